Source: an optimization exercise on an open RTL-to-GDS flow (aim: small area). Production flows keep margins and buffers that such runs may drop. Where RTL was checked, it was by simulation tests only, not by an equivalence proof against the original. Runs are listed by start time; runs that overlapped did not see each other's results, and the first one shown may already differ from the original design. The series may have gaps, and a smaller design here may also do less where the tests do not look. For run 2, only the layout was checked, not whether the RTL still works. Power figures rest on the tool's default switching activity, not on a simulated workload.

### design/flow/constraint.sdc
create_clock -name core_clock -period 10.0 [get_ports {clk}]
set_input_delay 2.0000 -clock core_clock [delete_from_list [all_inputs] [get_ports {clk}]]
set_output_delay 2.0000 -clock core_clock [all_outputs]
set_load 0.01 [all_outputs]
### design/flow/design.v
module processor(clk, rst_n, load, dload, laddr, insload, loadreg, reg_addr, reg_load,
                 pc_out, rf_we, rf_waddr, rf_wdata, dm_we, dm_addr, dm_wdata);
	input clk;
	input rst_n;
	input load,dload;
	input [15:0]laddr;
	input [15:0]insload;
	input loadreg;
	input [3:0]reg_addr;
	input [15:0]reg_load;
	output [15:0]pc_out;
	output rf_we;
	output [3:0]rf_waddr;
	output [15:0]rf_wdata;
	output dm_we;
	output [15:0]dm_addr;
	output [15:0]dm_wdata;
	wire [16:1]insout;
	wire [15:0]pcaddr;
	wire c_load;
	wire [15:0] w_write;
	wire [15:0] A,B;
	wire [15:0]m0_out;
	wire [15:0]i2,i3;
	wire c_m0,c_m1,cout,lt,eq,gt,overf;
	wire cout1,lt1,eq1,gt1,overf1;
	wire cout2,lt2,eq2,gt2,overf2;
	wire [15:0]w_extend,reginput;
	wire [15:0]alu0_out;
	wire [2:0] c_alu0;
	wire [15:0]mem_out;
	wire memread,memwrite,c_and,c_m2,c_m3,cload;
	wire [15:0]m2_out;
	wire [15:0] alu1_out,alu2_out,m3_out,jump_out;
	wire [3:0]regload,iMe1,iMe2;
	assign i2 = 16'd0;
	assign i3 = 16'd0;
	assign iMe1 = 4'd0;
	assign iMe2 = 4'd0;
	MUX4bit Me0(regload,insout[4:1],reg_addr,iMe1, iMe2, 1'b0,loadreg);
	MUX Me(w_write,reginput,reg_load, i2, i3, 1'b0,loadreg);
	assign c_load = loadreg | (cload & rst_n);
	pc progcounter(pcaddr,m2_out,rst_n,clk);
	insmemory insfetch(insout,insload,laddr,pcaddr,load,rst_n,clk);
	registerfile reg_file(A,B,insout[12:9],insout[8:5],regload,w_write,c_load,rst_n,clk);
	MUX M0(m0_out, B,w_extend, i2, i3, 1'b0, c_m0);
	signextender wordextend(w_extend,insout[4:1]);
	alu alu0(alu0_out,cout,lt,eq,gt,overf,A,m0_out,1'b0,c_alu0);
	memory datamem(mem_out,alu0_out,B,memread & rst_n,memwrite & rst_n,insload,laddr,dload,rst_n,clk);
	MUX M1(reginput,mem_out,alu0_out, i2, i3, 1'b0, c_m1);
	alu alu1(alu1_out,cout1,lt1,eq1,gt1,overf1,pcaddr,16'd2,1'b0,3'b010);
	alu alu2(alu2_out,cout2,lt2,eq2,gt2,overf2,alu1_out,w_extend,1'b0,3'b010);
	MUX M3(m3_out,alu1_out,alu2_out, i2, i3, 1'b0, c_and);
	and (c_and ,~eq ,c_m3);
	MUX M2(m2_out,m3_out,jump_out, i2, i3, 1'b0, c_m2);
	jump jumpins(jump_out,insout[12:1],pcaddr[15:13]);
	controller maincontroller({c_m2,c_m1,c_m0},c_m3,c_alu0,memread,memwrite,cload,insout[16:13],rst_n,clk);
	assign pc_out = pcaddr;
	assign rf_we = c_load;
	assign rf_waddr = regload;
	assign rf_wdata = w_write;
	assign dm_we = memwrite & rst_n;
	assign dm_addr = alu0_out;
	assign dm_wdata = B;
endmodule
module insmemory(ins_out,ins_load,l_addr,pc_addr,load,rst_n,clock);
input  clock,load,rst_n;
input  [15:0]ins_load;   
input  [15:0]l_addr;      
input  [15:0]pc_addr;     
output reg[15:0]ins_out;    
reg [7:0]mem_file[63:0];    
wire [5:0] l0 = l_addr[5:0];
wire [5:0] l1 = l_addr[5:0] + 6'd1;
wire [5:0] p0 = pc_addr[5:0];
wire [5:0] p1 = pc_addr[5:0] + 6'd1;
always @(posedge clock)
begin
    if (load)
    begin
        mem_file[l0] <= ins_load[15:8];
        mem_file[l1] <= ins_load[7:0];
    end
end
always @(posedge clock)
begin
     if (!rst_n)
         ins_out <= 16'd0;
     else
         ins_out[15:0] <= {mem_file[p0],mem_file[p1]};
end
endmodule
module registerfile(A,B,Aaddr,Baddr,Caddr,C,load,rst_n,clock);
input [3:0] Aaddr,Baddr,Caddr;
input [15:0]C;
input load,rst_n,clock;
output reg [15:0] A,B;
reg [15:0]reg_file[15:0];
always @(posedge clock)
begin
	if(load)
		begin
		reg_file[Caddr]	<= C;
		end
end
always @(posedge clock)
begin
	if (!rst_n)
	begin
		A <= 16'd0;
		B <= 16'd0;
	end
	else
	begin
		A <= reg_file[Aaddr];
		B <= reg_file[Baddr];
	end
end
endmodule
module MUX(out, i0, i1, i2, i3, s1, s0);
	output [15:0]out;
	input [15:0]i0, i1, i2, i3;
	input s1, s0;
	reg [15:0]tempout;
	always @(*)
	begin	
		case ({s1,s0})
			2'd0 : tempout = i0;
			2'd1 : tempout = i1;
			2'd2 : tempout = i2;
			default : tempout = i3;
		endcase
	end	
	assign out=tempout;
endmodule
module MUX4bit(out, i0, i1, i2, i3, s1, s0);
	output [3:0]out;
	input [3:0]i0, i1, i2, i3;
	input s1, s0;
	reg [3:0]tempout;
	always @(*)
	begin	
		case ({s1,s0})
			2'd0 : tempout = i0;
			2'd1 : tempout = i1;
			2'd2 : tempout = i2;
			default : tempout = i3;
		endcase
	end	
	assign out=tempout;
endmodule
module signextender(out,in);
input [3:0]in;
output reg [15:0] out;
always @(*)
begin
	case(in[3])
		1'd0 : 	out = {12'b0,in};
		default :	out = {12'b1,in};
	endcase	
end
endmodule
module alu(z,c_out,lt,eq,gt,overflow,x,y,c_in,c);
input c_in;
input [2:0] c;
input [15:0]x,y;
output reg [15:0] z;
output reg c_out,lt,eq,gt,overflow;
always @(*)
begin
	c_out = 1'b0;
	case(c)
		3'd0:	z = x & y;
		3'd1:	z = x | y;
		3'd2:	{c_out,z} = x + y + c_in ; 	
		3'd3:	z = x - y;
		3'd7:	z = (x < y) ? 16'd1 : 16'd0;
		default : z = 16'd0;
	endcase
	overflow = c_out;
end
always @(*)
begin
	lt = (x < y);
	gt = (x > y);
	eq = (x == y);
end
endmodule 
module memory(read,addr,write,memread,memwrite,ld_data,ld_addr,ld,rst_n,clock);
input [15:0] addr,write;
input memread,memwrite,clock;
input [15:0] ld_data,ld_addr;
input ld,rst_n;
output reg [15:0] read;
reg [15:0]reg_file[31:0];
always @(posedge clock)
begin
	if(ld == 1)
		begin
		reg_file[ld_addr[4:0]] <= ld_data;
		end
	else if(memwrite == 1)
		begin
		reg_file[addr[4:0]] <= write;
		end
end
always @(posedge clock)
begin
	if(!rst_n)
		read <= 16'd0;
	else if(memwrite == 0 && memread == 1)
		read <= reg_file[addr[4:0]];
end
endmodule
module pc(pc_old,pc_new,rst_n,clock);
input clock,rst_n;
input [15:0]pc_new;
output reg[15:0]pc_old;
always@(posedge clock)
begin
   if (!rst_n)
      pc_old <= 16'd0;
   else
      pc_old <= pc_new; 
end
endmodule
module jump(out,offset,pc);
input [11:0] offset;
input [2:0] pc;
output reg [15:0] out;
always @(*)
begin
	out = {pc,offset,1'b0};
end
endmodule
module controller(muxinput,inputofand,aluinput,memread,memwrite,regload,opcode,rst_n,clock);
input [3:0] opcode;
input clock,rst_n;
output reg [2:0] muxinput;	 
output reg inputofand,memread,memwrite,regload;	 
output reg [2:0] aluinput;	 
always @(posedge clock)
begin
	if (!rst_n)
	begin
		regload <= 0;
		memread <= 0;
		memwrite <= 0;
		inputofand <= 0;
		aluinput <= 3'd0;
		muxinput <= 3'd0;
	end
	else
	case(opcode)
	4'd0:	begin
				regload <= 1;
				memread <= 0;
				memwrite <= 0;
				inputofand <= 0;
				aluinput <= 3'd0;
				muxinput[0] <= 0;
				muxinput[1] <= 1;
				muxinput[2] <= 0;
			end
	4'd1:	begin
				regload <= 1;
				memread <= 0;
				memwrite <= 0;
				inputofand <= 0;
				aluinput <= 3'd1;
				muxinput[0] <= 0;
				muxinput[1] <= 1;
				muxinput[2] <= 0;
			end
	4'd2:	begin
				regload <= 1;
				memread <= 0;
				memwrite <= 0;
				inputofand <= 0;
				aluinput <= 3'd2;
				muxinput[0] <= 0;
				muxinput[1] <= 1;
				muxinput[2] <= 0;
			end
	4'd6:	begin
				regload <= 1;
				memread <= 0;
				memwrite <= 0;
				inputofand <= 0;
				aluinput <= 3'd3;
				muxinput[0] <= 0;
				muxinput[1] <= 1;
				muxinput[2] <= 0;
			end
	4'd7:	begin
				regload <= 1;
				memread <= 0;
				memwrite <= 0;
				inputofand <= 0;
				aluinput <= 3'd7;
				muxinput[0] <= 0;
				muxinput[1] <= 1;
				muxinput[2] <= 0;
			end
	4'd8:	begin
				regload <= 1;
				inputofand <= 0;
				aluinput <= 3'd2;
				memread <= 1;
				memwrite <= 0;
				muxinput[0] <= 1;
				muxinput[1] <= 0;
				muxinput[2] <= 0;
			end
	4'd10:	begin
				regload <= 0;
				inputofand <= 0;
				aluinput <= 3'd2;
				memread <= 0;
				memwrite <= 1;
				muxinput[0] <= 1;
				muxinput[2] <= 0;
			end
	4'd14:	begin
				regload <= 0;
				inputofand <= 1;
				aluinput <= 3'd7;
				memread <= 0;
				memwrite <= 0;
				muxinput[0] <= 0;
				muxinput[2] <= 0;
			end		
	4'd15:	begin
				regload <= 0;
				memread <= 0;
				memwrite <= 0;
				muxinput[2] <= 1;
			end	
	default: ;
	endcase
end
endmodule
### design/flow/config.mk
export PLATFORM = sky130hd
export DESIGN_NAME = processor
export DESIGN_NICKNAME = processor
export VERILOG_FILES = /design/flow/design.v
export SDC_FILE = /design/flow/constraint.sdc
export NUM_CORES = 4
export LEC_CHECK = 0
export CAP_MARGIN = 20
export CORE_MARGIN = 2
export CORE_UTILIZATION = 40
export SLEW_MARGIN = 20
### design/flow/run.sh
#!/bin/bash
# synth_recipe.tcl (not shown) runs the flow's synth.tcl, then flattens the netlist and writes it again
# the make line also repeats each setting of config.mk as NAME=value (left out here)
make -C /OpenROAD-flow-scripts/flow DESIGN_CONFIG=/design/flow/config.mk WORK_HOME=/design/flow/orfs CLKGATE_MAP_FILE= SYNTH_SCRIPT=/design/flow/synth_recipe.tcl finish
==> summary.txt, run 1 <==
Status
  • Status: no timing/DRC/antenna violations

Setup path
  • Critical-path top delay cell: dfxtp_1
  • Critical Path Sink Type: primary output
  • Worst Path Max Fanout: 18
  • Slowest stage delay, CP: 840 ps
  • Reg2Reg Setup Slack: 3240 ps
  • CP Data Arrival Time: 5980 ps
  • Setup Crit Path Kind: flop to primary output
  • Worst Setup Start Kind: flop
  • Required @ worst endpoint: 8000 ps
  • FF-to-FF Start: maincontroller.muxinput[0]
  • Worst r2r path cells: 17
  • Worst R2R End: datamem.read[15]
  • Worst path cell trace: mux2i_1 > ha_1 > nor3_1 > or3_1 > a221o_1 > a221oi_1 > a21oi_1 > or4b_2 > o311ai_1 > a221o_1 > clkdlybuf4s50_1
  • Most used cell, CP: a221o_1

Synthesis
  • Most used DFF post-synth: edfxtp_1
  • Post-synthesis sequential area ratio: 57.7%
  • Cell area after synthesis: 69700 µm²
  • Cell count after synthesis: 4731
  • Ys Warns: 10
  • Post-synth EDFFs: 1280
  • Adder-Cell Fraction of Synth Area: 1.13%
  • Xor and xnor area share after synthesis: 0.452%
  • Yosys reg bits: 1370
  • Simple-gate share of the synthesized area: 6.60%
  • Largest family of logic cells by synthesized area: multiplexers
  • Mux cell area share after synthesis: 24.8%
  • Post-synthesis area per instance: 14.7 µm²
  • Post-synthesis compound-gate area fraction: 6.39%
  • Distinct cells, synth: 84
  • Share of synthesized registers carrying an async set or reset: 0%

Clock tree
  • Post-CTS Resized: 0
  • Clock Path Buffers: 3
  • Setup Fix Bufs, Post-CTS: 0
  • Post-CTS Hold Buffers: 0
  • CTS Buf Count: 145
  • Clk sinks: 1370
  • Clk latency of the worst-skew pair: 820 ps
  • CTS H-tree lvls: 4
  • CTS clk-pin slew, worst paths: 60 ps
  • Root Buffer: clkbuf_16
  • TritonCTS clock tree: done

Timing
  • RSZ-0062 raised after global routing: false
  • Min Hold Slack: 517 ps
  • Final Slew Violations: 0
  • Final Cycle Share: 79.8%
  • Setup TNS: 0 ps
  • Hold Vio Cnt, Final: 0
  • Tmin final: 7980 ps
  • Clock Skews: 40.1 ps
  • Finish-stage setup viols: 0
  • Post-route setup slack: 2020 ps
  • Fmax: 125 MHz
  • Worst slew margin: 18.7%
  • Actual slew at the worst max-slew pin: 1220 ps

Die
  • Die H: 421 µm
  • Core Region: 173000 µm²
  • Die width: 421 µm
  • Number of I/O pins: 127
  • Initial core utilization: 40.2%
  • Num rows: 153
  • Die ar.: 178000 µm²

Global route
  • First-pass GRT wire length: 304000 µm
  • Tot GR Track Use: 23.2%
  • Vias in the first global route: 43015
  • Total gr overflow: 0
  • Largest net degree at the start of global routing: 99
  • Initial antenna violation count: 9

Pwr
  • Pwr dens: 188 nW/µm²
  • VDD IR max: 0.000198 V
  • P_leak: 24.9 nW
  • Tot Pwr: 14.7 mW

Placement
  • Number of buffers added on ports: 116
  • DP Wirelength: 132000 µm
  • Placed inst area: 73500 µm²
  • GPL Wtd Cong: 0.896
  • Pre-CTS setup slack: 2920 ps

Finish
  • Syn-to-layout area delta: 12.2%
  • Commonest non-fill, non-tap cells in the layout: edfxtp_1 (1280), mux2_2 (549), mux4_2 (431)
  • Multi-input gate area: 27700 µm²
  • Reg area: 40300 µm²
  • Fin area: 78200 µm²
  • Most common cell after layout, fill and taps aside: edfxtp_1
  • Final nets: 4871
  • Share of layout cells above drive strength 1: 30.2%
  • Filler Cells Inserted: 15299

Drt
  • Total number of vias: 43912
  • Routed vias/inst: 6.10
  • DRT Pass-1 Iters: 9
  • Number of DRC markers in iteration 0: 4706
  • Number of routed nets with antenna violations: 0
  • Drt total wl: 209000 µm
  • DRC viols: 0
  • DR WL/cell: 29.1 µm

Hold path
  • Hold worst-path end: maincontroller.memread
  • HP Start: maincontroller.memread
  • Hold crit path type: flop to flop
  • Hold depth: 2

Run
  • Maxcap violations: 0
==> metrics by stage <==
| stage | instances | utilization [%] |
|---|---|---|
| global route | 7196 | 45.1 |
| detailed placement | 6928 | 42.4 |
| floorplan | 4731 | - |
| CTS | 7192 | 45.0 |
| finish | 7197 | 45.1 |
| global placement | 6924 | 42.3 |
==> worst max-delay path: cells and delay by family, from the launching register on <==
| family | cells | cell delay (ps) |
|---|---|---|
| multiplexers | 1 | 740 |
| buffers and inverters | 1 | 760 |
| adder cells (fa/ha/maj) | 1 | 400 |
| AND/OR/NAND/NOR | 3 | 1080 |
| AO/OA/AOI/OAI | 5 | 1350 |
| flip-flops | 1 | 840 |
==> cell usage after synthesis (60+ instances only) <==
cell	number	area [µm²]
a211oi_1	61	458
a21oi_1	109	546
clkbuf_1	290	1090
dfxtp_1	90	1800
edfxtp_1	1280	38400
inv_1	80	300
mux2_2	549	6180
mux2i_1	138	1380
mux4_2	431	9710
nand2_1	397	1490
nand3_1	138	691
nor2_1	165	619
o21ai_0	161	806
o22ai_1	60	375
==> report_power, final <==
group	total (mW)	switching, mW	internal (mW)
combinational	2.94	1.84	1.10
clock	5.19	2.36	2.83
sequential	6.59	0.154	6.44
==> per-layer routing <==
metal / routed length [µm] / up-vias / global-route usage, %
met4: 7620 / 4 / 8.21
met3: 14300 / 350 / 3.38
met5: 33 / - / 0
met2: 100000 / 1836 / 37.6
li1: - / 18810 / -
met1: 86800 / 22912 / 31.9
==> final cells by class <==
class	count	area share (%)
Clock buffer	195	5.04
Inverter	85	0.416
Multi-Input combinational cell	2864	35.5
Sequential cell	1370	51.5
Clock inverter	69	0.789
Antenna cell	2	0.00640
Tap cell	2325	3.72
Timing Repair Buffer	287	3.03
==> logic make-up after synthesis <==
| family | Yosys count |
|---|---|
| buffers and inverters | 497 |
| AND/OR/NAND/NOR | 987 |
| multiplexers | 1120 |
| flip-flops | 1370 |
| adder cells (fa/ha/maj) | 61 |
| AO/OA/AOI/OAI | 660 |
| XOR/XNOR | 36 |
==> state kept, by name, summed over array words and instances (netlist names) <==
signal and flops:
datamem.read 16, datamem.reg_file 512, insfetch.ins_out 16, insfetch.mem_file 512, maincontroller.aluinput 3, maincontroller.inputofand 1
maincontroller.memread 1, maincontroller.memwrite 1, maincontroller.muxinput 3, maincontroller.regload 1, progcounter.pc_old 16, reg_file.A 16
reg_file.B 16, reg_file.reg_file 256
==> worst max-delay path by stage <==
| stage | from | to | slack [ps] | cells after the start |
|---|---|---|---|---|
| 3_3_place_gp | maincontroller.muxinput[0] | rf_wdata[14] | 2960 | 14 |
| 2_1_floorplan | maincontroller.muxinput[0] | rf_wdata[0] | 3730 | 17 |
| 3_5_place_dp | maincontroller.muxinput[0] | rf_wdata[14] | 2920 | 14 |
| 4_1_cts | maincontroller.muxinput[0] | rf_wdata[14] | 2040 | 14 |
| 5_1_grt | maincontroller.muxinput[0] | rf_wdata[14] | 1700 | 11 |
| 6_report | maincontroller.muxinput[0] | rf_wdata[15] | 2020 | 11 |
==> run 2, diff against run 1 <==
==> design/flow/design.v (replaced) <==
module bcell(clk, w, wn, cd, s);
	input clk, w, wn, cd;
	output reg s;
	always @(posedge clk)
		s <= ~((s | w) & (wn | cd));
endmodule
module aoi222(a1, b1, a2, b2, a3, b3, y);
	input a1, b1, a2, b2, a3, b3;
	output y;
	assign y = ~((a1 & b1) | (a2 & b2) | (a3 & b3));
endmodule
module aoi22(a1, b1, a2, b2, y);
	input a1, b1, a2, b2;
	output y;
	assign y = ~((a1 & b1) | (a2 & b2));
endmodule
module nand4(a, b, c, d, y);
	input a, b, c, d;
	output y;
	assign y = ~(a & b & c & d);
endmodule
module nand3(a, b, c, y);
	input a, b, c;
	output y;
	assign y = ~(a & b & c);
endmodule
module nand2(a, b, y);
	input a, b;
	output y;
	assign y = ~(a & b);
endmodule
module or3(a, b, c, y);
	input a, b, c;
	output y;
	assign y = a | b | c;
endmodule
module or2(a, b, y);
	input a, b;
	output y;
	assign y = a | b;
endmodule
module xor2(a, b, y);
	input a, b;
	output y;
	assign y = a ^ b;
endmodule
module nor2(a, b, y);
	input a, b;
	output y;
	assign y = ~(a | b);
endmodule
module rd32(sel, d, ph, y);
	input [31:0] sel, d;
	input ph;
	output y;
	wire [11:0] t;
	wire [2:0] u;
	wire v;
	genvar k;
	generate
		for (k = 0; k < 10; k = k + 1) begin : g
			aoi222 a(.a1(sel[3*k]), .b1(d[3*k]), .a2(sel[3*k+1]), .b2(d[3*k+1]),
			         .a3(sel[3*k+2]), .b3(d[3*k+2]), .y(t[k]));
		end
	endgenerate
	nand2 a10(.a(sel[30]), .b(d[30]), .y(t[10]));
	nand2 a11(.a(sel[31]), .b(d[31]), .y(t[11]));
	nand4 n0(.a(t[0]), .b(t[1]), .c(t[2]), .d(t[3]), .y(u[0]));
	nand4 n1(.a(t[4]), .b(t[5]), .c(t[6]), .d(t[7]), .y(u[1]));
	nand4 n2(.a(t[8]), .b(t[9]), .c(t[10]), .d(t[11]), .y(u[2]));
	or3 o(.a(u[0]), .b(u[1]), .c(u[2]), .y(v));
	xor2 x(.a(v), .b(ph), .y(y));
endmodule
module rd16(sel, d, ph, y);
	input [15:0] sel, d;
	input ph;
	output y;
	wire [5:0] t;
	wire [1:0] u;
	wire v;
	genvar k;
	generate
		for (k = 0; k < 5; k = k + 1) begin : g
			aoi222 a(.a1(sel[3*k]), .b1(d[3*k]), .a2(sel[3*k+1]), .b2(d[3*k+1]),
			         .a3(sel[3*k+2]), .b3(d[3*k+2]), .y(t[k]));
		end
	endgenerate
	nand2 a5(.a(sel[15]), .b(d[15]), .y(t[5]));
	nand3 n0(.a(t[0]), .b(t[1]), .c(t[2]), .y(u[0]));
	nand3 n1(.a(t[3]), .b(t[4]), .c(t[5]), .y(u[1]));
	or2 o(.a(u[0]), .b(u[1]), .y(v));
	xor2 x(.a(v), .b(ph), .y(y));
endmodule
module srow #(parameter W = 16) (clk, w, wn, cd, s);
	input clk, w, wn;
	input [W-1:0] cd;
	output [W-1:0] s;
	genvar b;
	generate
		for (b = 0; b < W; b = b + 1) begin : g
			bcell c(.clk(clk), .w(w), .wn(wn), .cd(cd[b]), .s(s[b]));
		end
	endgenerate
endmodule
module pre2(a, y, yn);
	input [1:0] a;
	output [3:0] y, yn;
	assign y = 4'b0001 << a;
	assign yn = ~y;
endmodule
module pre2n(a, yn);
	input [1:0] a;
	output [3:0] yn;
	assign yn = ~(4'b0001 << a);
endmodule
module pre3(a, en, y, yn);
	input [2:0] a;
	input en;
	output [7:0] y, yn;
	assign y = {7'd0, en} << a;
	assign yn = ~y;
endmodule
module pre3n(a, en, yn);
	input [2:0] a;
	input en;
	output [7:0] yn;
	assign yn = ~({7'd0, en} << a);
endmodule
module pre2en(a, en, y, yn);
	input [1:0] a;
	input en;
	output [3:0] y, yn;
	assign y = {3'd0, en} << a;
	assign yn = ~y;
endmodule
module pre2enn(a, en, yn);
	input [1:0] a;
	input en;
	output [3:0] yn;
	assign yn = ~({3'd0, en} << a);
endmodule
module dec5w(a, en, y, yn);
	input [4:0] a;
	input en;
	output [31:0] y, yn;
	wire [3:0] l, ln;
	wire [7:0] h, hn;
	pre2 pl(.a(a[1:0]), .y(l), .yn(ln));
	pre3 ph(.a(a[4:2]), .en(en), .y(h), .yn(hn));
	genvar i;
	generate
		for (i = 0; i < 32; i = i + 1) begin : g
			nor2 p(.a(ln[i%4]), .b(hn[i/4]), .y(y[i]));
			nand2 n(.a(l[i%4]), .b(h[i/4]), .y(yn[i]));
		end
	endgenerate
endmodule
module dec5r(a, en, y);
	input [4:0] a;
	input en;
	output [31:0] y;
	wire [3:0] ln;
	wire [7:0] hn;
	pre2n pl(.a(a[1:0]), .yn(ln));
	pre3n ph(.a(a[4:2]), .en(en), .yn(hn));
	genvar i;
	generate
		for (i = 0; i < 32; i = i + 1) begin : g
			nor2 p(.a(ln[i%4]), .b(hn[i/4]), .y(y[i]));
		end
	endgenerate
endmodule
module dec4w(a, en, y, yn);
	input [3:0] a;
	input en;
	output [15:0] y, yn;
	wire [3:0] l, ln, h, hn;
	pre2 pl(.a(a[1:0]), .y(l), .yn(ln));
	pre2en ph(.a(a[3:2]), .en(en), .y(h), .yn(hn));
	genvar i;
	generate
		for (i = 0; i < 16; i = i + 1) begin : g
			nor2 p(.a(ln[i%4]), .b(hn[i/4]), .y(y[i]));
			nand2 n(.a(l[i%4]), .b(h[i/4]), .y(yn[i]));
		end
	endgenerate
endmodule
module dec4r(a, en, y);
	input [3:0] a;
	input en;
	output [15:0] y;
	wire [3:0] ln, hn;
	pre2n pl(.a(a[1:0]), .yn(ln));
	pre2enn ph(.a(a[3:2]), .en(en), .yn(hn));
	genvar i;
	generate
		for (i = 0; i < 16; i = i + 1) begin : g
			nor2 p(.a(ln[i%4]), .b(hn[i/4]), .y(y[i]));
		end
	endgenerate
endmodule
module processor(clk, rst_n, load, dload, laddr, insload, loadreg, reg_addr, reg_load,
                 pc_out, rf_we, rf_waddr, rf_wdata, dm_we, dm_addr, dm_wdata);
	input clk;
	input rst_n;
	input load,dload;
	input [15:0]laddr;
	input [15:0]insload;
	input loadreg;
	input [3:0]reg_addr;
	input [15:0]reg_load;
	output [15:0]pc_out;
	output rf_we;
	output [3:0]rf_waddr;
	output [15:0]rf_wdata;
	output dm_we;
	output [15:0]dm_addr;
	output [15:0]dm_wdata;
	reg ph;
	always @(posedge clk) ph <= ~ph;
	wire phr = ph & rst_n;
	reg [15:0] pc, ins, A, B, mrd;
	reg regload, memread, memwrite, inputofand;
	reg [2:0] aluop;
	reg c_m0, c_m1, c_m2;
	genvar i, b;
	wire [4:0] lE = laddr[5:1] + {4'd0, laddr[0]};
	wire [4:0] lO = laddr[5:1];
	wire [7:0] lhi = insload[15:8], llo = insload[7:0];
	wire [7:0] cdE = (laddr[0] ? llo : lhi) ^ {8{ph}};
	wire [7:0] cdO = (laddr[0] ? lhi : llo) ^ {8{ph}};
	wire [31:0] wE, wEn, wO, wOn;
	dec5w dwE(.a(lE), .en(load), .y(wE), .yn(wEn));
	dec5w dwO(.a(lO), .en(load), .y(wO), .yn(wOn));
	wire [4:0] pE = pc[5:1] + {4'd0, pc[0]};
	wire [4:0] pO = pc[5:1];
	wire [31:0] rselE, rselO;
	dec5r drE(.a(pE), .en(rst_n), .y(rselE));
	dec5r drO(.a(pO), .en(rst_n), .y(rselO));
	wire [7:0] qE [0:31];
	wire [7:0] qO [0:31];
	generate
		for (i = 0; i < 32; i = i + 1) begin : im
			srow #(8) e(.clk(clk), .w(wE[i]), .wn(wEn[i]), .cd(cdE), .s(qE[i]));
			srow #(8) o(.clk(clk), .w(wO[i]), .wn(wOn[i]), .cd(cdO), .s(qO[i]));
		end
	endgenerate
	wire [7:0] bE, bO;
	generate
		for (b = 0; b < 8; b = b + 1) begin : imr
			wire [31:0] cE, cO;
			for (i = 0; i < 32; i = i + 1) begin : c
				assign cE[i] = qE[i][b];
				assign cO[i] = qO[i][b];
			end
			rd32 re(.sel(rselE), .d(cE), .ph(phr), .y(bE[b]));
			rd32 ro(.sel(rselO), .d(cO), .ph(phr), .y(bO[b]));
		end
	endgenerate
	wire [15:0] fetch = pc[0] ? {bO, bE} : {bE, bO};
	wire [15:0] wext = {11'd0, ins[3], ins[3:0]};
	wire [15:0] y = c_m0 ? wext : B;
	wire sub = aluop[0] & aluop[1];
	wire [16:0] sum = {1'b0, A} + {1'b0, y ^ {16{sub}}} + {16'd0, sub};
	reg [15:0] alu;
	always @(*) begin
		case (aluop)
			3'd0: alu = A & y;
			3'd1: alu = A | y;
			3'd2, 3'd3: alu = sum[15:0];
			3'd7: alu = {15'd0, ~sum[16]};
			default: alu = 16'd0;
		endcase
	end
	wire c_and = inputofand & (|sum[15:0]);
	wire [5:0] off = c_and ? ({1'b0, wext[4:0]} + 6'd2) : 6'd2;
	wire [15:0] pcinc = pc + {10'd0, off};
	wire [15:0] pcn = c_m2 ? {pc[15:13], ins[11:0], 1'b0} : pcinc;
	wire [15:0] reginput = c_m1 ? alu : mrd;
	wire rfwe = loadreg | (regload & rst_n);
	wire [3:0] rfwa = loadreg ? reg_addr : ins[3:0];
	wire [15:0] rfwd = loadreg ? reg_load : reginput;
	wire [15:0] cdR = rfwd ^ {16{ph}};
	wire [15:0] wR, wRn, rselA, rselB;
	dec4w dwR(.a(rfwa), .en(rfwe), .y(wR), .yn(wRn));
	dec4r drA(.a(ins[11:8]), .en(rst_n), .y(rselA));
	dec4r drB(.a(ins[7:4]), .en(rst_n), .y(rselB));
	wire [15:0] qR [0:15];
	generate
		for (i = 0; i < 16; i = i + 1) begin : rf
			srow #(16) r(.clk(clk), .w(wR[i]), .wn(wRn[i]), .cd(cdR), .s(qR[i]));
		end
	endgenerate
	wire [15:0] nA, nB;
	generate
		for (b = 0; b < 16; b = b + 1) begin : rfr
			wire [15:0] c;
			for (i = 0; i < 16; i = i + 1) begin : c_
				assign c[i] = qR[i][b];
			end
			rd16 ra(.sel(rselA), .d(c), .ph(phr), .y(nA[b]));
			rd16 rb(.sel(rselB), .d(c), .ph(phr), .y(nB[b]));
		end
	endgenerate
	wire dmwe = dload | (memwrite & rst_n);
	wire [4:0] dmwa = dload ? laddr[4:0] : alu[4:0];
	wire [15:0] dmwd = dload ? insload : B;
	wire [15:0] cdD = dmwd ^ {16{ph}};
	wire [31:0] wD, wDn, rselD;
	dec5w dwD(.a(dmwa), .en(dmwe), .y(wD), .yn(wDn));
	dec5r drD(.a(alu[4:0]), .en(rst_n), .y(rselD));
	wire [15:0] qD [0:31];
	generate
		for (i = 0; i < 32; i = i + 1) begin : dm
			srow #(16) r(.clk(clk), .w(wD[i]), .wn(wDn[i]), .cd(cdD), .s(qD[i]));
		end
	endgenerate
	wire [15:0] nD;
	generate
		for (b = 0; b < 16; b = b + 1) begin : dmr
			wire [31:0] c;
			for (i = 0; i < 32; i = i + 1) begin : c_
				assign c[i] = qD[i][b];
			end
			rd32 rd(.sel(rselD), .d(c), .ph(phr), .y(nD[b]));
		end
	endgenerate
	always @(posedge clk) begin
		pc  <= rst_n ? pcn : 16'd0;
		ins <= fetch;
		A   <= nA;
		B   <= nB;
		if (!rst_n || memread)
			mrd <= nD;
	end
	always @(posedge clk) begin
		if (!rst_n) begin
			regload <= 0; memread <= 0; memwrite <= 0; inputofand <= 0;
			aluop <= 3'd0; c_m0 <= 0; c_m1 <= 0; c_m2 <= 0;
		end else begin
			case (ins[15:12])
				4'd0, 4'd1, 4'd2, 4'd6, 4'd7: begin
					regload <= 1; memread <= 0; memwrite <= 0; inputofand <= 0;
					aluop <= (ins[15:12] == 4'd6) ? 3'd3 : ins[14:12];
					c_m0 <= 0; c_m1 <= 1; c_m2 <= 0;
				end
				4'd8: begin
					regload <= 1; memread <= 1; memwrite <= 0; inputofand <= 0;
					aluop <= 3'd2; c_m0 <= 1; c_m1 <= 0; c_m2 <= 0;
				end
				4'd10: begin
					regload <= 0; memread <= 0; memwrite <= 1; inputofand <= 0;
					aluop <= 3'd2; c_m0 <= 1; c_m2 <= 0;
				end
				4'd14: begin
					regload <= 0; memread <= 0; memwrite <= 0; inputofand <= 1;
					aluop <= 3'd7; c_m0 <= 0; c_m2 <= 0;
				end
				4'd15: begin
					regload <= 0; memread <= 0; memwrite <= 0; c_m2 <= 1;
				end
				default: ;
			endcase
		end
	end
	assign pc_out = pc;
	assign rf_we = rfwe;
	assign rf_waddr = rfwa;
	assign rf_wdata = rfwd;
	assign dm_we = memwrite & rst_n;
	assign dm_addr = alu;
	assign dm_wdata = B;
endmodule
--- a/design/flow/config.mk
+++ b/design/flow/config.mk
@@ -7,5 +7,7 @@
 export LEC_CHECK = 0
 export CAP_MARGIN = 20
 export CORE_MARGIN = 2
-export CORE_UTILIZATION = 40
+export CORE_UTILIZATION = 55
 export SLEW_MARGIN = 20
+export SYNTH_HIERARCHICAL = 1
+export SYNTH_MINIMUM_KEEP_SIZE = 0
==> summary.txt, run 2 <==
Synthesis
  • Leading area contributor after synthesis: dfxtp_1
  • Post-synthesis sequential area ratio: 55.6% (-2.1 points)
  • Ys Warns: 8 (-2)
  • Most used DFF post-synth: dfxtp_1
  • Commonest cells in the synthesized netlist: dfxtp_1 (1355), o22ai_1 (1280), a222oi_1 (480)
  • Post-synthesis area per instance: 10.7 µm² (-27%)
  • Most frequent cell after synthesis: dfxtp_1
  • Top-area cell type share of the netlist area: 54.6% (-0.53 points)
  • Yosys reg bits: 1371 (+0.073%)
  • Cell area after synthesis: 49700 µm² (-29%)
  • Cell count after synthesis: 4633 (-2.1%)
  • Distinct cells, synth: 87 (+3.6%)
  • Synth area leaders: dfxtp_1 (55%), o22ai_1 (16%), a222oi_1 (9.7%), nand2_1 (2.1%), nor2_1 (2.0%)
  • Share of synthesized registers carrying an async set or reset: 0% (unchanged)
  • Post-synth EDFFs: 16 (-99%)

Clock tree
  • Clock Path Buffers: 3 (unchanged)
  • Root Buffer: clkbuf_16
  • Clk latency of the worst-skew pair: 760 ps (-60 ps)
  • TritonCTS clock tree: done
  • Post-CTS Resized: 0 (unchanged)
  • Post-CTS Hold Buffers: 0 (unchanged)
  • Clk sinks: 1371 (+0.073%)
  • CTS Buf Count: 140 (-3.4%)
  • CTS clk-pin slew, worst paths: 60 ps (about the same)
  • CTS H-tree lvls: 4 (unchanged)
  • Setup Fix Bufs, Post-CTS: 0 (unchanged)

Die
  • Die H: 304 µm (-28%)
  • Number of I/O pins: 127 (unchanged)
  • Die width: 304 µm (-28%)
  • Num rows: 110 (-28%)
  • Initial core utilization: 55.3% (+15 points)
  • Core Region: 89700 µm² (-48%)
  • Die ar.: 92700 µm² (-48%)

Finish
  • Most flop-heavy register: dm.r.g.c.s
  • Final nets: 5059 (+3.9%)
  • Final std cells w/o fill: 6263 (-13%)
  • Share of layout cells above drive strength 1: 9.97% (-20 points)
  • Syn-to-layout area delta: 16.9%
  • Reg area: 27600 µm² (-31%)
  • Commonest non-fill, non-tap cells in the layout: dfxtp_1 (1354), o22ai_1 (1280), a222oi_1 (480)
  • Largest register FFs: 512
  • Fin area: 58100 µm² (-26%)
  • Most common cell after layout, fill and taps aside: dfxtp_1
  • Filler Cells Inserted: 7419 (-52%)
  • Multi-input gate area: 22000 µm² (-21%)

Timing
  • Final Slew Violations: 0 (unchanged)
  • Worst slew margin: 21.8% (+3.2 points)
  • Hold Vio Cnt, Final: 0 (unchanged)
  • Tmin final: 8260 ps (+281 ps)
  • Actual slew at the worst max-slew pin: 1170 ps (-47.2 ps)
  • Setup TNS: 0 ps (unchanged)
  • Clock Skews: 27.9 ps (-12.3 ps)
  • Finish-stage setup viols: 0 (unchanged)
  • RSZ-0062 raised after global routing: false
  • Final Cycle Share: 82.6% (+2.8 points)
  • Min Hold Slack: 440 ps (-77.2 ps)
  • Fmax: 121 MHz (-3.4%)

Pwr
  • VDD IR max: 0.000197 V (-0.24%)
  • Tot Pwr: 19.4 mW (+32%)
  • Pwr dens: 334 nW/µm² (+77%)
  • P_leak: 21.3 nW (-14%)

Global route
  • Met2 Use GR: 54.6% (+17 points)
  • Total gr overflow: 0 (unchanged)
  • Initial antenna violation count: 9 (unchanged)
  • Largest net degree at the start of global routing: 48 (-52%)
  • GRT Max-Usage Layer: met2
  • Met1 Use GR: 53.6% (+22 points)
  • Vias in the first global route: 42237 (-1.8%)
  • First-pass GRT wire length: 268000 µm (-12%)
  • Tot GR Track Use: 37.4% (+14 points)
  • Met3 Use GR: 8.24% (+4.9 points)

Hold path
  • Hold worst-path end: dm[22].r.g[1].c.s
  • Hold depth: 1 (-1)
  • HP Start: dm[22].r.g[1].c.s
  • Hold crit path type: flop to flop

Setup path
  • Setup Crit Path Kind: flop to primary output
  • Worst r2r path cells: 17 (unchanged)
  • Critical Path Sink Type: primary output
  • Required @ worst endpoint: 8000 ps (about the same)
  • Worst Setup Start Kind: flop
  • Worst Path Max Fanout: 21 (+3)
  • Worst R2R End: mrd[11]
  • CP Data Arrival Time: 6260 ps (+280 ps)
  • FF-to-FF Start: aluop[0]
  • Reg2Reg Setup Slack: 2810 ps (-430 ps)

Drt
  • DRC viols: 0 (unchanged)
  • Number of DRC markers in iteration 0: 7777 (+65%)
  • Routed vias/inst: 7.31 (+20%)
  • Total number of vias: 45795 (+4.3%)
  • Number of routed nets with antenna violations: 0 (unchanged)
  • DR WL/cell: 28.9 µm (-0.62%)
  • DRT Pass-1 Iters: 10 (+1)
  • Drt total wl: 181000 µm (-14%)

Placement
  • GPL Wtd Cong: 0.920 (+2.6%)
  • Number of buffers added on ports: 116 (unchanged)
  • Placed inst area: 53300 µm² (-27%)
  • Placed Instances: 6007 (-13%)
  • DP Wirelength: 118000 µm (-11%)

Run
  • Maxcap violations: 0 (unchanged)

Status
  • Status: no timing/DRC/antenna violations
-- run 2: report_power, final --
part	internal (mW)	total, mW	switching, mW
clock	3.12	5.33	2.20
sequential	7.85	9.31	1.46
combinational	2.07	4.75	2.68
-- run 2: worst max-delay path by stage --
stage / startpoint / end / depth (start not counted)
3_3_place_gp: aluop[0] / rf_wdata[4] / 12
2_1_floorplan: aluop[0] / rf_wdata[4] / 12
5_1_grt: aluop[0] / rf_wdata[4] / 12
3_5_place_dp: aluop[0] / rf_wdata[4] / 12
4_1_cts: aluop[0] / rf_wdata[4] / 12
6_report: aluop[0] / rf_wdata[4] / 12
-- run 2: metrics by stage --
stage / util, % / worst slack, ps
final: 64.7 / 1740
after global routing: 64.7 / 1600
after CTS: 64.6 / 1960
after detailed placement: 59.4 / 2770
after global placement: 59.3 / 2770
after floorplan: - / 4510
-- run 2: layout make-up --
| type | instances | area share (%) |
|---|---|---|
| Clock inverter | 46 | 0.866 |
| Sequential cell | 1371 | 47.6 |
| Clock buffer | 206 | 7.23 |
| Timing Repair Buffer | 256 | 3.80 |
| Antenna cell | 4 | 0.0172 |
| Tap cell | 1176 | 2.53 |
| Multi-Input combinational cell | 3184 | 37.9 |
| Inverter | 20 | 0.129 |
-- run 2: critical path, stage by stage, from the launching register on --
cell             delay (ps)
dfxtp_1                 840
nand2_1                 770
xor2_1                  460
inv_1                   100
fa_1                    470
nor2b_4                 140
o21ai_0                  80
a21oi_1                 200
nor2_1                   70
a211oi_2                810
mux2i_1                 150
o21ai_0                 740
clkdlybuf4s50_1         690
-- run 2: metal layers --
metal | part of all wire, % | vias to the layer above
li1 | - | 20283
met2 | 43 | 2741
met5 | 0.040 | -
met4 | 3.7 | 10
met1 | 42 | 22392
met3 | 11 | 369
-- run 2: cell families after synthesis --
family	share of synthesized area (%)
DFF	55.6
adders and majority gates	0.882
and+or+nand+nor	10.3
buffers and inverters	0.847
xor gates and xnor gates	2.73
AOI/OAI and AO/OA	28.1
muxes	1.55
-- run 2: per-module statistics from Yosys (local to each module, per instance), excerpt --
module | flops+latches | copies in the design
xor2 | 0 | 64
nand4 | 0 | 96
pre2en | 0 | 1
processor | 91 | 1
pre3n | 0 | 3
or2 | 0 | 32
pre2enn | 0 | 2
bcell | 1 | 1280
aoi222 | 0 | 480
==> run 3, diff against run 2 <==
--- a/design/flow/design.v
+++ b/design/flow/design.v
@@ -199,6 +199,26 @@
 		end
 	endgenerate
 endmodule
+module ha(a, b, s, co);
+	input a, b;
+	output s, co;
+	assign {co, s} = a + b;
+endmodule
+module fa(a, b, c, s, co);
+	input a, b, c;
+	output s, co;
+	assign {co, s} = a + b + c;
+endmodule
+module a21o(a, b, c, y);
+	input a, b, c;
+	output y;
+	assign y = (a & b) | c;
+endmodule
+module aluout(g, p, s, kor, klog, kar, y);
+	input g, p, s, kor, klog, kar;
+	output y;
+	assign y = (klog & (g | (kor & p))) | (kar & s);
+endmodule
 module processor(clk, rst_n, load, dload, laddr, insload, loadreg, reg_addr, reg_load,
                  pc_out, rf_we, rf_waddr, rf_wdata, dm_we, dm_addr, dm_wdata);
 	input clk;
@@ -261,21 +281,45 @@
 	wire [15:0] wext = {11'd0, ins[3], ins[3:0]};
 	wire [15:0] y = c_m0 ? wext : B;
 	wire sub = aluop[0] & aluop[1];
-	wire [16:0] sum = {1'b0, A} + {1'b0, y ^ {16{sub}}} + {16'd0, sub};
-	reg [15:0] alu;
-	always @(*) begin
-		case (aluop)
-			3'd0: alu = A & y;
-			3'd1: alu = A | y;
-			3'd2, 3'd3: alu = sum[15:0];
-			3'd7: alu = {15'd0, ~sum[16]};
-			default: alu = 16'd0;
-		endcase
-	end
-	wire c_and = inputofand & (|sum[15:0]);
-	wire [5:0] off = c_and ? ({1'b0, wext[4:0]} + 6'd2) : 6'd2;
-	wire [15:0] pcinc = pc + {10'd0, off};
-	wire [15:0] pcn = c_m2 ? {pc[15:13], ins[11:0], 1'b0} : pcinc;
+	wire klog = ~aluop[1];
+	wire kor = aluop[0];
+	wire kar = aluop[1] & ~aluop[2];
+	wire kslt = aluop[2];
+	wire [15:0] yb = y ^ {16{sub}};
+	wire [15:0] p, g, s;
+	wire [16:0] c;
+	wire [15:0] alu;
+	assign c[0] = sub;
+	generate
+		for (i = 0; i < 16; i = i + 1) begin : al
+			ha h(.a(A[i]), .b(yb[i]), .s(p[i]), .co(g[i]));
+			a21o cy(.a(p[i]), .b(c[i]), .c(g[i]), .y(c[i+1]));
+			xor2 sx(.a(p[i]), .b(c[i]), .y(s[i]));
+			if (i == 0) begin : b0
+				wire o;
+				aluout u(.g(g[i]), .p(p[i]), .s(s[i]), .kor(kor), .klog(klog), .kar(kar), .y(o));
+				assign alu[0] = o | (kslt & ~c[16]);
+			end else begin : bn
+				aluout u(.g(g[i]), .p(p[i]), .s(s[i]), .kor(kor), .klog(klog), .kar(kar), .y(alu[i]));
+			end
+		end
+	endgenerate
+	wire c_and = inputofand & ~(&p);
+	wire [4:0] m = c_and ? wext[4:0] : 5'd0;
+	wire [5:0] off = {1'b0, m} + 6'd2;
+	wire [15:0] pcadd;
+	wire [15:0] pc_c;
+	ha pa0(.a(pc[0]), .b(off[0]), .s(pcadd[0]), .co(pc_c[0]));
+	generate
+		for (i = 1; i < 16; i = i + 1) begin : pa
+			if (i < 6) begin : f
+				fa f(.a(pc[i]), .b(off[i]), .c(pc_c[i-1]), .s(pcadd[i]), .co(pc_c[i]));
+			end else begin : h
+				ha h(.a(pc[i]), .b(pc_c[i-1]), .s(pcadd[i]), .co(pc_c[i]));
+			end
+		end
+	endgenerate
+	wire [15:0] pcn = c_m2 ? {pc[15:13], ins[11:0], 1'b0} : pcadd;
 	wire [15:0] reginput = c_m1 ? alu : mrd;
 	wire rfwe = loadreg | (regload & rst_n);
 	wire [3:0] rfwa = loadreg ? reg_addr : ins[3:0];
@@ -294,12 +338,12 @@
 	wire [15:0] nA, nB;
 	generate
 		for (b = 0; b < 16; b = b + 1) begin : rfr
-			wire [15:0] c;
+			wire [15:0] cc;
 			for (i = 0; i < 16; i = i + 1) begin : c_
-				assign c[i] = qR[i][b];
+				assign cc[i] = qR[i][b];
 			end
-			rd16 ra(.sel(rselA), .d(c), .ph(phr), .y(nA[b]));
-			rd16 rb(.sel(rselB), .d(c), .ph(phr), .y(nB[b]));
+			rd16 ra(.sel(rselA), .d(cc), .ph(phr), .y(nA[b]));
+			rd16 rb(.sel(rselB), .d(cc), .ph(phr), .y(nB[b]));
 		end
 	endgenerate
 	wire dmwe = dload | (memwrite & rst_n);
@@ -318,11 +362,11 @@
 	wire [15:0] nD;
 	generate
 		for (b = 0; b < 16; b = b + 1) begin : dmr
-			wire [31:0] c;
+			wire [31:0] cc;
 			for (i = 0; i < 32; i = i + 1) begin : c_
-				assign c[i] = qD[i][b];
+				assign cc[i] = qD[i][b];
 			end
-			rd32 rd(.sel(rselD), .d(c), .ph(phr), .y(nD[b]));
+			rd32 rd(.sel(rselD), .d(cc), .ph(phr), .y(nD[b]));
 		end
 	endgenerate
 	always @(posedge clk) begin
==> design/flow/flow/run.sh (new file) <==
#!/bin/bash
# Layout flow: the standard synthesis and ORFS steps (standard.sh), with
# three settings changed for area:
#  - ports are buffered with buf_1 instead of the default port buffer,
#  - buffers that ABC inserted are removed before placement (the resizer
#    re-buffers where slew or capacitance needs it),
#  - the clock tree is built without dummy balancing loads.
# Each step's full log is in orfs/logs/; make's own output is in flow_*.log.
set -euo pipefail
bash standard.sh synth > flow_synth.log 2>&1
bash standard.sh \
  REMOVE_ABC_BUFFERS=1 \
  "BUFFER_PORTS_ARGS=-buffer_cell sky130_fd_sc_hd__buf_1" \
  "CTS_ARGS=-sink_clustering_enable -repair_clock_nets -buf_list sky130_fd_sc_hd__clkbuf_16 -sink_clustering_size 25 -sink_clustering_max_diameter 150 -dont_use_dummy_load" \
  finish > flow_layout.log 2>&1
==> design/flow/standard.sh (new file) <==
#!/bin/bash
# synth_recipe.tcl (not shown) runs the flow's synth.tcl, then flattens the netlist and writes it again
# the make line also repeats each setting of config.mk as NAME=value (left out here)
make -C /OpenROAD-flow-scripts/flow DESIGN_CONFIG=/design/flow/config.mk WORK_HOME=/design/flow/orfs CLKGATE_MAP_FILE= SYNTH_SCRIPT=/design/flow/synth_recipe.tcl "${@:-finish}"
--- a/design/flow/config.mk
+++ b/design/flow/config.mk
@@ -7,7 +7,10 @@
 export LEC_CHECK = 0
 export CAP_MARGIN = 20
 export CORE_MARGIN = 2
-export CORE_UTILIZATION = 55
+export CORE_UTILIZATION = 45
+export CTS_BUF_LIST = sky130_fd_sc_hd__clkbuf_16
+export CTS_CLUSTER_DIAMETER = 150
+export CTS_CLUSTER_SIZE = 25
 export SLEW_MARGIN = 20
 export SYNTH_HIERARCHICAL = 1
 export SYNTH_MINIMUM_KEEP_SIZE = 0
removed: design/flow/run.sh
==> summary.txt, run 3 <==
Status
  • Status: no timing/DRC/antenna violations

Die
  • Core Region: 107000 µm² (+20%)
  • Die H: 333 µm (+9.5%)
  • Die ar.: 111000 µm² (+20%)
  • Initial core utilization: 45.5% (-9.9 points)
  • Number of I/O pins: 127 (unchanged)
  • Die width: 333 µm (+9.5%)
  • Num rows: 120 (+9.1%)

Clock tree
  • Post-CTS Resized: 0 (unchanged)
  • Setup Fix Bufs, Post-CTS: 0 (unchanged)
  • CTS clk-pin slew, worst paths: 100 ps (+40 ps)
  • TritonCTS clock tree: done
  • Post-CTS Hold Buffers: 0 (unchanged)
  • Root Buffer: clkbuf_16
  • Clock Path Buffers: 3 (unchanged)
  • Clk latency of the worst-skew pair: 740 ps (-20 ps)
  • Clk sinks: 1371 (unchanged)
  • CTS Buf Count: 60 (-57%)
  • CTS H-tree lvls: 2 (-2)

Global route
  • Total gr overflow: 0 (unchanged)
  • GRT Max-Usage Layer: met2
  • First-pass GRT wire length: 263000 µm (-1.9%)
  • Met1 Use GR: 43.6% (-10 points)
  • Met2 Use GR: 45.4% (-9.2 points)
  • Initial antenna violation count: 4 (-5)
  • Vias in the first global route: 40081 (-5.1%)
  • Tot GR Track Use: 30.6% (-6.7 points)
  • Largest net degree at the start of global routing: 49 (+2.1%)
  • Met3 Use GR: 7.51% (-0.73 points)

Pwr
  • Tot Pwr: 19.6 mW (+1.0%)
  • VDD IR max: 0.000251 V (+27%)
  • P_leak: 19.2 nW (-10%)
  • Pwr dens: 364 nW/µm² (+9.1%)

Setup path
  • Family with the most delay on the worst path: compound AO/OA/AOI/OAI gates
  • CP Data Arrival Time: 6390 ps (+130 ps)
  • Reg2Reg Setup Slack: 1630 ps (-1180 ps)
  • Setup Crit Path Kind: flop to primary output
  • Slowest stage delay, CP: 800 ps (-40 ps)
  • Most used cell, CP: a21o_1
  • Crit path buf inv count: 1 (-1)
  • Worst Setup Start Kind: flop
  • FF-to-FF Start: aluop[0]
  • WP depth: 22 (+10)
  • Worst r2r path cells: 28 (+11)
  • Worst setup path endpoint: dm_addr[0]
  • Crit path from: aluop[0]
  • Critical-path top delay cell: dfxtp_1
  • Worst Path Max Fanout: 18 (-14%)
  • Required @ worst endpoint: 8000 ps (about the same)
  • Worst R2R End: mrd[4]
  • Worst path cell trace: nand2_1 > xor2_1 > ha_1 > a21o_1 > a21o_1 > a21o_1 > a21o_1 > a21o_1 > a21o_1 > a21o_1 > a21o_1 > a21o_1 > a21o_1 > a21o_1 > a21o_1 > a21o_1 > a21o_1 > a21o_1 > a21o_1 > nand2b_1 > nand2b_1 > buf_1
  • Critical Path Sink Type: primary output

Finish
  • Fin area: 53800 µm² (-7.4%)
  • Commonest non-fill, non-tap cells in the layout: dfxtp_1 (1354), o22ai_1 (1280), a222oi_1 (480)
  • Most common cell after layout, fill and taps aside: dfxtp_1
  • Fin util: 50.1% (-15 points)
  • Final std cells w/o fill: 6166 (-1.5%)
  • Largest register FFs: 512 (unchanged)
  • Most flop-heavy register: dm.r.g.c.s
  • Final nets: 4859 (-4.0%)
  • Share of layout cells above drive strength 1: 7.14% (-2.8 points)
  • Syn-to-layout area delta: 10.1%

Timing
  • Worst slew margin: 24.5% (+2.6 points)
  • Finish-stage setup viols: 0 (unchanged)
  • Tmin final: 8390 ps (+127 ps)
  • Post-route setup slack: 1610 ps (-127 ps)
  • Setup TNS: 0 ps (unchanged)
  • Hold Vio Cnt, Final: 0 (unchanged)
  • Final Slew Violations: 0 (unchanged)
  • RSZ-0062 raised after global routing: false
  • Fmax: 119 MHz (-1.5%)
  • Final Cycle Share: 83.9% (+1.3 points)
  • Min Hold Slack: 446 ps (+6.17 ps)
  • Actual slew at the worst max-slew pin: 1130 ps (-39.3 ps)
  • Clock Skews: 79.4 ps (+51.5 ps)

Drt
  • Drt total wl: 179000 µm (-1.1%)
  • Number of DRC markers in iteration 0: 7353 (-5.5%)
  • Total number of vias: 43993 (-3.9%)
  • Number of routed nets with antenna violations: 0 (unchanged)
  • DRT Pass-1 Iters: 12 (+2)
  • Routed vias/inst: 7.13 (-2.4%)
  • DRC viols: 0 (unchanged)
  • DR WL/cell: 29.0 µm (+0.44%)

Placement
  • GPL Wtd Cong: 0.924 (+0.45%)
  • Pre-CTS setup slack: 1890 ps (-882 ps)
  • Placed Instances: 6103 (+1.6%)
  • Number of buffers added on ports: 116 (unchanged)
  • Placed inst area: 52200 µm² (-2.1%)
  • DP Wirelength: 115000 µm (-2.1%)

Synthesis
  • Synth area leaders: dfxtp_1 (56%), o22ai_1 (16%), a222oi_1 (9.8%), nor2_1 (2.1%), nand2_1 (2.0%)
  • Most frequent cell after synthesis: dfxtp_1
  • Distinct cells, synth: 66 (-24%)
  • Cell count after synthesis: 4477 (-3.4%)
  • Commonest cells in the synthesized netlist: dfxtp_1 (1355), o22ai_1 (1280), a222oi_1 (480)
  • Share of synthesized registers carrying an async set or reset: 0% (unchanged)
  • Yosys reg bits: 1371 (unchanged)
  • Ys Warns: 8 (unchanged)
  • Post-synthesis sequential area ratio: 56.5% (+0.95 points)
  • Top-area cell type share of the netlist area: 55.6% (+0.93 points)
  • Most used DFF post-synth: dfxtp_1
  • Cell area after synthesis: 48800 µm² (-1.7%)
  • Post-synthesis area per instance: 10.9 µm² (+1.8%)
  • Post-synth EDFFs: 16 (unchanged)
  • Leading area contributor after synthesis: dfxtp_1

Run
  • Maxcap violations: 0 (unchanged)

Hold path
  • Hold crit path type: flop to flop
==> run 3: cell count changes after synthesis, sizes merged, moves of 14 or more <==
cell / delta
and2: -18
mux2i: +23
a21oi: -40
inv: -14
nand2: -16
o21ai: -26
clkbuf: -28
xnor2: -16
a22oi: +16
==> run 3: power breakdown <==
part | internal [mW] | switching, mW
clock | 1.07 | 1.70
combinational | 2.72 | 4.53
sequential | 7.96 | 1.61
total | 11.8 | 7.83
==> run 3: how the worst min path moves through the flow <==
stage	start	end	slack, ps	depth (start not counted)
CTS	dm[26].r.g[4].c.s	dm[26].r.g[4].c.s	450	1
finish	im[8].o.g[4].c.s	im[8].o.g[4].c.s	450	1
global route	dm[4].r.g[15].c.s	dm[4].r.g[15].c.s	460	1
floorplan	dm[0].r.g[0].c.s	dm[0].r.g[0].c.s	420	1
global placement	im[21].o.g[0].c.s	im[21].o.g[0].c.s	430	1
detailed placement	dm[0].r.g[7].c.s	dm[0].r.g[7].c.s	440	1
==> run 3: cell type report <==
class | count | area [µm²]
Antenna cell | 1 | 2.50
Timing Repair Buffer | 266 | 1590
Inverter | 6 | 22.5
Fill cell | 9894 | 53600
Tap cell | 1403 | 1760
Clock buffer | 60 | 1500
Sequential cell | 1371 | 27600
Multi-Input combinational cell | 3059 | 21300
==> run 3: cells by family (layout without fill, tap and decap cells) <==
kind of cell    Yosys count  after routing  share of synthesized area, %
buf+inv                  47            332                         0.530
other cells               0              1                             0
fa+ha+maj                38             38                          1.05
compound gates         1837           1837                          27.4
simple gates            942            942                          9.83
xor+xnor                149            149                          2.67
flops                  1371           1371                          56.5
mux                      93             93                          1.97
==> run 3: per-module statistics from Yosys, one instance, submodules excluded, excerpt <==
module	cell area, µm²	flip-flops and latches
pre2en	63.8	0
pre2	46.3	0
pre2enn	28.8	0
bcell	26.3	1
pre2n	22.5	0
ha	12.5	0
aoi222	10.0	0
xor2	8.76	0
or2	6.26	0
or3	6.26	0
nand2	3.75	0
==> run 3: metal layers <==
metal	part of all wire [%]	up-vias
met5	0.012	-
met4	3.6	4
met3	11	351
met2	43	2552
met1	43	21659
li1	-	19427
==> run 4, diff against run 3 <==
==> design/flow/run.sh (new file) <==
#!/bin/bash
# synth_recipe.tcl (not shown) runs the flow's synth.tcl, then flattens the netlist and writes it again
# the make line also repeats each setting of config.mk as NAME=value (left out here)
make -C /OpenROAD-flow-scripts/flow DESIGN_CONFIG=/design/flow/config.mk WORK_HOME=/design/flow/orfs CLKGATE_MAP_FILE= SYNTH_SCRIPT=/design/flow/synth_recipe.tcl finish
--- a/design/flow/config.mk
+++ b/design/flow/config.mk
@@ -7,7 +7,7 @@
 export LEC_CHECK = 0
 export CAP_MARGIN = 20
 export CORE_MARGIN = 2
-export CORE_UTILIZATION = 45
+export CORE_UTILIZATION = 50
 export CTS_BUF_LIST = sky130_fd_sc_hd__clkbuf_16
 export CTS_CLUSTER_DIAMETER = 150
 export CTS_CLUSTER_SIZE = 25
removed: design/flow/flow/run.sh
removed: design/flow/standard.sh
==> summary.txt, run 4 <==
Clock tree
  • Post-CTS Hold Buffers: 0 (unchanged)
  • Clk latency of the worst-skew pair: 750 ps (about the same)
  • Post-CTS Resized: 0 (unchanged)
  • Setup Fix Bufs, Post-CTS: 0 (unchanged)
  • CTS H-tree lvls: 2 (unchanged)
  • Root Buffer: clkbuf_16
  • CTS Buf Count: 60 (unchanged)
  • TritonCTS clock tree: done
  • Clock Path Buffers: 3 (unchanged)
  • Clk sinks: 1371 (unchanged)
  • CTS clk-pin slew, worst paths: 100 ps (about the same)

Die
  • Die ar.: 100000 µm² (-9.9%)
  • Die width: 316 µm (-5.1%)
  • Initial core utilization: 50.5% (+5.0 points)
  • Die H: 316 µm (-5.1%)
  • Core Region: 96700 µm² (-9.9%)
  • Number of I/O pins: 127 (unchanged)
  • Num rows: 114 (-5.0%)

Drt
  • Routed vias/inst: 7.25 (+1.7%)
  • Wire length on met1: 76400 µm (+0.15%)
  • DRT Pass-1 Iters: 14 (+2)
  • Number of DRC markers in iteration 0: 7298 (-0.75%)
  • Routed wl met3: 17400 µm (-12%)
  • DRC viols: 0 (unchanged)
  • DR WL/cell: 29.4 µm (+1.4%)
  • Drt total wl: 177000 µm (-1.1%)
  • Met2 WL post-DR: 75800 µm (-1.0%)
  • Total number of vias: 43650 (-0.78%)
  • Max Used Layer: met5
  • Number of routed nets with antenna violations: 0 (unchanged)

Timing
  • Setup TNS: 0 ps (unchanged)
  • Actual slew at the worst max-slew pin: 1190 ps (+65.9 ps)
  • Hold Vio Cnt, Final: 0 (unchanged)
  • Fmax: 116 MHz (-2.9%)
  • Tmin final: 8650 ps (+254 ps)
  • Min Hold Slack: 447 ps (+0.652 ps)
  • Finish-stage setup viols: 0 (unchanged)
  • Worst slew margin: 20.0% (-4.4 points)
  • Final Slew Violations: 0 (unchanged)
  • Clock Skews: 25.1 ps (-54.2 ps)
  • RSZ-0062 raised after global routing: false
  • Final Cycle Share: 86.5% (+2.5 points)

Synthesis
  • Post-synth EDFFs: 16 (unchanged)
  • Most used DFF post-synth: dfxtp_1
  • Leading area contributor after synthesis: dfxtp_1
  • Ys Warns: 8 (unchanged)
  • Top-area cell type share of the netlist area: 55.6% (unchanged)
  • Synth area leaders: dfxtp_1 (56%), o22ai_1 (16%), a222oi_1 (9.8%), nor2_1 (2.1%), nand2_1 (2.0%)
  • Post-synthesis sequential area ratio: 56.5% (unchanged)
  • Cell count after synthesis: 4477 (unchanged)
  • Most frequent cell after synthesis: dfxtp_1
  • Post-synthesis area per instance: 10.9 µm² (unchanged)
  • Cell area after synthesis: 48800 µm² (unchanged)
  • Commonest cells in the synthesized netlist: dfxtp_1 (1355), o22ai_1 (1280), a222oi_1 (480)
  • Yosys reg bits: 1371 (unchanged)
  • Distinct cells, synth: 66 (unchanged)
  • Share of synthesized registers carrying an async set or reset: 0% (unchanged)

Pwr
  • VDD IR max: 0.000193 V (-23%)
  • Tot Pwr: 19.9 mW (+1.4%)
  • Clock power share: 14.3% (+0.2 points)
  • P_leak: 19.4 nW (+1.4%)
  • Logic pwr share: 37.7% (+0.7 points)
  • Switching power: 7.86 mW (+0.35%)
  • Register share of total power: 48.0% (-0.8 points)
  • Int Pwr: 12.0 mW (+2.2%)
  • Pwr dens: 366 nW/µm² (+0.36%)
  • Switching share of power: 39.6% (-0.43 points)

Placement
  • Placed Instances: 5945 (-2.6%)
  • GPL Wtd Cong: 0.952 (+3.1%)
  • DP Wirelength: 116000 µm (+0.94%)
  • Number of buffers added on ports: 116 (unchanged)

Finish
  • Fin util: 56.2% (+6.1 points)
  • Largest register FFs: 512 (unchanged)
  • Final nets: 4828 (-0.64%)
  • Final std cells w/o fill: 6018 (-2.4%)
  • Filler Cells Inserted: 8562 (-13%)
  • Most flop-heavy register: dm.r.g.c.s
  • Syn-to-layout area delta: 11.3%
  • Commonest non-fill, non-tap cells in the layout: dfxtp_1 (1353), o22ai_1 (1280), a222oi_1 (480)
  • Most common cell after layout, fill and taps aside: dfxtp_1
  • Share of layout cells above drive strength 1: 7.17% (+0.032 points)

Status
  • Status: no timing/DRC/antenna violations

Global route
  • Total gr overflow: 0 (unchanged)
  • Initial antenna violation count: 6 (+2)
  • Largest net degree at the start of global routing: 43 (-12%)
  • Tot GR Track Use: 33.7% (+3.1 points)
  • Vias in the first global route: 39151 (-2.3%)
  • First-pass GRT wire length: 258000 µm (-2.1%)

Setup path
  • Worst path cell trace: mux2i_1 > xor2_1 > ha_1 > a21o_1 > a21o_1 > a21o_1 > a21o_1 > a21o_1 > a21o_1 > a21o_1 > a21o_1 > a21o_1 > a21o_1 > a21o_1 > a21o_1 > a21o_1 > a21o_1 > a21o_1 > a21o_1 > nand2b_1 > nand2b_1 > clkdlybuf4s50_1
  • Required @ worst endpoint: 8000 ps (about the same)
  • Crit path buf inv count: 1 (unchanged)
  • CP Data Arrival Time: 6650 ps (+260 ps)
  • Family with the most delay on the worst path: compound AO/OA/AOI/OAI gates
  • Critical-path top delay cell: dfxtp_1
  • Worst Path Max Fanout: 18 (unchanged)
  • Setup Crit Path Kind: flop to primary output
  • Worst Setup Start Kind: flop
  • Critical Path Sink Type: primary output
  • Most used cell, CP: a21o_1
  • Slowest stage delay, CP: 870 ps (+70 ps)

Hold path
  • Hold crit path type: flop to flop

Run
  • Maxcap violations: 0 (unchanged)
## run 4: final cells by class
cell class | instances | area (µm²) | share of cell area, %
repair buffers | 235 | 2060 | 3.78
flip-flops and latches | 1371 | 27600 | 50.8
multi-input cells | 3059 | 21500 | 39.5
clock inverters | 10 | 100 | 0.184
clock buffers | 60 | 1500 | 2.76
diodes | 1 | 2.50 | 0.00460
inverters | 6 | 22.5 | 0.0414
well taps | 1276 | 1600 | 2.94
## run 4: final timing paths
path | to | slack (ps) | from | cells past startpoint
setup / recovery | dm_addr[0] | 1350 | c_m0 | 22
hold / removal | im[8].e.g[5].c.s | 450 | im[8].e.g[5].c.s | 1
setup reg to reg | mrd[0] | 1660 | c_m0 | 27
hold reg to reg | im[8].e.g[5].c.s | 450 | im[8].e.g[5].c.s | 1
## run 4: cells by family (layout without fill, tap and decap cells)
family                     after synthesis  in the layout  share of synthesized area, %
xor gates and xnor gates               149            149                          2.67
adders and majority gates               38             38                          1.05
and+or+nand+nor                        942            942                          9.83
muxes                                   93             93                          1.97
buffers and inverters                   47            311                         0.530
AOI/OAI and AO/OA                     1837           1837                          27.4
other                                    0              1                             0
DFF                                   1371           1371                          56.5
## run 4: stage by stage
step	area, µm²	setup WS [ps]
global placement	52500	2030
detailed placement	52600	2160
finish	54300	1350
global route	54300	1130
CTS	54200	1410
floorplan	48800	3140
## run 4: modules after synthesis (local to each module, per instance), excerpt
module     copies in the design  flip-flops and latches  cells
or2                          32                       0      1
fa                            5                       0      1
or3                          32                       0      1
nor2                        240                       0      1
aoi222                      480                       0      1
a21o                         16                       0      1
aluout                       16                       0      3
xor2                         80                       0      1
pre2en                        1                       0      8
processor                     1                      91    437
pre2enn                       2                       0      4
bcell                      1280                       1      2
pre2n                         5                       0      4
pre3                          3                       0     20
## run 4: power by group through the flow
| stage | clock network (mW) | registers [mW] | logic [mW] |
|---|---|---|---|
| floorplan | 0 | 9.10 | 4.46 |
| global placement | 0 | 9.55 | 7.01 |
| detailed placement | 0 | 9.58 | 7.18 |
| CTS | 2.88 | 9.47 | 7.18 |
| global route | 3.07 | 9.78 | 7.84 |
| finish | 2.84 | 9.54 | 7.49 |
## run 4: routing by layer
layer,vias up,global-route usage [%]
li1,19419,-
met1,21441,49.1
met2,2393,49.9
met3,393,6.18
met4,4,12.0
met5,-,0
==> run 5, diff against run 4 <==
--- a/design/flow/design.v
+++ b/design/flow/design.v
@@ -91,6 +91,28 @@
 	or2 o(.a(u[0]), .b(u[1]), .y(v));
 	xor2 x(.a(v), .b(ph), .y(y));
 endmodule
+module and2(a, b, y);
+	input a, b;
+	output y;
+	assign y = a & b;
+endmodule
+module inv(a, y);
+	input a;
+	output y;
+	assign y = ~a;
+endmodule
+module xnor2(a, b, y);
+	input a, b;
+	output y;
+	assign y = ~(a ^ b);
+endmodule
+module cddrv(a, b, y);
+	input a, b;
+	output y;
+	wire t;
+	xnor2 x(.a(a), .b(b), .y(t));
+	inv i(.a(t), .y(y));
+endmodule
 module srow #(parameter W = 16) (clk, w, wn, cd, s);
 	input clk, w, wn;
 	input [W-1:0] cd;
@@ -139,6 +161,23 @@
 	output [3:0] yn;
 	assign yn = ~({3'd0, en} << a);
 endmodule
+module pre2p(a, y);
+	input [1:0] a;
+	output [3:0] y;
+	assign y = 4'b0001 << a;
+endmodule
+module pre3p(a, en, y);
+	input [2:0] a;
+	input en;
+	output [7:0] y;
+	assign y = {7'd0, en} << a;
+endmodule
+module pre2enp(a, en, y);
+	input [1:0] a;
+	input en;
+	output [3:0] y;
+	assign y = {3'd0, en} << a;
+endmodule
 module dec5w(a, en, y, yn);
 	input [4:0] a;
 	input en;
@@ -199,6 +238,66 @@
 		end
 	endgenerate
 endmodule
+module dec5ws(a, en, y, yn);
+	input [4:0] a;
+	input en;
+	output [31:0] y, yn;
+	wire [3:0] l;
+	wire [7:0] h;
+	pre2p pl(.a(a[1:0]), .y(l));
+	pre3p ph(.a(a[4:2]), .en(en), .y(h));
+	genvar i;
+	generate
+		for (i = 0; i < 32; i = i + 1) begin : g
+			nand2 n(.a(l[i%4]), .b(h[i/4]), .y(yn[i]));
+			inv p(.a(yn[i]), .y(y[i]));
+		end
+	endgenerate
+endmodule
+module dec5rs(a, en, y);
+	input [4:0] a;
+	input en;
+	output [31:0] y;
+	wire [3:0] l;
+	wire [7:0] h;
+	pre2p pl(.a(a[1:0]), .y(l));
+	pre3p ph(.a(a[4:2]), .en(en), .y(h));
+	genvar i;
+	generate
+		for (i = 0; i < 32; i = i + 1) begin : g
+			and2 p(.a(l[i%4]), .b(h[i/4]), .y(y[i]));
+		end
+	endgenerate
+endmodule
+module dec4ws(a, en, y, yn);
+	input [3:0] a;
+	input en;
+	output [15:0] y, yn;
+	wire [3:0] l, h;
+	pre2p pl(.a(a[1:0]), .y(l));
+	pre2enp ph(.a(a[3:2]), .en(en), .y(h));
+	genvar i;
+	generate
+		for (i = 0; i < 16; i = i + 1) begin : g
+			nand2 n(.a(l[i%4]), .b(h[i/4]), .y(yn[i]));
+			inv p(.a(yn[i]), .y(y[i]));
+		end
+	endgenerate
+endmodule
+module dec4rs(a, en, y);
+	input [3:0] a;
+	input en;
+	output [15:0] y;
+	wire [3:0] l, h;
+	pre2p pl(.a(a[1:0]), .y(l));
+	pre2enp ph(.a(a[3:2]), .en(en), .y(h));
+	genvar i;
+	generate
+		for (i = 0; i < 16; i = i + 1) begin : g
+			and2 p(.a(l[i%4]), .b(h[i/4]), .y(y[i]));
+		end
+	endgenerate
+endmodule
 module ha(a, b, s, co);
 	input a, b;
 	output s, co;
@@ -247,8 +346,13 @@
 	wire [4:0] lE = laddr[5:1] + {4'd0, laddr[0]};
 	wire [4:0] lO = laddr[5:1];
 	wire [7:0] lhi = insload[15:8], llo = insload[7:0];
-	wire [7:0] cdE = (laddr[0] ? llo : lhi) ^ {8{ph}};
-	wire [7:0] cdO = (laddr[0] ? lhi : llo) ^ {8{ph}};
+	wire [7:0] dE = laddr[0] ? llo : lhi;
+	wire [7:0] dO = laddr[0] ? lhi : llo;
+	wire [7:0] cdE, cdO;
+	generate for (i = 0; i < 8; i = i + 1) begin : ci
+		cddrv de(.a(dE[i]), .b(ph), .y(cdE[i]));
+		cddrv do_(.a(dO[i]), .b(ph), .y(cdO[i]));
+	end endgenerate
 	wire [31:0] wE, wEn, wO, wOn;
 	dec5w dwE(.a(lE), .en(load), .y(wE), .yn(wEn));
 	dec5w dwO(.a(lO), .en(load), .y(wO), .yn(wOn));
@@ -324,11 +428,14 @@
 	wire rfwe = loadreg | (regload & rst_n);
 	wire [3:0] rfwa = loadreg ? reg_addr : ins[3:0];
 	wire [15:0] rfwd = loadreg ? reg_load : reginput;
-	wire [15:0] cdR = rfwd ^ {16{ph}};
+	wire [15:0] cdR;
+	generate for (i = 0; i < 16; i = i + 1) begin : cr
+		cddrv d(.a(rfwd[i]), .b(ph), .y(cdR[i]));
+	end endgenerate
 	wire [15:0] wR, wRn, rselA, rselB;
-	dec4w dwR(.a(rfwa), .en(rfwe), .y(wR), .yn(wRn));
-	dec4r drA(.a(ins[11:8]), .en(rst_n), .y(rselA));
-	dec4r drB(.a(ins[7:4]), .en(rst_n), .y(rselB));
+	dec4ws dwR(.a(rfwa), .en(rfwe), .y(wR), .yn(wRn));
+	dec4rs drA(.a(ins[11:8]), .en(rst_n), .y(rselA));
+	dec4rs drB(.a(ins[7:4]), .en(rst_n), .y(rselB));
 	wire [15:0] qR [0:15];
 	generate
 		for (i = 0; i < 16; i = i + 1) begin : rf
@@ -349,10 +456,13 @@
 	wire dmwe = dload | (memwrite & rst_n);
 	wire [4:0] dmwa = dload ? laddr[4:0] : alu[4:0];
 	wire [15:0] dmwd = dload ? insload : B;
-	wire [15:0] cdD = dmwd ^ {16{ph}};
+	wire [15:0] cdD;
+	generate for (i = 0; i < 16; i = i + 1) begin : cdm
+		cddrv d(.a(dmwd[i]), .b(ph), .y(cdD[i]));
+	end endgenerate
 	wire [31:0] wD, wDn, rselD;
-	dec5w dwD(.a(dmwa), .en(dmwe), .y(wD), .yn(wDn));
-	dec5r drD(.a(alu[4:0]), .en(rst_n), .y(rselD));
+	dec5ws dwD(.a(dmwa), .en(dmwe), .y(wD), .yn(wDn));
+	dec5rs drD(.a(alu[4:0]), .en(rst_n), .y(rselD));
 	wire [15:0] qD [0:31];
 	generate
 		for (i = 0; i < 32; i = i + 1) begin : dm
==> design/flow/flow/run.sh (new file) <==
#!/bin/bash
# Layout flow: the standard synthesis and ORFS steps (standard.sh), with
# three settings changed for area:
#  - ports are buffered with buf_1 instead of the default port buffer,
#  - buffers that ABC inserted are removed before placement (the resizer
#    re-buffers where slew or capacitance needs it),
#  - the clock tree is built without dummy balancing loads.
# Each step's full log is in orfs/logs/; make's own output is in flow_*.log.
set -euo pipefail
bash standard.sh synth > flow_synth.log 2>&1
bash standard.sh \
  REMOVE_ABC_BUFFERS=1 \
  "BUFFER_PORTS_ARGS=-buffer_cell sky130_fd_sc_hd__buf_1" \
  "CTS_ARGS=-sink_clustering_enable -repair_clock_nets -buf_list sky130_fd_sc_hd__clkbuf_16 -sink_clustering_size 25 -sink_clustering_max_diameter 150 -dont_use_dummy_load" \
  finish > flow_layout.log 2>&1
==> design/flow/standard.sh (new file) <==
#!/bin/bash
# synth_recipe.tcl (not shown) runs the flow's synth.tcl, then flattens the netlist and writes it again
# the make line also repeats each setting of config.mk as NAME=value (left out here)
make -C /OpenROAD-flow-scripts/flow DESIGN_CONFIG=/design/flow/config.mk WORK_HOME=/design/flow/orfs CLKGATE_MAP_FILE= SYNTH_SCRIPT=/design/flow/synth_recipe.tcl "${@:-finish}"
--- a/design/flow/config.mk
+++ b/design/flow/config.mk
@@ -7,7 +7,7 @@
 export LEC_CHECK = 0
 export CAP_MARGIN = 20
 export CORE_MARGIN = 2
-export CORE_UTILIZATION = 50
+export CORE_UTILIZATION = 45
 export CTS_BUF_LIST = sky130_fd_sc_hd__clkbuf_16
 export CTS_CLUSTER_DIAMETER = 150
 export CTS_CLUSTER_SIZE = 25
removed: design/flow/run.sh
==> summary.txt, run 5 <==
Setup path
  • Slowest stage delay, CP: 370 ps (-500 ps)
  • Critical-path top delay cell: o31ai_1
  • Worst Setup Start Kind: flop
  • CP Data Arrival Time: 5850 ps (-800 ps)
  • Setup Crit Path Kind: flop to primary output
  • Worst Path Max Fanout: 17 (-1)
  • Worst path cell trace: nand2_2 > xor2_1 > ha_1 > a21o_1 > a21o_1 > a21o_1 > a21o_1 > a21o_1 > a21o_1 > a21o_1 > a21o_1 > a21o_1 > a21o_1 > a21o_1 > a21o_1 > a21o_1 > a21o_1 > a21o_1 > a21o_1 > inv_2 > a211oi_1 > o31ai_1 > buf_1
  • Critical Path Sink Type: primary output
  • Required @ worst endpoint: 8000 ps (about the same)
  • Worst r2r path cells: 27 (unchanged)
  • Family with the most delay on the worst path: compound AO/OA/AOI/OAI gates
  • Crit path buf inv count: 2 (+1)
  • Most used cell, CP: a21o_1
  • WP depth: 23 (+4.5%)

Clock tree
  • Post-CTS Resized: 0 (unchanged)
  • Clock Path Buffers: 3 (unchanged)
  • Post-CTS Hold Buffers: 0 (unchanged)
  • CTS clk-pin slew, worst paths: 100 ps (about the same)
  • TritonCTS clock tree: done
  • Clk latency of the worst-skew pair: 720 ps (-30 ps)
  • CTS Buf Count: 60 (unchanged)
  • Setup Fix Bufs, Post-CTS: 0 (unchanged)
  • Clk sinks: 1371 (unchanged)
  • CTS H-tree lvls: 2 (unchanged)
  • Root Buffer: clkbuf_16

Synthesis
  • Commonest cells in the synthesized netlist: dfxtp_1 (1355), o22ai_1 (1280), a222oi_1 (480)
  • Post-synthesis sequential area ratio: 56.3% (-0.22 points)
  • Cell area after synthesis: 49000 µm² (+0.38%)
  • Most frequent cell after synthesis: dfxtp_1
  • Synth area leaders: dfxtp_1 (55%), o22ai_1 (16%), a222oi_1 (9.8%), nand2_1 (1.9%), xor2_1 (1.6%)
  • Cell count after synthesis: 4488 (+0.25%)
  • Distinct cells, synth: 64 (-3.0%)
  • Yosys reg bits: 1371 (unchanged)
  • Leading area contributor after synthesis: dfxtp_1
  • Top-area cell type share of the netlist area: 55.3% (-0.21 points)
  • Share of synthesized registers carrying an async set or reset: 0% (unchanged)
  • Ys Warns: 8 (unchanged)
  • Post-synth EDFFs: 16 (unchanged)
  • Post-synthesis area per instance: 10.9 µm² (+0.14%)
  • Most used DFF post-synth: dfxtp_1

Pwr
  • P_leak: 19.4 nW (-0.15%)
  • Pwr dens: 363 nW/µm² (-0.76%)
  • Tot Pwr: 19.3 mW (-2.9%)
  • VDD IR max: 0.000179 V (-7.7%)

Drt
  • DRT Pass-1 Iters: 10 (-4)
  • DR WL/cell: 28.2 µm (-4.2%)
  • Number of DRC markers in iteration 0: 6963 (-4.6%)
  • DRC viols: 0 (unchanged)
  • Routed vias/inst: 7.08 (-2.3%)
  • Total number of vias: 43415 (-0.54%)
  • Number of routed nets with antenna violations: 0 (unchanged)
  • Drt total wl: 173000 µm (-2.4%)

Timing
  • Final Cycle Share: 78.5% (-8.0 points)
  • Hold Vio Cnt, Final: 0 (unchanged)
  • Worst slew margin: 25.1% (+5.0 points)
  • Finish-stage setup viols: 0 (unchanged)
  • Actual slew at the worst max-slew pin: 1120 ps (-73.8 ps)
  • Fmax: 127 MHz (+10%)
  • Post-route setup slack: 2150 ps (+796 ps)
  • Setup TNS: 0 ps (unchanged)
  • Clock Skews: 58.3 ps (+33.2 ps)
  • Final Slew Violations: 0 (unchanged)
  • Tmin final: 7850 ps (-796 ps)
  • Min Hold Slack: 442 ps (-4.88 ps)
  • RSZ-0062 raised after global routing: false

Placement
  • Placed Instances: 6062 (+2.0%)
  • DP Wirelength: 112000 µm (-3.6%)
  • Number of buffers added on ports: 116 (unchanged)
  • Placed inst area: 51600 µm² (-2.0%)
  • Pre-CTS setup slack: 2540 ps (+383 ps)
  • GPL Wtd Cong: 0.898 (-5.7%)

Die
  • Number of I/O pins: 127 (unchanged)
  • Initial core utilization: 45.2% (-5.3 points)
  • Core Region: 108000 µm² (+12%)
  • Die ar.: 112000 µm² (+11%)
  • Die width: 334 µm (+5.5%)
  • Num rows: 121 (+6.1%)
  • Die H: 334 µm (+5.5%)

Finish
  • Largest register FFs: 512 (unchanged)
  • Share of layout cells above drive strength 1: 4.29% (-2.9 points)
  • Fin area: 53200 µm² (-2.2%)
  • Final std cells w/o fill: 6128 (+1.8%)
  • Fin util: 49.0% (-7.2 points)
  • Most flop-heavy register: dm.r.g.c.s
  • Most common cell after layout, fill and taps aside: dfxtp_1
  • Commonest non-fill, non-tap cells in the layout: dfxtp_1 (1354), o22ai_1 (1280), a222oi_1 (480)
  • Final nets: 4807 (-0.43%)
  • Syn-to-layout area delta: 8.46%

Run
  • Maxcap violations: 0 (unchanged)

Global route
  • First-pass GRT wire length: 256000 µm (-0.88%)
  • Tot GR Track Use: 29.4% (-4.3 points)
  • Largest net degree at the start of global routing: 49 (+14%)
  • Initial antenna violation count: 8 (+2)
  • Total gr overflow: 0 (unchanged)
  • Vias in the first global route: 39773 (+1.6%)

Hold path
  • Hold depth: 1 (unchanged)
  • Hold crit path type: flop to flop

Status
  • Status: no timing/DRC/antenna violations
run 5: final timing paths:
path | startpoint | endpoint | slack [ps]
max | aluop[0] | rf_wdata[0] | 2150
min | ph | ph | 440
max reg2reg | aluop[0] | mrd[3] | 2260
min reg2reg | ph | ph | 440
run 5: worst reg2reg max path: stages, from the launching register on:
cell and delay, ps:
dfxtp_1 360, nand2_2 340, xor2_1 300, ha_1 350
a21o_1 220, a21o_1 180, a21o_1 180, a21o_1 200
a21o_1 190, a21o_1 190, a21o_1 180, a21o_1 190
a21o_1 190, a21o_1 180, a21o_1 180, a21o_1 180
a21o_1 180, a21o_1 180, a21o_1 190, a21o_1 190
inv_2 60, a21o_1 370, nor2_1 360, and2_1 500
a222oi_1 680, nand4_1 360, or3_1 580, xor2_1 190
run 5: Yosys stat by module (local to each module, per instance), excerpt:
module	area, µm²	flip-flops and latches	cells
nand3	5.00	0	1
inv	3.75	0	1
nand4	6.26	0	1
pre2p	26.3	0	4
pre2enp	37.5	0	4
processor	4190	91	376
aoi222	10.0	0	1
ha	12.5	0	1
and2	6.26	0	1
pre2n	22.5	0	4
pre3p	96.3	0	8
run 5: power breakdown:
group	switching [mW]	internal (mW)	leakage, nW
registers	1.56	7.96	11.7
clock network	1.69	1.07	0.739
logic	4.37	2.64	6.89
run 5: cells by family (layout without fill, tap and decap cells):
family	count (synthesis)	after routing	share of synthesized area (%)
AOI/OAI and AO/OA	1836	1836	27.2
DFF	1371	1371	56.3
and+or+nand+nor	865	865	9.49
xor gates and xnor gates	150	150	2.68
buffers and inverters	134	356	1.17
muxes	94	94	2.07
adders and majority gates	38	38	1.05
other	0	4	0
run 5: area by class of cell:
class | count | area (µm²)
inverter | 103 | 387
fill | 10058 | 55200
clock buffer | 60 | 1500
antenna | 4 | 10.0
sequential | 1371 | 27600
multi-input combinational | 2983 | 20800
timing repair buffer | 193 | 1040
tap | 1414 | 1770
run 5: routing by layer:
| metal | global-route usage, % | part of all wire (%) |
|---|---|---|
| met1 | 42.5 | 43 |
| met2 | 43.9 | 43 |
| met3 | 5.65 | 10 |
| met5 | 0 | 0.016 |
| met4 | 9.94 | 3.7 |
==> run 6, diff against run 5 <==
==> design/flow/flow/run.sh (replaced) <==
#!/bin/bash
# Layout flow: the standard synthesis and ORFS steps (standard.sh), with
# a few settings changed for area:
#  - ports are buffered with buf_1 instead of the default port buffer,
#  - buffers that ABC inserted are removed before placement (the resizer
#    re-buffers where slew or capacitance needs it),
#  - the clock tree is built without dummy balancing loads,
#  - after global routing, gates off the critical paths are downsized
#    (ORFS's power recovery, which also recovers area).
# Each step's full log is in orfs/logs/; make's own output is in flow_*.log.
set -euo pipefail
bash standard.sh synth > flow_synth.log 2>&1
bash standard.sh \
  REMOVE_ABC_BUFFERS=1 \
  "BUFFER_PORTS_ARGS=-buffer_cell sky130_fd_sc_hd__buf_1" \
  "CTS_ARGS=-sink_clustering_enable -repair_clock_nets -buf_list sky130_fd_sc_hd__clkbuf_16 -sink_clustering_size 25 -sink_clustering_max_diameter 100 -dont_use_dummy_load" \
  RECOVER_POWER=100 \
  finish > flow_layout.log 2>&1
--- a/design/flow/config.mk
+++ b/design/flow/config.mk
@@ -9,8 +9,9 @@
 export CORE_MARGIN = 2
 export CORE_UTILIZATION = 45
 export CTS_BUF_LIST = sky130_fd_sc_hd__clkbuf_16
-export CTS_CLUSTER_DIAMETER = 150
+export CTS_CLUSTER_DIAMETER = 100
 export CTS_CLUSTER_SIZE = 25
+export GPL_TIMING_DRIVEN = 0
 export SLEW_MARGIN = 20
 export SYNTH_HIERARCHICAL = 1
 export SYNTH_MINIMUM_KEEP_SIZE = 0
==> summary.txt, run 6 <==
Drt
  • DRC viols: 0 (unchanged)
  • DRT Pass-1 Iters: 10 (unchanged)
  • Number of routed nets with antenna violations: 0 (unchanged)
  • Number of DRC markers in iteration 0: 6683 (-4.0%)
  • Routed vias/inst: 7.09 (about the same)
  • Drt total wl: 171000 µm (-0.98%)
  • Total number of vias: 42966 (-1.0%)
  • DR WL/cell: 28.2 µm (+0.10%)

Setup path
  • Worst setup path endpoint: mrd[8]
  • Reg2Reg Setup Slack: 780 ps (-1480 ps)
  • Worst R2R End: mrd[8]
  • Worst r2r path cells: 27 (unchanged)
  • Crit path from: aluop[0]
  • FF-to-FF Start: aluop[0]
  • Worst Path Max Fanout: 18 (+1)
  • Worst Setup Start Kind: flop
  • Required @ worst endpoint: 10430 ps (+2430 ps)
  • Critical Path Sink Type: flop
  • CP Data Arrival Time: 9640 ps (+3790 ps)
  • Setup Crit Path Kind: flop to flop

Pwr
  • Int Pwr: 11.6 mW (-0.43%)
  • Switching share of power: 39.5% (about the same)
  • Clock power share: 14.5% (+0.2 points)
  • Switching power: 7.59 mW (-0.31%)
  • Pwr dens: 365 nW/µm² (+0.50%)
  • P_leak: 19.1 nW (-1.7%)
  • Logic pwr share: 35.8% (-0.5 points)
  • Register share of total power: 49.8% (+0.4 points)
  • VDD IR max: 0.000181 V (+1.1%)

Finish
  • Final std cells w/o fill: 6062 (-1.1%)
  • Share of layout cells above drive strength 1: 3.23% (-1.1 points)
  • Filler Cells Inserted: 10184 (+1.3%)
  • Largest register FFs: 512 (unchanged)
  • Most flop-heavy register: dm.r.g.c.s
  • Syn-to-layout area delta: 7.51%
  • Commonest non-fill, non-tap cells in the layout: dfxtp_1 (1355), o22ai_1 (1280), a222oi_1 (480)
  • Reg area: 27600 µm² (about the same)
  • Fin area: 52700 µm² (-0.88%)
  • Most common cell after layout, fill and taps aside: dfxtp_1
  • Multi-input gate area: 20800 µm² (-0.12%)
  • Final nets: 4743 (-1.3%)

Synthesis
  • Ys Warns: 8 (unchanged)
  • Cell count after synthesis: 4488 (unchanged)
  • Leading area contributor after synthesis: dfxtp_1
  • Top-area cell type share of the netlist area: 55.3% (unchanged)
  • Distinct cells, synth: 64 (unchanged)
  • Post-synthesis sequential area ratio: 56.3% (unchanged)
  • Share of synthesized registers carrying an async set or reset: 0% (unchanged)
  • Post-synthesis area per instance: 10.9 µm² (unchanged)
  • Synth area leaders: dfxtp_1 (55%), o22ai_1 (16%), a222oi_1 (9.8%), nand2_1 (1.9%), xor2_1 (1.6%)
  • Post-synth EDFFs: 16 (unchanged)
  • Commonest cells in the synthesized netlist: dfxtp_1 (1355), o22ai_1 (1280), a222oi_1 (480)
  • Most used DFF post-synth: dfxtp_1
  • Yosys reg bits: 1371 (unchanged)
  • Cell area after synthesis: 49000 µm² (unchanged)
  • Most frequent cell after synthesis: dfxtp_1

Run
  • Maxcap violations: 4 (+4)

Clock tree
  • CTS clk-pin slew, worst paths: 100 ps (about the same)
  • Clk sinks: 1371 (unchanged)
  • Post-CTS Resized: 0 (unchanged)
  • Clock Path Buffers: 3 (unchanged)
  • Clk latency of the worst-skew pair: 730 ps (about the same)
  • Post-CTS Hold Buffers: 0 (unchanged)
  • CTS Buf Count: 61 (+1.7%)
  • Root Buffer: clkbuf_16
  • Setup Fix Bufs, Post-CTS: 0 (unchanged)
  • CTS H-tree lvls: 2 (unchanged)
  • TritonCTS clock tree: done

Timing
  • Clock Skews: 76.4 ps (+18.0 ps)
  • Final Slew Violations: 78 (+78)
  • Worst slew margin: -26.1% (-51 points)
  • RSZ-0062 raised after global routing: false
  • Finish-stage setup viols: 0 (unchanged)
  • Actual slew at the worst max-slew pin: 1890 ps (+771 ps)
  • Hold Vio Cnt, Final: 0 (unchanged)
  • Tmin final: 9220 ps (+1370 ps)
  • Final Cycle Share: 92.2% (+14 points)
  • Fmax: 109 MHz (-15%)

Die
  • Num rows: 121 (unchanged)
  • Number of I/O pins: 127 (unchanged)
  • Initial core utilization: 45.2% (unchanged)
  • Die H: 334 µm (unchanged)
  • Die width: 334 µm (unchanged)
  • Core Region: 108000 µm² (unchanged)
  • Die ar.: 112000 µm² (unchanged)

Placement
  • Placed Instances: 5997 (-1.1%)
  • Number of buffers added on ports: 116 (unchanged)
  • DP Wirelength: 112000 µm (-0.20%)
  • GPL Wtd Cong: 0.900 (+0.26%)
  • Placed inst area: 51300 µm² (-0.66%)

Status
  • Layout check faults: max-capacitance violations, max-slew violations
  • Status: failed layout checks

Global route
  • First-pass GRT wire length: 254000 µm (-0.75%)
  • Largest net degree at the start of global routing: 38 (-22%)
  • Vias in the first global route: 39374 (-1.0%)
  • Total gr overflow: 0 (unchanged)
  • Initial antenna violation count: 6 (-2)
  • Tot GR Track Use: 29.2% (-0.20 points)

Hold path
  • Hold crit path type: flop to flop
-- run 6: cell types whose count changed in the layout (fill, tap and decap cells not counted), moves of 4 or more --
cell      before  now
buf_4         75    0
o21ai_1       17    2
clkbuf_1       0    9
inv_2          4   24
buf_2          0    4
inv_1         99   77
buf_1        114  107
o21ai_0        0   15
buf_12         0    5
-- run 6: how the worst min path moves through the flow --
| stage | startpoint | endpoint | slack, ps | cells past startpoint |
|---|---|---|---|---|
| after floorplan | dm[0].r.g[0].c.s | dm[0].r.g[0].c.s | 420 | 1 |
| after global placement | dm[18].r.g[7].c.s | dm[18].r.g[7].c.s | 430 | 1 |
| after detailed placement | dm[15].r.g[14].c.s | dm[15].r.g[14].c.s | 440 | 1 |
| after CTS | dm[18].r.g[7].c.s | dm[18].r.g[7].c.s | 450 | 1 |
| after global routing | dm[20].r.g[6].c.s | dm[20].r.g[6].c.s | 460 | 1 |
| final | dm[1].r.g[4].c.s | dm[1].r.g[4].c.s | 450 | 1 |
-- run 6: per-stage QoR --
stage	utilization [%]	power, mW	hold WS [ps]	setup WS (ps)	TNS, ps
3_5_place_dp	47.3	16.3	436	1710	0
6_report	48.6	19.2	445	784	0
2_1_floorplan	-	13.4	421	3150	0
5_1_grt	48.6	20.1	455	635	0
3_3_place_gp	47.1	16.0	428	-2020	-76280
4_1_cts	48.7	19.0	445	1460	0
-- run 6: layout make-up --
cell class	instances	share of cell area, %
repair buffers	128	1.11
well taps	1414	3.36
inverters	103	0.734
flip-flops and latches	1371	52.4
diodes	2	0.00950
multi-input cells	2983	39.5
clock buffers	61	2.90
-- run 6: logic make-up after synthesis --
logic type,count (synthesis),share of synthesized area (%)
XOR/XNOR,150,2.68
AND/OR/NAND/NOR,865,9.49
AO/OA/AOI/OAI,1836,27.2
buffers and inverters,134,1.17
flip-flops,1371,56.3
multiplexers,94,2.07
adder cells (fa/ha/maj),38,1.05
-- run 6: critical path, cell delays in order, from the launching register on --
cell and delay [ps]:
dfxtp_1 830, nand2_1 860, xor2_1 390, ha_1 370, a21o_1 220, a21o_1 180
a21o_1 180, a21o_1 200, a21o_1 210, a21o_1 190, a21o_1 180, a21o_1 200
a21o_1 200, a21o_1 180, a21o_1 190, a21o_1 190, a21o_1 180, a21o_1 180
a21o_1 180, a21o_1 180, inv_1 70, a21o_1 470, nor2_1 390, and2_0 640
a222oi_1 710, nand4_1 440, or3_1 520, xor2_1 160
-- run 6: Yosys stat by module (local to each module, per instance), excerpt --
module  copies in the design  cells  flip-flops and latches  cell area, µm²
nand4                     96      1                       0            6.26
pre3p                      2      8                       0            96.3
and2                      64      1                       0            6.26
nand2                    208      1                       0            3.75
xor2                      80      1                       0            8.76
nand3                     64      1                       0            5.00
xnor2                     48      1                       0            8.76
pre3                       2     20                       0             188
-- run 6: power by group through the flow --
| stage | logic [mW] | clock network (mW) | registers (mW) |
|---|---|---|---|
| 3_5_place_dp | 6.66 | 0 | 9.60 |
| 3_3_place_gp | 6.47 | 0 | 9.55 |
| 5_1_grt | 7.26 | 3.02 | 9.81 |
| 6_report | 6.87 | 2.78 | 9.56 |
| 4_1_cts | 6.66 | 2.83 | 9.48 |
| 2_1_floorplan | 4.31 | 0 | 9.13 |
-- run 6: per-layer routing --
| metal | up-vias | share of wire (%) | track usage (%) | wire, µm |
|---|---|---|---|---|
| li1 | 19126 | - | - | - |
| met1 | 21140 | 43 | 42.2 | 73000 |
| met2 | 2369 | 43 | 43.5 | 73600 |
| met3 | 329 | 11 | 6.32 | 18700 |
| met4 | 2 | 3.4 | 9.03 | 5830 |
| met5 | - | 0.0076 | 0 | 13 |
==> run 7, diff against run 6 <==
--- a/design/flow/design.v
+++ b/design/flow/design.v
@@ -9,11 +9,6 @@
 	output y;
 	assign y = ~((a1 & b1) | (a2 & b2) | (a3 & b3));
 endmodule
-module aoi22(a1, b1, a2, b2, y);
-	input a1, b1, a2, b2;
-	output y;
-	assign y = ~((a1 & b1) | (a2 & b2));
-endmodule
 module nand4(a, b, c, d, y);
 	input a, b, c, d;
 	output y;
@@ -124,53 +119,63 @@
 		end
 	endgenerate
 endmodule
-module pre2(a, y, yn);
-	input [1:0] a;
-	output [3:0] y, yn;
-	assign y = 4'b0001 << a;
-	assign yn = ~y;
+module nand2b(a, bn, y);
+	input a, bn;
+	output y;
+	assign y = ~(a & ~bn);
 endmodule
 module pre2n(a, yn);
 	input [1:0] a;
 	output [3:0] yn;
 	assign yn = ~(4'b0001 << a);
 endmodule
-module pre3(a, en, y, yn);
-	input [2:0] a;
-	input en;
-	output [7:0] y, yn;
-	assign y = {7'd0, en} << a;
-	assign yn = ~y;
-endmodule
 module pre3n(a, en, yn);
 	input [2:0] a;
 	input en;
 	output [7:0] yn;
-	assign yn = ~({7'd0, en} << a);
-endmodule
-module pre2en(a, en, y, yn);
-	input [1:0] a;
-	input en;
-	output [3:0] y, yn;
-	assign y = {3'd0, en} << a;
-	assign yn = ~y;
-endmodule
-module pre2enn(a, en, yn);
-	input [1:0] a;
-	input en;
-	output [3:0] yn;
-	assign yn = ~({3'd0, en} << a);
+	wire [3:0] q;
+	wire [1:0] e;
+	wire enn;
+	pre2p pq(.a(a[1:0]), .y(q));
+	inv ie(.a(en), .y(enn));
+	nor2 e0(.a(enn), .b(a[2]), .y(e[0]));
+	and2 e1(.a(en), .b(a[2]), .y(e[1]));
+	genvar k;
+	generate
+		for (k = 0; k < 8; k = k + 1) begin : g
+			nand2 h(.a(q[k%4]), .b(e[k/4]), .y(yn[k]));
+		end
+	endgenerate
 endmodule
 module pre2p(a, y);
 	input [1:0] a;
 	output [3:0] y;
-	assign y = 4'b0001 << a;
+	wire [1:0] an;
+	inv i0(.a(a[0]), .y(an[0]));
+	inv i1(.a(a[1]), .y(an[1]));
+	nor2 g0(.a(a[1]), .b(a[0]), .y(y[0]));
+	nor2 g1(.a(a[1]), .b(an[0]), .y(y[1]));
+	nor2 g2(.a(an[1]), .b(a[0]), .y(y[2]));
+	nor2 g3(.a(an[1]), .b(an[0]), .y(y[3]));
 endmodule
 module pre3p(a, en, y);
 	input [2:0] a;
 	input en;
 	output [7:0] y;
-	assign y = {7'd0, en} << a;
+	wire [3:0] qn;
+	wire [1:0] en_n;
+	or2 q0(.a(a[1]), .b(a[0]), .y(qn[0]));
+	nand2b q1(.a(a[0]), .bn(a[1]), .y(qn[1]));
+	nand2b q2(.a(a[1]), .bn(a[0]), .y(qn[2]));
+	nand2 q3(.a(a[1]), .b(a[0]), .y(qn[3]));
+	nand2b e0(.a(en), .bn(a[2]), .y(en_n[0]));
+	nand2 e1(.a(en), .b(a[2]), .y(en_n[1]));
+	genvar k;
+	generate
+		for (k = 0; k < 8; k = k + 1) begin : g
+			nor2 h(.a(qn[k%4]), .b(en_n[k/4]), .y(y[k]));
+		end
+	endgenerate
 endmodule
 module pre2enp(a, en, y);
 	input [1:0] a;
@@ -178,22 +183,6 @@
 	output [3:0] y;
 	assign y = {3'd0, en} << a;
 endmodule
-module dec5w(a, en, y, yn);
-	input [4:0] a;
-	input en;
-	output [31:0] y, yn;
-	wire [3:0] l, ln;
-	wire [7:0] h, hn;
-	pre2 pl(.a(a[1:0]), .y(l), .yn(ln));
-	pre3 ph(.a(a[4:2]), .en(en), .y(h), .yn(hn));
-	genvar i;
-	generate
-		for (i = 0; i < 32; i = i + 1) begin : g
-			nor2 p(.a(ln[i%4]), .b(hn[i/4]), .y(y[i]));
-			nand2 n(.a(l[i%4]), .b(h[i/4]), .y(yn[i]));
-		end
-	endgenerate
-endmodule
 module dec5r(a, en, y);
 	input [4:0] a;
 	input en;
@@ -209,35 +198,6 @@
 		end
 	endgenerate
 endmodule
-module dec4w(a, en, y, yn);
-	input [3:0] a;
-	input en;
-	output [15:0] y, yn;
-	wire [3:0] l, ln, h, hn;
-	pre2 pl(.a(a[1:0]), .y(l), .yn(ln));
-	pre2en ph(.a(a[3:2]), .en(en), .y(h), .yn(hn));
-	genvar i;
-	generate
-		for (i = 0; i < 16; i = i + 1) begin : g
-			nor2 p(.a(ln[i%4]), .b(hn[i/4]), .y(y[i]));
-			nand2 n(.a(l[i%4]), .b(h[i/4]), .y(yn[i]));
-		end
-	endgenerate
-endmodule
-module dec4r(a, en, y);
-	input [3:0] a;
-	input en;
-	output [15:0] y;
-	wire [3:0] ln, hn;
-	pre2n pl(.a(a[1:0]), .yn(ln));
-	pre2enn ph(.a(a[3:2]), .en(en), .yn(hn));
-	genvar i;
-	generate
-		for (i = 0; i < 16; i = i + 1) begin : g
-			nor2 p(.a(ln[i%4]), .b(hn[i/4]), .y(y[i]));
-		end
-	endgenerate
-endmodule
 module dec5ws(a, en, y, yn);
 	input [4:0] a;
 	input en;
@@ -354,8 +314,8 @@
 		cddrv do_(.a(dO[i]), .b(ph), .y(cdO[i]));
 	end endgenerate
 	wire [31:0] wE, wEn, wO, wOn;
-	dec5w dwE(.a(lE), .en(load), .y(wE), .yn(wEn));
-	dec5w dwO(.a(lO), .en(load), .y(wO), .yn(wOn));
+	dec5ws dwE(.a(lE), .en(load), .y(wE), .yn(wEn));
+	dec5ws dwO(.a(lO), .en(load), .y(wO), .yn(wOn));
 	wire [4:0] pE = pc[5:1] + {4'd0, pc[0]};
 	wire [4:0] pO = pc[5:1];
 	wire [31:0] rselE, rselO;
==> design/flow/flow/run.sh (replaced) <==
#!/bin/bash
# Layout flow: the standard synthesis and ORFS steps (standard.sh), with
# a few settings changed for area:
#  - ports are buffered with buf_1 instead of the default port buffer,
#  - buffers that ABC inserted are removed before placement (the resizer
#    re-buffers where slew or capacitance needs it),
#  - the clock tree is built without dummy balancing loads.
# Each step's full log is in orfs/logs/; make's own output is in flow_*.log.
set -euo pipefail
bash standard.sh synth > flow_synth.log 2>&1
bash standard.sh \
  REMOVE_ABC_BUFFERS=1 \
  "BUFFER_PORTS_ARGS=-buffer_cell sky130_fd_sc_hd__buf_1" \
  "CTS_ARGS=-sink_clustering_enable -repair_clock_nets -buf_list sky130_fd_sc_hd__clkbuf_16 -sink_clustering_size 25 -sink_clustering_max_diameter 100 -dont_use_dummy_load" \
  finish > flow_layout.log 2>&1
==> summary.txt, run 7 <==
Status
  • Status: no timing/DRC/antenna violations

Timing
  • Fmax: 114 MHz (+4.8%)
  • Hold Vio Cnt, Final: 0 (unchanged)
  • Actual slew at the worst max-slew pin: 1150 ps (-745 ps)
  • Worst slew margin: 23.3% (+49 points)
  • RSZ-0062 raised after global routing: false
  • Tmin final: 8790 ps (-425 ps)
  • Final Cycle Share: 87.9% (-4.3 points)
  • Min Hold Slack: 444 ps (-1.22 ps)
  • Final Slew Violations: 0 (-100%)
  • Clock Skews: 101 ps (+24.3 ps)
  • Finish-stage setup viols: 0 (unchanged)

Setup path
  • Worst R2R End: mrd[3]
  • Worst path cell trace: nand2_2 > xor2_1 > ha_1 > a21o_1 > a21o_1 > a21o_1 > a21o_1 > a21o_1 > a21o_1 > a21o_1 > a21o_1 > a21o_1 > a21o_1 > a21o_1 > a21o_1 > a21o_1 > a21o_1 > a21o_1 > a21o_1 > inv_2 > a211oi_1 > o31ai_1 > buf_1
  • Required @ worst endpoint: 8000 ps (-2430 ps)
  • CP Data Arrival Time: 6790 ps (-2850 ps)
  • Critical Path Sink Type: primary output
  • Slowest stage delay, CP: 830 ps (-30 ps)
  • Setup Crit Path Kind: flop to primary output
  • Critical-path top delay cell: dfxtp_1
  • Reg2Reg Setup Slack: 1240 ps (+460 ps)
  • Most used cell, CP: a21o_1
  • Worst Path Max Fanout: 18 (unchanged)
  • Worst r2r path cells: 27 (unchanged)
  • FF-to-FF Start: aluop[0]
  • Worst Setup Start Kind: flop

Synthesis
  • Most frequent cell after synthesis: dfxtp_1
  • Post-synthesis area per instance: 10.8 µm² (-1.4%)
  • Most used DFF post-synth: dfxtp_1
  • Ys Warns: 8 (unchanged)
  • Yosys reg bits: 1371 (unchanged)
  • Synth area leaders: dfxtp_1 (56%), o22ai_1 (16%), a222oi_1 (9.9%), nand2_1 (2.1%), xor2_1 (1.6%)
  • Commonest cells in the synthesized netlist: dfxtp_1 (1355), o22ai_1 (1280), a222oi_1 (480)
  • Share of synthesized registers carrying an async set or reset: 0% (unchanged)
  • Distinct cells, synth: 51 (-20%)
  • Leading area contributor after synthesis: dfxtp_1
  • Top-area cell type share of the netlist area: 55.8% (+0.46 points)
  • Post-synth EDFFs: 16 (unchanged)
  • Cell area after synthesis: 48600 µm² (-0.82%)
  • Post-synthesis sequential area ratio: 56.8% (+0.47 points)
  • Cell count after synthesis: 4512 (+0.53%)

Run
  • Maxcap violations: 0 (-4)

Clock tree
  • Clock Path Buffers: 3 (unchanged)
  • Post-CTS Hold Buffers: 0 (unchanged)
  • Post-CTS Resized: 0 (unchanged)
  • CTS H-tree lvls: 2 (unchanged)
  • Root Buffer: clkbuf_16
  • Setup Fix Bufs, Post-CTS: 0 (unchanged)
  • CTS clk-pin slew, worst paths: 80 ps (-20 ps)
  • Clk latency of the worst-skew pair: 740 ps (about the same)
  • Clk sinks: 1371 (unchanged)
  • CTS Buf Count: 61 (unchanged)
  • TritonCTS clock tree: done

Placement
  • Placed inst area: 50900 µm² (-0.67%)
  • GPL Wtd Cong: 0.903 (+0.34%)
  • DP Wirelength: 114000 µm (+1.8%)
  • Number of buffers added on ports: 116 (unchanged)
  • Placed Instances: 6018 (+0.35%)

Drt
  • DRT Pass-1 Iters: 10 (unchanged)
  • Total number of vias: 42635 (-0.77%)
  • Number of DRC markers in iteration 0: 6940 (+3.8%)
  • Drt total wl: 174000 µm (+1.6%)
  • Number of routed nets with antenna violations: 0 (unchanged)
  • DR WL/cell: 28.6 µm (+1.2%)
  • Routed vias/inst: 7.01 (-1.1%)
  • DRC viols: 0 (unchanged)

Hold path
  • Hold depth: 1 (unchanged)
  • Hold crit path type: flop to flop
  • HP Start: dm[6].r.g[2].c.s
  • Hold worst-path end: dm[6].r.g[2].c.s

Die
  • Number of I/O pins: 127 (unchanged)
  • Die width: 333 µm (-0.41%)
  • Initial core utilization: 45.4% (+0.19 points)
  • Core Region: 107000 µm² (-1.2%)
  • Die ar.: 111000 µm² (-0.82%)
  • Num rows: 120 (-0.83%)
  • Die H: 333 µm (-0.41%)

Finish
  • Fin area: 52500 µm² (-0.45%)
  • Multi-input gate area: 20200 µm² (-3.1%)
  • Most flop-heavy register: dm.r.g.c.s
  • Share of layout cells above drive strength 1: 2.93% (-0.30 points)
  • Syn-to-layout area delta: 7.91%
  • Final nets: 4773 (+0.63%)
  • Largest register FFs: 512 (unchanged)
  • Most common cell after layout, fill and taps aside: dfxtp_1
  • Commonest non-fill, non-tap cells in the layout: dfxtp_1 (1353), o22ai_1 (1280), a222oi_1 (480)
  • Filler Cells Inserted: 9955 (-2.2%)
  • Reg area: 27600 µm² (about the same)
  • Final std cells w/o fill: 6082 (+0.33%)

Pwr
  • Pwr dens: 369 nW/µm² (+1.1%)
  • Switching power: 7.75 mW (+2.1%)
  • P_leak: 19.7 nW (+3.3%)
  • Register share of total power: 49.4% (-0.4 points)
  • VDD IR max: 0.000250 V (+38%)
  • Clock power share: 14.5% (about the same)
  • Int Pwr: 11.6 mW (-0.23%)
  • Logic pwr share: 36.1% (+0.3 points)
  • Switching share of power: 40.1% (+0.55 points)

Global route
  • Vias in the first global route: 38608 (-1.9%)
  • First-pass GRT wire length: 254000 µm (+0.28%)
  • Tot GR Track Use: 29.7% (+0.47 points)
  • Largest net degree at the start of global routing: 42 (+11%)
  • Initial antenna violation count: 9 (+3)
  • Total gr overflow: 0 (unchanged)
==> run 7: cell families (layout without fill, tap and decap cells) <==
group,count (synthesis),count (layout),share of synthesized area (%)
AO/OA/AOI/OAI,1836,1836,27.4
flip-flops,1371,1371,56.8
AND/OR/NAND/NOR,813,813,8.17
buffers and inverters,210,374,1.75
XOR/XNOR,150,150,2.70
multiplexers,94,94,2.09
adder cells (fa/ha/maj),38,38,1.06
other,0,3,0
==> run 7: worst max-delay path by stage <==
stage / slack [ps] / startpoint / depth (start not counted) / end
final: 1210 / aluop[0] / 23 / rf_wdata[0]
after global routing: 990 / aluop[0] / 23 / rf_wdata[0]
after CTS: 1290 / aluop[0] / 23 / rf_wdata[0]
after detailed placement: 1650 / aluop[0] / 27 / mrd[3]
after global placement: -1140 / rst_n / 5 / ins[9]
after floorplan: 3150 / aluop[0] / 23 / rf_wdata[15]
==> run 7: power by group through the flow <==
| stage | logic (mW) | registers [mW] | clock network, mW |
|---|---|---|---|
| 3_3_place_gp | 6.56 | 9.55 | 0 |
| 5_1_grt | 7.34 | 9.78 | 3.03 |
| 2_1_floorplan | 4.28 | 9.13 | 0 |
| 6_report | 6.98 | 9.55 | 2.81 |
| 4_1_cts | 6.76 | 9.48 | 2.85 |
| 3_5_place_dp | 6.76 | 9.58 | 0 |
==> run 7: Yosys stat by module (local to each module, per instance), excerpt <==
module | flops+latches | cell area (µm²) | cells | times used
xor2 | 0 | 8.76 | 1 | 80
nand2 | 0 | 3.75 | 1 | 232
xnor2 | 0 | 8.76 | 1 | 48
ha | 0 | 12.5 | 1 | 27
pre2enp | 0 | 37.5 | 4 | 3
nand2b | 0 | 6.26 | 1 | 12
inv | 0 | 3.75 | 1 | 180
or3 | 0 | 6.26 | 1 | 32
a21o | 0 | 7.51 | 1 | 16
==> run 7: per-stage QoR <==
stage	setup TNS, ps	util [%]	total power [mW]	setup WS [ps]
3_3_place_gp	-29360	47.3	16.1	-1140
3_5_place_dp	0	47.6	16.3	1650
4_1_cts	0	49.0	19.1	1290
5_1_grt	0	49.0	20.2	995
2_1_floorplan	0	-	13.4	3150
6_report	0	49.0	19.3	1210
==> run 7: area by class of cell <==
cell class              count  share of cell area (%)
diodes                      3                  0.0143
clock buffers              61                    2.91
inverters                 187                    1.34
multi-input cells        2931                    38.4
flip-flops and latches   1371                    52.6
well taps                1403                    3.35
repair buffers            126                    1.31
==> run 7: critical path: cells and delay by family, from the launching register on <==
family	cells	cell delay, ps
simple gates	1	540
compound gates	18	3750
fa+ha+maj	1	360
xor+xnor	1	310
flops	1	830
buf+inv	2	290
==> run 7: routing by layer <==
metal / vias to the layer above / routed length, µm / GRT usage (%)
met3: 324 / 18200 / 5.63
li1: 19004 / - / -
met2: 2368 / 73900 / 44.3
met1: 20929 / 75900 / 43.2
met4: 10 / 5750 / 9.18
met5: - / 69 / 0
==> run 8, diff against run 7 <==
--- a/design/flow/config.mk
+++ b/design/flow/config.mk
@@ -11,7 +11,6 @@
 export CTS_BUF_LIST = sky130_fd_sc_hd__clkbuf_16
 export CTS_CLUSTER_DIAMETER = 100
 export CTS_CLUSTER_SIZE = 25
-export GPL_TIMING_DRIVEN = 0
 export SLEW_MARGIN = 20
 export SYNTH_HIERARCHICAL = 1
 export SYNTH_MINIMUM_KEEP_SIZE = 0
==> summary.txt, run 8 <==
Setup path
  • Setup Crit Path Kind: flop to primary output
  • Required @ worst endpoint: 8000 ps (about the same)
  • Crit path buf inv count: 2 (unchanged)
  • Family with the most delay on the worst path: compound AO/OA/AOI/OAI gates
  • Worst path cell trace: nand2_2 > xor2_1 > ha_1 > a21o_1 > a21o_1 > a21o_1 > a21o_1 > a21o_1 > a21o_1 > a21o_1 > a21o_1 > a21o_1 > a21o_1 > a21o_1 > a21o_1 > a21o_1 > a21o_1 > a21o_1 > a21o_1 > inv_2 > a211oi_1 > o31ai_1 > buf_1
  • Critical-path top delay cell: dfxtp_1
  • Most used cell, CP: a21o_1
  • Reg2Reg Setup Slack: 1490 ps (+250 ps)
  • Slowest stage delay, CP: 840 ps (about the same)
  • Worst Setup Start Kind: flop
  • Critical Path Sink Type: primary output
  • CP Data Arrival Time: 6710 ps (-80 ps)
  • Worst r2r path cells: 27 (unchanged)
  • Worst Path Max Fanout: 18 (unchanged)
  • Worst R2R End: dm[5].r.g[2].c.s
  • FF-to-FF Start: aluop[0]

Clock tree
  • CTS clk-pin slew, worst paths: 100 ps (+20 ps)
  • Clk sinks: 1371 (unchanged)
  • Setup Fix Bufs, Post-CTS: 0 (unchanged)
  • Clk latency of the worst-skew pair: 740 ps (about the same)
  • Post-CTS Hold Buffers: 0 (unchanged)
  • Clock Path Buffers: 3 (unchanged)
  • Root Buffer: clkbuf_16
  • Post-CTS Resized: 0 (unchanged)
  • CTS H-tree lvls: 2 (unchanged)
  • CTS Buf Count: 61 (unchanged)
  • TritonCTS clock tree: done

Pwr
  • VDD IR max: 0.000194 V (-22%)
  • P_leak: 19.9 nW (+1.3%)
  • Pwr dens: 365 nW/µm² (-1.0%)

Timing
  • Final Slew Violations: 0 (unchanged)
  • Worst slew margin: 18.6% (-4.7 points)
  • Final Cycle Share: 87.1% (-0.81 points)
  • Min Hold Slack: 436 ps (-7.82 ps)
  • RSZ-0062 raised after global routing: false
  • Actual slew at the worst max-slew pin: 1220 ps (+70.5 ps)
  • Fmax: 115 MHz (+0.93%)
  • Hold Vio Cnt, Final: 0 (unchanged)
  • Tmin final: 8710 ps (-81.3 ps)
  • Finish-stage setup viols: 0 (unchanged)
  • Setup TNS: 0 ps (unchanged)
  • Clock Skews: 100 ps (-0.241 ps)

Die
  • Die H: 333 µm (unchanged)
  • Core Region: 107000 µm² (unchanged)
  • Die width: 333 µm (unchanged)
  • Number of I/O pins: 127 (unchanged)
  • Die ar.: 111000 µm² (unchanged)
  • Initial core utilization: 45.4% (unchanged)
  • Num rows: 120 (unchanged)

Finish
  • Share of layout cells above drive strength 1: 3.40% (+0.47 points)
  • Commonest non-fill, non-tap cells in the layout: dfxtp_1 (1354), o22ai_1 (1280), a222oi_1 (480)
  • Most common cell after layout, fill and taps aside: dfxtp_1
  • Most flop-heavy register: dm.r.g.c.s
  • Syn-to-layout area delta: 8.49%
  • Largest register FFs: 512 (unchanged)
  • Final nets: 4835 (+1.3%)

Synthesis
  • Cell area after synthesis: 48600 µm² (unchanged)
  • Post-synthesis sequential area ratio: 56.8% (unchanged)
  • Post-synth EDFFs: 16 (unchanged)
  • Leading area contributor after synthesis: dfxtp_1
  • Distinct cells, synth: 51 (unchanged)
  • Most frequent cell after synthesis: dfxtp_1
  • Commonest cells in the synthesized netlist: dfxtp_1 (1355), o22ai_1 (1280), a222oi_1 (480)
  • Synth area leaders: dfxtp_1 (56%), o22ai_1 (16%), a222oi_1 (9.9%), nand2_1 (2.1%), xor2_1 (1.6%)
  • Cell count after synthesis: 4512 (unchanged)
  • Top-area cell type share of the netlist area: 55.8% (unchanged)
  • Yosys reg bits: 1371 (unchanged)
  • Ys Warns: 8 (unchanged)
  • Post-synthesis area per instance: 10.8 µm² (unchanged)
  • Share of synthesized registers carrying an async set or reset: 0% (unchanged)
  • Most used DFF post-synth: dfxtp_1

Placement
  • GPL Wtd Cong: 0.927 (+2.7%)
  • Number of buffers added on ports: 116 (unchanged)
  • DP Wirelength: 113000 µm (-0.85%)

Hold path
  • Hold crit path type: flop to flop
  • HP Start: ph
  • Hold worst-path end: ph
  • Hold depth: 1 (unchanged)

Global route
  • Total gr overflow: 0 (unchanged)
  • First-pass GRT wire length: 253000 µm (-0.43%)
  • Vias in the first global route: 39058 (+1.2%)
  • Tot GR Track Use: 29.3% (-0.39 points)
  • Initial antenna violation count: 8 (-1)
  • Largest net degree at the start of global routing: 49 (+17%)

Drt
  • Total number of vias: 42730 (+0.22%)
  • Drt total wl: 169000 µm (-2.5%)
  • DRC viols: 0 (unchanged)
  • DRT Pass-1 Iters: 14 (+4)
  • Routed vias/inst: 6.96 (-0.77%)
  • Number of routed nets with antenna violations: 0 (unchanged)
  • Number of DRC markers in iteration 0: 6854 (-1.2%)
  • DR WL/cell: 27.6 µm (-3.4%)

Status
  • Status: no timing/DRC/antenna violations

Run
  • Maxcap violations: 0 (unchanged)
## run 8: cell count changes in the layout (fill, tap and decap cells not counted), moves of 2 or more
cell	previous run	this run
inv_2	34	2
buf_1	112	115
buf_4	0	72
buf_12	4	0
buf_2	4	0
nor2_1	156	158
inv_1	153	185
nor2_2	2	0
buf_16	6	0
## run 8: final cells by class
cell class,count,area [µm²]
Multi-Input combinational cell,2931,20200
Tap cell,1403,1760
Clock buffer,61,1530
Fill cell,9946,54300
Sequential cell,1371,27600
Antenna cell,2,5.00
Inverter,187,702
Timing Repair Buffer,188,977
## run 8: where the power goes
part / switching [mW] / internal, mW / leakage, nW
registers: 1.57 / 7.96 / 11.7
clock network: 1.71 / 1.09 / 0.752
logic: 4.36 / 2.56 / 7.44
total: 7.64 / 11.6 / 19.9
## run 8: worst reg2reg max path: stages (launching register included)
cell     delay, ps
dfxtp_1        840
nand2_2        560
xor2_1         310
ha_1           350
a21o_1         210
a21o_1         180
a21o_1         180
a21o_1         180
a21o_1         180
a21o_1         180
a21o_1         180
a21o_1         190
a21o_1         180
a21o_1         180
a21o_1         190
a21o_1         250
a21o_1         220
a21o_1         190
a21o_1         180
a21o_1         160
inv_2           50
a21o_1         430
mux2_2         310
inv_1           60
nor2_1         790
nand2_1        710
inv_1          690
o22ai_1        180
## run 8: per-stage QoR
stage	worst slack (ps)	instances	util, %	area, µm²	total power, mW
final	1290	6143	49.3	52700	19.2
after global routing	1010	6141	49.3	52700	20.1
after CTS	1340	6141	49.3	52700	19.0
after detailed placement	1890	6080	47.8	51200	16.3
after global placement	1980	6080	47.8	51200	16.1
after floorplan	3150	4489	-	48500	13.4
## run 8: routing by layer
layer  global-route usage, %  vias to the layer above  wire (µm)
met5                       0                        -         34
met1                    43.2                    21080      75200
met2                    43.1                     2265      71900
met4                    8.56                        6       5000
li1                        -                    19104          -
met3                    5.76                      275      17400
## run 8: how the worst max path moves through the flow
stage / endpoint / depth (start not counted) / slack, ps / from
2_1_floorplan: rf_wdata[15] / 23 / 3150 / aluop[0]
3_3_place_gp: dm[5].r.g[4].c.s / 27 / 1980 / aluop[0]
3_5_place_dp: dm[5].r.g[4].c.s / 27 / 1890 / aluop[0]
4_1_cts: rf_wdata[0] / 23 / 1340 / aluop[0]
5_1_grt: rf_wdata[0] / 23 / 1010 / aluop[0]
6_report: rf_wdata[0] / 23 / 1290 / aluop[0]
## run 8: modules after synthesis (local to each module, per instance), a selection
module / cells inside / copies in the design / area, µm²
or2: 1 / 36 / 6.26
processor: 376 / 1 / 4190
a21o: 1 / 16 / 7.51
pre2n: 4 / 2 / 22.5
xor2: 1 / 80 / 8.76
pre2enp: 4 / 3 / 37.5
nand2b: 1 / 12 / 6.26
fa: 1 / 5 / 20.0
xnor2: 1 / 48 / 8.76
or3: 1 / 32 / 6.26
bcell: 2 / 1280 / 26.3
nand3: 1 / 64 / 5.00
## run 8: kinds of logic after synthesis
| family | Yosys count | share of synthesized area (%) |
|---|---|---|
| AOI/OAI and AO/OA | 1836 | 27.4 |
| xor gates and xnor gates | 150 | 2.70 |
| adders and majority gates | 38 | 1.06 |
| buffers and inverters | 210 | 1.75 |
| DFF | 1371 | 56.8 |
| muxes | 94 | 2.09 |
| and+or+nand+nor | 813 | 8.17 |
==> run 9, diff against run 8 <==
--- a/design/flow/flow/run.sh
+++ b/design/flow/flow/run.sh
@@ -11,5 +11,5 @@
 bash standard.sh \
   REMOVE_ABC_BUFFERS=1 \
   "BUFFER_PORTS_ARGS=-buffer_cell sky130_fd_sc_hd__buf_1" \
-  "CTS_ARGS=-sink_clustering_enable -repair_clock_nets -buf_list sky130_fd_sc_hd__clkbuf_16 -sink_clustering_size 25 -sink_clustering_max_diameter 100 -dont_use_dummy_load" \
+  "CTS_ARGS=-sink_clustering_enable -repair_clock_nets -buf_list sky130_fd_sc_hd__clkbuf_16 -sink_clustering_size 30 -sink_clustering_max_diameter 80 -dont_use_dummy_load" \
   finish > flow_layout.log 2>&1
--- a/design/flow/config.mk
+++ b/design/flow/config.mk
@@ -9,8 +9,9 @@
 export CORE_MARGIN = 2
 export CORE_UTILIZATION = 45
 export CTS_BUF_LIST = sky130_fd_sc_hd__clkbuf_16
-export CTS_CLUSTER_DIAMETER = 100
-export CTS_CLUSTER_SIZE = 25
+export CTS_CLUSTER_DIAMETER = 80
+export CTS_CLUSTER_SIZE = 30
+export GPL_TIMING_DRIVEN = 0
 export SLEW_MARGIN = 20
 export SYNTH_HIERARCHICAL = 1
 export SYNTH_MINIMUM_KEEP_SIZE = 0
==> summary.txt, run 9 <==
Status
  • Status: no timing/DRC/antenna violations

Placement
  • GPL Wtd Cong: 0.903 (-2.6%)
  • Pre-CTS setup slack: 1650 ps (-236 ps)
  • DP Wirelength: 114000 µm (+0.86%)
  • Number of buffers added on ports: 116 (unchanged)

Clock tree
  • Root Buffer: clkbuf_16
  • Clock Path Buffers: 3 (unchanged)
  • TritonCTS clock tree: done
  • Post-CTS Hold Buffers: 0 (unchanged)
  • Post-CTS Resized: 0 (unchanged)
  • Setup Fix Bufs, Post-CTS: 0 (unchanged)
  • Clk latency of the worst-skew pair: 740 ps (about the same)
  • CTS Buf Count: 56 (-8.2%)
  • CTS H-tree lvls: 2 (unchanged)
  • CTS clk-pin slew, worst paths: 100 ps (about the same)
  • Clk sinks: 1371 (unchanged)

Synthesis
  • Commonest cells in the synthesized netlist: dfxtp_1 (1355), o22ai_1 (1280), a222oi_1 (480)
  • Post-synthesis area per instance: 10.8 µm² (unchanged)
  • Leading area contributor after synthesis: dfxtp_1
  • Yosys reg bits: 1371 (unchanged)
  • Post-synth EDFFs: 16 (unchanged)
  • Most frequent cell after synthesis: dfxtp_1
  • Cell count after synthesis: 4512 (unchanged)
  • Synth area leaders: dfxtp_1 (56%), o22ai_1 (16%), a222oi_1 (9.9%), nand2_1 (2.1%), xor2_1 (1.6%)
  • Distinct cells, synth: 51 (unchanged)
  • Cell area after synthesis: 48600 µm² (unchanged)
  • Top-area cell type share of the netlist area: 55.8% (unchanged)
  • Post-synthesis sequential area ratio: 56.8% (unchanged)
  • Share of synthesized registers carrying an async set or reset: 0% (unchanged)
  • Most used DFF post-synth: dfxtp_1
  • Ys Warns: 8 (unchanged)

Timing
  • Final Slew Violations: 0 (unchanged)
  • Worst slew margin: 21.2% (+2.6 points)
  • Hold Vio Cnt, Final: 0 (unchanged)
  • Fmax: 113 MHz (-1.2%)
  • Finish-stage setup viols: 0 (unchanged)
  • Tmin final: 8820 ps (+110 ps)
  • RSZ-0062 raised after global routing: false
  • Min Hold Slack: 442 ps (+6.10 ps)
  • Post-route setup slack: 1180 ps (-110 ps)
  • Actual slew at the worst max-slew pin: 1180 ps (-38.9 ps)
  • Final Cycle Share: 88.2% (+1.1 points)
  • Clock Skews: 110 ps (+9.04 ps)

Setup path
  • Setup Crit Path Kind: flop to primary output
  • Worst Path Max Fanout: 18 (unchanged)
  • Worst Setup Start Kind: flop
  • Required @ worst endpoint: 8000 ps (about the same)
  • Worst r2r path cells: 27 (unchanged)
  • Worst R2R End: dm[7].r.g[4].c.s
  • FF-to-FF Start: aluop[0]
  • CP Data Arrival Time: 6820 ps (+110 ps)
  • Reg2Reg Setup Slack: 1200 ps (-290 ps)
  • Critical Path Sink Type: primary output

Die
  • Initial core utilization: 45.4% (unchanged)
  • Num rows: 120 (unchanged)
  • Core Region: 107000 µm² (unchanged)
  • Die width: 333 µm (unchanged)
  • Die H: 333 µm (unchanged)
  • Die ar.: 111000 µm² (unchanged)
  • Number of I/O pins: 127 (unchanged)

Drt
  • DRC viols: 0 (unchanged)
  • Drt total wl: 174000 µm (+2.4%)
  • Number of routed nets with antenna violations: 0 (unchanged)
  • DRT Pass-1 Iters: 10 (-4)
  • Total number of vias: 42688 (-0.098%)
  • DR WL/cell: 28.6 µm (+3.5%)
  • Routed vias/inst: 7.03 (+1.0%)
  • Number of DRC markers in iteration 0: 7099 (+3.6%)

Finish
  • Commonest non-fill, non-tap cells in the layout: dfxtp_1 (1353), o22ai_1 (1280), a222oi_1 (480)
  • Filler Cells Inserted: 9969 (+0.23%)
  • Share of layout cells above drive strength 1: 2.83% (-0.57 points)
  • Most common cell after layout, fill and taps aside: dfxtp_1
  • Most flop-heavy register: dm.r.g.c.s
  • Final nets: 4768 (-1.4%)
  • Largest register FFs: 512 (unchanged)
  • Syn-to-layout area delta: 7.65%

Hold path
  • Hold worst-path end: dm[7].r.g[0].c.s
  • HP Start: dm[7].r.g[0].c.s
  • Hold depth: 1 (unchanged)
  • Hold crit path type: flop to flop

Pwr
  • Pwr dens: 367 nW/µm² (+0.58%)
  • VDD IR max: 0.000250 V (+29%)
  • P_leak: 19.6 nW (-1.5%)

Run
  • Maxcap violations: 0 (unchanged)

Global route
  • Largest net degree at the start of global routing: 42 (-14%)
  • Total gr overflow: 0 (unchanged)
  • First-pass GRT wire length: 254000 µm (+0.19%)
  • Initial antenna violation count: 8 (unchanged)
  • Tot GR Track Use: 29.6% (+0.32 points)
  • Vias in the first global route: 38573 (-1.2%)
-- run 9: cell counts after synthesis --
No cell type changed its count.
-- run 9: modules after synthesis, one instance, submodules excluded, excerpt --
module | copies in the design | flip-flops and latches
and2 | 66 | 0
or2 | 36 | 0
ha | 27 | 0
xor2 | 80 | 0
nand4 | 96 | 0
or3 | 32 | 0
pre2n | 2 | 0
nand3 | 64 | 0
aoi222 | 480 | 0
nand2b | 12 | 0
bcell | 1280 | 1
-- run 9: worst max-delay path by stage --
stage / start / end / slack [ps] / cells after the start
2_1_floorplan: aluop[0] / rf_wdata[15] / 3150 / 23
3_3_place_gp: rst_n / ins[9] / -1140 / 5
3_5_place_dp: aluop[0] / mrd[3] / 1650 / 27
4_1_cts: aluop[0] / rf_wdata[0] / 1250 / 23
5_1_grt: aluop[0] / rf_wdata[0] / 940 / 23
6_report: aluop[0] / rf_wdata[0] / 1180 / 23
-- run 9: where the power goes --
group	switching [mW]	internal, mW	leakage (nW)
combinational	4.42	2.54	7.19
clock	1.69	1.00	0.690
sequential	1.59	7.96	11.7
total	7.70	11.5	19.6
-- run 9: area by class of cell --
| cell class | count | area [µm²] | area share (%) |
|---|---|---|---|
| Antenna cell | 2 | 5.00 | 0.00957 |
| Clock buffer | 56 | 1400 | 2.68 |
| Inverter | 187 | 702 | 1.34 |
| Multi-Input combinational cell | 2931 | 20200 | 38.5 |
| Sequential cell | 1371 | 27600 | 52.8 |
| Tap cell | 1403 | 1760 | 3.36 |
| Timing Repair Buffer | 126 | 686 | 1.31 |
-- run 9: metrics by stage --
stage	setup TNS [ps]	util [%]	cell area [µm²]	cells	power, mW
floorplan	0	-	48500	4489	13.4
global placement	-29360	47.3	50600	6008	16.1
detailed placement	0	47.6	50900	6018	16.3
CTS	0	48.9	52300	6074	19.0
global route	0	48.9	52300	6074	20.0
finish	0	48.9	52300	6076	19.2
-- run 9: cells by family after synthesis --
group / Yosys count / share of synthesized area (%)
AO/OA/AOI/OAI: 1836 / 27.4
XOR/XNOR: 150 / 2.70
adder cells (fa/ha/maj): 38 / 1.06
buffers and inverters: 210 / 1.75
flip-flops: 1371 / 56.8
multiplexers: 94 / 2.09
AND/OR/NAND/NOR: 813 / 8.17
-- run 9: critical path, cell delays in order, from the launching register on --
cell      delay, ps
dfxtp_1         840
nand2_2         560
xor2_1          300
ha_1            350
a21o_1          220
a21o_1          180
a21o_1          180
a21o_1          190
a21o_1          180
a21o_1          180
a21o_1          180
a21o_1          180
a21o_1          180
a21o_1          180
a21o_1          190
a21o_1          230
a21o_1          200
a21o_1          180
a21o_1          180
a21o_1          180
inv_2            60
a211oi_1         80
o31ai_1         630
buf_1           230
-- run 9: per-layer routing --
metal	global-route usage (%)	wire length (µm)	vias up
li1	-	-	18983
met3	5.85	18000	320
met2	44.3	74000	2326
met4	8.38	5550	6
met5	0	38	-
met1	43.3	76000	21053
==> run 10, diff against run 9 <==
--- a/design/flow/design.v
+++ b/design/flow/design.v
@@ -298,7 +298,7 @@
 	reg ph;
 	always @(posedge clk) ph <= ~ph;
 	wire phr = ph & rst_n;
-	reg [15:0] pc, ins, A, B, mrd;
+	reg [15:0] pc, ins, A, Bx, mrd;
 	reg regload, memread, memwrite, inputofand;
 	reg [2:0] aluop;
 	reg c_m0, c_m1, c_m2;
@@ -343,13 +343,12 @@
 	endgenerate
 	wire [15:0] fetch = pc[0] ? {bO, bE} : {bE, bO};
 	wire [15:0] wext = {11'd0, ins[3], ins[3:0]};
-	wire [15:0] y = c_m0 ? wext : B;
 	wire sub = aluop[0] & aluop[1];
 	wire klog = ~aluop[1];
 	wire kor = aluop[0];
 	wire kar = aluop[1] & ~aluop[2];
 	wire kslt = aluop[2];
-	wire [15:0] yb = y ^ {16{sub}};
+	wire [15:0] yb = c_m0 ? wext : Bx;
 	wire [15:0] p, g, s;
 	wire [16:0] c;
 	wire [15:0] alu;
@@ -410,12 +409,12 @@
 				assign cc[i] = qR[i][b];
 			end
 			rd16 ra(.sel(rselA), .d(cc), .ph(phr), .y(nA[b]));
-			rd16 rb(.sel(rselB), .d(cc), .ph(phr), .y(nB[b]));
+			rd16 rb(.sel(rselB), .d(cc), .ph(phrs), .y(nB[b]));
 		end
 	endgenerate
 	wire dmwe = dload | (memwrite & rst_n);
 	wire [4:0] dmwa = dload ? laddr[4:0] : alu[4:0];
-	wire [15:0] dmwd = dload ? insload : B;
+	wire [15:0] dmwd = dload ? insload : Bx;
 	wire [15:0] cdD;
 	generate for (i = 0; i < 16; i = i + 1) begin : cdm
 		cddrv d(.a(dmwd[i]), .b(ph), .y(cdD[i]));
@@ -443,45 +442,56 @@
 		pc  <= rst_n ? pcn : 16'd0;
 		ins <= fetch;
 		A   <= nA;
-		B   <= nB;
+		Bx  <= nB;
 		if (!rst_n || memread)
 			mrd <= nD;
 	end
-	always @(posedge clk) begin
+	reg regload_n, memread_n, memwrite_n, inputofand_n, c_m0_n, c_m1_n, c_m2_n;
+	reg [2:0] aluop_n;
+	always @(*) begin
+		regload_n = regload; memread_n = memread; memwrite_n = memwrite;
+		inputofand_n = inputofand; aluop_n = aluop;
+		c_m0_n = c_m0; c_m1_n = c_m1; c_m2_n = c_m2;
 		if (!rst_n) begin
-			regload <= 0; memread <= 0; memwrite <= 0; inputofand <= 0;
-			aluop <= 3'd0; c_m0 <= 0; c_m1 <= 0; c_m2 <= 0;
+			regload_n = 0; memread_n = 0; memwrite_n = 0; inputofand_n = 0;
+			aluop_n = 3'd0; c_m0_n = 0; c_m1_n = 0; c_m2_n = 0;
 		end else begin
 			case (ins[15:12])
 				4'd0, 4'd1, 4'd2, 4'd6, 4'd7: begin
-					regload <= 1; memread <= 0; memwrite <= 0; inputofand <= 0;
-					aluop <= (ins[15:12] == 4'd6) ? 3'd3 : ins[14:12];
-					c_m0 <= 0; c_m1 <= 1; c_m2 <= 0;
+					regload_n = 1; memread_n = 0; memwrite_n = 0; inputofand_n = 0;
+					aluop_n = (ins[15:12] == 4'd6) ? 3'd3 : ins[14:12];
+					c_m0_n = 0; c_m1_n = 1; c_m2_n = 0;
 				end
 				4'd8: begin
-					regload <= 1; memread <= 1; memwrite <= 0; inputofand <= 0;
-					aluop <= 3'd2; c_m0 <= 1; c_m1 <= 0; c_m2 <= 0;
+					regload_n = 1; memread_n = 1; memwrite_n = 0; inputofand_n = 0;
+					aluop_n = 3'd2; c_m0_n = 1; c_m1_n = 0; c_m2_n = 0;
 				end
 				4'd10: begin
-					regload <= 0; memread <= 0; memwrite <= 1; inputofand <= 0;
-					aluop <= 3'd2; c_m0 <= 1; c_m2 <= 0;
+					regload_n = 0; memread_n = 0; memwrite_n = 1; inputofand_n = 0;
+					aluop_n = 3'd2; c_m0_n = 1; c_m2_n = 0;
 				end
 				4'd14: begin
-					regload <= 0; memread <= 0; memwrite <= 0; inputofand <= 1;
-					aluop <= 3'd7; c_m0 <= 0; c_m2 <= 0;
+					regload_n = 0; memread_n = 0; memwrite_n = 0; inputofand_n = 1;
+					aluop_n = 3'd7; c_m0_n = 0; c_m2_n = 0;
 				end
 				4'd15: begin
-					regload <= 0; memread <= 0; memwrite <= 0; c_m2 <= 1;
+					regload_n = 0; memread_n = 0; memwrite_n = 0; c_m2_n = 1;
 				end
 				default: ;
 			endcase
 		end
 	end
+	wire phrs = phr ^ (aluop_n[0] & aluop_n[1]);
+	always @(posedge clk) begin
+		regload <= regload_n; memread <= memread_n; memwrite <= memwrite_n;
+		inputofand <= inputofand_n; aluop <= aluop_n;
+		c_m0 <= c_m0_n; c_m1 <= c_m1_n; c_m2 <= c_m2_n;
+	end
 	assign pc_out = pc;
 	assign rf_we = rfwe;
 	assign rf_waddr = rfwa;
 	assign rf_wdata = rfwd;
 	assign dm_we = memwrite & rst_n;
 	assign dm_addr = alu;
-	assign dm_wdata = B;
+	assign dm_wdata = Bx;
 endmodule
--- a/design/flow/flow/run.sh
+++ b/design/flow/flow/run.sh
@@ -11,5 +11,5 @@
 bash standard.sh \
   REMOVE_ABC_BUFFERS=1 \
   "BUFFER_PORTS_ARGS=-buffer_cell sky130_fd_sc_hd__buf_1" \
-  "CTS_ARGS=-sink_clustering_enable -repair_clock_nets -buf_list sky130_fd_sc_hd__clkbuf_16 -sink_clustering_size 30 -sink_clustering_max_diameter 80 -dont_use_dummy_load" \
+  "CTS_ARGS=-sink_clustering_enable -repair_clock_nets -buf_list sky130_fd_sc_hd__clkbuf_16 -sink_clustering_size 25 -sink_clustering_max_diameter 100 -dont_use_dummy_load" \
   finish > flow_layout.log 2>&1
--- a/design/flow/config.mk
+++ b/design/flow/config.mk
@@ -9,8 +9,8 @@
 export CORE_MARGIN = 2
 export CORE_UTILIZATION = 45
 export CTS_BUF_LIST = sky130_fd_sc_hd__clkbuf_16
-export CTS_CLUSTER_DIAMETER = 80
-export CTS_CLUSTER_SIZE = 30
+export CTS_CLUSTER_DIAMETER = 100
+export CTS_CLUSTER_SIZE = 25
 export GPL_TIMING_DRIVEN = 0
 export SLEW_MARGIN = 20
 export SYNTH_HIERARCHICAL = 1
==> summary.txt, run 10 <==
Hold path
  • Hold crit path type: flop to flop
  • Hold depth: 1 (unchanged)

Synthesis
  • Most used DFF post-synth: dfxtp_1
  • Commonest cells in the synthesized netlist: dfxtp_1 (1355), o22ai_1 (1280), a222oi_1 (480)
  • Synth area leaders: dfxtp_1 (56%), o22ai_1 (17%), a222oi_1 (9.9%), nand2_1 (2.2%), xor2_1 (1.5%)
  • Distinct cells, synth: 43 (-16%)
  • Cell count after synthesis: 4507 (-0.11%)
  • Leading area contributor after synthesis: dfxtp_1
  • Post-synthesis sequential area ratio: 57.1% (+0.25 points)
  • Share of synthesized registers carrying an async set or reset: 0% (unchanged)
  • Post-synth EDFFs: 16 (unchanged)
  • Yosys reg bits: 1371 (unchanged)
  • Most frequent cell after synthesis: dfxtp_1
  • Top-area cell type share of the netlist area: 56.1% (+0.25 points)
  • Cell area after synthesis: 48400 µm² (-0.45%)
  • Post-synthesis area per instance: 10.7 µm² (-0.33%)
  • Ys Warns: 8 (unchanged)

Setup path
  • Worst Path Max Fanout: 19 (+1)
  • Required @ worst endpoint: 8000 ps (about the same)
  • WP depth: 23 (unchanged)
  • Worst Setup Start Kind: flop
  • CP Data Arrival Time: 6990 ps (+170 ps)
  • Worst r2r path cells: 26 (-3.7%)
  • Slowest stage delay, CP: 990 ps (+150 ps)
  • Family with the most delay on the worst path: compound AO/OA/AOI/OAI gates
  • Most used cell, CP: a21o_1
  • Crit path buf inv count: 1 (-1)
  • Worst path cell trace: mux2_2 > ha_1 > a21o_1 > a21o_1 > a21o_1 > a21o_1 > a21o_1 > a21o_1 > a21o_1 > a21o_1 > a21o_1 > a21o_1 > a21o_1 > a21o_1 > a21o_1 > a21o_1 > a21o_1 > xor2_1 > a22oi_1 > nand2_1 > mux2i_1 > o21ai_0 > buf_1
  • Critical Path Sink Type: primary output
  • Setup Crit Path Kind: flop to primary output
  • Critical-path top delay cell: o21ai_0

Clock tree
  • Clock Path Buffers: 3 (unchanged)
  • Root Buffer: clkbuf_16
  • CTS Buf Count: 60 (+7.1%)
  • Setup Fix Bufs, Post-CTS: 0 (unchanged)
  • Post-CTS Resized: 0 (unchanged)
  • Clk latency of the worst-skew pair: 720 ps (-20 ps)
  • Clk sinks: 1371 (unchanged)
  • CTS H-tree lvls: 2 (unchanged)
  • Post-CTS Hold Buffers: 0 (unchanged)
  • TritonCTS clock tree: done
  • CTS clk-pin slew, worst paths: 100 ps (about the same)

Drt
  • DR WL/cell: 27.8 µm (-2.8%)
  • Routed vias/inst: 6.93 (-1.4%)
  • Number of DRC markers in iteration 0: 6214 (-12%)
  • DRT Pass-1 Iters: 13 (+3)
  • Number of routed nets with antenna violations: 0 (unchanged)
  • Drt total wl: 169000 µm (-2.9%)
  • Total number of vias: 42094 (-1.4%)
  • DRC viols: 0 (unchanged)

Global route
  • First-pass GRT wire length: 247000 µm (-2.5%)
  • Largest net degree at the start of global routing: 34 (-19%)
  • Vias in the first global route: 38469 (-0.27%)
  • Tot GR Track Use: 28.9% (-0.76 points)
  • Total gr overflow: 0 (unchanged)
  • Initial antenna violation count: 3 (-5)

Placement
  • Number of buffers added on ports: 116 (unchanged)
  • DP Wirelength: 113000 µm (-0.87%)
  • Pre-CTS setup slack: 1960 ps (+303 ps)
  • GPL Wtd Cong: 0.905 (+0.17%)
  • Placed inst area: 50700 µm² (-0.36%)

Timing
  • RSZ-0062 raised after global routing: false
  • Worst slew margin: 14.9% (-6.2 points)
  • Hold Vio Cnt, Final: 0 (unchanged)
  • Setup TNS: 0 ps (unchanged)
  • Fmax: 111 MHz (-1.8%)
  • Tmin final: 8990 ps (+166 ps)
  • Clock Skews: 36.3 ps (-73.2 ps)
  • Post-route setup slack: 1010 ps (-166 ps)
  • Finish-stage setup viols: 0 (unchanged)
  • Final Slew Violations: 0 (unchanged)
  • Actual slew at the worst max-slew pin: 1260 ps (+84.6 ps)
  • Final Cycle Share: 89.9% (+1.7 points)

Pwr
  • Pwr dens: 358 nW/µm² (-2.6%)
  • VDD IR max: 0.000178 V (-29%)
  • P_leak: 19.6 nW (about the same)

Status
  • Status: no timing/DRC/antenna violations

Die
  • Initial core utilization: 45.3% (-0.14 points)
  • Number of I/O pins: 127 (unchanged)
  • Die width: 332 µm (-0.22%)
  • Die H: 332 µm (-0.22%)
  • Core Region: 107000 µm² (-0.14%)
  • Num rows: 120 (unchanged)
  • Die ar.: 110000 µm² (-0.44%)

Finish
  • Syn-to-layout area delta: 7.96%
  • Commonest non-fill, non-tap cells in the layout: dfxtp_1 (1353), o22ai_1 (1280), a222oi_1 (480)
  • Most common cell after layout, fill and taps aside: dfxtp_1
  • Fin util: 48.9% (about the same)
  • Share of layout cells above drive strength 1: 3.83% (+1.0 points)
  • Fin area: 52200 µm² (-0.16%)
  • Most flop-heavy register: dm.r.g.c.s
  • Largest register FFs: 512 (unchanged)
  • Final nets: 4766 (-0.042%)

Run
  • Maxcap violations: 0 (unchanged)
-- run 10: per-module statistics from Yosys (local to each module, per instance), excerpt --
module,cell area [µm²],cells,times used
pre2enp,37.5,4,3
fa,20.0,1,5
ha,12.5,1,27
a21o,7.51,1,16
nand4,6.26,1,96
nand2b,6.26,1,12
inv,3.75,1,180
-- run 10: kinds of logic (layout without fill, tap and decap cells) --
kind of cell,after synthesis,in the layout,share of synthesized area [%]
adder cells (fa/ha/maj),38,38,1.06
flip-flops,1371,1371,57.1
buffers and inverters,216,378,1.72
multiplexers,88,88,1.97
other,0,2,0
XOR/XNOR,135,135,2.44
AO/OA/AOI/OAI,1839,1839,27.6
AND/OR/NAND/NOR,820,820,8.19
-- run 10: final timing paths --
kind | slack [ps] | startpoint | to
worst min register to register | 450 | dm[31].r.g[0].c.s | dm[31].r.g[0].c.s
worst max register to register | 1910 | c_m0 | dm[9].r.g[10].c.s
worst min-delay path | 450 | dm[31].r.g[0].c.s | dm[31].r.g[0].c.s
worst max-delay path | 1010 | c_m0 | rf_wdata[15]
-- run 10: report_power, final --
group          switching, mW  internal [mW]
clock network           1.69           1.07
registers               1.59           7.98
logic                   3.93           2.42
total                   7.22           11.5
-- run 10: layer usage --
metal	vias to the layer above	GRT usage, %	wire, µm
li1	18961	-	-
met1	20776	41.3	72900
met5	-	0	29
met2	2092	43.9	73500
met3	261	5.49	16700
met4	4	9.06	5570
-- run 10: layout make-up --
type                    count  area, µm²
fillers                 10004      54700
flip-flops and latches   1371      27600
multi-input cells        2920      20000
well taps                1403       1760
clock buffers              60       1500
inverters                 193        724
repair buffers            125        658
diodes                      2       5.00
-- run 10: per-stage QoR --
stage | power (mW) | std cells | hold slack, ps
global route | 19.5 | 6072 | 457
detailed placement | 15.8 | 6012 | 436
CTS | 18.5 | 6072 | 450
finish | 18.7 | 6074 | 447
floorplan | 13.2 | 4484 | 421
global placement | 15.6 | 6003 | 428
==> run 11, diff against run 10 <==
--- a/design/flow/flow/run.sh
+++ b/design/flow/flow/run.sh
@@ -11,5 +11,5 @@
 bash standard.sh \
   REMOVE_ABC_BUFFERS=1 \
   "BUFFER_PORTS_ARGS=-buffer_cell sky130_fd_sc_hd__buf_1" \
-  "CTS_ARGS=-sink_clustering_enable -repair_clock_nets -buf_list sky130_fd_sc_hd__clkbuf_16 -sink_clustering_size 25 -sink_clustering_max_diameter 100 -dont_use_dummy_load" \
+  "CTS_ARGS=-sink_clustering_enable -repair_clock_nets -buf_list sky130_fd_sc_hd__clkbuf_16 -sink_clustering_size 30 -sink_clustering_max_diameter 80 -dont_use_dummy_load" \
   finish > flow_layout.log 2>&1
--- a/design/flow/config.mk
+++ b/design/flow/config.mk
@@ -9,8 +9,8 @@
 export CORE_MARGIN = 2
 export CORE_UTILIZATION = 45
 export CTS_BUF_LIST = sky130_fd_sc_hd__clkbuf_16
-export CTS_CLUSTER_DIAMETER = 100
-export CTS_CLUSTER_SIZE = 25
+export CTS_CLUSTER_DIAMETER = 80
+export CTS_CLUSTER_SIZE = 30
 export GPL_TIMING_DRIVEN = 0
 export SLEW_MARGIN = 20
 export SYNTH_HIERARCHICAL = 1
==> summary.txt, run 11 <==
Status
  • Status: no timing/DRC/antenna violations

Synthesis
  • Most used DFF post-synth: dfxtp_1
  • Leading area contributor after synthesis: dfxtp_1
  • Commonest cells in the synthesized netlist: dfxtp_1 (1355), o22ai_1 (1280), a222oi_1 (480)
  • Most frequent cell after synthesis: dfxtp_1
  • Cell count after synthesis: 4507 (unchanged)
  • Synth area leaders: dfxtp_1 (56%), o22ai_1 (17%), a222oi_1 (9.9%), nand2_1 (2.2%), xor2_1 (1.5%)
  • Yosys reg bits: 1371 (unchanged)
  • Top-area cell type share of the netlist area: 56.1% (unchanged)
  • Ys Warns: 8 (unchanged)
  • Post-synthesis sequential area ratio: 57.1% (unchanged)
  • Post-synth EDFFs: 16 (unchanged)
  • Cell area after synthesis: 48400 µm² (unchanged)
  • Post-synthesis area per instance: 10.7 µm² (unchanged)
  • Share of synthesized registers carrying an async set or reset: 0% (unchanged)
  • Distinct cells, synth: 43 (unchanged)

Finish
  • Most flop-heavy register: dm.r.g.c.s
  • Commonest non-fill, non-tap cells in the layout: dfxtp_1 (1353), o22ai_1 (1280), a222oi_1 (480)
  • Multi-input gate area: 20000 µm² (unchanged)
  • Final std cells w/o fill: 6071 (-0.049%)
  • Most common cell after layout, fill and taps aside: dfxtp_1
  • Largest register FFs: 512 (unchanged)
  • Final nets: 4762 (-0.084%)
  • Filler Cells Inserted: 10022 (+0.18%)
  • Fin area: 52100 µm² (-0.19%)
  • Share of layout cells above drive strength 1: 3.75% (-0.082 points)
  • Syn-to-layout area delta: 7.75%
  • Reg area: 27600 µm² (unchanged)
  • Fin util: 48.8% (-0.091 points)

Global route
  • First-pass GRT wire length: 248000 µm (about the same)
  • Total gr overflow: 0 (unchanged)
  • Largest net degree at the start of global routing: 34 (unchanged)
  • Tot GR Track Use: 28.9% (+0.041 points)
  • Initial antenna violation count: 5 (+2)
  • Vias in the first global route: 38323 (-0.38%)

Clock tree
  • Setup Fix Bufs, Post-CTS: 0 (unchanged)
  • CTS Buf Count: 56 (-6.7%)
  • Clk latency of the worst-skew pair: 720 ps (about the same)
  • CTS H-tree lvls: 2 (unchanged)
  • Clk sinks: 1371 (unchanged)
  • Root Buffer: clkbuf_16
  • CTS clk-pin slew, worst paths: 110 ps (about the same)
  • Post-CTS Resized: 0 (unchanged)
  • Clock Path Buffers: 3 (unchanged)
  • TritonCTS clock tree: done
  • Post-CTS Hold Buffers: 0 (unchanged)

Drt
  • DR WL/cell: 27.8 µm (about the same)
  • Drt total wl: 169000 µm (about the same)
  • DRC viols: 0 (unchanged)
  • Number of DRC markers in iteration 0: 6248 (+0.55%)
  • Total number of vias: 42109 (+0.036%)
  • DRT Pass-1 Iters: 10 (-3)
  • Routed vias/inst: 6.94 (about the same)
  • Number of routed nets with antenna violations: 0 (unchanged)

Timing
  • Hold Vio Cnt, Final: 0 (unchanged)
  • Final Slew Violations: 0 (unchanged)
  • Final Cycle Share: 87.9% (-2.0 points)
  • Tmin final: 8790 ps (-197 ps)
  • Finish-stage setup viols: 0 (unchanged)
  • Worst slew margin: 18.9% (+4.0 points)
  • Clock Skews: 71.4 ps (+35.1 ps)
  • Fmax: 114 MHz (+2.2%)
  • Min Hold Slack: 446 ps (-1.65 ps)
  • RSZ-0062 raised after global routing: false
  • Actual slew at the worst max-slew pin: 1200 ps (-59.1 ps)

Pwr
  • P_leak: 19.6 nW (-0.25%)
  • VDD IR max: 0.000168 V (-5.8%)
  • Tot Pwr: 18.6 mW (-0.38%)
  • Pwr dens: 357 nW/µm² (-0.19%)

Placement
  • Number of buffers added on ports: 116 (unchanged)
  • Placed Instances: 6012 (unchanged)
  • Placed inst area: 50700 µm² (unchanged)
  • GPL Wtd Cong: 0.905 (unchanged)
  • DP Wirelength: 113000 µm (unchanged)

Die
  • Core Region: 107000 µm² (unchanged)
  • Die H: 332 µm (unchanged)
  • Die ar.: 110000 µm² (unchanged)
  • Die width: 332 µm (unchanged)
  • Initial core utilization: 45.3% (unchanged)
  • Num rows: 120 (unchanged)
  • Number of I/O pins: 127 (unchanged)

Setup path
  • Critical Path Sink Type: primary output
  • FF-to-FF Start: c_m0
  • Required @ worst endpoint: 8000 ps (about the same)
  • Worst r2r path cells: 26 (unchanged)
  • Crit path from: c_m0
  • Setup Crit Path Kind: flop to primary output
  • CP Data Arrival Time: 6790 ps (-200 ps)
  • Worst Setup Start Kind: flop
  • Worst Path Max Fanout: 19 (unchanged)

Hold path
  • Hold depth: 1 (unchanged)
  • Hold crit path type: flop to flop
  • HP Start: im[8].o.g[2].c.s

Run
  • Maxcap violations: 0 (unchanged)
run 11: cell counts after synthesis:
Identical to the previous run, type by type.
run 11: area by class of cell:
class / count / share of cell area (%)
Antenna cell: 3 / 0.0144
Clock buffer: 56 / 2.69
Inverter: 193 / 1.39
Multi-Input combinational cell: 2920 / 38.3
Sequential cell: 1371 / 53.0
Tap cell: 1403 / 3.37
Timing Repair Buffer: 125 / 1.26
run 11: critical path: stages, from the launching register on:
cell	delay [ps]
dfxtp_1	810
mux2_2	410
ha_1	340
a21o_1	220
a21o_1	180
a21o_1	180
a21o_1	180
a21o_1	190
a21o_1	180
a21o_1	180
a21o_1	180
a21o_1	190
a21o_1	190
a21o_1	180
a21o_1	180
a21o_1	190
a21o_1	180
a21o_1	190
a21o_1	160
inv_1	70
a21o_1	440
mux2i_1	150
o21ai_1	690
buf_1	210
run 11: path summary, 6_finish.rpt:
check	endpoint	slack [ps]
hold reg to reg	im[8].o.g[2].c.s	450
setup reg to reg	dm[13].r.g[9].c.s	1930
hold / removal	im[8].o.g[2].c.s	450
setup / recovery	rf_wdata[0]	1210
run 11: kinds of logic after synthesis:
group	synth area share, %
compound gates	27.6
simple gates	8.19
fa+ha+maj	1.06
mux	1.97
xor+xnor	2.44
buf+inv	1.72
flops	57.1
run 11: power by group:
part / leakage, nW / switching, mW / internal, mW
Clock: 0.690 / 1.68 / 1.00
Sequential: 11.7 / 1.59 / 7.98
Combinational: 7.14 / 3.94 / 2.42
run 11: routing by layer:
| metal | track usage [%] | vias up | part of all wire [%] |
|---|---|---|---|
| li1 | - | 18953 | - |
| met1 | 41.7 | 20721 | 44 |
| met2 | 43.8 | 2150 | 44 |
| met3 | 5.27 | 281 | 9.6 |
| met4 | 9.00 | 4 | 3.3 |
| met5 | 0 | - | 0.014 |
run 11: metrics by stage:
step / worst slack [ps] / setup TNS (ps)
after global placement: -1370 / -21880
after CTS: 1140 / 0
final: 1210 / 0
after global routing: 1010 / 0
after floorplan: 3230 / 0
after detailed placement: 1960 / 0
run 11: Yosys stat by module (local to each module, per instance), excerpt:
| module | cell area [µm²] | flip-flops and latches | copies in the design |
|---|---|---|---|
| and2 | 6.26 | 0 | 66 |
| or3 | 6.26 | 0 | 32 |
| aluout | 16.3 | 0 | 16 |
| fa | 20.0 | 0 | 5 |
| pre2n | 22.5 | 0 | 2 |
| inv | 3.75 | 0 | 180 |
| xnor2 | 8.76 | 0 | 48 |
| nand2b | 6.26 | 0 | 12 |
| nand3 | 5.00 | 0 | 64 |
| nor2 | 3.75 | 0 | 134 |
| or2 | 6.26 | 0 | 36 |
==> run 12, diff against run 11 <==
--- a/design/flow/design.v
+++ b/design/flow/design.v
@@ -108,6 +108,14 @@
 	xnor2 x(.a(a), .b(b), .y(t));
 	inv i(.a(t), .y(y));
 endmodule
+module cddrv2(a, b, y0, y1);
+	input a, b;
+	output y0, y1;
+	wire t;
+	xnor2 x(.a(a), .b(b), .y(t));
+	inv i0(.a(t), .y(y0));
+	inv i1(.a(t), .y(y1));
+endmodule
 module srow #(parameter W = 16) (clk, w, wn, cd, s);
 	input clk, w, wn;
 	input [W-1:0] cd;
@@ -297,7 +305,12 @@
 	output [15:0]dm_wdata;
 	reg ph;
 	always @(posedge clk) ph <= ~ph;
-	wire phr = ph & rst_n;
+	wire phrE, phrO, phrA, phrD;
+	and2 gphE(.a(ph), .b(rst_n), .y(phrE));
+	and2 gphO(.a(ph), .b(rst_n), .y(phrO));
+	and2 gphA(.a(ph), .b(rst_n), .y(phrA));
+	and2 gphD(.a(ph), .b(rst_n), .y(phrD));
+	wire phr = phrA;
 	reg [15:0] pc, ins, A, Bx, mrd;
 	reg regload, memread, memwrite, inputofand;
 	reg [2:0] aluop;
@@ -337,8 +350,8 @@
 				assign cE[i] = qE[i][b];
 				assign cO[i] = qO[i][b];
 			end
-			rd32 re(.sel(rselE), .d(cE), .ph(phr), .y(bE[b]));
-			rd32 ro(.sel(rselO), .d(cO), .ph(phr), .y(bO[b]));
+			rd32 re(.sel(rselE), .d(cE), .ph(phrE), .y(bE[b]));
+			rd32 ro(.sel(rselO), .d(cO), .ph(phrO), .y(bO[b]));
 		end
 	endgenerate
 	wire [15:0] fetch = pc[0] ? {bO, bE} : {bE, bO};
@@ -408,16 +421,16 @@
 			for (i = 0; i < 16; i = i + 1) begin : c_
 				assign cc[i] = qR[i][b];
 			end
-			rd16 ra(.sel(rselA), .d(cc), .ph(phr), .y(nA[b]));
+			rd16 ra(.sel(rselA), .d(cc), .ph(phrA), .y(nA[b]));
 			rd16 rb(.sel(rselB), .d(cc), .ph(phrs), .y(nB[b]));
 		end
 	endgenerate
 	wire dmwe = dload | (memwrite & rst_n);
 	wire [4:0] dmwa = dload ? laddr[4:0] : alu[4:0];
 	wire [15:0] dmwd = dload ? insload : Bx;
-	wire [15:0] cdD;
+	wire [15:0] cdD, cdD1;
 	generate for (i = 0; i < 16; i = i + 1) begin : cdm
-		cddrv d(.a(dmwd[i]), .b(ph), .y(cdD[i]));
+		cddrv2 d(.a(dmwd[i]), .b(ph), .y0(cdD[i]), .y1(cdD1[i]));
 	end endgenerate
 	wire [31:0] wD, wDn, rselD;
 	dec5ws dwD(.a(dmwa), .en(dmwe), .y(wD), .yn(wDn));
@@ -425,7 +438,7 @@
 	wire [15:0] qD [0:31];
 	generate
 		for (i = 0; i < 32; i = i + 1) begin : dm
-			srow #(16) r(.clk(clk), .w(wD[i]), .wn(wDn[i]), .cd(cdD), .s(qD[i]));
+			srow #(16) r(.clk(clk), .w(wD[i]), .wn(wDn[i]), .cd(i < 16 ? cdD : cdD1), .s(qD[i]));
 		end
 	endgenerate
 	wire [15:0] nD;
@@ -435,7 +448,7 @@
 			for (i = 0; i < 32; i = i + 1) begin : c_
 				assign cc[i] = qD[i][b];
 			end
-			rd32 rd(.sel(rselD), .d(cc), .ph(phr), .y(nD[b]));
+			rd32 rd(.sel(rselD), .d(cc), .ph(phrD), .y(nD[b]));
 		end
 	endgenerate
 	always @(posedge clk) begin
==> summary.txt, run 12 <==
Status
  • Status: no timing/DRC/antenna violations

Setup path
  • Worst r2r path cells: 26 (unchanged)
  • Setup Crit Path Kind: flop to primary output
  • Critical-path top delay cell: o21ai_0
  • Required @ worst endpoint: 8000 ps (about the same)
  • FF-to-FF Start: c_m0
  • Reg2Reg Setup Slack: 2030 ps (+100 ps)
  • Critical Path Sink Type: primary output
  • Family with the most delay on the worst path: compound AO/OA/AOI/OAI gates
  • Worst path cell trace: mux2_2 > ha_1 > a21o_1 > a21o_1 > a21o_1 > a21o_1 > a21o_1 > a21o_1 > a21o_1 > a21o_1 > a21o_1 > a21o_1 > a21o_1 > a21o_1 > a21o_1 > a21o_1 > a21o_1 > xor2_1 > a22oi_1 > nand2_1 > mux2i_1 > o21ai_0 > buf_1
  • Crit path buf inv count: 1 (-1)
  • Most used cell, CP: a21o_1
  • Worst R2R End: mrd[14]
  • Worst Setup Start Kind: flop
  • Worst Path Max Fanout: 19 (unchanged)
  • Slowest stage delay, CP: 1040 ps (+230 ps)
  • CP Data Arrival Time: 7080 ps (+290 ps)

Clock tree
  • Clk sinks: 1371 (unchanged)
  • Clk latency of the worst-skew pair: 750 ps (+30 ps)
  • Post-CTS Resized: 0 (unchanged)
  • Post-CTS Hold Buffers: 0 (unchanged)
  • Root Buffer: clkbuf_16
  • Setup Fix Bufs, Post-CTS: 0 (unchanged)
  • CTS clk-pin slew, worst paths: 110 ps (about the same)
  • CTS H-tree lvls: 2 (unchanged)
  • Clock Path Buffers: 3 (unchanged)
  • CTS Buf Count: 56 (unchanged)
  • TritonCTS clock tree: done

Timing
  • Clock Skews: 103 ps (+31.7 ps)
  • Actual slew at the worst max-slew pin: 1330 ps (+124 ps)
  • Finish-stage setup viols: 0 (unchanged)
  • Tmin final: 9080 ps (+288 ps)
  • Worst slew margin: 10.5% (-8.4 points)
  • Hold Vio Cnt, Final: 0 (unchanged)
  • RSZ-0062 raised after global routing: false
  • Fmax: 110 MHz (-3.2%)
  • Final Slew Violations: 0 (unchanged)
  • Setup TNS: 0 ps (unchanged)
  • Final Cycle Share: 90.8% (+2.9 points)

Synthesis
  • Post-synthesis sequential area ratio: 57.0% (-0.096 points)
  • Leading area contributor after synthesis: dfxtp_1
  • Synth area leaders: dfxtp_1 (56%), o22ai_1 (17%), a222oi_1 (9.9%), nand2_1 (2.2%), inv_1 (1.6%)
  • Commonest cells in the synthesized netlist: dfxtp_1 (1355), o22ai_1 (1280), a222oi_1 (480)
  • Most used DFF post-synth: dfxtp_1
  • Cell count after synthesis: 4526 (+0.42%)
  • Most frequent cell after synthesis: dfxtp_1
  • Distinct cells, synth: 42 (-2.3%)
  • Share of synthesized registers carrying an async set or reset: 0% (unchanged)
  • Top-area cell type share of the netlist area: 56.0% (-0.094 points)
  • Post-synth EDFFs: 16 (unchanged)
  • Post-synthesis area per instance: 10.7 µm² (-0.25%)
  • Yosys reg bits: 1371 (unchanged)
  • Ys Warns: 8 (unchanged)
  • Cell area after synthesis: 48500 µm² (+0.17%)

Global route
  • Largest net degree at the start of global routing: 34 (unchanged)
  • Total gr overflow: 0 (unchanged)
  • Initial antenna violation count: 10 (+5)
  • Tot GR Track Use: 29.9% (+0.97 points)
  • Vias in the first global route: 38496 (+0.45%)
  • First-pass GRT wire length: 255000 µm (+2.9%)

Die
  • Number of I/O pins: 127 (unchanged)
  • Num rows: 120 (unchanged)
  • Core Region: 107000 µm² (unchanged)
  • Initial core utilization: 45.3% (+0.076 points)
  • Die ar.: 110000 µm² (+0.17%)
  • Die H: 332 µm (about the same)
  • Die width: 332 µm (about the same)

Pwr
  • Int Pwr: 10.5 mW (-8.1%)
  • Logic pwr share: 25.6% (-8.5 points)
  • Register share of total power: 57.6% (+6.2 points)
  • Clock power share: 16.8% (+2.4 points)
  • Pwr dens: 307 nW/µm² (-14%)
  • VDD IR max: 0.000202 V (+20%)
  • Switching share of power: 34.5% (-4.2 points)
  • Switching power: 5.52 mW (-23%)
  • P_leak: 20.0 nW (+2.3%)

Finish
  • Final std cells w/o fill: 6092 (+0.35%)
  • Commonest non-fill, non-tap cells in the layout: dfxtp_1 (1353), o22ai_1 (1280), a222oi_1 (480)
  • Syn-to-layout area delta: 7.62%
  • Share of layout cells above drive strength 1: 3.27% (-0.48 points)
  • Most common cell after layout, fill and taps aside: dfxtp_1
  • Most flop-heavy register: dm.r.g.c.s
  • Largest register FFs: 512 (unchanged)
  • Final nets: 4780 (+0.38%)

Run
  • Maxcap violations: 0 (unchanged)

Hold path
  • Hold crit path type: flop to flop
  • HP Start: dm[30].r.g[14].c.s
  • Hold depth: 1 (unchanged)
  • Hold worst-path end: dm[30].r.g[14].c.s

Drt
  • Routed vias/inst: 6.99 (+0.83%)
  • DRC viols: 0 (unchanged)
  • DR WL/cell: 28.5 µm (+2.7%)
  • Drt total wl: 174000 µm (+3.1%)
  • Number of DRC markers in iteration 0: 7429 (+19%)
  • Total number of vias: 42605 (+1.2%)
  • Number of routed nets with antenna violations: 0 (unchanged)
  • DRT Pass-1 Iters: 12 (+2)

Placement
  • Number of buffers added on ports: 116 (unchanged)
  • DP Wirelength: 116000 µm (+2.6%)
  • Placed Instances: 6030 (+0.30%)
  • GPL Wtd Cong: 0.908 (+0.32%)
[run 12: worst max-delay path by stage]
stage	start	end	cells after the start
after floorplan	c_m0	rf_wdata[0]	22
after global placement	c_m0	rf_wdata[15]	23
after detailed placement	c_m0	rf_wdata[15]	23
after CTS	c_m0	rf_wdata[15]	23
after global routing	c_m0	rf_wdata[15]	23
final	c_m0	rf_wdata[15]	23
[run 12: through the flow]
| stage | util, % | hold slack (ps) | setup WS (ps) | total power, mW | instance area, µm² |
|---|---|---|---|---|---|
| 2_1_floorplan | - | 421 | 3240 | 11.6 | 48400 |
| 3_3_place_gp | 47.3 | 428 | 1900 | 13.1 | 50600 |
| 3_5_place_dp | 47.5 | 436 | 1920 | 13.2 | 50700 |
| 4_1_cts | 48.8 | 448 | 1130 | 15.9 | 52100 |
| 5_1_grt | 48.8 | 458 | 805 | 16.7 | 52200 |
| 6_report | 48.8 | 444 | 924 | 16.0 | 52200 |
[run 12: cell families after synthesis]
kind of cell,count (synthesis),synth area share [%]
compound gates,1839,27.5
simple gates,823,8.22
flops,1371,57.0
fa+ha+maj,38,1.06
mux,88,1.96
xor+xnor,135,2.44
buf+inv,232,1.84
[run 12: layer usage]
metal  GRT usage (%)  share of wire (%)  wire [µm]  vias to the layer above
met1            43.9                 43      75000                    21001
met5               0              0.020         34                        -
met4            10.1                3.5       6070                        6
met3            5.35                 11      18300                      286
met2            44.0                 43      74300                     2315
li1                -                  -          -                    18997
[run 12: area by class of cell]
type,count,area [µm²]
diodes,6,15.0
flip-flops and latches,1371,27600
multi-input cells,2923,20000
repair buffers,124,604
inverters,209,785
clock buffers,56,1400
fillers,10054,54700
well taps,1403,1760
[run 12: Yosys stat by module, one instance, submodules excluded, excerpt]
module     cell area (µm²)  cells inside  flip-flops and latches  copies in the design
nand2b                6.26             1                       0                    12
processor             3970           370                      91                     1
xnor2                 8.76             1                       0                    48
aluout                16.3             3                       0                    16
inv                   3.75             1                       0                   196
a21o                  7.51             1                       0                    16
nor2                  3.75             1                       0                   134
ha                    12.5             1                       0                    27
nand2                 3.75             1                       0                   232
or3                   6.26             1                       0                    32
fa                    20.0             1                       0                     5
bcell                 26.3             2                       1                  1280
and2                  6.26             1                       0                    70
or2                   6.26             1                       0                    36
pre2n                 22.5             4                       0                     2
xor2                  8.76             1                       0                    80
[run 12: worst reg2reg max path, delay by kind of cell, from the launching register on]
family / cells / cell delay (ps)
mux: 1 / 420
buf+inv: 1 / 50
xor+xnor: 1 / 170
compound gates: 18 / 4170
simple gates: 4 / 1660
fa+ha+maj: 1 / 340
flops: 1 / 850
[run 12: power by group through the flow]
stage | Combinational [mW] | Sequential (mW) | Clock (mW)
2_1_floorplan | 2.73 | 8.84 | 0
3_3_place_gp | 3.86 | 9.21 | 0
3_5_place_dp | 3.99 | 9.25 | 0
4_1_cts | 3.99 | 9.15 | 2.74
5_1_grt | 4.37 | 9.43 | 2.91
6_report | 4.09 | 9.22 | 2.69

[port drivers added, routing unchanged]
The flow's constraints put no driver on any port. The routed layouts listed below were extracted and timed again, unchanged, in two steps.
Step 1 assumes that a clkbuf_16 drives the clock port and a buf_2 every other input.
Step 2 moves the port delays by t, midway between the first and last clock arrival at a register: inputs arrive t later, outputs are due t later. That takes back most of the time a late clock gives input paths.
Three values: no drivers, after step 1, after step 2; two values: the first two.
run | t, ns | setup slack, ns | worst setup path at the end
run 1 | 0.882 | 2.017 / 1.930 / 2.812 | register to output
run 2 | 0.819 | 1.736 / 1.661 / 2.480 | register to output
run 3 | 0.768 | 1.609 / 1.540 / 1.626 | register to register
run 4 | 0.805 | 1.355 / 1.282 / 1.662 | register to register
run 5 | 0.764 | 2.150 / 2.078 / 2.257 | register to register
run 6 | 0.766 | 0.784 / 0.784 / 0.784 | register to register
run 7 | 0.768 | 1.210 / 1.140 / 1.237 | register to register
run 8 | 0.763 | 1.291 / 1.220 / 1.487 | register to register
run 9 | 0.759 | 1.181 / 1.106 / 1.201 | register to register
run 10 | 0.768 | 1.015 / 0.946 / 1.714 | register to output
run 11 | 0.758 | 1.212 / 1.142 / 1.900 | register to output
run 12 | 0.773 | 0.924 / 0.849 / 1.622 | register to output
